From an optimization exercise on the open Yosys and OpenROAD flow, aimed at small area, a short achievable clock period and few clock cycles; shortcuts taken in it are not production practice. RTL that was checked went through simulation tests only; none was proved equivalent to the original. The runs stand in the order in which they began. Some may have run side by side, so a run need not build on the results above it, and the first need not be the original design. Some runs may be left out. An edit can pass the tests and still lose a function that they never use. For runs 2 to 4, only the layout was checked, not whether the RTL still works. Power is estimated from default activity; no workload was simulated.

### design/flow/config.mk
export PLATFORM = sky130hd
export DESIGN_NAME = SingleCycleCPU
export DESIGN_NICKNAME = SingleCycleCPU
export VERILOG_FILES = /design/flow/design.v
export SDC_FILE = /design/flow/constraint.sdc
export NUM_CORES = 4
export LEC_CHECK = 0
export CAP_MARGIN = 20
export CORE_MARGIN = 2
export CORE_UTILIZATION = 30
export PLACE_DENSITY = 0.5
export SLEW_MARGIN = 20
### design/flow/constraint.sdc
create_clock -name core_clock -period 10.0 [get_ports {clk}]
set_input_delay 2.0000 -clock core_clock [delete_from_list [all_inputs] [get_ports {clk}]]
set_output_delay 2.0000 -clock core_clock [all_outputs]
set_load 0.01 [all_outputs]
### design/flow/run.sh
#!/bin/bash
# synth_recipe.tcl (not shown) runs the flow's synth.tcl, then flattens the netlist and writes it again
# the make line also repeats each setting of config.mk as NAME=value (left out here)
make -C /OpenROAD-flow-scripts/flow DESIGN_CONFIG=/design/flow/config.mk WORK_HOME=/design/flow/orfs CLKGATE_MAP_FILE= SYNTH_SCRIPT=/design/flow/synth_recipe.tcl finish
### design/flow/design.v
`timescale 1ns / 1ps
module PC(
    input signed[31:0] PC_old,
    input CLK,
    input Reset,
    input PCWre,
    output reg signed[31:0] IAddr
    );
    always@(posedge CLK)
    begin
        if(Reset==1'b0)
            IAddr<=32'h0000_0000;
        else if(PCWre)
            IAddr<=PC_old;
    end
endmodule
`timescale 1ns / 1ps
module RegisterFile(
    input[4:0] ReadReg1,
    input[4:0] ReadReg2,
    input [4:0]WriteReg,
    input [31:0]WriteData,
    output [31:0]ReadData1,
    output [31:0] ReadData2,
    input WE,
    input CLK
    );
    reg[31:0] registers[1:31];
    assign ReadData1=ReadReg1==0?0:registers[ReadReg1];
    assign ReadData2=ReadReg2==0?0:registers[ReadReg2];
    always@(posedge CLK)
    begin
        if(WE==1 && WriteReg!=0)
            registers[WriteReg]<=WriteData;
    end
endmodule
`timescale 1ns / 1ps
module DataMemory(
    input[31:0] DAddr,
    input [31:0]DataIn,
    output reg [31:0]Dataout,
    input RD,
    input WR,
    input CLK
    );
    reg [7:0] memory [0:63];
    wire [5:0] a0 = DAddr[5:0];
    wire [5:0] a1 = DAddr[5:0] + 6'd1;
    wire [5:0] a2 = DAddr[5:0] + 6'd2;
    wire [5:0] a3 = DAddr[5:0] + 6'd3;
    always@(*)
    begin
        Dataout={memory[a0],memory[a1],memory[a2],memory[a3]};
    end
    always@(posedge CLK)
    begin
        if(WR==0)
        begin
            memory[a0]<=DataIn[31:24];
            memory[a1]<=DataIn[23:16];
            memory[a2]<=DataIn[15:8];
            memory[a3]<=DataIn[7:0];
        end
    end
endmodule
`timescale 1ns / 1ps
module SignZeroExtend(
    input ExtSel,
    input [15:0] Input,
    output  reg signed[31:0] Output
    );
    always@(*)
    begin
        if(ExtSel==0)
            Output={16'b0000_0000_0000_0000,Input};
        else
            Output={{16{Input[15]}},Input};
    end
endmodule
`timescale 1ns / 1ps
module ALU(
    input [31:0] ALUInputA,
    input [31:0] ReadData2,
    input[31:0] ExtendOut,
    output reg[31:0] Result,
    input ALUSrcB,
    input [2:0] ALUOp,
    output reg zero
    );
    reg[31:0] TempResult;
    reg[31:0] TempB;
    always@(*)
    begin
        if(ALUSrcB==1)
            TempB=ExtendOut;
        else
            TempB=ReadData2;
        case(ALUOp)
            3'b000: TempResult=ALUInputA+TempB;
            3'b001: TempResult=ALUInputA-TempB;
            3'b010: TempResult=TempB<<ALUInputA;
            3'b011: TempResult=TempB|ALUInputA;
            3'b100: TempResult=TempB&ALUInputA;
            3'b101: TempResult=(~TempB)&ALUInputA;
            3'b110: TempResult=TempB^ALUInputA;
            default: TempResult=TempB^~ALUInputA;
        endcase
        zero=(TempResult==0);
        Result=TempResult;
    end
endmodule
`timescale 1ns / 1ps
module ControlUnit(
    input [5:0] Ins,
    input zero,
    output reg PCWre,
    output reg Extsel,
    output reg InsMemRW,
    output reg ALUSrcB,
    output reg PCSrc,
    output reg[2:0]ALUOp,
    output reg RD,
    output reg WR,
    output reg DBDataSrc,
    output reg RegWre,
    output reg RegDst
    );
    always@(*)
    begin
        Extsel=0;
        RegDst=0;
        ALUSrcB=0;
        ALUOp=3'b000;
        PCWre=1;
        InsMemRW=1;
        RegWre=0;
        PCSrc=0;
        RD=1;
        WR=1;
        DBDataSrc=0;
        case(Ins)
            6'b000000: 
            begin
                Extsel=0;
                RegDst=1;
                ALUSrcB=0;
                ALUOp=3'b000;
                RegWre=1;
            end
            6'b000001: 
            begin
                RegDst=0;
                ALUSrcB=1;
                ALUOp=3'b000;
                Extsel=0;
                RegWre=1;
            end
            6'b000010: 
            begin
                RegDst=1;
                ALUSrcB=0;
                ALUOp=3'b001;
                RegWre=1;
            end
            6'b010000: 
            begin
                RegDst=0;
                ALUSrcB=1;
                ALUOp=3'b011;
                Extsel=0;
                RegWre=1;
            end
            6'b010001: 
            begin
                RegDst=1;
                ALUSrcB=0;
                ALUOp=3'b100;
                RegWre=1;
            end
            6'b010010: 
            begin
                RegDst=1;
                ALUSrcB=0;
                ALUOp=3'b011;
                RegWre=1;
            end
            6'b100110: 
            begin
                Extsel=1;
                ALUSrcB=1;
                WR=0;
                ALUOp=3'b000;
            end
            6'b100111: 
            begin
                Extsel=1;
                RegDst=0;
                ALUSrcB=1;
                RD=0;
                ALUOp=3'b000;
                DBDataSrc=1;
                RegWre=1;
            end
            6'b110000: 
            begin
                Extsel=1;
                ALUSrcB=0;
                ALUOp=3'b001;
                PCSrc=(zero==0);
            end
            6'b111111: 
            begin
                PCWre=0;
            end
            default: ;
        endcase
    end
endmodule
`timescale 1ns / 1ps
module Two2One0(
    input RegDst,
    input [4:0] rd,
    input [4:0] rt,
    output reg[4:0] Output
    );
    always@(*)
    begin
        if(RegDst==0)
            Output=rt;
        else
            Output=rd;
    end
endmodule
`timescale 1ns / 1ps
module Two2One2(
    input PCSrc,
    input signed[31:0] PC,
    input signed[31:0] Imme,
    output reg signed[31:0]PC_new
    );
    always@(*)
    begin
        if(PCSrc==0)
            PC_new=PC+4;
        else
            PC_new=PC+(Imme<<2)+4;
    end
endmodule
`timescale 1ns / 1ps
module Two2One3(
    input [31:0] ALUResult,
    input [31:0] DataMemory,
    input DBDataSrc,
    output reg[31:0] DB
    );
    always@(*)
    begin
        if(DBDataSrc==0)
            DB=ALUResult;
        else
            DB=DataMemory;
    end
endmodule
`timescale 1ns / 1ps
module SingleCycleCPU(
    input clk,
    input Reset,                  
    output [31:0] pc,
    input  [31:0] instr,
    output reg reg_we,
    output reg [4:0] reg_waddr,
    output reg [31:0] reg_wdata,
    output reg mem_we,
    output reg [5:0] mem_addr,
    output reg [31:0] mem_wdata,
    output halted
    );
    wire Extsel,PCWre,InsMemRW,ALUSrcB,DBDataSrc,RegWre,RD,WR,RegDst,PCSrc;
    wire [2:0] ALUOp;
    wire [31:0] _instruction = instr;
    wire signed[31:0] _PCOut;
    wire signed[31:0] _PCIn;
    wire _zero;
    wire signed[31:0] _ExtendOut;
    wire [4:0] _ThirdReg;
    wire [31:0] _RegData1;
    wire [31:0] _RegData2;
    wire [31:0] _WriteData;
    wire [31:0] _ALUResult;
    wire [31:0] _DataOut;
    wire RegWE = RegWre & Reset;
    wire MemWR = WR | ~Reset;
    assign pc = _PCOut;
    assign halted = (_instruction[31:26] == 6'b111111);
    PC pc_reg(
        .CLK(clk),
        .Reset(Reset),
        .PCWre(PCWre),
        .PC_old(_PCIn),
        .IAddr(_PCOut)
    );
    SignZeroExtend sign_zero_extend(
        .ExtSel(Extsel),
        .Input(_instruction[15:0]),
        .Output(_ExtendOut)
    );
    RegisterFile register_file(
        .ReadReg1(_instruction[25:21]),
        .ReadReg2(_instruction[20:16]),
        .WriteReg(_ThirdReg),
        .WriteData(_WriteData),
        .ReadData1(_RegData1),
        .ReadData2(_RegData2),
        .CLK(clk),
        .WE(RegWE)
    );
    DataMemory data_memory(
        .WR(MemWR),
        .RD(RD),
        .DAddr(_ALUResult),
        .DataIn(_RegData2),
        .Dataout(_DataOut),
        .CLK(clk)
    );
    ControlUnit control_unit(
        .Ins(_instruction[31:26]),
        .PCWre(PCWre),
        .Extsel(Extsel),
        .InsMemRW(InsMemRW),
        .ALUSrcB(ALUSrcB),
        .PCSrc(PCSrc),
        .ALUOp(ALUOp),
        .RD(RD),
        .WR(WR),
        .DBDataSrc(DBDataSrc),
        .RegWre(RegWre),
        .RegDst(RegDst),
        .zero(_zero)
    );
    ALU alu(
        .ALUInputA(_RegData1),
        .ReadData2(_RegData2),
        .Result(_ALUResult),
        .ALUSrcB(ALUSrcB),
        .ExtendOut(_ExtendOut),
        .ALUOp(ALUOp),
        .zero(_zero)
    );
    Two2One0 two2one0(
        .RegDst(RegDst),
        .rd(_instruction[15:11]),
        .rt(_instruction[20:16]),
        .Output(_ThirdReg)
    );
    Two2One2 two2one2(
        .PCSrc(PCSrc),
        .PC(_PCOut),
        .Imme(_ExtendOut),
        .PC_new(_PCIn)
    );
    Two2One3 two2one3(
        .ALUResult(_ALUResult),
        .DataMemory(_DataOut),
        .DBDataSrc(DBDataSrc),
        .DB(_WriteData)
    );
    always@(posedge clk)
    begin
        if(Reset==1'b0)
        begin
            reg_we<=1'b0;
            mem_we<=1'b0;
        end
        else
        begin
            reg_we<=RegWE;
            mem_we<=~MemWR;
        end
        reg_waddr<=_ThirdReg;
        reg_wdata<=_WriteData;
        mem_addr<=_ALUResult[5:0];
        mem_wdata<=_RegData2;
    end
endmodule
==> results.tsv, run 1 <==
stage	metric	value	unit
outcome	status	finished clean	
run	maxCapViolCount	0	
synthesis	yosysMostFrequentCell	nand2_1	
timing	final-hold-violation-count	0	
synthesis	syn_avg_cell_area	9.59	µm²
clock_tree	cts_made_buffers	196	
routing	wire_per_inst	39.8	µm
clock_tree	cts_max_level	4	
power	p_total	0.0376	W
place	place.gp.congestion	1.04	
synthesis	synth_area_leaders	edfxtp_1 (42%), nand2_1 (8.8%), mux4_2 (8.6%)	
floorplanning	rows	218	
global_route	grt_pass1_wl	875	mm
floorplanning	dieArea	360000	µm²
timing	clock_skew	101	ps
clock_tree	clock-sinks	1611	
floorplanning	design.core.area	353000	µm²
setup_path	cp_max_fo	32	
hold_path	hold_path_class	reg2reg	
routing	wl	658	mm
synthesis	ys_ff_latch	1611	
layout	n_fill_cell	35100	
power	p_per_area	295	nW/µm²
synthesis	synth_edf_count	1504	
synthesis	synth_top_area_cell	edfxtp_1	
timing	final.period_utilization	91.1	%
floorplanning	die_y	600	µm
synthesis	synth.cell_area	107000	µm²
synthesis	synth_commonest_cells	nand2_1 (2,488), edfxtp_1 (1,504), nand3_1 (823)	
routing	first_pass_iters	9	
global_route	grt_pass1_vias	97900	
setup_path	crit_required	10600	ps
setup_path	reg2reg_depth	34	
setup_path	endpoint_kind	flip-flop	
global_route	grt_max_degree	136	
global_route	grt_overflow_total	0	
setup_path	critPathLaunch	instr[28]	
clock_tree	ctsResizeCount	0	
floorplanning	die_w	600	µm
setup_path	worstSetupPathType	in2reg	
routing	drt_iter0_markers	16900	
clock_tree	postCtsSetupRepairBufs	0	
timing	fin_crit	9110	ps
synthesis	synth.distinct_cells	106	
clock_tree	clkLatencyLatePin	980	ps
power	p_leak	45.4	nW
timing	slew_headroom	14.6	%
timing	fin_tns_setup	0	ps
routing	viasPerCell	6.47	
timing	rsz0062_at_grt	no	
clock_tree	clk_pin_slew	60	ps
timing	hold_ws	584	ps
layout	syn2layout_area_growth	19.6	%
layout	drive_above_1_share	18.6	%
synthesis	synth_top_area_share	42.4	%
place	port_buffers	141	
setup_path	start_kind	input pin	
setup_path	timing.rr.start	register_file.registers[28][0]$_DFFE_PP_	
timing	max_freq	110	MHz
timing	setup_viol	0	
hold_path	hold_path_depth	2	
hold_path	min_to	pc_reg.IAddr[2]$_SDFFE_PN0N_	
hold_path	hold_start	pc_reg.IAddr[2]$_SDFFE_PN0N_	
routing	num_vias	107000	
synthesis	ys_warn_count	10	
clock_tree	clockRootBuffer	clkbuf_16	
synthesis	async_flop_share	0	%
power	vdd_ir_drop_max	334	µV
layout	layout.nets	11700	
setup_path	reg2reg_slack	1970	ps
floorplanning	pin_count	144	
timing	worstMarginPinSlew	1280	ps
routing	postRouteAntennaNets	0	
setup_path	slowest_delay	670	ps
clock_tree	hold_buffers	0	
synthesis	synthCells	11100	
global_route	antenna_found_initial	74	
setup_path	cpMostUsedCell	buf_4	
clock_tree	cts_tree	built	
synthesis	synth-main-ff-cell	edfxtp_1	
setup_path	critPathSlowestCell	xnor2_2	
setup_path	reg2reg_to	pc_reg.IAddr[22]$_SDFFE_PN0N_	
global_route	grt.total_usage	35.4	%
synthesis	ys_seq_area_share	44.4	%
timing	slew_violations	0	
setup_path	critPathArrivalTime	9710	ps
routing	drc	0	
layout	final_util	36.1	%
floorplanning	start_util	30.2	%
place	dp_hpwl	454	mm
clock_tree	cts_buffer_depth	4	
[stage by stage]
step	area, µm²	setup WS (ps)	cells
after detailed placement	121000	-186	16100
after floorplan	107000	105	11100
final	128000	891	16500
after global placement	121000	-423	16100
after CTS	127000	709	16500
after global routing	127000	262	16500
[cells by family (layout without fill, tap and decap cells)]
logic type | count (synthesis) | in the layout | share of synthesized area, %
AO/OA/AOI/OAI | 2828 | 2828 | 17.3
XOR/XNOR | 109 | 109 | 0.917
adder cells (fa/ha/maj) | 128 | 128 | 1.52
buffers and inverters | 1182 | 1798 | 4.69
flip-flops | 1611 | 1611 | 44.4
multiplexers | 930 | 930 | 13.6
other | 1 | 66 | 0.00352
AND/OR/NAND/NOR | 4324 | 4324 | 17.6
[layout by cell type (no fill, tap or decap), types with 132 or more instances in the layout]
| master | count |
|---|---|
| mux4_2 | 409 |
| a21oi_1 | 398 |
| o22ai_1 | 144 |
| nand2_1 | 2479 |
| mux2i_1 | 467 |
| a311oi_1 | 157 |
| a211oi_1 | 151 |
| o21ai_0 | 796 |
| o211ai_1 | 480 |
| clkbuf_16 | 199 |
| buf_4 | 1070 |
| buf_12 | 132 |
| nand3_1 | 823 |
| and3_1 | 179 |
| edfxtp_1 | 1504 |
| a31oi_1 | 204 |
| nor2_1 | 403 |
[layout make-up]
cell class              count  area (µm²)  area share, %
multi-input cells        8321       55400           43.4
flip-flops and latches   1611       47300           37.1
repair buffers           1342       12100           9.49
well taps                4730        5920           4.64
clock buffers             256        5380           4.22
clock inverters            97         838          0.657
inverters                 103         410          0.322
diodes                     64         160          0.126
[worst max path at each step]
stage                                                      endpoint  slack (ps)  depth (start not counted)
after floorplan           register_file.registers[10][16]$_DFFE_PP_         110                         30
after global placement     register_file.registers[23][9]$_DFFE_PP_        -420                         27
after detailed placement              pc_reg.IAddr[18]$_SDFFE_PN0N_        -190                         37
after CTS                             pc_reg.IAddr[22]$_SDFFE_PN0N_         710                         37
after global routing                  pc_reg.IAddr[22]$_SDFFE_PN0N_         260                         37
final                     register_file.registers[15][20]$_DFFE_PP_         890                         29
[power by group]
part           total (W)  leakage [nW]  switching (W)  internal [W]
registers        0.00831          14.4      0.0000574       0.00826
logic             0.0220          27.9         0.0156       0.00649
clock network    0.00722          3.05        0.00318       0.00404
total             0.0376          45.4         0.0188        0.0188
[layer usage]
layer	part of all wire, %	vias to the layer above	GRT usage, %
li1	-	43100	-
met1	37	53500	44.0
met2	43	8216	53.3
met3	11	2066	8.44
met4	8.8	38	26.8
met5	0.043	-	0.0936
[state kept, by name, summed over array words and instances (netlist names)]
register,cells
data_memory.memory,512
mem_addr,6
mem_wdata,32
mem_we,1
pc_reg.IAddr,30
reg_waddr,5
reg_wdata,32
reg_we,1
register_file.registers,992
[critical path: cells and delay by family]
kind                       cells  cell delay (ps)
AOI/OAI and AO/OA             10             2780
buffers and inverters          9             2040
and+or+nand+nor                6             1050
adders and majority gates      3             1050
xor gates and xnor gates       1              670
Testbench counts, summed over its fixed seeds: cycles 192,077.
==> run 2, diff against run 1 <==
==> design/flow/design.v (replaced) <==
`timescale 1ns / 1ps
module PC(
    input CLK,
    input Reset,
    input halted,
    input taken,
    input f_halt,
    input [11:2] target,
    output reg [11:2] IAddr
    );
    always@(posedge CLK)
    begin
        if(Reset==1'b0)
            IAddr<=10'd0;
        else if(taken)
            IAddr<=target;
        else if(!halted && !f_halt)
            IAddr<=IAddr+10'd1;
    end
endmodule
`timescale 1ns / 1ps
module RegisterFile(
    input[4:0] ReadReg1,
    input[4:0] ReadReg2,
    input [4:0]WriteReg,
    input [31:0]WriteData,
    output [31:0]ReadData1,
    output [31:0] ReadData2,
    input WE,
    input CLK
    );
    reg[31:0] registers[1:31];
    assign ReadData1=ReadReg1==0?0:registers[ReadReg1];
    assign ReadData2=ReadReg2==0?0:registers[ReadReg2];
    always@(posedge CLK)
    begin
        if(WE==1 && WriteReg!=0)
            registers[WriteReg]<=WriteData;
    end
endmodule
`timescale 1ns / 1ps
module DataMemory(
    input [5:0] A,
    input [31:0] DataIn,
    output [31:0] Dataout,
    input WE,
    input CLK
    );
    reg [7:0] bank0 [0:15];
    reg [7:0] bank1 [0:15];
    reg [7:0] bank2 [0:15];
    reg [7:0] bank3 [0:15];
    wire [1:0] o = A[1:0];
    wire [3:0] r = A[5:2];
    wire [3:0] r1 = A[5:2] + 4'd1;
    wire [3:0] row0 = (o > 2'd0) ? r1 : r;
    wire [3:0] row1 = (o > 2'd1) ? r1 : r;
    wire [3:0] row2 = (o > 2'd2) ? r1 : r;
    wire [3:0] row3 = r;
    wire [7:0] q0 = bank0[row0];
    wire [7:0] q1 = bank1[row1];
    wire [7:0] q2 = bank2[row2];
    wire [7:0] q3 = bank3[row3];
    reg [31:0] rd;
    always @(*) begin
        case (o)
            2'd0: rd = {q0, q1, q2, q3};
            2'd1: rd = {q1, q2, q3, q0};
            2'd2: rd = {q2, q3, q0, q1};
            default: rd = {q3, q0, q1, q2};
        endcase
    end
    assign Dataout = rd;
    reg [31:0] wd;  
    always @(*) begin
        case (o)
            2'd0: wd = DataIn;
            2'd1: wd = {DataIn[7:0], DataIn[31:8]};
            2'd2: wd = {DataIn[15:0], DataIn[31:16]};
            default: wd = {DataIn[23:0], DataIn[31:24]};
        endcase
    end
    always @(posedge CLK) begin
        if (WE) begin
            bank0[row0] <= wd[31:24];
            bank1[row1] <= wd[23:16];
            bank2[row2] <= wd[15:8];
            bank3[row3] <= wd[7:0];
        end
    end
endmodule
`timescale 1ns / 1ps
`timescale 1ns / 1ps
module ALU(
    input [31:0] A,
    input [31:0] B,
    input [15:0] imm,
    input addu, addiu, subu, ori, and_, or_,
    output [31:0] Result,
    output ne
    );
    wire [31:0] b2 = addiu ? {16'b0, imm} : B;
    wire [31:0] sum = A + (subu ? ~b2 : b2) + {31'b0, subu};
    wire [31:0] orv = A | (ori ? {16'b0, imm} : B);
    wire [31:0] andv = A & B;
    assign Result = (addu | addiu | subu) ? sum : (and_ ? andv : orv);
    assign ne = (A != B);
endmodule
`timescale 1ns / 1ps
module ControlUnit(
    input [5:0] Ins,
    input valid,
    output addu, addiu, subu, ori, and_, or_, sw, lw, bne,
    output RegWre,
    output RegDst
    );
    assign addu  = valid & (Ins == 6'b000000);
    assign addiu = valid & (Ins == 6'b000001);
    assign subu  = valid & (Ins == 6'b000010);
    assign ori   = valid & (Ins == 6'b010000);
    assign and_  = valid & (Ins == 6'b010001);
    assign or_   = valid & (Ins == 6'b010010);
    assign sw    = valid & (Ins == 6'b100110);
    assign lw    = valid & (Ins == 6'b100111);
    assign bne   = valid & (Ins == 6'b110000);
    assign RegWre = addu | addiu | subu | ori | and_ | or_ | lw;
    assign RegDst = addu | subu | and_ | or_;
endmodule
`timescale 1ns / 1ps
module Two2One0(
    input RegDst,
    input [4:0] rd,
    input [4:0] rt,
    output [4:0] Output
    );
    assign Output = RegDst ? rd : rt;
endmodule
`timescale 1ns / 1ps
module Two2One2(
    input [11:2] PC,
    input [9:0] Imme,
    output [11:2] PC_new
    );
    assign PC_new = PC + Imme;
endmodule
`timescale 1ns / 1ps
module Two2One3(
    input [31:0] ALUResult,
    input [31:0] DataMemory,
    input DBDataSrc,
    output [31:0] DB
    );
    assign DB = DBDataSrc ? DataMemory : ALUResult;
endmodule
`timescale 1ns / 1ps
module SingleCycleCPU(
    input clk,
    input Reset,                  
    output [31:0] pc,
    input  [31:0] instr,
    output reg reg_we,
    output reg [4:0] reg_waddr,
    output reg [31:0] reg_wdata,
    output reg mem_we,
    output reg [5:0] mem_addr,
    output reg [31:0] mem_wdata,
    output reg halted
    );
    reg [11:2] pcr;
    reg [31:0] ir;
    reg        irv;
    assign pc = {20'b0, pcr, 2'b00};
    wire [5:0] op = ir[31:26];
    wire [4:0] rs = ir[25:21];
    wire [4:0] rt = ir[20:16];
    wire [4:0] rd = ir[15:11];
    wire [15:0] imm = ir[15:0];
    wire [31:0] rsv, rtv;
    wire        c_addu, c_addiu, c_subu, c_ori, c_and, c_or, c_sw, c_lw, c_bne, c_wr, c_dst_rd;
    ControlUnit control_unit(
        .Ins(op), .valid(irv),
        .addu(c_addu), .addiu(c_addiu), .subu(c_subu), .ori(c_ori),
        .and_(c_and), .or_(c_or), .sw(c_sw), .lw(c_lw), .bne(c_bne),
        .RegWre(c_wr), .RegDst(c_dst_rd)
    );
    wire [4:0] waddr;
    Two2One0 two2one0(.RegDst(c_dst_rd), .rd(rd), .rt(rt), .Output(waddr));
    wire [31:0] alu_res;
    wire        ne;
    ALU alu(
        .A(rsv), .B(rtv), .imm(imm),
        .addu(c_addu), .addiu(c_addiu), .subu(c_subu), .ori(c_ori),
        .and_(c_and), .or_(c_or),
        .Result(alu_res), .ne(ne)
    );
    wire [5:0]  maddr = rsv[5:0] + imm[5:0];
    wire [31:0] mdata;
    wire        mwe = c_sw & Reset;
    DataMemory data_memory(
        .A(maddr), .DataIn(rtv), .Dataout(mdata), .WE(mwe), .CLK(clk)
    );
    wire [31:0] wdata;
    Two2One3 two2one3(.ALUResult(alu_res), .DataMemory(mdata), .DBDataSrc(c_lw), .DB(wdata));
    wire rwe = c_wr & Reset;
    RegisterFile register_file(
        .ReadReg1(rs), .ReadReg2(rt), .WriteReg(waddr), .WriteData(wdata),
        .ReadData1(rsv), .ReadData2(rtv), .WE(rwe), .CLK(clk)
    );
    wire taken = c_bne & ne;
    wire [11:2] target;
    Two2One2 two2one2(.PC(pcr), .Imme(imm[9:0]), .PC_new(target));
    wire f_halt = (instr[31:26] == 6'b111111);
    PC pc_reg(
        .CLK(clk), .Reset(Reset), .halted(halted), .taken(taken),
        .f_halt(f_halt), .target(target), .IAddr(pcr)
    );
    always @(posedge clk) begin
        if (Reset == 1'b0) begin
            irv <= 1'b0;
            halted <= 1'b0;
        end else if (halted | taken) begin
            irv <= 1'b0;
        end else if (f_halt) begin
            irv <= 1'b0;
            halted <= 1'b1;
        end else begin
            irv <= 1'b1;
        end
        ir <= instr;
    end
    always @(posedge clk) begin
        if (Reset == 1'b0) begin
            reg_we <= 1'b0;
            mem_we <= 1'b0;
        end else begin
            reg_we <= c_wr;
            mem_we <= c_sw;
        end
        reg_waddr <= waddr;
        reg_wdata <= wdata;
        mem_addr <= maddr;
        mem_wdata <= rtv;
    end
endmodule
==> run 2 against run 1 <==
- still clean on timing, DRC and antenna
- clock skew fell by 53 ps
- count of clock-buffer cells in the layout fell by 5
- first-iteration DRC count fell by 69%
- via count fell by 59%
==> results.tsv, run 2 <==
stage	metric	value	unit
setup_path	slowest_delay	890	ps
synthesis	yosysMostFrequentCell	edfxtp_1	
layout	stdcell_count	7956	
synthesis	ys_seq_area_share	64.1	%
clock_tree	cts_max_level	4	
power	p_leak	28.0	nW
clock_tree	hold_buffers	0	
layout	syn2layout_area_growth	16.5	%
power	pwr-share-seq	42.4	%
timing	rsz0062_at_grt	no	
layout	layout.nets	4696	
global_route	grt.total_usage	19.6	%
routing	postRouteAntennaNets	0	
timing	fin_tns_setup	0	ps
synthesis	synth_top_area_share	60.9	%
layout	n_fill_cell	23100	
floorplanning	dieArea	251000	µm²
timing	worstMarginPinSlew	1270	ps
timing	setup_viol	0	
synthesis	async_flop_share	0	%
power	power_frac_comb	21.9	%
global_route	grt_pass1_wl	348	mm
routing	drt_iter0_markers	5189	
layout	final_common_cell	edfxtp_1	
global_route	antenna_found_initial	9	
synthesis	synth_edf_count	1504	
place	dp_hpwl	154	mm
synthesis	synth_commonest_cells	edfxtp_1 (1,504), mux4_2 (547), mux2i_1 (297)	
setup_path	cp_max_fo	32	
setup_path	critPathArrivalTime	8690	ps
timing	fin_crit	8240	ps
routing	first_pass_iters	5	
setup_path	crit_required	10460	ps
power	p_total	0.0187	W
global_route	grt_pass1_vias	44100	
power	p_per_area	217	nW/µm²
layout	final_cell_mix	edfxtp_1 (1,504), mux4_2 (547), mux2i_1 (289)	
timing	clock_skew	47.4	ps
layout	top_register	register_file.registers	
setup_path	endpoint_kind	flip-flop	
layout	drive_above_1_share	26.1	%
timing	slew_violations	0	
setup_path	critPathSlowestCell	or3_2	
outcome	status	finished clean	
place	port_buffers	121	
synthesis	synthCells	4365	
floorplanning	start_util	30.2	%
routing	wire_per_inst	31.5	µm
floorplanning	design.core.area	246000	µm²
synthesis	synth.cell_area	74200	µm²
hold_path	hold_path_class	reg2reg	
clock_tree	ctsResizeCount	0	
hold_path	hold_start	halted$_SDFFE_PN0P_	
clock_tree	cts_buffer_depth	3	
routing	drc	0	
clock_tree	cts_made_buffers	181	
synthesis	ys_warn_count	4	
setup_path	worstSetupPathType	reg2reg	
power	pwr-share-clk	35.7	%
timing	max_freq	121	MHz
place	place.gp.congestion	0.862	
clock_tree	postCtsSetupRepairBufs	0	
timing	final.period_utilization	82.4	%
synthesis	synth.distinct_cells	76	
layout	largest_reg_flops	992	
power	switching_share	29.7	%
clock_tree	clk_pin_slew	60	ps
power	p_switching	0.00556	W
floorplanning	die_y	501	µm
floorplanning	rows	182	
routing	viasPerCell	5.57	
setup_path	start_kind	flip-flop	
routing	wl	251	mm
routing	num_vias	44300	
setup_path	timing.rr.start	ir[22]$_DFF_P_	
timing	final-hold-violation-count	0	
floorplanning	die_w	501	µm
setup_path	cpMostUsedCell	mux2i_1	
run	maxCapViolCount	0	
synthesis	synth_area_leaders	edfxtp_1 (61%), mux4_2 (17%), mux2i_1 (4.0%)	
synthesis	synth-main-ff-cell	edfxtp_1	
power	vdd_ir_drop_max	180	µV
hold_path	min_to	halted$_SDFFE_PN0P_	
synthesis	synth_top_area_cell	edfxtp_1	
synthesis	ys_ff_latch	1625	
clock_tree	clock-sinks	1625	
power	p_int	0.0132	W
timing	slew_headroom	14.6	%
clock_tree	clkLatencyLatePin	850	ps
floorplanning	pin_count	144	
setup_path	reg2reg_to	register_file.registers[15][12]$_DFFE_PP_	
setup_path	reg2reg_depth	21	
synthesis	syn_avg_cell_area	17.0	µm²
setup_path	reg2reg_slack	1760	ps
global_route	grt_max_degree	76	
place	dp_cells	7616	
global_route	grt_overflow_total	0	
setup_path	crit_chain	or3_2 > nor3_2 > buf_4 > or3_1 > inv_1 > ha_1 > a21o_1 > a21oi_1 > xnor2_2 > ha_1 > nor2_1 > a22oi_2 > buf_4 > o22ai_1 > o21ai_0 > o221ai_1 > mux2i_1 > mux2i_1 > mux2i_1 > nor2_1 > a21oi_4	
clock_tree	clockRootBuffer	clkbuf_16	
clock_tree	cts_tree	built	
hold_path	hold_path_depth	2	
-- run 2: changes by cell type after synthesis, sizes merged, moves of 169 or more --
cell | before | now
a31oi | 210 | 3
o21ai | 823 | 102
and3 | 179 | 10
buf | 390 | 124
a21oi | 418 | 246
nand3 | 825 | 19
o211ai | 480 | 9
mux2i | 468 | 297
nand2 | 2488 | 86
clkbuf | 689 | 206
-- run 2: power groups by stage --
stage / sequential (W) / clock [W] / combinational, W
6_report: 0.00794 / 0.00670 / 0.00410
5_1_grt: 0.00795 / 0.00708 / 0.00435
4_1_cts: 0.00795 / 0.00683 / 0.00410
3_5_place_dp: 0.00809 / 0 / 0.00409
3_3_place_gp: 0.00809 / 0 / 0.00406
2_1_floorplan: 0.00804 / 0 / 0.00239
-- run 2: cell type report --
cell class / count / area [µm²] / area share (%)
tap: 3220 / 4030 / 4.66
multi-input combinational: 2390 / 25700 / 29.7
clock inverter: 84 / 862 / 0.997
timing repair buffer: 340 / 3030 / 3.50
inverter: 41 / 154 / 0.178
antenna: 5 / 12.5 / 0.0145
clock buffer: 251 / 5040 / 5.83
sequential: 1625 / 47600 / 55.1
-- run 2: cell families (layout without fill, tap and decap cells) --
group                      count (synthesis)  in the layout  share of synthesized area [%]
muxes                                    918            918                           21.8
xor gates and xnor gates                  79             79                          0.968
and+or+nand+nor                          605            605                           3.73
adders and majority gates                 83             83                           1.43
buffers and inverters                    371            716                           2.16
DFF                                     1625           1625                           64.1
other                                      1             27                        0.00505
AOI/OAI and AO/OA                        683            683                           5.79
-- run 2: worst max-delay path: cells and delay by family (launching register included) --
kind	cells	cell delay, ps
compound gates	7	2630
simple gates	5	1790
mux	3	960
flops	1	470
fa+ha+maj	2	790
xor+xnor	1	230
buf+inv	3	890
-- run 2: routing by layer --
layer	GRT usage (%)	up-vias	wire length, µm
met5	0	-	0
li1	-	18400	-
met2	31.1	1886	117000
met3	3.86	327	19400
met1	27.1	23700	107000
met4	5.83	0	7340
-- run 2: through the flow --
stage,util (%),cell area [µm²],hold WS [ps],worst slack [ps]
6_report,35.2,86500,498,1760
2_1_floorplan,-,74300,490,1370
4_1_cts,35.1,86400,508,1830
3_5_place_dp,32.7,80500,501,1880
5_1_grt,35.2,86500,568,1490
3_3_place_gp,32.7,80500,492,1940
-- run 2: how the worst max path moves through the flow --
stage	from	depth (start not counted)	slack, ps	to
global route	ir[22]$_DFF_P_	21	1490	register_file.registers[14][12]$_DFFE_PP_
global placement	ir[22]$_DFF_P_	21	1940	register_file.registers[27][23]$_DFFE_PP_
finish	ir[22]$_DFF_P_	21	1760	register_file.registers[15][12]$_DFFE_PP_
floorplan	ir[21]$_DFF_P_	25	1370	register_file.registers[10][0]$_DFFE_PP_
CTS	ir[21]$_DFF_P_	22	1830	register_file.registers[6][11]$_DFFE_PP_
detailed placement	ir[21]$_DFF_P_	22	1880	register_file.registers[6][11]$_DFFE_PP_
==> run 3, diff against run 2 <==
--- a/design/flow/design.v
+++ b/design/flow/design.v
@@ -4,5 +4,4 @@
     input Reset,
-    input halted,
     input taken,
-    input f_halt,
+    input inc,
     input [11:2] target,
@@ -16,3 +15,3 @@
             IAddr<=target;
-        else if(!halted && !f_halt)
+        else if(inc)
             IAddr<=IAddr+10'd1;
@@ -22,8 +21,8 @@
 module RegisterFile(
-    input[4:0] ReadReg1,
-    input[4:0] ReadReg2,
+    input [31:1] Sel1,
+    input [31:1] Sel2,
     input [4:0]WriteReg,
     input [31:0]WriteData,
-    output [31:0]ReadData1,
-    output [31:0] ReadData2,
+    output reg [31:0]ReadData1,
+    output reg [31:0] ReadData2,
     input WE,
@@ -32,4 +31,11 @@
     reg[31:0] registers[1:31];
-    assign ReadData1=ReadReg1==0?0:registers[ReadReg1];
-    assign ReadData2=ReadReg2==0?0:registers[ReadReg2];
+    integer i;
+    always @(*) begin
+        ReadData1 = 32'b0;
+        ReadData2 = 32'b0;
+        for (i = 1; i < 32; i = i + 1) begin
+            ReadData1 = ReadData1 | ({32{Sel1[i]}} & registers[i]);
+            ReadData2 = ReadData2 | ({32{Sel2[i]}} & registers[i]);
+        end
+    end
     always@(posedge CLK)
@@ -112,5 +118,6 @@
     input valid,
-    output addu, addiu, subu, ori, and_, or_, sw, lw, bne,
+    output addu, addiu, subu, ori, and_, or_, sw, lw, bne, halt,
     output RegWre,
-    output RegDst
+    output RegDst,
+    output UseRt
     );
@@ -125,4 +132,6 @@
     assign bne   = valid & (Ins == 6'b110000);
+    assign halt  = valid & (Ins == 6'b111111);
     assign RegWre = addu | addiu | subu | ori | and_ | or_ | lw;
     assign RegDst = addu | subu | and_ | or_;
+    assign UseRt  = addu | subu | and_ | or_ | sw | bne;
 endmodule
@@ -168,6 +177,12 @@
     );
-    reg [11:2] pcr;
+    wire [11:2] pcr;
+    assign pc = {20'b0, pcr, 2'b00};
     reg [31:0] ir;
     reg        irv;
-    assign pc = {20'b0, pcr, 2'b00};
+    reg [31:1] rs_sel, rt_sel;     
+    reg        fstop;              
+    reg        w_wr;               
+    reg        w_lw;
+    reg [4:0]  w_waddr;
+    reg [31:0] w_res;
     wire [5:0] op = ir[31:26];
@@ -177,4 +192,3 @@
     wire [15:0] imm = ir[15:0];
-    wire [31:0] rsv, rtv;
-    wire        c_addu, c_addiu, c_subu, c_ori, c_and, c_or, c_sw, c_lw, c_bne, c_wr, c_dst_rd;
+    wire c_addu, c_addiu, c_subu, c_ori, c_and, c_or, c_sw, c_lw, c_bne, c_halt, c_wr, c_dst_rd, c_use_rt;
     ControlUnit control_unit(
@@ -182,7 +196,21 @@
         .addu(c_addu), .addiu(c_addiu), .subu(c_subu), .ori(c_ori),
-        .and_(c_and), .or_(c_or), .sw(c_sw), .lw(c_lw), .bne(c_bne),
-        .RegWre(c_wr), .RegDst(c_dst_rd)
-    );
+        .and_(c_and), .or_(c_or), .sw(c_sw), .lw(c_lw), .bne(c_bne), .halt(c_halt),
+        .RegWre(c_wr), .RegDst(c_dst_rd), .UseRt(c_use_rt)
+    );
+    wire stall = w_lw & (w_waddr != 5'd0) &
+                 ((w_waddr == rs) | (c_use_rt & (w_waddr == rt)));
+    wire go = ~stall;
     wire [4:0] waddr;
     Two2One0 two2one0(.RegDst(c_dst_rd), .rd(rd), .rt(rt), .Output(waddr));
+    wire [31:0] rf_rs, rf_rt;
+    wire [31:0] wb_data;
+    wire        wb_we = w_wr & Reset;
+    RegisterFile register_file(
+        .Sel1(rs_sel), .Sel2(rt_sel), .WriteReg(w_waddr), .WriteData(wb_data),
+        .ReadData1(rf_rs), .ReadData2(rf_rt), .WE(wb_we), .CLK(clk)
+    );
+    wire byp_rs = w_wr & (w_waddr == rs) & (rs != 5'd0);
+    wire byp_rt = w_wr & (w_waddr == rt) & (rt != 5'd0);
+    wire [31:0] rsv = byp_rs ? w_res : rf_rs;
+    wire [31:0] rtv = byp_rt ? w_res : rf_rt;
     wire [31:0] alu_res;
@@ -195,22 +223,18 @@
     );
-    wire [5:0]  maddr = rsv[5:0] + imm[5:0];
-    wire [31:0] mdata;
-    wire        mwe = c_sw & Reset;
-    DataMemory data_memory(
-        .A(maddr), .DataIn(rtv), .Dataout(mdata), .WE(mwe), .CLK(clk)
-    );
-    wire [31:0] wdata;
-    Two2One3 two2one3(.ALUResult(alu_res), .DataMemory(mdata), .DBDataSrc(c_lw), .DB(wdata));
-    wire rwe = c_wr & Reset;
-    RegisterFile register_file(
-        .ReadReg1(rs), .ReadReg2(rt), .WriteReg(waddr), .WriteData(wdata),
-        .ReadData1(rsv), .ReadData2(rtv), .WE(rwe), .CLK(clk)
-    );
-    wire taken = c_bne & ne;
+    wire [5:0] maddr = rsv[5:0] + imm[5:0];
+    wire taken = c_bne & go & ne;
     wire [11:2] target;
     Two2One2 two2one2(.PC(pcr), .Imme(imm[9:0]), .PC_new(target));
+    wire [31:0] mdata;
+    DataMemory data_memory(
+        .A(mem_addr), .DataIn(mem_wdata), .Dataout(mdata), .WE(mem_we & Reset), .CLK(clk)
+    );
+    Two2One3 two2one3(.ALUResult(w_res), .DataMemory(mdata), .DBDataSrc(w_lw), .DB(wb_data));
     wire f_halt = (instr[31:26] == 6'b111111);
+    wire [31:0] f_rs_dec = 32'b1 << instr[25:21];
+    wire [31:0] f_rt_dec = 32'b1 << instr[20:16];
+    wire fetch = go & ~taken & ~fstop;    
     PC pc_reg(
-        .CLK(clk), .Reset(Reset), .halted(halted), .taken(taken),
-        .f_halt(f_halt), .target(target), .IAddr(pcr)
+        .CLK(clk), .Reset(Reset), .taken(taken), .inc(fetch & ~f_halt),
+        .target(target), .IAddr(pcr)
     );
@@ -219,12 +243,17 @@
             irv <= 1'b0;
+            fstop <= 1'b0;
             halted <= 1'b0;
-        end else if (halted | taken) begin
-            irv <= 1'b0;
-        end else if (f_halt) begin
-            irv <= 1'b0;
-            halted <= 1'b1;
         end else begin
-            irv <= 1'b1;
-        end
-        ir <= instr;
+            if (go)
+                irv <= fetch;
+            if (fetch & f_halt)
+                fstop <= 1'b1;
+            if (c_halt)
+                halted <= 1'b1;
+        end
+        if (go) begin
+            ir <= instr;
+            rs_sel <= f_rs_dec[31:1];
+            rt_sel <= f_rt_dec[31:1];
+        end
     end
@@ -232,10 +261,12 @@
         if (Reset == 1'b0) begin
-            reg_we <= 1'b0;
+            w_wr <= 1'b0;
+            w_lw <= 1'b0;
             mem_we <= 1'b0;
         end else begin
-            reg_we <= c_wr;
-            mem_we <= c_sw;
-        end
-        reg_waddr <= waddr;
-        reg_wdata <= wdata;
+            w_wr <= c_wr & go;
+            w_lw <= c_lw & go;
+            mem_we <= c_sw & go;
+        end
+        w_waddr <= waddr;
+        w_res <= alu_res;
         mem_addr <= maddr;
@@ -243,2 +274,10 @@
     end
-endmodule
+    always @(posedge clk) begin
+        if (Reset == 1'b0)
+            reg_we <= 1'b0;
+        else
+            reg_we <= w_wr;
+        reg_waddr <= w_waddr;
+        reg_wdata <= wb_data;
+    end
+endmodule
==> run 3 against run 2 <==
- maximum frequency is 12% higher
- setup slack better by 890 ps
- count of clock-buffer cells in the layout down 39
- utilization decreased by 0.25 points
- largest cell class unchanged
- largest power group unchanged
==> results.tsv, run 3 <==
stage	metric	value	unit
outcome	status	finished clean	
timing	fin_crit	7350	ps
synthesis	synth_edf_count	1598	
floorplanning	dieArea	247000	µm²
global_route	grt.total_usage	25.0	%
timing	slew_headroom	11.9	%
floorplanning	die_y	497	µm
setup_path	path_buf_inv	1	
synthesis	synth_area_leaders	edfxtp_1 (66%), mux4_2 (5.9%), a22oi_1 (4.1%)	
timing	max_freq	136	MHz
synthesis	ys_warn_count	4	
global_route	antenna_found_initial	16	
run	maxCapViolCount	0	
global_route	met1_usage	31.9	%
layout	syn2layout_area_growth	16.0	%
setup_path	crit_chain	buf_4 > a22o_1 > a221oi_1 > nand4_1 > nor3_1 > a21oi_1 > ha_1 > nor4_1 > nand4_1 > o21ai_0 > nor2_1 > and2_1 > ha_1 > a21o_1 > a21oi_1 > o21bai_1 > a21oi_1 > o21bai_1 > a21oi_1 > o21ai_0 > xnor2_1 > nand2_1 > xor2_1 > nor2_1	
timing	fin_tns_setup	0	ps
synthesis	synth-main-ff-cell	edfxtp_1	
clock_tree	clock-sinks	1727	
setup_path	cp_top_family	simple AND/OR/NAND/NOR gates	
timing	clock_skew	40.3	ps
layout	drive_above_1_share	15.9	%
timing	final.period_utilization	73.5	%
routing	postRouteAntennaNets	0	
timing	slew_violations	0	
floorplanning	design.core.area	243000	µm²
synthesis	synth.distinct_cells	73	
synthesis	ys_ff_latch	1727	
clock_tree	cts_max_level	4	
synthesis	synth.cell_area	73000	µm²
power	p_leak	27.0	nW
layout	multiInputGateArea	21600	µm²
setup_path	cpMostUsedCell	a21oi_1	
setup_path	endpoint_kind	flip-flop	
timing	hold_ws	494	ps
setup_path	timing.rr.start	rs_sel[23]$_SDFFCE_PN0N_	
setup_path	cp_max_fo	15	
global_route	grt_max_degree	73	
floorplanning	rows	181	
synthesis	ys_seq_area_share	69.2	%
layout	top_register	register_file.registers	
setup_path	worstSetupPathType	reg2reg	
synthesis	synth_top_area_share	65.7	%
clock_tree	cts_tree	built	
floorplanning	die_w	497	µm
layout	ff_latch_area	50600	µm²
setup_path	critPathSlowestCell	nor3_1	
setup_path	crit_required	10690	ps
routing	drt_iter0_markers	11600	
synthesis	synth_top_area_cell	edfxtp_1	
synthesis	synthCells	4571	
timing	rsz0062_at_grt	no	
clock_tree	ctsResizeCount	0	
layout	final_common_cell	edfxtp_1	
place	dp_hpwl	190	mm
layout	n_fill_cell	22800	
routing	num_vias	52100	
routing	wire_per_inst	39.7	µm
clock_tree	cts_made_buffers	173	
global_route	grt_pass1_vias	49600	
global_route	use_met2	36.8	%
timing	worstMarginPinSlew	1310	ps
hold_path	hold_path_class	reg2reg	
layout	final_cell_mix	edfxtp_1 (1,598), a22oi_1 (394), a22o_1 (251), a221oi_1 (251), nor2_1 (232)	
synthesis	async_flop_share	0	%
power	p_per_area	230	nW/µm²
floorplanning	pin_count	144	
routing	drc	0	
synthesis	syn_avg_cell_area	16.0	µm²
synthesis	yosysMostFrequentCell	edfxtp_1	
power	vdd_ir_drop_max	160	µV
routing	viasPerCell	6.42	
place	port_buffers	121	
setup_path	critPathArrivalTime	8040	ps
setup_path	start_kind	flip-flop	
layout	largest_reg_flops	992	
clock_tree	postCtsSetupRepairBufs	0	
global_route	grt_pass1_wl	429	mm
clock_tree	cts_buffer_depth	3	
clock_tree	hold_buffers	0	
timing	final-hold-violation-count	0	
routing	first_pass_iters	13	
global_route	met3_usage	10.3	%
global_route	grt-busiest-layer	met2	
global_route	grt_overflow_total	0	
layout	layout.nets	4875	
setup_path	critPathLaunch	rs_sel[23]$_SDFFCE_PN0N_	
floorplanning	start_util	30.1	%
synthesis	synth_commonest_cells	edfxtp_1 (1,598), a22oi_1 (394), nor2_1 (264)	
clock_tree	clkLatencyLatePin	850	ps
place	place.gp.congestion	0.954	
setup_path	slowest_delay	890	ps
routing	wl	322	mm
hold_path	hold_start	fstop$_SDFFE_PN0P_	
clock_tree	clockRootBuffer	clkbuf_16	
timing	setup_viol	0	
clock_tree	clk_pin_slew	60	ps
-- run 3: cell count changes after synthesis, moves of 131 or more --
cell	change
a22o_1	+251
mux2i_1	-203
mux4_2	-355
a221oi_1	+193
a21oi_1	-131
a22oi_1	+387
-- run 3: cells by family after synthesis --
family          after synthesis  share of synthesized area [%]
other cells                   1                        0.00514
buf+inv                     342                           1.91
xor+xnor                     91                           1.11
mux                         323                           7.78
flops                      1727                           69.2
simple gates                779                           5.26
compound gates             1225                           13.2
fa+ha+maj                    83                           1.45
-- run 3: path summary, 6_finish.rpt --
path,cells past startpoint,end,slack [ps]
worst max-delay path,24,pc_reg.IAddr[11]$_SDFFE_PN0P_,2650
worst min register to register,2,fstop$_SDFFE_PN0P_,490
worst max register to register,24,pc_reg.IAddr[11]$_SDFFE_PN0P_,2650
worst min-delay path,2,fstop$_SDFFE_PN0P_,490
-- run 3: layer usage --
layer / vias to the layer above / wire length, µm
met5: - / 406
met4: 8 / 19500
met3: 1299 / 47800
met2: 4969 / 137000
met1: 26300 / 117000
li1: 19600 / -
-- run 3: layout make-up --
type	instances	area share, %
antenna	4	0.0118
clock buffer	212	5.43
clock inverter	111	1.23
inverter	20	0.0901
multi-input combinational	2523	25.5
sequential	1727	59.7
tap	3202	4.73
timing repair buffer	313	3.27
-- run 3: tightest hold or removal path: stages, from the launching register on --
cell and delay [ps]:
dfxtp_1 330, a31oi_1 40, nor2_1 80
-- run 3: power breakdown --
part | total [W] | switching, W | internal [W] | leakage, nW
registers | 0.00863 | 0.000181 | 0.00845 | 15.7
clock network | 0.00658 | 0.00298 | 0.00359 | 2.73
logic | 0.00423 | 0.00270 | 0.00153 | 8.62
-- run 3: stage by stage --
stage          setup slack, ps  util (%)  instance area (µm²)  instances  total power [W]
2_1_floorplan             4980         -                73100       4592           0.0111
3_3_place_gp              2800      32.5                78900       7784           0.0129
3_5_place_dp              2940      32.5                78900       7784           0.0130
4_1_cts                   2910      34.9                84600       8107           0.0195
5_1_grt                   2420      34.9                84700       8108           0.0200
6_report                  2650      34.9                84700       8112           0.0194
==> run 4, diff against run 3 <==
--- a/design/flow/config.mk
+++ b/design/flow/config.mk
@@ -11,2 +11,3 @@
 export PLACE_DENSITY = 0.5
+export SETUP_SLACK_MARGIN = 5
 export SLEW_MARGIN = 20
==> run 4 against run 3 <==
- non-clock buffer count increased by 242
- final cell count increased by 3.2%
- synthesized cell count is the same
==> results.tsv, run 4 <==
stage	metric	value	unit
synthesis	synthCells	4571	
layout	top_register	register_file.registers	
floorplanning	die_y	497	µm
routing	topRoutingLayerUsed	met5	
power	p_leak	29.2	nW
clock_tree	cts_made_buffers	178	
setup_path	endpoint_kind	flip-flop	
routing	viasPerCell	6.51	
global_route	grt_pass1_vias	50900	
setup_path	critPathArrivalTime	6140	ps
floorplanning	design.core.area	243000	µm²
timing	final-hold-violation-count	0	
timing	max_freq	184	MHz
place	dp_cells	7778	
hold_path	hold_path_class	reg2reg	
synthesis	synth-main-ff-cell	edfxtp_1	
routing	first_pass_iters	13	
layout	largest_reg_flops	992	
clock_tree	clk_pin_slew	60	ps
synthesis	ys_ff_latch	1727	
synthesis	ys_warn_count	4	
global_route	grt_pass1_wl	444	mm
routing	drt-met1-wl	119	mm
floorplanning	start_util	30.1	%
floorplanning	pin_count	144	
synthesis	synth.distinct_cells	73	
timing	fin_tns_setup	0	ps
layout	syn2layout_area_growth	23.0	%
layout	stdcell_count	8373	
place	place.gp.congestion	0.936	
global_route	grt.total_usage	26.0	%
setup_path	cp_max_fo	6	
layout	final_common_cell	edfxtp_1	
setup_path	worstSetupPathType	reg2reg	
clock_tree	cts_buffer_depth	3	
routing	drc	0	
routing	drt_iter0_markers	11900	
place	pre_cts_ws	2870	ps
clock_tree	cts_max_level	4	
floorplanning	die_w	497	µm
timing	clock_skew	42.4	ps
clock_tree	clock-sinks	1727	
routing	postRouteAntennaNets	0	
timing	worstMarginPinSlew	1160	ps
synthesis	synth_commonest_cells	edfxtp_1 (1,598), a22oi_1 (394), nor2_1 (264)	
clock_tree	clockRootBuffer	clkbuf_16	
global_route	grt_overflow_total	0	
synthesis	syn_avg_cell_area	16.0	µm²
global_route	grt_max_degree	69	
floorplanning	dieArea	247000	µm²
layout	drive_above_1_share	23.3	%
synthesis	synth_area_leaders	edfxtp_1 (66%), mux4_2 (5.9%), a22oi_1 (4.1%)	
timing	slew_violations	0	
timing	final.period_utilization	54.4	%
timing	setup_viol	0	
setup_path	crit_required	10700	ps
layout	final_cell_mix	edfxtp_1 (1,598), a22oi_1 (393), buf_4 (257)	
place	dp_hpwl	184	mm
run	maxCapViolCount	0	
global_route	antenna_found_initial	25	
layout	layout.nets	5122	
timing	fin_crit	5440	ps
floorplanning	rows	181	
clock_tree	clkLatencyLatePin	850	ps
power	vdd_ir_drop_max	194	µV
routing	wire_per_inst	40.3	µm
place	port_buffers	121	
synthesis	synth_top_area_cell	edfxtp_1	
synthesis	ys_seq_area_share	69.2	%
clock_tree	cts_tree	built	
timing	rsz0062_at_grt	yes	
routing	routed-wl-met3	50.7	mm
synthesis	synth.cell_area	73000	µm²
timing	setup_ws	4560	ps
outcome	status	finished clean	
power	p_per_area	223	nW/µm²
synthesis	synth_edf_count	1598	
setup_path	start_kind	flip-flop	
routing	num_vias	54500	
synthesis	yosysMostFrequentCell	edfxtp_1	
routing	wl	337	mm
synthesis	synth_top_area_share	65.7	%
synthesis	async_flop_share	0	%
routing	met2_length	143	mm
clock_tree	hold_buffers	0	
timing	slew_headroom	22.5	%
==> run 4: cell types whose count changed in the layout (fill, tap and decap cells not counted), moves of 36 or more <==
cell / delta
a21oi_2: +55
nor3_1: -36
buf_4: +75
buf_6: +70
buf_12: +44
a21oi_1: -59
nor3_4: +48
==> run 4: cell type report <==
| class | count | area [µm²] |
|---|---|---|
| clock inverter | 115 | 1120 |
| fill | 22500 | 153000 |
| sequential | 1727 | 50600 |
| tap | 3202 | 4010 |
| timing repair buffer | 555 | 6310 |
| multi-input combinational | 2523 | 23000 |
| clock buffer | 217 | 4730 |
| inverter | 20 | 76.3 |
| antenna | 14 | 35.0 |
==> run 4: worst max-delay path: stages, from the launching register on <==
cell and delay (ps):
edfxtp_1 560, buf_12 230, buf_4 160, a22oi_1 260, nand4_1 230, nor3_4 470
a21oi_2 130, ha_1 350, nor4_4 330, nand4_1 340, o21ai_2 320, nor2_4 80
and2_4 180, ha_4 210, a21o_1 180, a21oi_2 150, o21bai_1 100, a21oi_2 150
o21bai_1 110, a21oi_2 180, o21ai_1 90, xnor2_1 210, nand2_1 90, xor2_1 130
nor2_1 50
==> run 4: power by group <==
part | internal, W | total (W) | switching, W
sequential | 0.00845 | 0.00863 | 0.000180
combinational | 0.00173 | 0.00464 | 0.00290
clock | 0.00376 | 0.00677 | 0.00301
total | 0.0139 | 0.0200 | 0.00609
==> run 4: routing by layer <==
layer	global-route usage [%]	vias to the layer above
met5	0.212	-
met4	13.8	26
met3	10.9	1633
met2	38.5	5389
met1	32.1	27300
li1	-	20100
==> run 4: path summary, 6_finish.rpt <==
path                                 from                       endpoint  slack [ps]  cells past startpoint
setup / recovery  rt_sel[5]$_SDFFCE_PP0N_  pc_reg.IAddr[11]$_SDFFE_PN0P_        4560                     24
hold / removal         w_waddr[4]$_DFF_P_           reg_waddr[4]$_DFF_P_         460                      0
setup reg to reg  rt_sel[5]$_SDFFCE_PP0N_  pc_reg.IAddr[11]$_SDFFE_PN0P_        4560                     24
hold reg to reg        w_waddr[4]$_DFF_P_           reg_waddr[4]$_DFF_P_         460                      0
==> run 4: timing repair <==
| item | in CTS | in global routing |
|---|---|---|
| pin swaps | 110 | 69 |
| endpoints found under the setup margin | 149 | 83 |
| cloned | 20 | 8 |
| buffers inserted | 170 | 50 |
| resized for setup | 403 | 129 |
==> run 4: kinds of logic after synthesis <==
kind of cell | synth area share, %
compound gates | 13.2
xor+xnor | 1.11
fa+ha+maj | 1.45
buf+inv | 1.91
flops | 69.2
mux | 7.78
other cells | 0.00514
simple gates | 5.26
==> run 4: per-stage QoR <==
| step | utilization (%) | hold slack (ps) | total power, W | cell area [µm²] |
|---|---|---|---|---|
| after floorplan | - | 326 | 0.0111 | 73100 |
| after global placement | 32.5 | 468 | 0.0130 | 78800 |
| after detailed placement | 32.5 | 481 | 0.0130 | 78900 |
| after CTS | 36.5 | 488 | 0.0199 | 88600 |
| after global routing | 37.0 | 494 | 0.0206 | 89800 |
| final | 37.0 | 462 | 0.0200 | 89800 |
==> run 5, diff against run 4 <==
==> design/flow/design.v (replaced) <==
`timescale 1ns / 1ps
module PC(
    input CLK,
    input Reset,
    input taken,
    input inc,
    input [11:2] target,
    output reg [11:2] IAddr
    );
    always@(posedge CLK)
    begin
        if(Reset==1'b0)
            IAddr<=10'd0;
        else if(taken)
            IAddr<=target;
        else if(inc)
            IAddr<=IAddr+10'd1;
    end
endmodule
`timescale 1ns / 1ps
module RegisterFile(
    input [4:0] ReadReg1,
    input [4:0] ReadReg2,
    input [4:0]WriteReg,
    input [31:0]WriteData,
    output reg [31:0]ReadData1,
    output reg [31:0] ReadData2,
    input WE,
    input CLK
    );
    reg[31:0] registers[1:31];
    integer i;
    always @(*) begin
        ReadData1 = 32'b0;
        ReadData2 = 32'b0;
        for (i = 1; i < 32; i = i + 1) begin
            ReadData1 = ReadData1 | ({32{ReadReg1 == i}} & registers[i]);
            ReadData2 = ReadData2 | ({32{ReadReg2 == i}} & registers[i]);
        end
    end
    always@(posedge CLK)
    begin
        if(WE==1 && WriteReg!=0)
            registers[WriteReg]<=WriteData;
    end
endmodule
`timescale 1ns / 1ps
module DataMemory(
    input [1:0] O,
    input [15:0] Row,
    input [31:0] DataIn,
    output [31:0] Dataout,
    input WE,
    input CLK
    );
    reg [7:0] bank0 [0:15];
    reg [7:0] bank1 [0:15];
    reg [7:0] bank2 [0:15];
    reg [7:0] bank3 [0:15];
    wire [15:0] row1 = {Row[14:0], Row[15]};
    wire [15:0] s0 = (O > 2'd0) ? row1 : Row;
    wire [15:0] s1 = (O > 2'd1) ? row1 : Row;
    wire [15:0] s2 = (O > 2'd2) ? row1 : Row;
    wire [15:0] s3 = Row;
    reg [7:0] q0, q1, q2, q3;
    integer i;
    always @(*) begin
        q0 = 8'b0; q1 = 8'b0; q2 = 8'b0; q3 = 8'b0;
        for (i = 0; i < 16; i = i + 1) begin
            q0 = q0 | ({8{s0[i]}} & bank0[i]);
            q1 = q1 | ({8{s1[i]}} & bank1[i]);
            q2 = q2 | ({8{s2[i]}} & bank2[i]);
            q3 = q3 | ({8{s3[i]}} & bank3[i]);
        end
    end
    reg [31:0] rd;
    always @(*) begin
        case (O)
            2'd0: rd = {q0, q1, q2, q3};
            2'd1: rd = {q1, q2, q3, q0};
            2'd2: rd = {q2, q3, q0, q1};
            default: rd = {q3, q0, q1, q2};
        endcase
    end
    assign Dataout = rd;
    reg [31:0] wd;  
    always @(*) begin
        case (O)
            2'd0: wd = DataIn;
            2'd1: wd = {DataIn[7:0], DataIn[31:8]};
            2'd2: wd = {DataIn[15:0], DataIn[31:16]};
            default: wd = {DataIn[23:0], DataIn[31:24]};
        endcase
    end
    always @(posedge CLK) begin
        for (i = 0; i < 16; i = i + 1) begin
            if (WE & s0[i]) bank0[i] <= wd[31:24];
            if (WE & s1[i]) bank1[i] <= wd[23:16];
            if (WE & s2[i]) bank2[i] <= wd[15:8];
            if (WE & s3[i]) bank3[i] <= wd[7:0];
        end
    end
endmodule
`timescale 1ns / 1ps
`timescale 1ns / 1ps
module ALU(
    input [31:0] A,
    input [31:0] B,
    input add, sub, and_,
    output [31:0] Result,
    output ne
    );
    wire [31:0] sum;
    PrefixAdd #(.W(32)) adder(.a(A), .b(sub ? ~B : B), .cin(sub), .s(sum));
    assign Result = add ? sum : (and_ ? (A & B) : (A | B));
    assign ne = |(A ^ B);
endmodule
module PrefixAdd #(parameter W = 32, parameter L = 5) (
    input [W-1:0] a,
    input [W-1:0] b,
    input cin,
    output [W-1:0] s
    );
    wire [W-1:0] p0 = a ^ b;
    wire [W-1:0] g0 = (a & b) | {{(W-1){1'b0}}, p0[0] & cin};
    wire [W-1:0] g [0:L];
    wire [W-1:0] p [0:L];
    assign g[0] = g0;
    assign p[0] = p0;
    genvar l, i;
    generate
        for (l = 0; l < L; l = l + 1) begin : lvl
            for (i = 0; i < W; i = i + 1) begin : bit_
                if ((i >> l) % 2 == 1) begin : comb
                    localparam integer J = ((i >> l) << l) - 1;
                    assign g[l+1][i] = g[l][i] | (p[l][i] & g[l][J]);
                    assign p[l+1][i] = p[l][i] & p[l][J];
                end else begin : pass
                    assign g[l+1][i] = g[l][i];
                    assign p[l+1][i] = p[l][i];
                end
            end
        end
    endgenerate
    wire [W-1:0] c = {g[L][W-2:0], cin};
    assign s = p0 ^ c;
endmodule
`timescale 1ns / 1ps
module ControlUnit(
    input [5:0] Ins,
    output add,       
    output sub,       
    output and_,      
    output imm,       
    output sw, lw, bne, halt,
    output RegWre,
    output RegDst,
    output UseRs,
    output UseRt
    );
    wire addu  = (Ins == 6'b000000);
    wire addiu = (Ins == 6'b000001);
    wire subu  = (Ins == 6'b000010);
    wire ori   = (Ins == 6'b010000);
    wire andr  = (Ins == 6'b010001);
    wire orr   = (Ins == 6'b010010);
    assign sw    = (Ins == 6'b100110);
    assign lw    = (Ins == 6'b100111);
    assign bne   = (Ins == 6'b110000);
    assign halt  = (Ins == 6'b111111);
    assign add   = addu | addiu | subu;
    assign sub   = subu;
    assign and_  = andr;
    assign imm   = addiu | ori;
    assign RegWre = addu | addiu | subu | ori | andr | orr | lw;
    assign RegDst = addu | subu | andr | orr;
    assign UseRs  = RegWre | sw | bne;
    assign UseRt  = addu | subu | andr | orr | sw | bne;
endmodule
`timescale 1ns / 1ps
module Two2One0(
    input RegDst,
    input [4:0] rd,
    input [4:0] rt,
    output [4:0] Output
    );
    assign Output = RegDst ? rd : rt;
endmodule
`timescale 1ns / 1ps
module Two2One2(
    input [11:2] PC,
    input [9:0] Imme,
    output [11:2] PC_new
    );
    PrefixAdd #(.W(10), .L(4)) add(.a(PC), .b(Imme), .cin(1'b0), .s(PC_new));
endmodule
`timescale 1ns / 1ps
module Two2One3(
    input [31:0] ALUResult,
    input [31:0] DataMemory,
    input DBDataSrc,
    output [31:0] DB
    );
    assign DB = DBDataSrc ? DataMemory : ALUResult;
endmodule
`timescale 1ns / 1ps
module SingleCycleCPU(
    input clk,
    input Reset,                  
    output [31:0] pc,
    input  [31:0] instr,
    output reg reg_we,
    output reg [4:0] reg_waddr,
    output reg [31:0] reg_wdata,
    output reg mem_we,
    output reg [5:0] mem_addr,
    output reg [31:0] mem_wdata,
    output reg halted
    );
    wire [11:2] pcr;
    assign pc = {20'b0, pcr, 2'b00};
    reg fstop;                     
    reg [31:0] x_a, x_b;           
    reg [9:0]  x_imm;              
    reg [4:0]  x_dst;
    reg        x_wr, x_add, x_sub, x_and, x_sw, x_lw, x_bne, x_halt;
    reg [31:0] m_res;
    reg [15:0] m_row;              
    reg [4:0]  m_dst;
    reg        m_wr, m_lw;
    wire [31:0] alu_res;
    wire        ne;
    ALU alu(.A(x_a), .B(x_b), .add(x_add), .sub(x_sub), .and_(x_and),
            .Result(alu_res), .ne(ne));
    wire [5:0] maddr = x_a[5:0] + x_imm[5:0];
    wire taken = x_bne & ne;
    wire [11:2] target;
    Two2One2 two2one2(.PC(pcr), .Imme(x_imm), .PC_new(target));
    wire [31:0] mdata;
    DataMemory data_memory(.O(mem_addr[1:0]), .Row(m_row), .DataIn(mem_wdata),
                           .Dataout(mdata), .WE(mem_we & Reset), .CLK(clk));
    wire [31:0] wdata;
    Two2One3 two2one3(.ALUResult(m_res), .DataMemory(mdata), .DBDataSrc(m_lw), .DB(wdata));
    wire [5:0] op = instr[31:26];
    wire [4:0] rs = instr[25:21];
    wire [4:0] rt = instr[20:16];
    wire [4:0] rd = instr[15:11];
    wire [15:0] imm = instr[15:0];
    wire c_add, c_sub, c_and, c_imm, c_sw, c_lw, c_bne, c_halt, c_wr, c_dst_rd, c_use_rs, c_use_rt;
    ControlUnit control_unit(
        .Ins(op), .add(c_add), .sub(c_sub), .and_(c_and), .imm(c_imm),
        .sw(c_sw), .lw(c_lw), .bne(c_bne), .halt(c_halt),
        .RegWre(c_wr), .RegDst(c_dst_rd), .UseRs(c_use_rs), .UseRt(c_use_rt)
    );
    wire [4:0] dst;
    Two2One0 two2one0(.RegDst(c_dst_rd), .rd(rd), .rt(rt), .Output(dst));
    wire [31:0] rf_rs, rf_rt;
    RegisterFile register_file(
        .ReadReg1(rs), .ReadReg2(rt), .WriteReg(m_dst), .WriteData(wdata),
        .ReadData1(rf_rs), .ReadData2(rf_rt), .WE(m_wr & Reset), .CLK(clk)
    );
    wire xs = x_wr & (x_dst == rs);
    wire xt = x_wr & (x_dst == rt);
    wire ms = m_wr & (m_dst == rs);
    wire mt = m_wr & (m_dst == rt);
    wire [31:0] rsv = xs ? alu_res : (ms ? wdata : rf_rs);
    wire [31:0] rtv = xt ? alu_res : (mt ? wdata : rf_rt);
    wire wait_ld = x_lw & ((xs & c_use_rs) | (xt & c_use_rt));
    wire go = ~taken & ~fstop & ~wait_ld;
    PC pc_reg(.CLK(clk), .Reset(Reset), .taken(taken), .inc(go & ~c_halt),
              .target(target), .IAddr(pcr));
    always @(posedge clk) begin
        if (Reset == 1'b0) begin
            fstop <= 1'b0;
            halted <= 1'b0;
            x_wr <= 1'b0; x_add <= 1'b0; x_sub <= 1'b0; x_and <= 1'b0;
            x_sw <= 1'b0; x_lw <= 1'b0; x_bne <= 1'b0; x_halt <= 1'b0;
        end else begin
            if (go & c_halt)
                fstop <= 1'b1;
            if (x_halt)
                halted <= 1'b1;
            x_wr  <= go & c_wr & (dst != 5'd0);
            x_add <= go & c_add;
            x_sub <= go & c_sub;
            x_and <= go & c_and;
            x_sw  <= go & c_sw;
            x_lw  <= go & c_lw;
            x_bne <= go & c_bne;
            x_halt <= go & c_halt;
        end
        x_a <= rsv;
        x_b <= c_imm ? {16'b0, imm} : rtv;
        x_imm <= imm[9:0];
        x_dst <= dst;
    end
    always @(posedge clk) begin
        if (Reset == 1'b0) begin
            m_wr <= 1'b0;
            m_lw <= 1'b0;
            mem_we <= 1'b0;
        end else begin
            m_wr <= x_wr;
            m_lw <= x_lw;
            mem_we <= x_sw;
        end
        m_dst <= x_dst;
        m_res <= alu_res;
        m_row <= 16'b1 << maddr[5:2];
        mem_addr <= maddr;
        mem_wdata <= x_b;
    end
    always @(posedge clk) begin
        if (Reset == 1'b0)
            reg_we <= 1'b0;
        else
            reg_we <= m_wr;
        reg_waddr <= m_dst;
        reg_wdata <= wdata;
    end
endmodule
==> design/flow/flow/run.sh (new file) <==
#!/bin/bash
set -euo pipefail
cd "$(dirname "$0")/.."
bash standard.sh SETUP_SLACK_MARGIN=6.5 finish > make_finish.log 2>&1
==> design/flow/standard.sh (new file) <==
#!/bin/bash
# synth_recipe.tcl (not shown) runs the flow's synth.tcl, then flattens the netlist and writes it again
# the make line also repeats each setting of config.mk as NAME=value (left out here)
make -C /OpenROAD-flow-scripts/flow DESIGN_CONFIG=/design/flow/config.mk WORK_HOME=/design/flow/orfs CLKGATE_MAP_FILE= SYNTH_SCRIPT=/design/flow/synth_recipe.tcl "${@:-finish}"
--- a/design/flow/config.mk
+++ b/design/flow/config.mk
@@ -9,5 +9,4 @@
 export CORE_MARGIN = 2
-export CORE_UTILIZATION = 30
-export PLACE_DENSITY = 0.5
-export SETUP_SLACK_MARGIN = 5
+export CORE_UTILIZATION = 50
+export PLACE_DENSITY = 0.65
 export SLEW_MARGIN = 20
removed: design/flow/run.sh
==> run 5 against run 4 <==
- largest power group unchanged
- via count rose by 18%
- sequential share of layout area fell by 3.2 points
- hold slack got worse by 95 ps
- first-iteration DRC count rose by 24%
- critical path depth fell by 13
- synthesized cell count rose by 23%
- utilization rose by 26 points
- total power rose by 3.4%
- sequential power rose by 0.8%
==> results.tsv, run 5 <==
stage	metric	value	unit
clock_tree	clk_pin_slew	60	ps
clock_tree	cts_made_buffers	177	
floorplanning	dieArea	153000	µm²
floorplanning	pin_count	144	
synthesis	synth_xor_area_share	0.876	%
global_route	antenna_found_initial	17	
clock_tree	clkLatencyLatePin	890	ps
synthesis	synth_area_leaders	edfxtp_1 (60%), a22oi_1 (10%), dfxtp_1 (6.2%)	
timing	slew_headroom	11.1	%
outcome	status	finished clean	
setup_path	critPathSlowestCell	nand4_1	
layout	drive_above_1_share	25.5	%
clock_tree	cts_tree	built	
setup_path	crit_required	10750	ps
layout	syn2layout_area_growth	25.4	%
clock_tree	clock-sinks	1735	
setup_path	timing.rr.start	mem_addr[1]$_DFF_P_	
routing	num_vias	64400	
setup_path	start_kind	input pin	
timing	clock_skew	52.4	ps
setup_path	worstSetupPathType	in2reg	
routing	wl	370	mm
synthesis	synth_compound_gate_area_share	17.1	%
timing	final.period_utilization	36.7	%
synthesis	synth_edf_count	1504	
synthesis	synth_fa_ha_area_share	2.04	%
routing	drc	0	
floorplanning	design.core.area	149000	µm²
routing	wire_per_inst	44.6	µm
layout	top_register	register_file.registers	
timing	final-hold-violation-count	0	
power	p_switching	0.00660	W
synthesis	synth_top_area_share	60.2	%
global_route	grt_max_degree	62	
synthesis	async_flop_share	0	%
power	p_leak	32.6	nW
synthesis	synth.distinct_cells	94	
floorplanning	start_util	50.2	%
setup_path	cp_max_fo	14	
global_route	grt.total_usage	46.8	%
global_route	grt_overflow_total	0	
clock_tree	cts_buffer_depth	3	
power	pwr-share-clk	33.9	%
place	place.gp.congestion	0.978	
power	vdd_ir_drop_max	170	µV
routing	drt_iter0_markers	14800	
routing	first_pass_iters	17	
timing	worstMarginPinSlew	1320	ps
setup_path	slowest_delay	440	ps
synthesis	synth_top_family_by_area	compound AO/OA/AOI/OAI gates	
synthesis	synth_simple_gate_area_share	8.76	%
timing	max_freq	273	MHz
floorplanning	die_w	391	µm
global_route	grt_pass1_wl	486	mm
timing	fin_tns_setup	0	ps
power	switching_share	31.9	%
timing	hold_ws	367	ps
synthesis	ys_warn_count	10	
synthesis	ys_ff_latch	1735	
timing	slew_violations	0	
synthesis	synth.cell_area	75000	µm²
timing	fin_crit	3670	ps
clock_tree	hold_buffers	0	
hold_path	hold_start	x_b[19]$_SDFF_PP0_	
floorplanning	die_y	391	µm
place	port_buffers	121	
layout	largest_reg_flops	992	
synthesis	synth-main-ff-cell	edfxtp_1	
setup_path	cp_top_family	simple AND/OR/NAND/NOR gates	
place	dp_hpwl	200	mm
timing	setup_ws	6330	ps
hold_path	hold_path_class	reg2reg	
setup_path	critPathArrivalTime	4420	ps
clock_tree	clockRootBuffer	clkbuf_16	
layout	final_common_cell	edfxtp_1	
timing	setup_viol	0	
routing	viasPerCell	7.75	
layout	layout.nets	6267	
synthesis	syn_avg_cell_area	13.4	µm²
floorplanning	rows	142	
clock_tree	cts_max_level	4	
setup_path	crit_chain	buf_4 > buf_12 > nor2_1 > buf_6 > and2_4 > buf_12 > a22oi_2 > nand2_1 > nor4_2 > nand4_1 > o221a_2	
power	power_frac_comb	24.1	%
timing	rsz0062_at_grt	yes	
synthesis	synth_top_area_cell	edfxtp_1	
power	pwr-share-seq	42.0	%
place	pre_cts_ws	3740	ps
global_route	grt_pass1_vias	59000	
power	p_per_area	220	nW/µm²
setup_path	path_buf_inv	4	
synthesis	synth_commonest_cells	edfxtp_1 (1,504), a22oi_1 (1,002), nand2_1 (427)	
power	p_int	0.0141	W
synthesis	yosysMostFrequentCell	edfxtp_1	
setup_path	endpoint_kind	flip-flop	
setup_path	cpMostUsedCell	buf_12	
synthesis	synthMuxAreaShare	1.90	%
setup_path	critPathLaunch	instr[22]	
synthesis	synthCells	5612	
layout	final_cell_mix	edfxtp_1 (1,504), a22oi_1 (918), nand2_1 (421)	
run	maxCapViolCount	0	
synthesis	ys_seq_area_share	66.4	%
routing	postRouteAntennaNets	0	
## run 5: worst paths after layout
check / slack [ps] / depth (start not counted) / endpoint
max: 6330 / 11 / x_a[7]$_DFF_P_
min: 370 / 0 / mem_wdata[19]$_DFF_P_
max reg2reg: 6420 / 12 / x_b[29]$_SDFF_PP0_
min reg2reg: 370 / 0 / mem_wdata[19]$_DFF_P_
## run 5: layer usage
metal / global-route usage [%] / part of all wire (%) / up-vias
met5: 2.17 / 0.25 / -
met4: 38.0 / 11 / 26
met3: 22.7 / 17 / 2524
met2: 66.4 / 40 / 7429
met1: 53.2 / 31 / 30800
li1: - / - / 23600
## run 5: area by class of cell
cell class,instances,area [µm²]
sequential,1735,50000
antenna,16,40.0
fill,10900,55400
timing repair buffer,662,7860
timing repair inverter,8,60.1
clock inverter,102,1280
multi-input combinational,3405,26900
clock buffer,234,4870
tap,2016,2520
inverter,128,503
## run 5: cells by family after synthesis
group | after synthesis
AOI/OAI and AO/OA | 1737
xor gates and xnor gates | 75
adders and majority gates | 116
buffers and inverters | 513
DFF | 1735
muxes | 96
other | 1
and+or+nand+nor | 1339
## run 5: per-stage QoR
step	area, µm²	utilization, %	instances	power, W
after global placement	79900	53.5	7568	0.0124
after detailed placement	80000	53.5	7570	0.0124
final	94000	62.9	8306	0.0207
after floorplan	77200	-	5633	0.0107
after global routing	94000	62.9	8290	0.0210
after CTS	91600	61.3	8177	0.0201
## run 5: power groups by stage
stage | Clock [W] | Combinational, W | Sequential (W)
after floorplan | 0 | 0.00191 | 0.00875
after global placement | 0 | 0.00348 | 0.00888
after detailed placement | 0 | 0.00352 | 0.00888
after CTS | 0.00699 | 0.00445 | 0.00869
after global routing | 0.00728 | 0.00501 | 0.00870
final | 0.00703 | 0.00499 | 0.00870
## run 5: repair_timing
| item | in CTS | in global routing |
|---|---|---|
| setup endpoints to repair | 2619 | 1414 |
| gates resized for setup | 917 | 352 |
| pin swaps | 134 | 109 |
| setup buffers | 230 | 102 |
| endpoints found under the hold margin | 0 | 0 |
| cloned | 41 | 11 |
Testbench counts for the RTL of run 5, summed over its fixed seeds: cycles 211,539.
==> run 6, diff against run 5 <==
--- a/design/flow/design.v
+++ b/design/flow/design.v
@@ -4,7 +4,11 @@
     input Reset,
-    input taken,
+    input redirect,
+    input [11:2] alt,
     input inc,
+    input pred,
     input [11:2] target,
-    output reg [11:2] IAddr
+    output reg [11:2] IAddr,
+    output [11:2] Next
     );
+    assign Next = IAddr + 10'd1;
     always@(posedge CLK)
@@ -13,6 +17,6 @@
             IAddr<=10'd0;
-        else if(taken)
-            IAddr<=target;
+        else if(redirect)
+            IAddr<=alt;
         else if(inc)
-            IAddr<=IAddr+10'd1;
+            IAddr<=pred ? target : Next;
     end
@@ -49,5 +53,5 @@
     input [1:0] O,
-    input [15:0] Row,
+    input [15:0] S0, S1, S2, S3,
     input [31:0] DataIn,
-    output [31:0] Dataout,
+    output reg [7:0] Q0, Q1, Q2, Q3,
     input WE,
@@ -59,28 +63,12 @@
     reg [7:0] bank3 [0:15];
-    wire [15:0] row1 = {Row[14:0], Row[15]};
-    wire [15:0] s0 = (O > 2'd0) ? row1 : Row;
-    wire [15:0] s1 = (O > 2'd1) ? row1 : Row;
-    wire [15:0] s2 = (O > 2'd2) ? row1 : Row;
-    wire [15:0] s3 = Row;
-    reg [7:0] q0, q1, q2, q3;
     integer i;
     always @(*) begin
-        q0 = 8'b0; q1 = 8'b0; q2 = 8'b0; q3 = 8'b0;
+        Q0 = 8'b0; Q1 = 8'b0; Q2 = 8'b0; Q3 = 8'b0;
         for (i = 0; i < 16; i = i + 1) begin
-            q0 = q0 | ({8{s0[i]}} & bank0[i]);
-            q1 = q1 | ({8{s1[i]}} & bank1[i]);
-            q2 = q2 | ({8{s2[i]}} & bank2[i]);
-            q3 = q3 | ({8{s3[i]}} & bank3[i]);
+            Q0 = Q0 | ({8{S0[i]}} & bank0[i]);
+            Q1 = Q1 | ({8{S1[i]}} & bank1[i]);
+            Q2 = Q2 | ({8{S2[i]}} & bank2[i]);
+            Q3 = Q3 | ({8{S3[i]}} & bank3[i]);
         end
     end
-    reg [31:0] rd;
-    always @(*) begin
-        case (O)
-            2'd0: rd = {q0, q1, q2, q3};
-            2'd1: rd = {q1, q2, q3, q0};
-            2'd2: rd = {q2, q3, q0, q1};
-            default: rd = {q3, q0, q1, q2};
-        endcase
-    end
-    assign Dataout = rd;
     reg [31:0] wd;  
@@ -96,6 +84,6 @@
         for (i = 0; i < 16; i = i + 1) begin
-            if (WE & s0[i]) bank0[i] <= wd[31:24];
-            if (WE & s1[i]) bank1[i] <= wd[23:16];
-            if (WE & s2[i]) bank2[i] <= wd[15:8];
-            if (WE & s3[i]) bank3[i] <= wd[7:0];
+            if (WE & S0[i]) bank0[i] <= wd[31:24];
+            if (WE & S1[i]) bank1[i] <= wd[23:16];
+            if (WE & S2[i]) bank2[i] <= wd[15:8];
+            if (WE & S3[i]) bank3[i] <= wd[7:0];
         end
@@ -109,2 +97,4 @@
     input add, sub, and_,
+    output [31:0] Sum,
+    output [31:0] Logic,
     output [31:0] Result,
@@ -112,5 +102,5 @@
     );
-    wire [31:0] sum;
-    PrefixAdd #(.W(32)) adder(.a(A), .b(sub ? ~B : B), .cin(sub), .s(sum));
-    assign Result = add ? sum : (and_ ? (A & B) : (A | B));
+    PrefixAdd #(.W(32)) adder(.a(A), .b(sub ? ~B : B), .cin(sub), .s(Sum));
+    assign Logic = and_ ? (A & B) : (A | B);
+    assign Result = add ? Sum : Logic;
     assign ne = |(A ^ B);
@@ -190,3 +180,3 @@
 module Two2One2(
-    input [11:2] PC,
+    input [11:2] PC_next,
     input [9:0] Imme,
@@ -194,3 +184,15 @@
     );
-    PrefixAdd #(.W(10), .L(4)) add(.a(PC), .b(Imme), .cin(1'b0), .s(PC_new));
+    PrefixAdd #(.W(10), .L(4)) add(.a(PC_next), .b(Imme), .cin(1'b0), .s(PC_new));
+endmodule
+module ShortTarget(
+    input [11:2] PC,
+    input [5:0] Off,
+    output [11:2] Target
+    );
+    wire [5:0] lo = {1'b0, PC[6:2]} + {1'b0, Off[4:0]} + 6'd1;
+    wire [4:0] hi = PC[11:7];
+    wire [4:0] hi_p = hi + 5'd1;
+    wire [4:0] hi_m = hi - 5'd1;
+    wire [4:0] hi_t = Off[5] ? (lo[5] ? hi : hi_m) : (lo[5] ? hi_p : hi);
+    assign Target = {hi_t, lo[4:0]};
 endmodule
@@ -199,7 +201,11 @@
     input [31:0] ALUResult,
-    input [31:0] DataMemory,
-    input DBDataSrc,
+    input [7:0] Q0, Q1, Q2, Q3,
+    input [4:0] Sel,
     output [31:0] DB
     );
-    assign DB = DBDataSrc ? DataMemory : ALUResult;
+    assign DB = ({32{Sel[0]}} & ALUResult)
+              | ({32{Sel[1]}} & {Q0, Q1, Q2, Q3})
+              | ({32{Sel[2]}} & {Q1, Q2, Q3, Q0})
+              | ({32{Sel[3]}} & {Q2, Q3, Q0, Q1})
+              | ({32{Sel[4]}} & {Q3, Q0, Q1, Q2});
 endmodule
@@ -226,19 +232,27 @@
     reg        x_wr, x_add, x_sub, x_and, x_sw, x_lw, x_bne, x_halt;
+    reg        x_pred;             
+    reg [11:2] x_pcn;              
     reg [31:0] m_res;
-    reg [15:0] m_row;              
+    reg [15:0] m_s0, m_s1, m_s2, m_s3;   
+    reg [4:0]  m_sel;              
     reg [4:0]  m_dst;
-    reg        m_wr, m_lw;
-    wire [31:0] alu_res;
+    reg        m_wr;
+    wire [31:0] alu_sum, alu_logic, alu_res;
     wire        ne;
     ALU alu(.A(x_a), .B(x_b), .add(x_add), .sub(x_sub), .and_(x_and),
-            .Result(alu_res), .ne(ne));
+            .Sum(alu_sum), .Logic(alu_logic), .Result(alu_res), .ne(ne));
     wire [5:0] maddr = x_a[5:0] + x_imm[5:0];
-    wire taken = x_bne & ne;
-    wire [11:2] target;
-    Two2One2 two2one2(.PC(pcr), .Imme(x_imm), .PC_new(target));
-    wire [31:0] mdata;
-    DataMemory data_memory(.O(mem_addr[1:0]), .Row(m_row), .DataIn(mem_wdata),
-                           .Dataout(mdata), .WE(mem_we & Reset), .CLK(clk));
+    wire [15:0] hr = 16'b1 << maddr[5:2];
+    wire [15:0] hr1 = {hr[14:0], hr[15]};
+    wire redirect = x_bne & (ne ^ x_pred);
+    wire [11:2] x_target;
+    Two2One2 two2one2(.PC_next(x_pcn), .Imme(x_imm), .PC_new(x_target));
+    wire [11:2] x_alt = x_pred ? x_pcn : x_target;
+    wire [7:0] q0, q1, q2, q3;
+    DataMemory data_memory(.O(mem_addr[1:0]), .S0(m_s0), .S1(m_s1), .S2(m_s2), .S3(m_s3),
+                           .DataIn(mem_wdata), .Q0(q0), .Q1(q1), .Q2(q2), .Q3(q3),
+                           .WE(mem_we & Reset), .CLK(clk));
     wire [31:0] wdata;
-    Two2One3 two2one3(.ALUResult(m_res), .DataMemory(mdata), .DBDataSrc(m_lw), .DB(wdata));
+    Two2One3 two2one3(.ALUResult(m_res), .Q0(q0), .Q1(q1), .Q2(q2), .Q3(q3),
+                      .Sel(m_sel), .DB(wdata));
     wire [5:0] op = instr[31:26];
@@ -265,8 +279,18 @@
     wire mt = m_wr & (m_dst == rt);
-    wire [31:0] rsv = xs ? alu_res : (ms ? wdata : rf_rs);
-    wire [31:0] rtv = xt ? alu_res : (mt ? wdata : rf_rt);
+    wire [3:0] ss = {xs & x_add, xs & ~x_add, ~xs & ms, ~xs & ~ms};
+    wire [3:0] st = {xt & x_add, xt & ~x_add, ~xt & mt, ~xt & ~mt} & {4{~c_imm}};
+    wire [31:0] rsv = ({32{ss[3]}} & alu_sum) | ({32{ss[2]}} & alu_logic)
+                    | ({32{ss[1]}} & wdata) | ({32{ss[0]}} & rf_rs);
+    wire [31:0] bv = ({32{st[3]}} & alu_sum) | ({32{st[2]}} & alu_logic)
+                   | ({32{st[1]}} & wdata) | ({32{st[0]}} & rf_rt)
+                   | ({32{c_imm}} & {16'b0, imm});
     wire wait_ld = x_lw & ((xs & c_use_rs) | (xt & c_use_rt));
-    wire go = ~taken & ~fstop & ~wait_ld;
-    PC pc_reg(.CLK(clk), .Reset(Reset), .taken(taken), .inc(go & ~c_halt),
-              .target(target), .IAddr(pcr));
+    wire go = ~redirect & ~fstop & ~wait_ld;
+    wire short = (imm[9:5] == 5'b00000) | (imm[9:5] == 5'b11111);
+    wire pred = c_bne & (rs != rt) & short;
+    wire [11:2] pc_next, target;
+    ShortTarget short_target(.PC(pcr), .Off(imm[5:0]), .Target(target));
+    PC pc_reg(.CLK(clk), .Reset(Reset), .redirect(redirect), .alt(x_alt),
+              .inc(go & ~c_halt), .pred(pred), .target(target),
+              .IAddr(pcr), .Next(pc_next));
     always @(posedge clk) begin
@@ -292,4 +316,6 @@
         x_a <= rsv;
-        x_b <= c_imm ? {16'b0, imm} : rtv;
+        x_b <= bv;
         x_imm <= imm[9:0];
+        x_pred <= pred;
+        x_pcn <= pc_next;
         x_dst <= dst;
@@ -299,3 +325,2 @@
             m_wr <= 1'b0;
-            m_lw <= 1'b0;
             mem_we <= 1'b0;
@@ -303,8 +328,12 @@
             m_wr <= x_wr;
-            m_lw <= x_lw;
             mem_we <= x_sw;
         end
+        m_sel <= {x_lw & (maddr[1:0] == 2'd3), x_lw & (maddr[1:0] == 2'd2),
+                  x_lw & (maddr[1:0] == 2'd1), x_lw & (maddr[1:0] == 2'd0), ~x_lw};
         m_dst <= x_dst;
         m_res <= alu_res;
-        m_row <= 16'b1 << maddr[5:2];
+        m_s0 <= (maddr[1:0] > 2'd0) ? hr1 : hr;
+        m_s1 <= (maddr[1:0] > 2'd1) ? hr1 : hr;
+        m_s2 <= (maddr[1:0] > 2'd2) ? hr1 : hr;
+        m_s3 <= hr;
         mem_addr <= maddr;
--- a/design/flow/config.mk
+++ b/design/flow/config.mk
@@ -10,2 +10,4 @@
 export CORE_UTILIZATION = 50
+export CTS_CLUSTER_DIAMETER = 50
+export CTS_CLUSTER_SIZE = 35
 export PLACE_DENSITY = 0.65
==> run 6 against run 5 <==
- still clean on timing, DRC and antenna
- die area is essentially flat
- routed wire length is 14% lower
- total power is 8.4% lower
- synthesized cell count fell by 3.1%
- first-iteration DRC count decreased by 7.4%
- clock skew is 1.6 ps lower
- critical path depth unchanged
- sequential share of layout area increased by 5.5 points
- cell area decreased by 7.1%
- highest routed layer unchanged
==> results.tsv, run 6 <==
stage	metric	value	unit
timing	fin_crit	3740	ps
floorplanning	design.core.area	149000	µm²
synthesis	ys_seq_area_share	68.2	%
synthesis	synth_top_area_share	60.3	%
synthesis	synth.cell_area	74900	µm²
timing	max_freq	267	MHz
synthesis	synth_top_area_cell	edfxtp_1	
timing	slew_violations	0	
layout	largest_reg_flops	992	
floorplanning	die_w	391	µm
layout	n_fill_cell	11500	
outcome	status	finished clean	
synthesis	synth_edf_count	1504	
routing	topRoutingLayerUsed	met5	
setup_path	reg2reg_depth	11	
clock_tree	cts_max_level	4	
hold_path	hold_start	x_b[5]$_DFF_P_	
clock_tree	hold_buffers	0	
place	port_buffers	121	
routing	drc	0	
floorplanning	dieArea	153000	µm²
synthesis	async_flop_share	0	%
global_route	grt_max_degree	62	
routing	met2_length	132	mm
hold_path	min_to	mem_wdata[5]$_DFF_P_	
floorplanning	pin_count	144	
setup_path	start_kind	input pin	
synthesis	synth_commonest_cells	edfxtp_1 (1,504), a22oi_1 (960), nand2_1 (416)	
routing	postRouteAntennaNets	0	
timing	rsz0062_at_grt	yes	
timing	slew_headroom	24.4	%
timing	final.period_utilization	37.4	%
layout	ff_latch_area	51200	µm²
routing	wire_per_inst	41.0	µm
routing	wl	317	mm
synthesis	synthCells	5436	
power	vdd_ir_drop_max	193	µV
power	p_per_area	217	nW/µm²
setup_path	critPathLaunch	instr[22]	
global_route	grt_pass1_wl	426	mm
clock_tree	clk_pin_slew	80	ps
routing	num_vias	59300	
hold_path	hold_path_depth	0	
clock_tree	cts_tree	built	
synthesis	synth-main-ff-cell	edfxtp_1	
synthesis	synth.distinct_cells	83	
setup_path	endpoint_kind	flip-flop	
place	dp_hpwl	173	mm
synthesis	ys_ff_latch	1798	
layout	top_register	register_file.registers	
floorplanning	die_y	391	µm
layout	final_util	58.5	%
timing	final-hold-violation-count	0	
power	p_total	0.0190	W
setup_path	critPathArrivalTime	4420	ps
timing	setup_viol	0	
timing	hold_ws	378	ps
synthesis	ys_warn_count	10	
routing	routed-wl-met3	51.7	mm
clock_tree	cts_made_buffers	156	
synthesis	syn_avg_cell_area	13.8	µm²
power	p_leak	30.2	nW
layout	drive_above_1_share	17.1	%
layout	syn2layout_area_growth	16.6	%
floorplanning	start_util	50.2	%
setup_path	reg2reg_slack	6540	ps
clock_tree	clock-sinks	1798	
synthesis	yosysMostFrequentCell	edfxtp_1	
global_route	antenna_found_initial	17	
hold_path	hold_path_class	reg2reg	
timing	clock_skew	50.9	ps
timing	setup_ws	6260	ps
global_route	grt_pass1_vias	54700	
synthesis	synth_area_leaders	edfxtp_1 (60%), a22oi_1 (9.6%), dfxtp_1 (7.9%)	
setup_path	reg2reg_to	x_b[17]$_DFF_P_	
global_route	grt_overflow_total	0	
place	place.gp.congestion	0.952	
global_route	grt.total_usage	40.2	%
timing	worstMarginPinSlew	1130	ps
routing	viasPerCell	7.67	
floorplanning	rows	142	
layout	layout.nets	5794	
setup_path	timing.rr.start	x_sub$_SDFF_PN0_	
routing	first_pass_iters	17	
clock_tree	clkLatencyLatePin	850	ps
setup_path	cp_max_fo	32	
clock_tree	clockRootBuffer	clkbuf_16	
layout	final_cell_mix	edfxtp_1 (1,504), a22oi_1 (943), nand2_1 (396)	
timing	fin_tns_setup	0	ps
routing	drt-met1-wl	101	mm
layout	multiInputGateArea	23500	µm²
place	pre_cts_ws	4260	ps
layout	final_common_cell	edfxtp_1	
clock_tree	cts_buffer_depth	3	
setup_path	worstSetupPathType	in2reg	
routing	drt_iter0_markers	13700	
run	maxCapViolCount	0	
setup_path	crit_required	10680	ps
-- run 6: changes by cell type after synthesis, moves of 27 or more --
cell and delta:
a221oi_1 +74, a22o_1 +76, nor4_1 -59, dfxtp_1 +63, nor3_1 +32, clkbuf_1 +53
nor2b_1 -38, buf_1 -35, a31oi_1 -45, nand3_1 +27, a22oi_1 -42, nor2_1 -69
o21ai_0 -32
-- run 6: worst max-delay path by stage --
stage / endpoint / slack (ps) / depth (start not counted)
2_1_floorplan: pc_reg.IAddr[11]$_SDFFE_PN0P_ / 6100 / 10
5_1_grt: x_a[12]$_DFF_P_ / 6420 / 11
3_3_place_gp: x_a[29]$_DFF_P_ / 4270 / 10
6_report: x_a[5]$_DFF_P_ / 6260 / 11
3_5_place_dp: x_a[29]$_DFF_P_ / 4260 / 10
4_1_cts: mem_wdata[30] / 6500 / 1
-- run 6: stage by stage --
stage	cell area [µm²]	instances
floorplan	76500	5457
global placement	79100	7273
detailed placement	79100	7273
CTS	86600	7677
global route	87300	7715
finish	87300	7733
-- run 6: per-layer routing --
layer	up-vias	track usage [%]
met3	2106	17.8
met2	6431	58.6
met4	16	27.7
li1	22300	-
met5	-	0.351
met1	28500	47.7
-- run 6: cells by family after synthesis --
group / after synthesis / share of synthesized area [%]
buf+inv: 510 / 2.73
xor+xnor: 103 / 1.20
mux: 95 / 1.83
other cells: 1 / 0.00501
flops: 1798 / 68.2
fa+ha+maj: 126 / 2.23
simple gates: 1167 / 7.42
compound gates: 1636 / 16.4
-- run 6: critical path, stage by stage --
cell and delay, ps:
buf_6 150, nand2b_4 240, buf_4 150, nor2_4 40, buf_6 240, a222oi_1 580, nand3_1 120, nor3_1 160
nand3_1 340, o21ai_0 200, o21ai_0 90
-- run 6: final cells by class --
class,count,area share [%]
Inverter,122,0.527
Tap cell,1944,2.79
Timing Repair Buffer,405,4.52
Sequential cell,1798,58.7
Antenna cell,19,0.0545
Clock buffer,165,4.55
Clock inverter,129,1.96
Multi-Input combinational cell,3151,26.9
-- run 6: report_power, final --
| part | total [W] | switching, W | internal [W] |
|---|---|---|---|
| Clock | 0.00660 | 0.00330 | 0.00330 |
| Combinational | 0.00318 | 0.00224 | 0.000933 |
| Sequential | 0.00920 | 0.000403 | 0.00880 |
| Total | 0.0190 | 0.00595 | 0.0130 |
-- run 6: what timing repair did --
action / in CTS / in global routing
buffers inserted: 105 / 33
cloned: 5 / 4
endpoints found under the setup margin: 581 / 286
pin swaps: 53 / 41
resized for setup: 480 / 169
Testbench counts for the RTL of run 6, summed over its fixed seeds: cycles 199,094.
==> run 7, diff against run 6 <==
--- a/design/flow/config.mk
+++ b/design/flow/config.mk
@@ -9,6 +9,6 @@
 export CORE_MARGIN = 2
-export CORE_UTILIZATION = 50
+export CORE_UTILIZATION = 45
 export CTS_CLUSTER_DIAMETER = 50
 export CTS_CLUSTER_SIZE = 35
-export PLACE_DENSITY = 0.65
+export PLACE_DENSITY = 0.6
 export SLEW_MARGIN = 20
==> run 7 against run 6 <==
- first-iteration DRC count decreased by 1.4%
- final cell count increased by 3.8%
- largest cell class unchanged
- still clean on timing, DRC and antenna
- total power increased by 0.37%
==> results.tsv, run 7 <==
stage	metric	value	unit
synthesis	synth.cell_area	74900	µm²
layout	final_common_cell	edfxtp_1	
layout	syn2layout_area_growth	18.3	%
hold_path	min_to	mem_wdata[2]$_DFF_P_	
routing	num_vias	58900	
routing	drt_iter0_markers	13500	
synthesis	async_flop_share	0	%
place	port_buffers	121	
routing	viasPerCell	7.34	
clock_tree	clk_pin_slew	80	ps
synthesis	ys_warn_count	10	
clock_tree	cts_made_buffers	154	
power	p_per_area	215	nW/µm²
timing	max_freq	276	MHz
timing	setup_viol	0	
timing	fin_tns_setup	0	ps
floorplanning	start_util	45.3	%
global_route	grt_overflow_total	0	
clock_tree	cts_buffer_depth	3	
setup_path	reg2reg_slack	6460	ps
global_route	grt.total_usage	37.7	%
routing	first_pass_iters	14	
place	place.gp.congestion	0.965	
timing	slew_violations	0	
hold_path	hold_path_class	reg2reg	
layout	layout.nets	5853	
clock_tree	cts_max_level	4	
routing	postRouteAntennaNets	0	
floorplanning	design.core.area	165000	µm²
floorplanning	pin_count	144	
floorplanning	die_w	412	µm
layout	drive_above_1_share	18.3	%
setup_path	critPathArrivalTime	4360	ps
power	p_leak	30.7	nW
setup_path	cp_max_fo	19	
setup_path	worstSetupPathType	in2reg	
setup_path	crit_required	10740	ps
clock_tree	clockRootBuffer	clkbuf_16	
clock_tree	clkLatencyLatePin	870	ps
timing	fin_crit	3620	ps
synthesis	ys_ff_latch	1798	
setup_path	reg2reg_to	x_wr$_SDFF_PN0_	
global_route	grt_max_degree	62	
synthesis	yosysMostFrequentCell	edfxtp_1	
synthesis	syn_avg_cell_area	13.8	µm²
synthesis	ys_seq_area_share	68.2	%
timing	slew_headroom	25.2	%
layout	largest_reg_flops	992	
floorplanning	dieArea	170000	µm²
synthesis	synth_top_area_share	60.3	%
synthesis	synth_top_area_cell	edfxtp_1	
routing	drc	0	
layout	ff_latch_area	51200	µm²
layout	final_cell_mix	edfxtp_1 (1,504), a22oi_1 (942), nand2_1 (392)	
clock_tree	cts_tree	built	
setup_path	reg2reg_depth	11	
layout	final_util	53.6	%
layout	n_fill_cell	13500	
synthesis	synth_commonest_cells	edfxtp_1 (1,504), a22oi_1 (960), nand2_1 (416)	
clock_tree	hold_buffers	0	
synthesis	synthCells	5436	
synthesis	synth.distinct_cells	83	
place	dp_hpwl	183	mm
timing	rsz0062_at_grt	yes	
global_route	antenna_found_initial	15	
layout	stdcell_count	8025	
place	dpl_cell_area	79500	µm²
synthesis	synth-main-ff-cell	edfxtp_1	
timing	clock_skew	63.6	ps
routing	wire_per_inst	41.0	µm
setup_path	timing.rr.start	x_b[17]$_DFF_P_	
layout	multiInputGateArea	23700	µm²
floorplanning	die_y	412	µm
timing	worstMarginPinSlew	1120	ps
run	maxCapViolCount	0	
clock_tree	clock-sinks	1798	
timing	final.period_utilization	36.2	%
synthesis	synth_area_leaders	edfxtp_1 (60%), a22oi_1 (9.6%), dfxtp_1 (7.9%)	
timing	hold_ws	386	ps
global_route	grt_pass1_vias	54700	
place	dp_cells	7529	
layout	top_register	register_file.registers	
setup_path	start_kind	input pin	
timing	final-hold-violation-count	0	
hold_path	hold_start	x_b[2]$_DFF_P_	
outcome	status	finished clean	
hold_path	hold_path_depth	0	
power	vdd_ir_drop_max	198	µV
routing	wl	329	mm
synthesis	synth_edf_count	1504	
layout	final_cell_area	88600	µm²
global_route	grt_pass1_wl	441	mm
setup_path	endpoint_kind	flip-flop	
floorplanning	rows	149	
==> run 7: worst max path at each step <==
stage                                                to            start  slack [ps]  depth (start not counted)
final                                    x_a[2]$_DFF_P_        instr[25]        6380                         11
after global routing                    x_wr$_SDFF_PN0_  x_b[17]$_DFF_P_        6420                         11
after CTS                               x_a[27]$_DFF_P_        instr[23]        6480                         11
after detailed placement                x_a[27]$_DFF_P_        instr[22]        4070                          9
after global placement                  x_a[27]$_DFF_P_        instr[22]        4150                          9
after floorplan           pc_reg.IAddr[11]$_SDFFE_PN0P_        instr[31]        6100                         10
==> run 7: metrics by stage <==
stage          setup WS [ps]  power (W)
5_1_grt                 6420     0.0195
3_5_place_dp            4070     0.0123
2_1_floorplan           6100     0.0108
4_1_cts                 6480     0.0189
6_report                6380     0.0191
3_3_place_gp            4150     0.0123
==> run 7: cell type report <==
type                    count  area share [%]
repair buffers            465            5.39
flip-flops and latches   1798            57.8
multi-input cells        3152            26.8
diodes                      9          0.0254
inverters                 122           0.520
well taps                2189            3.09
clock inverters           120            1.81
clock buffers             170            4.56
==> run 7: cell families after synthesis <==
family	count (synthesis)	synth area share, %
simple gates	1167	7.42
xor+xnor	103	1.20
mux	95	1.83
buf+inv	510	2.73
fa+ha+maj	126	2.23
flops	1798	68.2
compound gates	1636	16.4
other cells	1	0.00501
==> run 7: where the power goes <==
group	internal (W)	switching, W
Combinational	0.000942	0.00231
Clock	0.00329	0.00330
Sequential	0.00880	0.000413
Total	0.0130	0.00602
==> run 7: timing repair <==
action                     in CTS  in global routing
pin swaps                      62                 70
gates resized for setup       549                201
buffers inserted              126                 57
gates cloned                    8                  6
setup endpoints to repair     823                354
==> run 7: critical path: stages <==
cell     delay, ps
buf_4          200
or3b_4         480
nor2_4         110
buf_6          290
buf_16         270
a22oi_1        150
nand3_1        140
nor2_1          40
nand3_1        270
o21ai_4        160
o21ai_0        190
==> run 7: layer usage <==
| layer | share of wire (%) | GRT usage (%) | vias to the layer above |
|---|---|---|---|
| met5 | 0.19 | 1.22 | - |
| met4 | 10 | 27.6 | 28 |
| met3 | 16 | 15.0 | 1912 |
| met2 | 42 | 55.6 | 5983 |
| met1 | 32 | 44.4 | 28600 |
| li1 | - | - | 22400 |
==> run 8, diff against run 7 <==
==> design/flow/flow/run.sh (replaced) <==
#!/bin/bash
set -euo pipefail
cd "$(dirname "$0")/.."
bash standard.sh SETUP_SLACK_MARGIN=6.8 finish > make_finish.log 2>&1
==> run 8 against run 7 <==
- clock skew fell by 20 ps
- setup slack improved by 9.0 ps
- total power rose by 2.5%
- die area did not move
- synthesized cell count did not move
- maximum frequency rose by 0.25%
- largest cell class unchanged
- register-to-register slack improved by 140 ps
- cell area rose by 7.3%
- critical path type unchanged
- combinational power rose by 12%
- via count rose by 6.1%
- clock power rose by 1%
- sequential share of layout area fell by 3.9 points
==> results.tsv, run 8 <==
stage	metric	value	unit
global_route	antenna_found_initial	19	
routing	first_pass_iters	22	
clock_tree	cts_buffer_depth	3	
setup_path	start_kind	input pin	
layout	multiInputGateArea	25300	µm²
synthesis	ys_seq_area_share	68.2	%
timing	setup_viol	0	
routing	num_vias	62400	
power	p_per_area	205	nW/µm²
synthesis	synth_top_area_cell	edfxtp_1	
power	p_leak	33.4	nW
routing	wire_per_inst	42.6	µm
run	maxCapViolCount	0	
clock_tree	clkLatencyLatePin	850	ps
clock_tree	cts_max_level	4	
synthesis	ys_warn_count	10	
layout	drive_above_1_share	27.6	%
timing	fin_crit	3610	ps
synthesis	async_flop_share	0	%
synthesis	synth_area_leaders	edfxtp_1 (60%), a22oi_1 (9.6%), dfxtp_1 (7.9%)	
floorplanning	pin_count	144	
layout	ff_latch_area	51300	µm²
floorplanning	design.core.area	165000	µm²
setup_path	worstSetupPathType	in2reg	
synthesis	yosysMostFrequentCell	edfxtp_1	
clock_tree	clock-sinks	1798	
timing	rsz0062_at_grt	yes	
floorplanning	rows	149	
place	dp_hpwl	182	mm
setup_path	crit_required	10730	ps
routing	drc	0	
synthesis	synth-main-ff-cell	edfxtp_1	
synthesis	synth_commonest_cells	edfxtp_1 (1,504), a22oi_1 (960), nand2_1 (416)	
hold_path	hold_path_class	reg2reg	
timing	final.period_utilization	36.1	%
clock_tree	hold_buffers	0	
layout	syn2layout_area_growth	26.9	%
synthesis	synth_top_area_share	60.3	%
synthesis	synthCells	5436	
global_route	grt_max_degree	62	
hold_path	hold_start	x_b[9]$_DFF_P_	
clock_tree	cts_made_buffers	155	
outcome	status	finished clean	
setup_path	cp_max_fo	7	
layout	final_common_cell	edfxtp_1	
synthesis	synth_edf_count	1504	
power	p_total	0.0195	W
synthesis	synth.cell_area	74900	µm²
place	place.gp.congestion	0.971	
floorplanning	die_w	412	µm
layout	n_fill_cell	12800	
global_route	grt_pass1_vias	56500	
timing	worstMarginPinSlew	1090	ps
synthesis	synth.distinct_cells	83	
setup_path	timing.rr.start	x_a[13]$_DFF_P_	
place	port_buffers	121	
timing	clock_skew	44.1	ps
timing	fin_tns_setup	0	ps
floorplanning	die_y	412	µm
synthesis	syn_avg_cell_area	13.8	µm²
floorplanning	start_util	45.3	%
clock_tree	clockRootBuffer	clkbuf_16	
synthesis	ys_ff_latch	1798	
power	vdd_ir_drop_max	204	µV
routing	postRouteAntennaNets	0	
layout	layout.nets	6161	
routing	drt_iter0_markers	14700	
timing	final-hold-violation-count	0	
clock_tree	cts_tree	built	
clock_tree	clk_pin_slew	90	ps
layout	stdcell_count	8344	
timing	slew_headroom	27.4	%
place	dp_cells	7530	
setup_path	critPathArrivalTime	4340	ps
global_route	grt.total_usage	39.6	%
setup_path	critPathLaunch	instr[20]	
layout	largest_reg_flops	992	
routing	wl	355	mm
floorplanning	dieArea	170000	µm²
routing	viasPerCell	7.48	
layout	final_cell_mix	edfxtp_1 (1,504), a22oi_1 (870), nand2_1 (376)	
timing	slew_violations	0	
setup_path	endpoint_kind	flip-flop	
layout	top_register	register_file.registers	
timing	max_freq	277	MHz
global_route	grt_overflow_total	0	
global_route	grt_pass1_wl	462	mm
-- run 8: final cells by class --
type / instances / area share (%)
clock buffers: 162 / 4.15
inverters: 122 / 0.484
clock inverters: 129 / 1.80
flip-flops and latches: 1798 / 53.9
multi-input cells: 3153 / 26.6
repair buffers: 771 / 10.1
well taps: 2189 / 2.88
diodes: 20 / 0.0526
-- run 8: worst max-delay path, stage by stage --
cell and delay, ps:
buf_12 130, xnor2_4 160, nand3_2 110, nor3_4 800, or3_4 350, buf_6 130, a21oi_4 40, or4_1 490
o211ai_1 110
-- run 8: worst paths after layout --
| check | to | slack [ps] | cells after the start |
|---|---|---|---|
| hold / removal | mem_wdata[9]$_DFF_P_ | 400 | 0 |
| hold reg to reg | mem_wdata[9]$_DFF_P_ | 400 | 0 |
| setup reg to reg | x_a[30]$_DFF_P_ | 6600 | 10 |
| setup / recovery | pc_reg.IAddr[9]$_SDFFE_PN0P_ | 6390 | 9 |
-- run 8: routing by layer --
layer  part of all wire (%)  wire length (µm)  GRT usage (%)
met5                   0.25               889           1.16
met4                     11             40500           30.3
met3                     16             58300           18.1
met2                     41            145000           57.1
met1                     31            111000           45.7
-- run 8: what timing repair did --
| item | CTS | global route |
|---|---|---|
| endpoints found under the setup margin | 1361 | 412 |
| pin swaps | 185 | 272 |
| buffers inserted | 288 | 166 |
| resized for setup | 1201 | 395 |
| cloned | 31 | 18 |
-- run 8: per-stage QoR --
step | utilization (%) | hold WS (ps) | setup slack [ps] | area (µm²)
6_report | 57.6 | 395 | 6390 | 95100
4_1_cts | 55.2 | 396 | 6560 | 91200
2_1_floorplan | - | 355 | 6090 | 76700
5_1_grt | 57.5 | 406 | 6360 | 95000
3_5_place_dp | 48.2 | 385 | 4280 | 79600
3_3_place_gp | 48.2 | 393 | 4340 | 79500
-- run 8: logic make-up after synthesis --
| kind of cell | synth area share (%) |
|---|---|
| other cells | 0.00501 |
| compound gates | 16.4 |
| buf+inv | 2.73 |
| mux | 1.83 |
| simple gates | 7.42 |
| xor+xnor | 1.20 |
| fa+ha+maj | 2.23 |
| flops | 68.2 |
-- run 8: where the power goes --
part	leakage, nW	total [W]	switching, W	internal [W]
clock	2.74	0.00667	0.00340	0.00327
combinational	14.7	0.00363	0.00245	0.00118
sequential	16.0	0.00922	0.000419	0.00880
==> run 9, diff against run 8 <==
==> design/flow/flow/run.sh (replaced) <==
#!/bin/bash
set -euo pipefail
cd "$(dirname "$0")/.."
bash standard.sh SETUP_SLACK_MARGIN=6.5 finish > make_finish.log 2>&1
--- a/design/flow/config.mk
+++ b/design/flow/config.mk
@@ -9,6 +9,6 @@
 export CORE_MARGIN = 2
-export CORE_UTILIZATION = 45
+export CORE_UTILIZATION = 40
 export CTS_CLUSTER_DIAMETER = 50
 export CTS_CLUSTER_SIZE = 35
-export PLACE_DENSITY = 0.6
+export PLACE_DENSITY = 0.55
 export SLEW_MARGIN = 20
==> run 9 against run 8 <==
- global-route usage decreased by 5.2 points
- sequential power barely moved
- total power down 0.72%
- die area grew 12%
- hold slack barely moved
- final cell count about the same
- via count down 6.4%
- largest cell class unchanged
==> results.tsv, run 9 <==
stage	metric	value	unit
outcome	status	finished clean	
timing	slew_headroom	22.0	%
synthesis	yosysMostFrequentCell	edfxtp_1	
floorplanning	rows	158	
floorplanning	die_w	437	µm
synthesis	synth_top_family_by_area	compound AO/OA/AOI/OAI gates	
setup_path	critPathArrivalTime	4330	ps
timing	max_freq	277	MHz
floorplanning	design.core.area	186000	µm²
routing	drt-met1-wl	113	mm
routing	first_pass_iters	13	
layout	final_cell_mix	edfxtp_1 (1,504), a22oi_1 (947), nand2_1 (395)	
timing	fin_tns_setup	0	ps
synthesis	synth_xor_area_share	1.20	%
setup_path	crit_required	10710	ps
power	pwr-share-seq	47.6	%
setup_path	endpoint_kind	flip-flop	
timing	final-hold-violation-count	0	
clock_tree	clk_pin_slew	90	ps
power	p_leak	30.8	nW
floorplanning	pin_count	144	
layout	multiInputGateArea	23700	µm²
routing	postRouteAntennaNets	0	
layout	top_register	register_file.registers	
routing	drt_iter0_markers	12300	
clock_tree	cts_buffer_depth	3	
clock_tree	cts_made_buffers	164	
clock_tree	cts_max_level	4	
routing	drc	0	
routing	routed-wl-met3	48.2	mm
layout	largest_reg_flops	992	
synthesis	synth_edf_count	1504	
setup_path	cpMostUsedCell	buf_4	
timing	final.period_utilization	36.1	%
synthesis	synthCells	5436	
power	power_frac_comb	16.7	%
synthesis	synthMuxAreaShare	1.83	%
power	p_per_area	217	nW/µm²
power	p_int	0.0133	W
clock_tree	cts_tree	built	
layout	final_util	48.1	%
layout	syn2layout_area_growth	19.2	%
layout	layout.nets	5867	
timing	hold_ws	396	ps
global_route	grt_pass1_wl	455	mm
synthesis	synth_area_leaders	edfxtp_1 (60%), a22oi_1 (9.6%), dfxtp_1 (7.9%)	
setup_path	slowest_delay	590	ps
synthesis	ys_ff_latch	1798	
global_route	grt_pass1_vias	54800	
synthesis	synth.cell_area	74900	µm²
layout	drive_above_1_share	18.7	%
routing	topRoutingLayerUsed	met5	
layout	final_common_cell	edfxtp_1	
routing	num_vias	58400	
setup_path	cp_max_fo	16	
place	place.gp.congestion	0.941	
synthesis	synth_top_area_cell	edfxtp_1	
timing	rsz0062_at_grt	yes	
synthesis	synth_simple_gate_area_share	7.42	%
clock_tree	clock-sinks	1798	
setup_path	crit_chain	buf_4 > or3b_4 > nor2_4 > buf_12 > buf_4 > a222oi_1 > nand3_1 > o31ai_4 > o211ai_1	
global_route	grt_max_degree	62	
power	vdd_ir_drop_max	173	µV
clock_tree	clkLatencyLatePin	870	ps
global_route	antenna_found_initial	16	
floorplanning	die_y	437	µm
synthesis	ys_warn_count	10	
synthesis	synth.distinct_cells	83	
run	maxCapViolCount	0	
setup_path	critPathSlowestCell	a222oi_1	
place	dp_hpwl	190	mm
power	switching_share	31.5	%
timing	slew_violations	0	
synthesis	synth_compound_gate_area_share	16.4	%
synthesis	synth_top_area_share	60.3	%
synthesis	ys_seq_area_share	68.2	%
routing	wire_per_inst	40.7	µm
synthesis	syn_avg_cell_area	13.8	µm²
synthesis	synth-main-ff-cell	edfxtp_1	
synthesis	async_flop_share	0	%
routing	wl	340	mm
global_route	grt.total_usage	34.4	%
hold_path	hold_path_class	reg2reg	
setup_path	worstSetupPathType	in2reg	
synthesis	synth_fa_ha_area_share	2.23	%
clock_tree	hold_buffers	0	
timing	fin_crit	3610	ps
timing	setup_viol	0	
place	port_buffers	121	
power	pwr-share-clk	35.7	%
layout	ff_latch_area	51200	µm²
floorplanning	dieArea	191000	µm²
timing	worstMarginPinSlew	1170	ps
floorplanning	start_util	40.3	%
routing	viasPerCell	7.00	
routing	met2_length	147	mm
power	p_switching	0.00611	W
global_route	grt_overflow_total	0	
setup_path	start_kind	input pin	
timing	clock_skew	63.2	ps
layout	n_fill_cell	16100	
synthesis	synth_commonest_cells	edfxtp_1 (1,504), a22oi_1 (960), nand2_1 (416)	
clock_tree	clockRootBuffer	clkbuf_16	
-- run 9: cell counts after synthesis --
Identical to the previous run, type by type.
-- run 9: layer usage --
| metal | GRT usage (%) | vias up |
|---|---|---|
| met5 | 1.89 | - |
| met4 | 23.1 | 16 |
| met3 | 12.7 | 1725 |
| met2 | 52.3 | 5472 |
| met1 | 40.6 | 28800 |
| li1 | - | 22400 |
-- run 9: worst paths after layout --
| check | start | endpoint | slack (ps) | cells past startpoint |
|---|---|---|---|---|
| worst max-delay path | instr[20] | x_b[24]$_DFF_P_ | 6390 | 9 |
| worst min-delay path | x_b[6]$_DFF_P_ | mem_wdata[6]$_DFF_P_ | 400 | 0 |
| worst max register to register | x_sub$_SDFF_PN0_ | x_b[16]$_DFF_P_ | 6520 | 11 |
| worst min register to register | x_b[6]$_DFF_P_ | mem_wdata[6]$_DFF_P_ | 400 | 0 |
-- run 9: repair_timing --
action                     CTS  global route
pin swaps                   63            55
resized for setup          598           145
buffers inserted           153            26
setup endpoints to repair  977           174
cloned                      12             3
-- run 9: power by group through the flow --
| stage | registers [W] | logic, W | clock network (W) |
|---|---|---|---|
| 6_report | 0.00922 | 0.00324 | 0.00692 |
| 5_1_grt | 0.00923 | 0.00336 | 0.00722 |
| 4_1_cts | 0.00921 | 0.00311 | 0.00694 |
| 3_5_place_dp | 0.00942 | 0.00297 | 0 |
| 3_3_place_gp | 0.00943 | 0.00294 | 0 |
| 2_1_floorplan | 0.00908 | 0.00170 | 0 |
-- run 9: final cells by class --
| cell class | count | share of cell area (%) |
|---|---|---|
| Sequential cell | 1798 | 57.4 |
| Multi-Input combinational cell | 3155 | 26.6 |
| Timing Repair Buffer | 466 | 5.30 |
| Clock buffer | 182 | 4.80 |
| Tap cell | 2480 | 3.48 |
| Clock inverter | 126 | 1.91 |
| Inverter | 122 | 0.516 |
| Antenna cell | 14 | 0.0392 |
-- run 9: kinds of logic after synthesis --
| group | after synthesis |
|---|---|
| compound gates | 1636 |
| xor+xnor | 103 |
| fa+ha+maj | 126 |
| buf+inv | 510 |
| flops | 1798 |
| mux | 95 |
| other cells | 1 |
| simple gates | 1167 |
-- run 9: through the flow --
stage | std cells | setup WS, ps | total power [W] | instance area [µm²]
final | 8343 | 6390 | 0.0194 | 89300
after global routing | 8333 | 6430 | 0.0198 | 89300
after CTS | 8300 | 6420 | 0.0193 | 88400
after detailed placement | 7827 | 3990 | 0.0124 | 79900
after global placement | 7827 | 4040 | 0.0124 | 79900
after floorplan | 5457 | 6100 | 0.0108 | 76500
-- run 9: worst max-delay path, delay by kind of cell --
| kind | cells | cell delay (ps) |
|---|---|---|
| simple gates | 3 | 530 |
| buf+inv | 3 | 650 |
| compound gates | 3 | 1100 |
==> run 10, diff against run 9 <==
--- a/design/flow/config.mk
+++ b/design/flow/config.mk
@@ -9,6 +9,6 @@
 export CORE_MARGIN = 2
-export CORE_UTILIZATION = 40
-export CTS_CLUSTER_DIAMETER = 50
+export CORE_UTILIZATION = 45
+export CTS_CLUSTER_DIAMETER = 60
 export CTS_CLUSTER_SIZE = 35
-export PLACE_DENSITY = 0.55
+export PLACE_DENSITY = 0.6
 export SLEW_MARGIN = 20
==> run 10 against run 9 <==
- clock power shrank 13%
- critical path depth grew 3
- global-route usage grew 3.2 points
- flip-flop and latch count is the same
- sequential share of layout area grew 0.91 points
- combinational power is essentially flat
- via count grew 1.1%
- final cell count shrank 4.3%
- register-to-register slack lost 130 ps
- sequential power is essentially flat
- die area shrank 11%
- synthesized area is the same
- largest cell class unchanged
- largest power group unchanged
==> results.tsv, run 10 <==
stage	metric	value	unit
synthesis	synth_area_leaders	edfxtp_1 (60%), a22oi_1 (9.6%), dfxtp_1 (7.9%)	
timing	max_freq	276	MHz
global_route	grt.total_usage	37.7	%
clock_tree	clock-sinks	1798	
setup_path	start_kind	input pin	
synthesis	synth_xor_area_share	1.20	%
layout	largest_reg_flops	992	
timing	fin_crit	3630	ps
hold_path	hold_start	x_b[5]$_DFF_P_	
setup_path	cp_top_family	simple AND/OR/NAND/NOR gates	
global_route	grt_pass1_vias	54800	
synthesis	ys_warn_count	10	
run	maxCapViolCount	0	
floorplanning	die_w	412	µm
power	p_total	0.0185	W
setup_path	endpoint_kind	flip-flop	
floorplanning	dieArea	170000	µm²
synthesis	synthCells	5436	
setup_path	critPathSlowestCell	buf_4	
routing	wire_per_inst	41.4	µm
synthesis	synthMuxAreaShare	1.83	%
routing	num_vias	59100	
setup_path	path_buf_inv	4	
hold_path	hold_path_class	reg2reg	
setup_path	timing.rr.start	m_s0[4]$_DFF_P_	
synthesis	yosysMostFrequentCell	edfxtp_1	
global_route	grt_pass1_wl	441	mm
synthesis	synth_compound_gate_area_share	16.4	%
synthesis	syn_avg_cell_area	13.8	µm²
setup_path	crit_required	10770	ps
global_route	antenna_found_initial	16	
synthesis	synth_top_family_by_area	compound AO/OA/AOI/OAI gates	
clock_tree	clk_pin_slew	80	ps
setup_path	critPathArrivalTime	4390	ps
setup_path	cp_max_fo	11	
synthesis	async_flop_share	0	%
layout	final_common_cell	edfxtp_1	
timing	hold_ws	385	ps
place	dp_hpwl	183	mm
timing	slew_headroom	11.3	%
floorplanning	start_util	45.3	%
layout	layout.nets	5839	
synthesis	synth.cell_area	74900	µm²
synthesis	synth_simple_gate_area_share	7.42	%
setup_path	crit_chain	buf_6 > nand3b_1 > buf_6 > nor2_4 > buf_4 > buf_4 > a22oi_1 > nand4_1 > nor3_1 > nand3_1 > o21ai_0 > o21ai_0	
layout	top_register	register_file.registers	
floorplanning	pin_count	144	
synthesis	synth_top_area_cell	edfxtp_1	
setup_path	critPathLaunch	instr[24]	
synthesis	synth_top_area_share	60.3	%
synthesis	synth_edf_count	1504	
floorplanning	rows	149	
layout	drive_above_1_share	17.5	%
timing	final.period_utilization	36.3	%
clock_tree	cts_made_buffers	131	
timing	rsz0062_at_grt	yes	
clock_tree	cts_max_level	4	
clock_tree	clockRootBuffer	clkbuf_16	
floorplanning	die_y	412	µm
layout	final_cell_mix	edfxtp_1 (1,504), a22oi_1 (942), nand2_1 (394)	
place	place.gp.congestion	0.965	
synthesis	synth.distinct_cells	83	
routing	postRouteAntennaNets	0	
routing	wl	331	mm
setup_path	slowest_delay	370	ps
routing	drc	0	
routing	first_pass_iters	22	
synthesis	synth_commonest_cells	edfxtp_1 (1,504), a22oi_1 (960), nand2_1 (416)	
outcome	status	finished clean	
place	port_buffers	121	
layout	syn2layout_area_growth	17.3	%
synthesis	synth_fa_ha_area_share	2.23	%
routing	drt_iter0_markers	13700	
power	vdd_ir_drop_max	200	µV
clock_tree	cts_buffer_depth	3	
timing	setup_viol	0	
routing	viasPerCell	7.39	
synthesis	ys_seq_area_share	68.2	%
setup_path	worstSetupPathType	in2reg	
synthesis	ys_ff_latch	1798	
global_route	grt_max_degree	62	
clock_tree	cts_tree	built	
timing	clock_skew	70.9	ps
power	p_per_area	210	nW/µm²
synthesis	synth-main-ff-cell	edfxtp_1	
global_route	grt_overflow_total	0	
clock_tree	clkLatencyLatePin	860	ps
timing	fin_tns_setup	0	ps
floorplanning	design.core.area	165000	µm²
timing	worstMarginPinSlew	1320	ps
timing	final-hold-violation-count	0	
power	p_leak	30.3	nW
timing	slew_violations	0	
run 10: cell types whose count changed in the layout (fill, tap and decap cells not counted), sizes merged, moves of 2 or more:
cell	delta
buf	-11
clkbuf	-18
clkdlybuf4s15	-8
clkinv	-24
diode	-5
dlygate4sd2	+4
inv	+3
nand2b	-2
run 10: repair_timing:
action	in CTS	in global routing
setup buffers	135	56
gates resized for setup	563	159
hold buffers	0	0
endpoints found under the hold margin	0	0
pin swaps	64	69
setup endpoints to repair	877	368
cloned	7	8
run 10: kinds of logic after synthesis:
family,Yosys count
flip-flops,1798
AO/OA/AOI/OAI,1636
AND/OR/NAND/NOR,1167
buffers and inverters,510
adder cells (fa/ha/maj),126
XOR/XNOR,103
multiplexers,95
other,1
run 10: per-layer routing:
layer	track usage (%)	vias up	routed length [µm]
met5	1.38	-	764
met3	15.1	2004	52100
li1	-	22300	-
met4	27.9	22	34000
met1	44.5	28600	105000
met2	55.2	6115	139000
run 10: stage by stage:
stage	utilization, %	cell area [µm²]	cells	setup slack (ps)
finish	53.2	87900	7988	6370
global route	53.2	87900	7981	6380
CTS	52.6	86800	7915	6470
detailed placement	48.1	79500	7529	4070
global placement	48.1	79500	7529	4150
floorplan	-	76500	5457	6100
run 10: cell type report:
cell class | instances | area (µm²)
Fill cell | 13500 | 77300
Inverter | 122 | 460
Clock buffer | 139 | 3350
Tap cell | 2189 | 2740
Antenna cell | 9 | 22.5
Timing Repair Buffer | 475 | 4900
Sequential cell | 1798 | 51200
Multi-Input combinational cell | 3151 | 23700
Clock inverter | 105 | 1510
run 10: where the power goes:
| part | leakage (nW) | internal [W] | switching [W] |
|---|---|---|---|
| clock | 2.35 | 0.00288 | 0.00314 |
| combinational | 12.0 | 0.000962 | 0.00231 |
| sequential | 16.0 | 0.00880 | 0.000412 |
run 10: path summary, 6_finish.rpt:
path / depth (start not counted) / end / slack (ps)
setup / recovery: 12 / x_a[7]$_DFF_P_ / 6370
hold / removal: 0 / mem_wdata[5]$_DFF_P_ / 390
hold reg to reg: 0 / mem_wdata[5]$_DFF_P_ / 390
setup reg to reg: 7 / x_b[17]$_DFF_P_ / 6390
==> run 11, diff against run 10 <==
==> design/flow/flow/run.sh (replaced) <==
#!/bin/bash
set -euo pipefail
cd "$(dirname "$0")/.."
bash standard.sh SETUP_SLACK_MARGIN=6.35 finish > make_finish.log 2>&1
--- a/design/flow/config.mk
+++ b/design/flow/config.mk
@@ -10,3 +10,3 @@
 export CORE_UTILIZATION = 45
-export CTS_CLUSTER_DIAMETER = 60
+export CTS_CLUSTER_DIAMETER = 50
 export CTS_CLUSTER_SIZE = 35
==> run 11 against run 10 <==
- routed wire length fell by 2.9%
- register-to-register slack about the same
- critical path depth unchanged
- clock skew is 15 ps lower
- flip-flop and latch count stayed put
- via count decreased by 1.9%
- setup slack lost 120 ps
- hold slack got worse by 8.3 ps
- first-iteration DRC count fell by 6.5%
- largest power group unchanged
==> results.tsv, run 11 <==
stage	metric	value	unit
outcome	status	finished clean	
setup_path	worstSetupPathType	in2reg	
layout	top_register	register_file.registers	
timing	rsz0062_at_grt	yes	
power	p_leak	30.0	nW
timing	slew_headroom	24.7	%
setup_path	critPathArrivalTime	4480	ps
synthesis	synth_area_leaders	edfxtp_1 (60%), a22oi_1 (9.6%), dfxtp_1 (7.9%)	
routing	met2_length	138	mm
clock_tree	cts_tree	built	
floorplanning	pin_count	144	
synthesis	synth.distinct_cells	83	
layout	syn2layout_area_growth	16.1	%
timing	fin_crit	3750	ps
synthesis	synth-main-ff-cell	edfxtp_1	
timing	max_freq	267	MHz
global_route	grt_max_degree	62	
setup_path	path_buf_inv	4	
floorplanning	dieArea	170000	µm²
layout	n_fill_cell	13600	
synthesis	async_flop_share	0	%
routing	wire_per_inst	40.4	µm
timing	final-hold-violation-count	0	
routing	postRouteAntennaNets	0	
place	port_buffers	121	
layout	ff_latch_area	51200	µm²
routing	num_vias	57900	
synthesis	ys_warn_count	10	
routing	first_pass_iters	12	
clock_tree	clock-sinks	1798	
routing	wl	321	mm
global_route	grt.total_usage	36.9	%
hold_path	hold_path_class	reg2reg	
setup_path	cp_max_fo	18	
routing	viasPerCell	7.28	
layout	drive_above_1_share	15.1	%
global_route	antenna_found_initial	15	
timing	worstMarginPinSlew	1130	ps
clock_tree	cts_max_level	4	
clock_tree	hold_buffers	0	
layout	final_common_cell	edfxtp_1	
run	maxCapViolCount	0	
setup_path	critPathSlowestCell	buf_4	
place	dp_hpwl	184	mm
clock_tree	clk_pin_slew	70	ps
routing	drt-met1-wl	105	mm
global_route	grt_pass1_wl	433	mm
clock_tree	cts_buffer_depth	3	
synthesis	yosysMostFrequentCell	edfxtp_1	
timing	slew_violations	0	
synthesis	synthCells	5436	
power	vdd_ir_drop_max	199	µV
floorplanning	design.core.area	165000	µm²
global_route	grt_pass1_vias	53900	
synthesis	synth_edf_count	1504	
synthesis	ys_ff_latch	1798	
timing	fin_tns_setup	0	ps
routing	routed-wl-met3	49.0	mm
routing	drt_iter0_markers	12800	
setup_path	endpoint_kind	flip-flop	
layout	final_cell_mix	edfxtp_1 (1,504), a22oi_1 (960), nand2_1 (398)	
synthesis	synth_top_area_cell	edfxtp_1	
synthesis	ys_seq_area_share	68.2	%
layout	multiInputGateArea	23100	µm²
clock_tree	cts_made_buffers	160	
setup_path	crit_required	10740	ps
power	p_per_area	218	nW/µm²
clock_tree	clockRootBuffer	clkbuf_16	
timing	setup_viol	0	
layout	layout.nets	5776	
layout	final_util	52.7	%
place	place.gp.congestion	0.964	
timing	clock_skew	56.0	ps
layout	final_cell_area	87000	µm²
timing	final.period_utilization	37.5	%
floorplanning	die_y	412	µm
power	p_total	0.0190	W
floorplanning	rows	149	
routing	drc	0	
layout	largest_reg_flops	992	
global_route	grt_overflow_total	0	
synthesis	synth.cell_area	74900	µm²
synthesis	synth_commonest_cells	edfxtp_1 (1,504), a22oi_1 (960), nand2_1 (416)	
setup_path	cp_top_family	buffers and inverters	
floorplanning	start_util	45.3	%
floorplanning	die_w	412	µm
synthesis	synth_top_area_share	60.3	%
setup_path	start_kind	input pin	
setup_path	crit_chain	clkbuf_4 > nand3b_1 > buf_4 > nor2_4 > buf_4 > buf_8 > a22oi_1 > nand4_1 > nor3_2 > nand3_2 > o21ai_0 > o21ai_0	
place	dpl_cell_area	79400	µm²
setup_path	slowest_delay	380	ps
routing	topRoutingLayerUsed	met5	
clock_tree	clkLatencyLatePin	860	ps
synthesis	syn_avg_cell_area	13.8	µm²
## run 11: cell counts after synthesis
Identical to the previous run, type by type.
## run 11: area by class of cell
type,count,area share (%)
Timing Repair Buffer,381,4.22
Clock buffer,167,4.68
Multi-Input combinational cell,3153,26.6
Inverter,122,0.537
Antenna cell,13,0.0374
Clock inverter,132,1.92
Sequential cell,1798,58.8
Tap cell,2189,3.15
## run 11: stage by stage
stage          hold slack (ps)  std cells  worst slack [ps]
2_1_floorplan              355       5457              6090
3_3_place_gp               387       7538              4210
3_5_place_dp               384       7538              4200
4_1_cts                    383       7931              6350
5_1_grt                    380       7942              6200
6_report                   377       7955              6250
## run 11: where the power goes
part	internal [W]	switching [W]	total, W
combinational	0.000880	0.00227	0.00315
sequential	0.00880	0.000408	0.00921
clock	0.00330	0.00332	0.00662
## run 11: cell families after synthesis
family / after synthesis / share of synthesized area, %
DFF: 1798 / 68.2
xor gates and xnor gates: 103 / 1.20
buffers and inverters: 510 / 2.73
AOI/OAI and AO/OA: 1636 / 16.4
adders and majority gates: 126 / 2.23
other: 1 / 0.00501
muxes: 95 / 1.83
and+or+nand+nor: 1167 / 7.42
## run 11: timing repair
action	4_1_cts	5_1_grt
endpoints found under the setup margin	185	316
gates resized for setup	369	88
pin swaps	46	18
gates cloned	6	2
buffers inserted	88	9
## run 11: path summary, 6_finish.rpt
check,startpoint,end,slack [ps],depth (start not counted)
setup / recovery,instr[25],x_a[2]$_DFF_P_,6250,12
hold / removal,x_dst[1]$_DFF_P_,m_dst[1]$_DFF_P_,380,0
setup reg to reg,m_s1[10]$_DFF_P_,x_b[2]$_DFF_P_,6380,8
hold reg to reg,x_dst[1]$_DFF_P_,m_dst[1]$_DFF_P_,380,0
## run 11: routing by layer
| layer | vias up | GRT usage (%) |
|---|---|---|
| li1 | 22200 | - |
| met5 | - | 0.452 |
| met3 | 1803 | 15.3 |
| met1 | 28100 | 43.6 |
| met4 | 15 | 24.1 |
| met2 | 5804 | 55.4 |
==> run 12, diff against run 11 <==
==> design/flow/flow/run.sh (replaced) <==
#!/bin/bash
set -euo pipefail
cd "$(dirname "$0")/.."
bash standard.sh SETUP_SLACK_MARGIN=6.5 finish > make_finish.log 2>&1
--- a/design/flow/config.mk
+++ b/design/flow/config.mk
@@ -9,6 +9,6 @@
 export CORE_MARGIN = 2
-export CORE_UTILIZATION = 45
-export CTS_CLUSTER_DIAMETER = 50
+export CORE_UTILIZATION = 40
+export CTS_CLUSTER_DIAMETER = 60
 export CTS_CLUSTER_SIZE = 35
-export PLACE_DENSITY = 0.6
+export PLACE_DENSITY = 0.55
 export SLEW_MARGIN = 20
==> run 12 against run 11 <==
- still clean
- maximum frequency is 2.5% higher
- global-route usage is 2.7 points lower
- setup slack better by 91 ps
- synthesized area stayed put
- critical endpoint is now x_b[28]$_DFF_P_
==> results.tsv, run 12 <==
stage	metric	value	unit
power	p_leak	30.6	nW
layout	largest_reg_flops	992	
layout	final_cell_mix	edfxtp_1 (1,504), a22oi_1 (945), nand2_1 (397)	
synthesis	synth_xor_area_share	1.20	%
outcome	status	finished clean	
synthesis	synth_simple_gate_area_share	7.42	%
synthesis	synth.distinct_cells	83	
layout	stdcell_count	8307	
synthesis	yosysMostFrequentCell	edfxtp_1	
clock_tree	cts_made_buffers	134	
routing	viasPerCell	7.03	
timing	max_freq	274	MHz
place	dp_hpwl	190	mm
clock_tree	clockRootBuffer	clkbuf_16	
layout	final_util	47.8	%
global_route	grt_overflow_total	0	
synthesis	synth_compound_gate_area_share	16.4	%
setup_path	cp-endpoint	x_b[28]$_DFF_P_	
setup_path	cpMostUsedCell	buf_4	
synthesis	synth_edf_count	1504	
synthesis	ys_warn_count	10	
synthesis	syn_avg_cell_area	13.8	µm²
routing	drt_iter0_markers	12500	
setup_path	timing.rr.start	x_b[17]$_DFF_P_	
routing	drc	0	
floorplanning	pin_count	144	
power	p_per_area	209	nW/µm²
setup_path	start_kind	input pin	
setup_path	critPathSlowestCell	a221oi_1	
global_route	grt_pass1_vias	54600	
place	port_buffers	121	
hold_path	hold_path_class	reg2reg	
power	vdd_ir_drop_max	140	µV
synthesis	synth_top_family_by_area	compound AO/OA/AOI/OAI gates	
routing	first_pass_iters	14	
timing	hold_ws	392	ps
synthesis	synth_area_leaders	edfxtp_1 (60%), a22oi_1 (9.6%), dfxtp_1 (7.9%)	
synthesis	async_flop_share	0	%
synthesis	ys_seq_area_share	68.2	%
timing	rsz0062_at_grt	yes	
timing	final-hold-violation-count	0	
synthesis	ys_ff_latch	1798	
global_route	grt.total_usage	34.3	%
clock_tree	clk_pin_slew	80	ps
layout	multiInputGateArea	23700	µm²
clock_tree	cts_max_level	4	
synthesis	synth.cell_area	74900	µm²
floorplanning	dieArea	191000	µm²
setup_path	critPathArrivalTime	4320	ps
synthesis	synth_top_area_cell	edfxtp_1	
timing	final.period_utilization	36.5	%
clock_tree	clock-sinks	1798	
global_route	grt_pass1_wl	453	mm
setup_path	critPathLaunch	instr[16]	
layout	top_register	register_file.registers	
synthesis	synthCells	5436	
setup_path	crit_required	10660	ps
setup_path	reg2reg_depth	11	
synthesis	synthMuxAreaShare	1.83	%
layout	layout.nets	5863	
setup_path	cp_max_fo	16	
routing	wire_per_inst	41.0	µm
place	pre_cts_ws	3990	ps
clock_tree	clkLatencyLatePin	840	ps
setup_path	slowest_delay	500	ps
setup_path	reg2reg_to	x_wr$_SDFF_PN0_	
run	maxCapViolCount	0	
global_route	grt_max_degree	62	
clock_tree	cts_buffer_depth	3	
timing	fin_crit	3650	ps
floorplanning	die_y	437	µm
floorplanning	die_w	437	µm
floorplanning	design.core.area	186000	µm²
setup_path	endpoint_kind	flip-flop	
routing	num_vias	58400	
timing	fin_tns_setup	0	ps
timing	clock_skew	61.6	ps
setup_path	worstSetupPathType	in2reg	
floorplanning	rows	158	
routing	wl	341	mm
timing	slew_violations	0	
timing	worstMarginPinSlew	1220	ps
clock_tree	hold_buffers	0	
layout	syn2layout_area_growth	18.7	%
timing	setup_ws	6350	ps
timing	setup_viol	0	
layout	n_fill_cell	16100	
layout	final_common_cell	edfxtp_1	
setup_path	crit_chain	buf_4 > or2_4 > buf_4 > nor2_4 > buf_4 > a22oi_1 > nand2_1 > a221oi_1 > nand3_2 > mux2i_4 > o22ai_1	
floorplanning	start_util	40.3	%
setup_path	reg2reg_slack	6540	ps
clock_tree	cts_tree	built	
routing	postRouteAntennaNets	0	
global_route	antenna_found_initial	11	
synthesis	synth-main-ff-cell	edfxtp_1	
place	place.gp.congestion	0.941	
synthesis	synth_fa_ha_area_share	2.23	%
timing	slew_headroom	18.4	%
place	dp_cells	7827	
synthesis	synth_top_area_share	60.3	%
layout	drive_above_1_share	18.1	%
layout	ff_latch_area	51200	µm²
synthesis	synth_commonest_cells	edfxtp_1 (1,504), a22oi_1 (960), nand2_1 (416)	
==> run 12: cell counts after synthesis <==
Identical to the previous run, type by type.
==> run 12: logic make-up (layout without fill, tap and decap cells) <==
group	Yosys count	after routing
flops	1798	1798
xor+xnor	103	103
compound gates	1636	1636
fa+ha+maj	126	126
mux	95	95
other cells	1	33
buf+inv	510	864
simple gates	1167	1172
==> run 12: where the power goes <==
group	leakage (nW)	total, W	internal (W)	switching [W]
logic	12.3	0.00324	0.000948	0.00229
registers	16.0	0.00922	0.00880	0.000419
clock network	2.41	0.00612	0.00297	0.00315
total	30.6	0.0186	0.0127	0.00586
==> run 12: what timing repair did <==
item                                    CTS  global route
pin swaps                                63            63
setup endpoints to repair              1039           152
cloned                                    9            10
resized for setup                       553           191
buffers inserted                        154            47
endpoints found under the hold margin     0             0
==> run 12: through the flow <==
stage | area, µm² | total power, W
after CTS | 87500 | 0.0185
after floorplan | 76500 | 0.0108
final | 88900 | 0.0186
after detailed placement | 79900 | 0.0124
after global routing | 88800 | 0.0190
after global placement | 79900 | 0.0124
==> run 12: how the worst min path moves through the flow <==
stage	startpoint	end	slack, ps	cells past startpoint
2_1_floorplan	x_b[31]$_DFF_P_	mem_wdata[31]$_DFF_P_	360	0
3_3_place_gp	x_dst[0]$_DFF_P_	m_dst[0]$_DFF_P_	390	0
3_5_place_dp	x_dst[0]$_DFF_P_	m_dst[0]$_DFF_P_	390	0
4_1_cts	x_b[28]$_DFF_P_	mem_wdata[28]$_DFF_P_	390	0
5_1_grt	x_dst[0]$_DFF_P_	m_dst[0]$_DFF_P_	400	0
6_report	x_dst[0]$_DFF_P_	m_dst[0]$_DFF_P_	390	0
==> run 12: cell type report <==
cell class	count	share of cell area (%)
tap	2480	3.49
inverter	122	0.518
multi-input combinational	3154	26.7
clock inverter	102	1.56
sequential	1798	57.6
antenna	11	0.0310
timing repair buffer	493	6.04
clock buffer	147	4.02
==> run 12: worst max-delay path: cells and delay by family <==
family,cells,cell delay [ps]
buffers and inverters,3,580
AOI/OAI and AO/OA,3,850
and+or+nand+nor,4,640
muxes,1,230
==> run 12: metal layers <==
metal	GRT usage, %	vias to the layer above	part of all wire (%)
met5	1.99	-	0.20
met3	12.8	1668	14
li1	-	22400	-
met1	40.6	28900	34
met2	51.6	5439	44
met4	23.7	22	8.9
==> run 13, diff against run 12 <==
--- a/design/flow/config.mk
+++ b/design/flow/config.mk
@@ -7,8 +7,8 @@
 export LEC_CHECK = 0
-export CAP_MARGIN = 20
+export CAP_MARGIN = 40
 export CORE_MARGIN = 2
-export CORE_UTILIZATION = 40
+export CORE_UTILIZATION = 45
 export CTS_CLUSTER_DIAMETER = 60
 export CTS_CLUSTER_SIZE = 35
-export PLACE_DENSITY = 0.55
-export SLEW_MARGIN = 20
+export PLACE_DENSITY = 0.6
+export SLEW_MARGIN = 60
==> run 13 against run 12 <==
- routed wire length shrank 5.2%
- register-to-register slack lost 60 ps
- non-clock buffer count shrank 26
- total power shrank 2.3%
- utilization grew 5.5 points
- critical endpoint is now x_a[0]$_DFF_P_
- largest power group unchanged
==> results.tsv, run 13 <==
stage	metric	value	unit
clock_tree	clkLatencyLatePin	850	ps
clock_tree	cts_made_buffers	120	
setup_path	endpoint_kind	flip-flop	
routing	wire_per_inst	40.5	µm
floorplanning	pin_count	144	
setup_path	reg2reg_to	x_b[16]$_DFF_P_	
layout	final_common_cell	edfxtp_1	
layout	final_cell_area	88100	µm²
synthesis	yosysMostFrequentCell	edfxtp_1	
timing	clock_skew	57.8	ps
layout	top_register	register_file.registers	
layout	final_cell_mix	edfxtp_1 (1,504), a22oi_1 (941), nand2_1 (395)	
synthesis	synth_top_area_share	60.3	%
routing	drc	0	
layout	n_fill_cell	13500	
synthesis	synth_area_leaders	edfxtp_1 (60%), a22oi_1 (9.6%), dfxtp_1 (7.9%)	
setup_path	cp-endpoint	x_a[0]$_DFF_P_	
routing	first_pass_iters	17	
synthesis	synth.cell_area	74900	µm²
floorplanning	die_w	412	µm
timing	slew_violations	0	
layout	largest_reg_flops	992	
timing	fin_crit	3620	ps
timing	max_freq	276	MHz
setup_path	cp_max_fo	14	
setup_path	critPathLaunch	instr[23]	
place	pre_cts_ws	4330	ps
setup_path	start_kind	input pin	
routing	postRouteAntennaNets	0	
clock_tree	cts_tree	built	
floorplanning	design.core.area	165000	µm²
setup_path	reg2reg_depth	11	
power	p_leak	30.3	nW
setup_path	slowest_delay	330	ps
timing	setup_ws	6380	ps
synthesis	syn_avg_cell_area	13.8	µm²
synthesis	synth_commonest_cells	edfxtp_1 (1,504), a22oi_1 (960), nand2_1 (416)	
synthesis	ys_ff_latch	1798	
hold_path	hold_path_class	reg2reg	
routing	wl	323	mm
timing	final-hold-violation-count	0	
global_route	grt_max_degree	62	
place	port_buffers	121	
synthesis	ys_seq_area_share	68.2	%
layout	drive_above_1_share	17.9	%
setup_path	crit_chain	buf_4 > or3b_4 > nor2_4 > buf_12 > buf_16 > a222oi_1 > nand3_1 > nor3_2 > nand3_4 > o211ai_1 > o21ai_1	
synthesis	synth-main-ff-cell	edfxtp_1	
synthesis	synth_edf_count	1504	
global_route	grt_pass1_wl	433	mm
global_route	grt_pass1_vias	54200	
timing	rsz0062_at_grt	yes	
routing	viasPerCell	7.32	
timing	setup_viol	0	
clock_tree	clk_pin_slew	70	ps
floorplanning	start_util	45.3	%
setup_path	reg2reg_slack	6480	ps
place	dpl_cell_area	80500	µm²
setup_path	critPathSlowestCell	or3b_4	
setup_path	critPathArrivalTime	4270	ps
global_route	antenna_found_initial	22	
timing	fin_tns_setup	0	ps
clock_tree	cts_max_level	3	
timing	final.period_utilization	36.2	%
layout	layout.nets	5819	
synthesis	synthCells	5436	
power	vdd_ir_drop_max	158	µV
global_route	grt.total_usage	36.8	%
timing	slew_headroom	53.0	%
routing	drt_iter0_markers	12700	
run	maxCapViolCount	0	
outcome	status	finished clean	
place	place.gp.congestion	0.965	
global_route	grt_overflow_total	0	
synthesis	synth_top_area_cell	edfxtp_1	
floorplanning	die_y	412	µm
synthesis	ys_warn_count	10	
clock_tree	cts_buffer_depth	3	
clock_tree	clockRootBuffer	clkbuf_16	
floorplanning	dieArea	170000	µm²
synthesis	async_flop_share	0	%
floorplanning	rows	149	
routing	num_vias	58300	
setup_path	worstSetupPathType	in2reg	
timing	worstMarginPinSlew	704	ps
clock_tree	clock-sinks	1798	
setup_path	crit_required	10650	ps
power	p_per_area	206	nW/µm²
setup_path	timing.rr.start	x_sub$_SDFF_PN0_	
layout	syn2layout_area_growth	17.7	%
synthesis	synth.distinct_cells	83	
place	dp_hpwl	187	mm
## run 13: cell types whose count changed in the layout (fill, tap and decap cells not counted), moves of 8 or more
cell	before	now
buf_8	27	61
clkbuf_2	6	15
buf_16	5	13
clkdlybuf4s15_2	19	7
inv_16	8	16
buf_12	56	42
dfxtp_1	237	229
clkbuf_16	150	125
o21ai_0	117	127
buf_6	57	68
buf_4	221	160
## run 13: final cells by class
type	count	area [µm²]	area share [%]
flip-flops and latches	1798	51200	58.1
well taps	2189	2740	3.11
clock inverters	105	1520	1.72
clock buffers	124	3040	3.45
diodes	16	40.0	0.0454
multi-input cells	3150	23800	27.0
repair buffers	467	5280	5.99
inverters	122	462	0.524
## run 13: power breakdown
group / internal [W] / leakage [nW] / switching [W]
Combinational: 0.000944 / 12.1 / 0.00230
Sequential: 0.00880 / 16.0 / 0.000411
Clock: 0.00255 / 2.19 / 0.00315
Total: 0.0123 / 30.3 / 0.00586
## run 13: worst min path at each step
stage                                 from               endpoint  cells after the start
after global routing      x_dst[3]$_DFF_P_       m_dst[3]$_DFF_P_                      0
after CTS                 x_dst[0]$_DFF_P_       m_dst[0]$_DFF_P_                      0
after detailed placement  x_dst[0]$_DFF_P_       m_dst[0]$_DFF_P_                      0
final                     x_dst[0]$_DFF_P_       m_dst[0]$_DFF_P_                      0
after global placement    x_dst[0]$_DFF_P_       m_dst[0]$_DFF_P_                      0
after floorplan            x_b[31]$_DFF_P_  mem_wdata[31]$_DFF_P_                      0
## run 13: per-stage QoR
step	hold WS, ps	std cells	util [%]	power (W)
final	393	7971	53.3	0.0182
after global routing	407	7958	53.3	0.0186
after CTS	392	7881	52.3	0.0179
after detailed placement	377	7574	48.8	0.0124
after global placement	388	7529	48.1	0.0123
after floorplan	355	5457	-	0.0108
## run 13: routing by layer
layer  GRT usage, %  vias to the layer above  share of wire, %
li1               -                    22300                 -
met1           43.6                    28200                32
met2           54.9                     5865                42
met3           14.9                     1925                15
met4           25.2                       18               9.9
met5          0.820                        -             0.099
## run 13: critical path, delay by kind of cell
family	cells	cell delay [ps]
buf+inv	3	570
compound gates	3	700
simple gates	5	930
## run 13: cell families after synthesis
| kind of cell | count (synthesis) | synth area share, % |
|---|---|---|
| flops | 1798 | 68.2 |
| buf+inv | 510 | 2.73 |
| compound gates | 1636 | 16.4 |
| xor+xnor | 103 | 1.20 |
| mux | 95 | 1.83 |
| simple gates | 1167 | 7.42 |
| other cells | 1 | 0.00501 |
| fa+ha+maj | 126 | 2.23 |
## run 13: timing repair
item,CTS,global route
resized for setup,443,213
pin swaps,37,84
setup endpoints to repair,235,98
hold buffers,0,0
cloned,3,6
buffers inserted,75,55
hold endpoints to repair,0,0
==> run 14, diff against run 13 <==
--- a/design/flow/config.mk
+++ b/design/flow/config.mk
@@ -7,3 +7,3 @@
 export LEC_CHECK = 0
-export CAP_MARGIN = 40
+export CAP_MARGIN = 60
 export CORE_MARGIN = 2
@@ -13,2 +13,2 @@
 export PLACE_DENSITY = 0.6
-export SLEW_MARGIN = 60
+export SLEW_MARGIN = 80
==> run 14 against run 13 <==
- synthesized area unchanged
- total power increased by 5.8%
- flip-flop and latch count unchanged
- largest cell class unchanged
- highest routed layer unchanged
- register-to-register slack improved by 20 ps
- global-route usage increased by 1.7 points
- synthesized cell count unchanged
- clock power increased by 4.6%
==> results.tsv, run 14 <==
stage	metric	value	unit
outcome	status	finished clean	
floorplanning	rows	149	
synthesis	synth.distinct_cells	83	
setup_path	slowest_delay	360	ps
layout	final_common_cell	edfxtp_1	
synthesis	yosysMostFrequentCell	edfxtp_1	
routing	met2_length	145	mm
timing	clock_skew	64.9	ps
synthesis	synth_top_area_share	60.3	%
setup_path	start_kind	input pin	
routing	wl	350	mm
timing	final.period_utilization	38.0	%
routing	drt_iter0_markers	14800	
synthesis	synth.cell_area	74900	µm²
synthesis	synth_compound_gate_area_share	16.4	%
synthesis	synthMuxAreaShare	1.83	%
hold_path	hold_path_class	reg2reg	
global_route	grt_pass1_vias	57600	
routing	topRoutingLayerUsed	met5	
layout	drive_above_1_share	31.9	%
global_route	grt.total_usage	38.6	%
synthesis	synthCells	5436	
floorplanning	dieArea	170000	µm²
routing	drc	0	
clock_tree	cts_buffer_depth	3	
synthesis	synth_top_area_cell	edfxtp_1	
setup_path	crit_required	10720	ps
layout	final_cell_mix	edfxtp_1 (1,504), a22oi_1 (890), nand2_1 (364)	
routing	first_pass_iters	22	
setup_path	crit_chain	buf_12 > nand3b_1 > buf_2 > buf_6 > nor2_4 > buf_6 > buf_8 > buf_12 > buf_12 > buf_4 > buf_12 > a22oi_2 > nand4_1 > o311ai_4 > buf_2 > a32oi_1	
layout	n_fill_cell	12100	
clock_tree	cts_made_buffers	130	
setup_path	cp_top_family	buffers and inverters	
synthesis	async_flop_share	0	%
layout	largest_reg_flops	992	
setup_path	critPathSlowestCell	o311ai_4	
setup_path	endpoint_kind	flip-flop	
setup_path	cp_max_fo	7	
floorplanning	die_y	412	µm
synthesis	ys_warn_count	10	
floorplanning	start_util	45.3	%
synthesis	ys_seq_area_share	68.2	%
run	maxCapViolCount	0	
routing	wire_per_inst	40.8	µm
setup_path	cpMostUsedCell	buf_12	
routing	postRouteAntennaNets	0	
layout	final_cell_area	99000	µm²
global_route	grt_pass1_wl	455	mm
routing	routed-wl-met3	56.9	mm
global_route	grt_overflow_total	0	
synthesis	syn_avg_cell_area	13.8	µm²
synthesis	synth-main-ff-cell	edfxtp_1	
clock_tree	cts_max_level	4	
synthesis	synth_simple_gate_area_share	7.42	%
floorplanning	die_w	412	µm
layout	top_register	register_file.registers	
setup_path	critPathArrivalTime	4520	ps
layout	layout.nets	6425	
clock_tree	cts_tree	built	
synthesis	synth_edf_count	1504	
place	port_buffers	121	
setup_path	path_buf_inv	10	
layout	syn2layout_area_growth	32.2	%
synthesis	synth_top_family_by_area	compound AO/OA/AOI/OAI gates	
routing	drt-met1-wl	110	mm
timing	fin_crit	3800	ps
synthesis	synth_xor_area_share	1.20	%
power	vdd_ir_drop_max	208	µV
timing	final-hold-violation-count	0	
routing	viasPerCell	7.35	
clock_tree	clock-sinks	1798	
global_route	grt_max_degree	37	
timing	setup_viol	0	
timing	rsz0062_at_grt	yes	
setup_path	worstSetupPathType	in2reg	
clock_tree	clockRootBuffer	clkbuf_16	
place	dp_hpwl	225	mm
synthesis	synth_area_leaders	edfxtp_1 (60%), a22oi_1 (9.6%), dfxtp_1 (7.9%)	
place	dpl_cell_area	87900	µm²
layout	multiInputGateArea	26000	µm²
global_route	antenna_found_initial	21	
clock_tree	clk_pin_slew	80	ps
layout	ff_latch_area	51400	µm²
timing	fin_tns_setup	0	ps
timing	slew_violations	0	
routing	num_vias	63000	
power	p_per_area	194	nW/µm²
synthesis	ys_ff_latch	1798	
synthesis	synth_fa_ha_area_share	2.23	%
clock_tree	clkLatencyLatePin	890	ps
place	place.gp.congestion	0.965	
floorplanning	design.core.area	165000	µm²
synthesis	synth_commonest_cells	edfxtp_1 (1,504), a22oi_1 (960), nand2_1 (416)	
floorplanning	pin_count	144	
timing	max_freq	263	MHz
power	p_leak	35.1	nW
==> run 14: repair_timing <==
item,CTS,global route
endpoints found under the setup margin,207,106
resized for setup,506,341
gates cloned,6,13
setup buffers,115,192
hold buffers,0,0
pin swaps,86,183
==> run 14: final cells by class <==
| type | count | share of cell area, % |
|---|---|---|
| clock inverters | 100 | 1.37 |
| well taps | 2189 | 2.77 |
| inverters | 122 | 0.470 |
| flip-flops and latches | 1798 | 51.9 |
| clock buffers | 142 | 3.47 |
| multi-input cells | 3151 | 26.3 |
| diodes | 16 | 0.0405 |
| repair buffers | 1062 | 13.6 |
==> run 14: logic make-up (layout without fill, tap and decap cells) <==
| logic type | count (synthesis) | count (layout) |
|---|---|---|
| AO/OA/AOI/OAI | 1636 | 1637 |
| XOR/XNOR | 103 | 103 |
| adder cells (fa/ha/maj) | 126 | 126 |
| buffers and inverters | 510 | 1426 |
| flip-flops | 1798 | 1798 |
| multiplexers | 95 | 95 |
| other | 1 | 38 |
| AND/OR/NAND/NOR | 1167 | 1168 |
==> run 14: power by group <==
| part | switching, W | leakage (nW) | internal, W |
|---|---|---|---|
| sequential | 0.000427 | 16.0 | 0.00881 |
| combinational | 0.00256 | 16.7 | 0.00144 |
| clock | 0.00309 | 2.33 | 0.00287 |
| total | 0.00608 | 35.1 | 0.0131 |
==> run 14: path summary, 6_finish.rpt <==
check | depth (start not counted) | startpoint | to | slack [ps]
setup reg to reg | 13 | x_sub$_SDFF_PN0_ | m_res[30]$_DFF_P_ | 6500
hold reg to reg | 0 | x_b[4]$_DFF_P_ | mem_wdata[4]$_DFF_P_ | 390
setup / recovery | 16 | instr[25] | x_a[19]$_DFF_P_ | 6200
hold / removal | 0 | x_b[4]$_DFF_P_ | mem_wdata[4]$_DFF_P_ | 390
==> run 14: stage by stage <==
step           total power, W  cells  setup WS (ps)  hold slack, ps  util, %
2_1_floorplan          0.0108   5457           6100             355        -
3_3_place_gp           0.0123   7529           4150             388     48.1
3_5_place_dp           0.0129   7963           4650             381     53.2
4_1_cts                0.0188   8326           6360             397     57.3
5_1_grt                0.0196   8570           6200             392     59.9
6_report               0.0192   8580           6200             395     59.9
==> run 14: per-layer routing <==
| layer | vias to the layer above | global-route usage (%) |
|---|---|---|
| met4 | 36 | 29.1 |
| met1 | 30200 | 45.0 |
| met2 | 6827 | 56.6 |
| met3 | 2475 | 16.2 |
| met5 | - | 0.650 |
| li1 | 23500 | - |
==> run 15, diff against run 14 <==
--- a/design/flow/config.mk
+++ b/design/flow/config.mk
@@ -7,8 +7,8 @@
 export LEC_CHECK = 0
-export CAP_MARGIN = 60
+export CAP_MARGIN = 40
 export CORE_MARGIN = 2
 export CORE_UTILIZATION = 45
-export CTS_CLUSTER_DIAMETER = 60
+export CTS_CLUSTER_DIAMETER = 50
 export CTS_CLUSTER_SIZE = 35
 export PLACE_DENSITY = 0.6
-export SLEW_MARGIN = 80
+export SLEW_MARGIN = 60
==> run 15 against run 14 <==
- combinational power decreased by 19%
- non-clock buffer count decreased by 605
- cell area decreased by 10%
- clock power increased by 7.2%
- total power decreased by 1.9%
- highest routed layer unchanged
- largest power group unchanged
- sequential share of layout area increased by 5.8 points
- setup slack improved by 190 ps
- critical path depth decreased by 5
- largest cell class unchanged
- sequential power about the same
- synthesized cell count unchanged
- clock skew decreased by 14 ps
==> results.tsv, run 15 <==
stage	metric	value	unit
routing	routed-wl-met3	51.1	mm
global_route	grt_pass1_wl	436	mm
setup_path	crit_required	10710	ps
global_route	grt_pass1_vias	54700	
routing	num_vias	58800	
timing	setup_viol	0	
synthesis	yosysMostFrequentCell	edfxtp_1	
timing	max_freq	276	MHz
layout	syn2layout_area_growth	18.4	%
layout	largest_reg_flops	992	
global_route	antenna_found_initial	18	
routing	wire_per_inst	40.5	µm
timing	clock_skew	50.4	ps
clock_tree	clkLatencyLatePin	840	ps
hold_path	hold_path_depth	0	
synthesis	synth_top_area_cell	edfxtp_1	
timing	final-hold-violation-count	0	
routing	drt-met1-wl	104	mm
clock_tree	cts_buffer_depth	3	
synthesis	ys_ff_latch	1798	
synthesis	ys_seq_area_share	68.2	%
run	maxCapViolCount	0	
synthesis	synth.cell_area	74900	µm²
routing	wl	324	mm
place	dp_hpwl	187	mm
routing	drt_iter0_markers	13100	
routing	viasPerCell	7.34	
clock_tree	hold_buffers	0	
routing	first_pass_iters	14	
power	p_per_area	212	nW/µm²
floorplanning	start_util	45.3	%
synthesis	synthCells	5436	
setup_path	worstSetupPathType	in2reg	
outcome	status	finished clean	
global_route	grt.total_usage	37.1	%
synthesis	synth_commonest_cells	edfxtp_1 (1,504), a22oi_1 (960), nand2_1 (416)	
clock_tree	clk_pin_slew	80	ps
synthesis	synth-main-ff-cell	edfxtp_1	
power	p_total	0.0188	W
floorplanning	dieArea	170000	µm²
place	port_buffers	121	
timing	worstMarginPinSlew	657	ps
setup_path	cp_max_fo	22	
power	vdd_ir_drop_max	189	µV
global_route	grt_overflow_total	0	
synthesis	async_flop_share	0	%
power	p_leak	30.6	nW
floorplanning	rows	149	
clock_tree	cts_made_buffers	151	
timing	fin_crit	3620	ps
layout	final_util	53.7	%
clock_tree	cts_max_level	4	
floorplanning	die_w	412	µm
layout	drive_above_1_share	18.5	%
layout	layout.nets	5841	
timing	fin_tns_setup	0	ps
synthesis	synth.distinct_cells	83	
timing	setup_ws	6380	ps
layout	final_cell_mix	edfxtp_1 (1,504), a22oi_1 (939), nand2_1 (394)	
setup_path	reg2reg_depth	12	
global_route	grt_max_degree	62	
routing	postRouteAntennaNets	0	
setup_path	critPathArrivalTime	4320	ps
routing	met2_length	137	mm
place	pre_cts_ws	4330	ps
timing	slew_violations	0	
place	place.gp.congestion	0.965	
floorplanning	design.core.area	165000	µm²
floorplanning	die_y	412	µm
timing	final.period_utilization	36.2	%
routing	topRoutingLayerUsed	met5	
timing	rsz0062_at_grt	yes	
synthesis	ys_warn_count	10	
setup_path	endpoint_kind	flip-flop	
timing	slew_headroom	56.2	%
hold_path	hold_path_class	reg2reg	
layout	final_common_cell	edfxtp_1	
synthesis	syn_avg_cell_area	13.8	µm²
clock_tree	clock-sinks	1798	
layout	n_fill_cell	13500	
synthesis	synth_area_leaders	edfxtp_1 (60%), a22oi_1 (9.6%), dfxtp_1 (7.9%)	
synthesis	synth_top_area_share	60.3	%
clock_tree	cts_tree	built	
routing	drc	0	
synthesis	synth_edf_count	1504	
floorplanning	pin_count	144	
clock_tree	clockRootBuffer	clkbuf_16	
setup_path	start_kind	input pin	
layout	top_register	register_file.registers	
==> run 15: cell counts after synthesis <==
No cell type changed its count.
==> run 15: what timing repair did <==
item                       CTS  global route
buffers inserted            84            40
setup endpoints to repair  214           101
pin swaps                   37            72
resized for setup          456           196
cloned                       3             8
hold endpoints to repair     0             0
==> run 15: path summary, 6_finish.rpt <==
| check | slack, ps | end | startpoint |
|---|---|---|---|
| worst max-delay path | 6380 | x_a[3]$_DFF_P_ | instr[21] |
| worst min-delay path | 390 | mem_wdata[5]$_DFF_P_ | x_b[5]$_DFF_P_ |
| worst max register to register | 6530 | m_res[30]$_DFF_P_ | x_sub$_SDFF_PN0_ |
| worst min register to register | 390 | mem_wdata[5]$_DFF_P_ | x_b[5]$_DFF_P_ |
==> run 15: cell families after synthesis <==
family | count (synthesis) | synth area share (%)
AOI/OAI and AO/OA | 1636 | 16.4
buffers and inverters | 510 | 2.73
and+or+nand+nor | 1167 | 7.42
DFF | 1798 | 68.2
xor gates and xnor gates | 103 | 1.20
muxes | 95 | 1.83
adders and majority gates | 126 | 2.23
other | 1 | 0.00501
==> run 15: through the flow <==
| step | cells | hold WS [ps] | instance area (µm²) |
|---|---|---|---|
| 2_1_floorplan | 5457 | 355 | 76500 |
| 3_3_place_gp | 7529 | 388 | 79500 |
| 3_5_place_dp | 7574 | 377 | 80500 |
| 4_1_cts | 7941 | 390 | 87400 |
| 5_1_grt | 8002 | 408 | 88700 |
| 6_report | 8007 | 395 | 88700 |
==> run 15: layout make-up <==
type / instances / area, µm² / share of cell area, %
Multi-Input combinational cell: 3151 / 23800 / 26.8
Antenna cell: 10 / 25.0 / 0.0282
Tap cell: 2189 / 2740 / 3.09
Inverter: 122 / 462 / 0.521
Clock buffer: 164 / 3900 / 4.40
Timing Repair Buffer: 457 / 5050 / 5.70
Clock inverter: 116 / 1480 / 1.66
Sequential cell: 1798 / 51200 / 57.8
==> run 15: worst max-delay path, stage by stage <==
cell and delay (ps):
buf_6 130, or2_4 300, buf_4 170, nor2_4 250, buf_6 410, a22oi_1 230, nand4_1 140, nor3_1 60
nand3_1 210, o21ai_0 150, o21ai_0 200
==> run 15: where the power goes <==
| group | leakage [nW] | internal, W | switching (W) |
|---|---|---|---|
| Sequential | 16.0 | 0.00880 | 0.000412 |
| Combinational | 12.0 | 0.000936 | 0.00230 |
| Clock | 2.59 | 0.00317 | 0.00322 |
==> run 15: layer usage <==
metal | vias up | GRT usage, %
li1 | 22400 | -
met1 | 28400 | 44.3
met2 | 6081 | 55.1
met3 | 1938 | 14.8
met4 | 15 | 25.4
met5 | - | 0.396

-- separate check: timing with driven ports --
Ports are ideal in the flow. The routed layouts listed here were re-timed in OpenROAD.
Step 1 (the two cells are an assumption about what drives the block):
set clk [get_ports {clk}]
set_driving_cell -lib_cell sky130_fd_sc_hd__clkbuf_16 $clk
set_driving_cell -lib_cell sky130_fd_sc_hd__buf_2 [delete_from_list [all_inputs] $clk]
Step 2 also shifts input and output timing later by t, the mid clock arrival at the registers, as if the neighbouring blocks saw the same clock.
Three values: ideal, step 1, step 2; two values: the first two.
| run | t (ns) | setup WS [ns] | latest minus earliest clock arrival (ns) | cell pins on the clock port's net |
|---|---|---|---|---|
| run 1 | 1.036 | 0.891 / 0.954 / -0.083 | 0.101 / 0.101 | 1 |
| run 2 | 0.918 | 1.763 / 1.763 / 1.763 | 0.047 / 0.047 | 1 |
| run 3 | 0.923 | 2.648 / 2.648 / 2.648 | 0.041 / 0.041 | 1 |
| run 4 | 0.920 | 4.559 / 4.559 / 4.269 | 0.046 / 0.046 | 1 |
| run 5 | 0.945 | 6.331 / 6.332 / 5.387 | 0.054 / 0.055 | 1 |
| run 6 | 0.901 | 6.262 / 6.300 / 5.398 | 0.051 / 0.051 | 1 |
| run 7 | 0.919 | 6.380 / 6.429 / 5.510 | 0.073 / 0.072 | 1 |
| run 8 | 0.916 | 6.389 / 6.331 / 5.415 | 0.046 / 0.046 | 1 |
| run 9 | 0.915 | 6.386 / 6.441 / 5.526 | 0.064 / 0.063 | 1 |
| run 10 | 0.908 | 6.374 / 6.385 / 5.513 | 0.071 / 0.071 | 1 |
| run 11 | 0.912 | 6.254 / 6.178 / 5.266 | 0.056 / 0.056 | 1 |
| run 12 | 0.889 | 6.345 / 6.367 / 5.479 | 0.067 / 0.067 | 1 |
| run 13 | 0.883 | 6.378 / 6.428 / 5.546 | 0.087 / 0.087 | 1 |
| run 14 | 0.934 | 6.195 / 6.209 / 5.274 | 0.074 / 0.073 | 1 |
| run 15 | 0.896 | 6.383 / 6.426 / 5.530 | 0.060 / 0.060 | 1 |
With both steps, setup timing fails in run 1, where it was met with ideal ports. For run 11, which loses most, drivers alone change the setup slack by -0.076 ns; drivers and shift together by -0.988 ns.
